From an optimization exercise on the open Yosys and OpenROAD flow, aimed at small area; shortcuts taken in it are not production practice. At most, simulation tests tie the RTL to the original design; equivalence was not proved. Runs are listed by start time; runs that overlapped did not see each other's results, and the first one shown may already differ from the original design. Not every run is shown, and edits may drop behaviour that the tests do not exercise. The RTL of runs 7 to 13 and 15 was laid out without a check of its function. The flow treats the clock pin as an ideal source, which a real chip does not have. Power figures rest on the tool's default switching activity, not on a simulated workload.

[config.mk]
export PLATFORM = sky130hd
export DESIGN_NAME = uart
export DESIGN_NICKNAME = uart
export VERILOG_FILES = /design/flow/design.v
export SDC_FILE = /design/flow/constraint.sdc
export NUM_CORES = 4
export LEC_CHECK = 0
export CAP_MARGIN = 20
export CORE_MARGIN = 2
export CORE_UTILIZATION = 40
export SLEW_MARGIN = 20
[constraint.sdc]
create_clock -name core_clock -period 20.0 [get_ports {clk}]
set_input_delay 4.0000 -clock core_clock [delete_from_list [all_inputs] [get_ports {clk}]]
set_output_delay 4.0000 -clock core_clock [all_outputs]
set_load 0.01 [all_outputs]
[design.v]
module uart_rx #(
    parameter CLK_FREQ      = 50_000_000    ,
    parameter BAUD_RATE     = 9600          ,
    parameter DATA_WIDTH    = 8             ,
    parameter PARITY        = 0             ,    
    parameter STOP_BIT      = 1                  
)(
    input   logic                   clk             ,
    input   logic                   rst             ,
    output  logic [DATA_WIDTH-1:0]  m_axis_tdata    ,
    output  logic                   m_axis_tvalid   ,
    input   logic                   m_axis_tready   ,
    output  logic                   frame_error     ,        
    output  logic                   parity_error    ,        
    input   logic                   rx_wire         
);
    localparam BIT_PERIOD = CLK_FREQ / BAUD_RATE;
    logic   [$clog2(BIT_PERIOD)-1:0]                    baud_cnt        ;
    logic   [$clog2(DATA_WIDTH+STOP_BIT+2)-1:0]         bit_cnt         ;
    logic                                               rx_wire_d0      ;
    logic                                               rx_wire_d1      ;
    logic                                               rx_flag         ;         
    wire                                                rx_wire_negedge ;
    assign rx_wire_negedge = ~rx_wire_d0 & rx_wire_d1; 
    always_ff @(posedge clk or posedge rst) begin
        if (rst) begin
           rx_wire_d0   <=  '0;
           rx_wire_d1   <=  '0;
        end
        else begin
            rx_wire_d0  <=  rx_wire;
            rx_wire_d1  <=  rx_wire_d0;
        end
    end
    always_ff @( posedge clk or posedge rst ) begin
        if (rst) begin
            rx_flag <=  1'b0;
        end
        else begin
            rx_flag <=  rx_wire_negedge? 1'b1 :
                        m_axis_tvalid?   1'b0 : rx_flag;         
        end 
    end
    always_ff @( posedge clk or posedge rst ) begin : baud_cnt_logic 
        if (rst) begin
            baud_cnt <= '0;
        end
        else if (rx_flag) begin
            baud_cnt <= (baud_cnt == BIT_PERIOD-1) ? '0 : baud_cnt + 1;
        end
        else begin
            baud_cnt <= '0;
        end
    end
    always_ff @( posedge clk or posedge rst ) begin : bit_cnt_logic
        if (rst) begin
            bit_cnt <= '0;
        end
        else if (rx_flag) begin
            bit_cnt <= (baud_cnt == BIT_PERIOD-1) ? bit_cnt + 1 : bit_cnt;
        end
        else begin
            bit_cnt <= '0;
        end
    end
    logic   [DATA_WIDTH:0]  rx_data;
    always_ff @( posedge clk or posedge rst ) begin
        if (rst) begin
           rx_data  <= '0; 
        end
        else begin
            rx_data[DATA_WIDTH]     <= (baud_cnt == BIT_PERIOD/2 - 1)? rx_wire : rx_data[DATA_WIDTH];
            rx_data[DATA_WIDTH-1:0] <= (baud_cnt == BIT_PERIOD/2 - 1)? rx_data[DATA_WIDTH:1] : rx_data[DATA_WIDTH-1:0];
        end
    end
    logic [DATA_WIDTH-1:0] uart_rx_data;
    logic [STOP_BIT:0] bit_data;             
    always_ff @( posedge clk or posedge rst ) begin
        if (rst) begin
            uart_rx_data <= '0;
            bit_data <= '0;
        end  
        else begin
            uart_rx_data <= (bit_cnt == DATA_WIDTH )&&(baud_cnt == BIT_PERIOD/2)? rx_data[DATA_WIDTH:1] : uart_rx_data;
            for (int i=0; i < STOP_BIT + 1;i++) begin
                bit_data[i] <= (bit_cnt == DATA_WIDTH + 1 +i) && (baud_cnt == BIT_PERIOD/2 - 1)? rx_wire : bit_data[i];   
            end
        end
    end
    always_comb begin
        if ( ( bit_cnt == DATA_WIDTH + STOP_BIT + PARITY[0] + PARITY[1]) && ( baud_cnt == BIT_PERIOD/2 ) ) begin         
            if (PARITY == 1) begin
                parity_error = ^uart_rx_data == bit_data[0];
                frame_error  = bit_data[STOP_BIT:1] != {STOP_BIT{1'b1}} ? 1'b1 : 1'b0;
            end
            else if (PARITY == 2) begin
                parity_error = ~^uart_rx_data == bit_data[0];
                frame_error  = bit_data[STOP_BIT:1] != {STOP_BIT{1'b1}} ? 1'b1 : 1'b0;
            end
            else begin
                parity_error = 1'b0;
                frame_error  = bit_data[STOP_BIT-1:0] != {STOP_BIT{1'b1}} ? 1'b1 : 1'b0;
            end
            m_axis_tdata = uart_rx_data;
            m_axis_tvalid = 1'b1;
        end
        else begin
            frame_error   = 1'b0;
            parity_error  = 1'b0;
            m_axis_tvalid = 1'b0;
            m_axis_tdata  = '0;
        end
    end
endmodule
module uart_tx #(
    parameter CLK_FREQ      = 50_000_000    ,
    parameter BAUD_RATE     = 9600          ,
    parameter DATA_WIDTH    = 8             ,
    parameter PARITY        = 0             ,    
    parameter STOP_BIT      = 1                  
)(
    input   logic                   clk             ,
    input   logic                   rst             ,
    input   logic [DATA_WIDTH-1:0]  s_axis_tdata    ,
    input   logic                   s_axis_tvalid   ,
    output  logic                   s_axis_tready   ,
    output  logic                   tx_wire         
);
    localparam BIT_PERIOD = CLK_FREQ / BAUD_RATE;
    logic   [$clog2(BIT_PERIOD)-1:0]                                        baud_cnt    ;
    logic   [$clog2(DATA_WIDTH+STOP_BIT+2)-1:0]                             bit_cnt     ;             
    logic   [DATA_WIDTH+STOP_BIT+PARITY[0]+PARITY[1]:0]                     tx_data     ;             
    logic                                                                   tx_finish   ;
    wire                                                                    parity_bit_data = ^s_axis_tdata;
    wire    [STOP_BIT-1:0]                                                  stop_bit_data = '1;
    assign tx_finish = (bit_cnt == DATA_WIDTH + STOP_BIT + PARITY[0] + PARITY[1])&&(baud_cnt == BIT_PERIOD - 1) ? 1'b1 : 1'b0;   
    always_ff @( posedge clk or posedge rst ) begin
        if (rst) begin
           s_axis_tready    <=  1'b1; 
           tx_data          <=  '0;
        end
        else if (s_axis_tvalid&&s_axis_tready) begin        
            s_axis_tready   <=  1'b0;
            if (PARITY == 1) begin  
                tx_data <= {stop_bit_data,~parity_bit_data,s_axis_tdata,1'b0};               
            end
            else if (PARITY == 2) begin 
                tx_data <= {stop_bit_data,parity_bit_data,s_axis_tdata,1'b0};              
            end
            else begin 
                tx_data <= {stop_bit_data,s_axis_tdata,1'b0};              
            end
        end
        else begin
            s_axis_tready   <=  tx_finish?     1'b1 : s_axis_tready;    
            tx_data         <=  (baud_cnt == BIT_PERIOD - 1)?   tx_data >> 1 : tx_data;
        end
    end
    always_ff @( posedge clk or posedge rst ) begin : baud_cnt_logic 
        if (rst) begin
            baud_cnt <= '0;
        end
        else if (!s_axis_tready) begin
            baud_cnt <= (baud_cnt == BIT_PERIOD-1) ? '0 : baud_cnt + 1;
        end
        else begin
            baud_cnt <= '0;
        end
    end
    always_ff @( posedge clk or posedge rst ) begin : bit_cnt_logic
        if (rst) begin
            bit_cnt <= '0;
        end
        else if (!s_axis_tready) begin
            bit_cnt <= (baud_cnt == BIT_PERIOD-1) ? bit_cnt + 1 : bit_cnt;
        end
        else begin
            bit_cnt <= '0;
        end
    end
    always_comb begin : send_data
        tx_wire = s_axis_tready? 1'b1 : tx_data[0];
    end
endmodule
module uart #(
    parameter CLK_FREQ      = 50_000_000    ,
    parameter BAUD_RATE     = 115200        ,
    parameter DATA_WIDTH    = 8             ,
    parameter PARITY        = 2             ,    
    parameter STOP_BIT      = 1                  
)(
    input   logic                   clk             ,
    input   logic                   rst             ,
    input   logic [DATA_WIDTH-1:0]  s_axis_tdata    ,
    input   logic                   s_axis_tvalid   ,
    output  logic                   s_axis_tready   ,
    output  logic [DATA_WIDTH-1:0]  m_axis_tdata    ,
    output  logic                   m_axis_tvalid   ,
    input   logic                   m_axis_tready   ,
    output  logic                   frame_error     ,        
    output  logic                   parity_error    ,        
    input   logic                   rx_wire         ,
    output  logic                   tx_wire         
);
    uart_rx #(
        .CLK_FREQ      (CLK_FREQ  ),
        .BAUD_RATE     (BAUD_RATE ),
        .DATA_WIDTH    (DATA_WIDTH),
        .PARITY        (PARITY    ),
        .STOP_BIT      (STOP_BIT  )   
    )u_uart_rx(
        .clk             ,
        .rst             ,
        .m_axis_tdata    ,
        .m_axis_tvalid   ,
        .m_axis_tready   ,
        .frame_error     ,
        .parity_error    ,
        .rx_wire         
    );
    uart_tx #(
        .CLK_FREQ      (CLK_FREQ  ),
        .BAUD_RATE     (BAUD_RATE ),
        .DATA_WIDTH    (DATA_WIDTH),    
        .PARITY        (PARITY    ),
        .STOP_BIT      (STOP_BIT  )   
    )u_uart_tx(
        .clk             ,
        .rst             ,
        .s_axis_tdata    ,
        .s_axis_tvalid   ,
        .s_axis_tready   ,
        .tx_wire         
    );
endmodule
[run.sh]
#!/bin/bash
# synth_recipe.tcl (not shown) runs the flow's synth.tcl, then flattens the netlist and writes it again
# the make line also repeats each setting of config.mk as NAME=value (left out here)
make -C /OpenROAD-flow-scripts/flow DESIGN_CONFIG=/design/flow/config.mk WORK_HOME=/design/flow/orfs CLKGATE_MAP_FILE= SYNTH_SCRIPT=/design/flow/synth_recipe.tcl finish
==> results.json, run 1 <==
{
  "status": "timing/DRC/antenna clean",
  "critPathLaunch": "u_uart_rx.baud_cnt[5]$_DFF_PP0_",
  "comb_power_share_pct": 14.8,
  "io_buffers": 24,
  "r2r_slack_ns": 17.77,
  "avgSynthCellArea_sq_um": 11.3,
  "pwr-share-seq_pct": 50.8,
  "ys_seq_area_share_pct": 51.4,
  "gp_congestion": 0.734,
  "ant_nets": 0,
  "critPathMaxFanout": 12,
  "fmax_ghz": 0.149,
  "drive_above_1_share_pct": 14.1,
  "finalCriticalPeriod_ns": 6.69,
  "ir_drop_mv": 0.0521,
  "max-slew-margin-rel_pct": 51.3,
  "min_path_type": "flip-flop to flip-flop",
  "final_cell_mix": "dfrtp_1, nor2_1, xnor2_1, clkdlybuf4s50_1, mux2_2",
  "clock_latency_ns": 0.34,
  "first_pass_iters": 5,
  "power.density_nw_per_um2": 92.3,
  "grt_antenna_before_repair": 0,
  "hp-start": "u_uart_rx.rx_wire_d0$_DFF_PP0_",
  "power.switching_uw": 93.6,
  "grtUsageMet1_pct": 19.2,
  "reg2reg_to": "u_uart_tx.baud_cnt[3]$_DFF_PP0_",
  "cts_setup_buffers": 0,
  "yosys.area.top_type": "dfrtp_1",
  "die_area_sq_um": 7890,
  "path_buf_inv": 1,
  "cts_resized": 0,
  "tightestPinTransition_ns": 0.730,
  "root_buffer": "clkbuf_8",
  "reg2reg_from": "u_uart_tx.baud_cnt[3]$_DFF_PP0_",
  "dp_hpwl_um": 3130,
  "rsz0062_at_grt": "false",
  "placed_area_sq_um": 3220,
  "fin_crit_sh_pct": 33.5,
  "die_h_um": 88.8,
  "syn-instance-count": 255,
  "grt_pass1_wl_um": 8260,
  "r2r_cells": 4,
  "stdcell_area_sq_um": 3420,
  "cpMaxStageDelayCell": "clkdlybuf4s50_1",
  "drtIter0Drc": 62,
  "clkPwrFrac_pct": 34.4,
  "nets": 310,
  "coreArea_sq_um": 6870,
  "wl_per_cell_um": 11.9,
  "ys_warn_count": 2,
  "worstSetupPathDepth": 5,
  "critical-path-max-stage-delay_ns": 0.54,
  "async_flop_share_pct": 100,
  "initial_core_util_pct": 41.9,
  "synth_cell_types": 36,
  "sw_frac_of_total_pct": 29.7,
  "busiest_layer": "met2",
  "tns_ns": 0,
  "p_leak_uw": 0.00157,
  "critPathKind": "flip-flop to output port",
  "track_usage_pct": 13.8,
  "die_w_um": 88.8,
  "grt_pass1_vias": 1718,
  "cts_sinks": 59,
  "area_growth_pct": 18.9,
  "path_delay_family": "simple AND/OR/NAND/NOR gates",
  "synth_area_sq_um": 2880,
  "synth_edf_count": 0,
  "end_kind": "output port",
  "drcViolationCount": 0,
  "cts_tree": "yes",
  "grtUsageMet3_pct": 4.76,
  "syn_nets": 279,
  "synthFlopType": "dfrtp_1",
  "synthTopCellsByArea": "dfrtp_1, xnor2_1, mux2_2, ha_1, nor2_1",
  "htree_levels": 3,
  "maxCapViolCount": 0,
  "ctsLongestPathBuffers": 2,
  "maxSlewViolCount": 0,
  "cp.arrival_ns": 2.69,
  "ys_ff_latch": 59,
  "num_vias": 1797,
  "layout_commonest_cell": "dfrtp_1",
  "crit_end": "m_axis_tdata[2]",
  "path_cells": "nand4b_1 > nor4b_4 > and4_1 > and2_1 > clkdlybuf4s50_1",
  "io_pins": 26,
  "routed_wl_um": 4620,
  "use_met2_pct": 19.3,
  "cts_inserted_buffers": 9,
  "synth_top_cell_area_share_pct": 50.5,
  "grt_max_degree": 60,
  "intPower_uw": 222,
  "finalHoldViolCount": 0,
  "finClkSkew_ns": 0.0133,
  "crit_path_start_kind": "flip-flop",
  "avgViaCountPerCell": 4.64,
  "finalSetupViolations": 0,
  "crit_required_ns": 16.00,
  "n_antenna_cell": 0,
  "path_clk_slew_ns": 0.08,
  "cts_hold_repair.buffers": 0,
  "overflow": 0,
  "fp-row-count": 30
}
-- how the worst min path moves through the flow --
stage	to	depth (start not counted)	slack, ns
5_1_grt	u_uart_rx.rx_wire_d1$_DFF_PP0_	0	0.41
2_1_floorplan	u_uart_rx.rx_wire_d1$_DFF_PP0_	0	0.35
4_1_cts	u_uart_rx.rx_wire_d1$_DFF_PP0_	0	0.39
6_report	u_uart_rx.rx_wire_d1$_DFF_PP0_	0	0.39
3_5_place_dp	u_uart_rx.rx_wire_d1$_DFF_PP0_	0	0.37
3_3_place_gp	u_uart_rx.rx_wire_d1$_DFF_PP0_	0	0.36
-- power groups by stage --
| stage | combinational [uW] | sequential [uW] | clock [uW] |
|---|---|---|---|
| floorplan | 38.2 | 156 | 0 |
| global placement | 46.5 | 161 | 0 |
| detailed placement | 47.6 | 162 | 0 |
| CTS | 47.6 | 160 | 113 |
| global route | 53.9 | 164 | 119 |
| finish | 46.5 | 160 | 109 |
-- flip-flops by register name, indices dropped and copies added (netlist names) --
| register | flops |
|---|---|
| u_uart_tx.tx_data | 11 |
| u_uart_rx.baud_cnt | 9 |
| u_uart_tx.baud_cnt | 9 |
| u_uart_rx.rx_data | 8 |
| u_uart_rx.uart_rx_data | 8 |
| u_uart_rx.bit_cnt | 4 |
| u_uart_tx.bit_cnt | 4 |
| u_uart_rx.bit_data | 2 |
| u_uart_rx.rx_flag | 1 |
| u_uart_rx.rx_wire_d0 | 1 |
| u_uart_rx.rx_wire_d1 | 1 |
| u_uart_tx.s_axis_tready | 1 |
-- kinds of logic (layout without fill, tap and decap cells) --
| group | after synthesis | in the layout | synth area share [%] |
|---|---|---|---|
| adders and majority gates | 11 | 11 | 4.78 |
| buffers and inverters | 17 | 53 | 2.44 |
| AOI/OAI and AO/OA | 17 | 17 | 3.18 |
| DFF | 59 | 59 | 51.4 |
| xor gates and xnor gates | 33 | 33 | 10.5 |
| muxes | 29 | 29 | 10.9 |
| and+or+nand+nor | 89 | 89 | 16.8 |
-- per-stage QoR --
stage	hold slack, ns	total power [uW]	utilization [%]	setup WS, ns	cells
global placement	0.363	208	46.9	13.67	371
detailed placement	0.369	210	46.9	13.65	371
finish	0.386	315	49.8	13.31	387
CTS	0.393	321	49.8	13.25	387
floorplan	0.355	195	-	14.39	255
global route	0.408	337	49.8	13.10	387
-- Yosys cell counts, drive strengths merged, types with 2 or more instances --
cell	count
a21oi	3
and2	11
and3	2
and4	4
buf	3
clkbuf	2
dfrtp	58
ha	11
inv	12
mux2	18
mux2i	11
nand2	16
nand3	8
nand4	4
nand4b	2
nor2	30
nor2b	2
nor3	4
nor4b	2
o21ai	11
xnor2	24
xor2	8
-- per-layer routing --
metal  up-vias  part of all wire [%]
met5         -                     0
met4         0                  0.85
met3         4                   4.1
met2        27                    44
met1       845                    51
li1        921                     -
-- cell type report --
class,instances,area [sq um]
clock buffer,9,124
clock inverter,7,76.3
fill,647,3450
inverter,12,45.0
multi-input combinational,179,1330
sequential,59,1480
tap,96,120
timing repair buffer,25,248
==> run 2: changes to the inputs <==
==> design.v (replaced) <==
module uart_rx #(
    parameter CLK_FREQ      = 50_000_000    ,
    parameter BAUD_RATE     = 9600          ,
    parameter DATA_WIDTH    = 8             ,
    parameter PARITY        = 0             ,
    parameter STOP_BIT      = 1
)(
    input   logic                   clk             ,
    input   logic                   rst             ,
    output  logic [DATA_WIDTH-1:0]  m_axis_tdata    ,
    output  logic                   m_axis_tvalid   ,
    input   logic                   m_axis_tready   ,
    output  logic                   frame_error     ,
    output  logic                   parity_error    ,
    input   logic                   rx_wire
);
    localparam logic [8:0] POS_0   = 9'b011000111;   
    localparam logic [8:0] POS_217 = 9'b000010000;   
    logic       rx_d0, rx_d1, rx_flag;
    logic [8:0] lfsr;
    logic [3:0] tick_cnt;      
    logic [7:0] shreg;
    logic       par;
    wire tick  = lfsr[0] & ~lfsr[1] & ~lfsr[3] & ~lfsr[4] & ~lfsr[5] & ~lfsr[6] & lfsr[7];
    wire pos_v = ~(lfsr[0] | lfsr[1] | lfsr[3] | lfsr[5] | lfsr[6] | lfsr[7] | lfsr[8]);
    wire rx_negedge = rx_d1 & ~rx_d0;
    assign m_axis_tvalid = pos_v & (tick_cnt == 4'd0);    
    assign m_axis_tdata  = shreg;
    assign parity_error  = par;
    assign frame_error   = ~rx_d0;
    always_ff @(posedge clk or posedge rst) begin
        if (rst) begin
            rx_d0    <= 1'b0;
            rx_d1    <= 1'b0;
            rx_flag  <= 1'b0;
            tick_cnt <= 4'd5;
        end else begin
            rx_d0    <= rx_wire;
            rx_d1    <= rx_d0;
            rx_flag  <= rx_negedge | (rx_flag & ~m_axis_tvalid);
            tick_cnt <= rx_flag ? tick_cnt + {3'd0, tick} : 4'd5;
        end
    end
    always_ff @(posedge clk) begin
        lfsr <= !rx_flag ? POS_0 : tick ? POS_217 : {lfsr[7:0], lfsr[8] ^ lfsr[1]};
        if (tick && tick_cnt[3:1] != 3'b111)
            shreg <= {rx_wire, shreg[7:1]};
        if (tick)
            par <= (tick_cnt == 4'd5) ? 1'b0 : (tick_cnt == 4'd15) ? par : par ^ rx_wire;
    end
endmodule
module uart_tx #(
    parameter CLK_FREQ      = 50_000_000    ,
    parameter BAUD_RATE     = 9600          ,
    parameter DATA_WIDTH    = 8             ,
    parameter PARITY        = 0             ,
    parameter STOP_BIT      = 1
)(
    input   logic                   clk             ,
    input   logic                   rst             ,
    input   logic [DATA_WIDTH-1:0]  s_axis_tdata    ,
    input   logic                   s_axis_tvalid   ,
    output  logic                   s_axis_tready   ,
    output  logic                   tx_wire
);
    localparam logic [8:0] POS_0 = 9'b000010000;
    logic [8:0] lfsr;
    logic [3:0] slot;          
    logic [7:0] data;          
    logic       par;           
    wire last = lfsr[0] & ~lfsr[1] & ~lfsr[3] & ~lfsr[4] & ~lfsr[5] & ~lfsr[6] & lfsr[7];
    wire hs   = s_axis_tvalid & s_axis_tready;
    always_ff @(posedge clk or posedge rst) begin
        if (rst)
            s_axis_tready <= 1'b1;
        else if (hs)
            s_axis_tready <= 1'b0;
        else if (last && slot == 4'd10)
            s_axis_tready <= 1'b1;
    end
    always_ff @(posedge clk) begin
        lfsr <= (s_axis_tready | last) ? POS_0 : {lfsr[7:0], lfsr[8] ^ lfsr[1]};
        slot <= s_axis_tready ? 4'd0 : slot + {3'd0, last};
        if (hs)
            data <= {s_axis_tdata[6:0], s_axis_tdata[7]};
        par  <= s_axis_tready ? 1'b0 : par ^ (last & tx_wire);
    end
    always_comb begin
        if (s_axis_tready)
            tx_wire = 1'b1;
        else if (slot == 4'd0)
            tx_wire = 1'b0;
        else if (slot == 4'd9)
            tx_wire = par;
        else if (slot == 4'd10)
            tx_wire = 1'b1;
        else
            tx_wire = data[slot[2:0]];
    end
endmodule
module uart #(
    parameter CLK_FREQ      = 50_000_000    ,
    parameter BAUD_RATE     = 115200        ,
    parameter DATA_WIDTH    = 8             ,
    parameter PARITY        = 2             ,    
    parameter STOP_BIT      = 1                  
)(
    input   logic                   clk             ,
    input   logic                   rst             ,
    input   logic [DATA_WIDTH-1:0]  s_axis_tdata    ,
    input   logic                   s_axis_tvalid   ,
    output  logic                   s_axis_tready   ,
    output  logic [DATA_WIDTH-1:0]  m_axis_tdata    ,
    output  logic                   m_axis_tvalid   ,
    input   logic                   m_axis_tready   ,
    output  logic                   frame_error     ,        
    output  logic                   parity_error    ,        
    input   logic                   rx_wire         ,
    output  logic                   tx_wire         
);
    uart_rx #(
        .CLK_FREQ      (CLK_FREQ  ),
        .BAUD_RATE     (BAUD_RATE ),
        .DATA_WIDTH    (DATA_WIDTH),
        .PARITY        (PARITY    ),
        .STOP_BIT      (STOP_BIT  )   
    )u_uart_rx(
        .clk             ,
        .rst             ,
        .m_axis_tdata    ,
        .m_axis_tvalid   ,
        .m_axis_tready   ,
        .frame_error     ,
        .parity_error    ,
        .rx_wire         
    );
    uart_tx #(
        .CLK_FREQ      (CLK_FREQ  ),
        .BAUD_RATE     (BAUD_RATE ),
        .DATA_WIDTH    (DATA_WIDTH),    
        .PARITY        (PARITY    ),
        .STOP_BIT      (STOP_BIT  )   
    )u_uart_tx(
        .clk             ,
        .rst             ,
        .s_axis_tdata    ,
        .s_axis_tvalid   ,
        .s_axis_tready   ,
        .tx_wire         
    );
endmodule
==> run 2 against run 1 <==
Against the previous run:
- synthesized area decreased by 39%
- core utilization increased by 0.36 points
- hold slack about the same
- synthesized cell count is 47% lower
- via count shrank 41%
- critical path depth unchanged
- largest cell class unchanged
==> results.json, run 2 <==
{
  "tightestPinTransition_ns": 0.885,
  "grt_antenna_before_repair": 0,
  "critPathKind": "flip-flop to output port",
  "status": "timing/DRC/antenna clean",
  "overflow": 0,
  "finalPower_uw": 253,
  "synthFlopType": "dfxtp_1",
  "drive_above_1_share_pct": 7.98,
  "synth_edf_count": 17,
  "grt_max_degree": 18,
  "nets": 179,
  "syn-instance-count": 135,
  "hp-start": "u_uart_rx.rx_d0$_DFF_PP0_",
  "yosysMostFrequentCell": "dfxtp_1",
  "finalSetupViolations": 0,
  "critical-path-max-stage-delay_ns": 0.50,
  "cts_inserted_buffers": 5,
  "drcViolationCount": 0,
  "grt_pass1_vias": 1066,
  "wl_per_cell_um": 13.0,
  "finalHoldViolCount": 0,
  "die_area_sq_um": 4940,
  "syn_nets": 152,
  "first_pass_iters": 4,
  "ys_ff_latch": 48,
  "cp.arrival_ns": 2.31,
  "fp-row-count": 24,
  "num_vias": 1064,
  "crit_path_start_kind": "flip-flop",
  "fin_crit_sh_pct": 31.6,
  "gp_congestion": 0.844,
  "root_buffer": "clkbuf_8",
  "ctsLongestPathBuffers": 2,
  "synth_compound_area_share_pct": 4.63,
  "cts_setup_buffers": 0,
  "die_w_um": 70.3,
  "io_buffers": 24,
  "ir_drop_mv": 0.0628,
  "critPathLaunch": "u_uart_tx.slot[0]$_SDFF_PP0_",
  "avgSynthCellArea_sq_um": 13.0,
  "synth_xor_area_share_pct": 3.49,
  "die_h_um": 70.3,
  "critPathMaxFanout": 8,
  "area_growth_pct": 22.5,
  "track_usage_pct": 13.1,
  "top_regs": "u_uart_rx.lfsr (9), u_uart_tx.lfsr (9)",
  "path_buf_inv": 1,
  "maxSlewViolCount": 0,
  "path_cells": "mux2i_1 > nor2_1 > or3_1 > or3_1 > clkdlybuf4s50_1",
  "ys_seq_area_share_pct": 66.8,
  "fmax_ghz": 0.158,
  "layout_commonest_cell": "clkdlybuf4s50_1",
  "cpMaxStageDelayCell": "dfxtp_1",
  "synth_area_sq_um": 1760,
  "min_path_type": "flip-flop to flip-flop",
  "path_delay_family": "simple AND/OR/NAND/NOR gates",
  "cts_sinks": 48,
  "yosys.area.top_type": "edfxtp_1",
  "rsz0062_at_grt": "false",
  "initial_core_util_pct": 40.9,
  "cpMostUsedCell": "or3_1",
  "clock_latency_ns": 0.30,
  "synth_fa_ha_area_share_pct": 2.85,
  "synth_mux_area_share_pct": 2.28,
  "cts_resized": 0,
  "synthTopCellsByArea": "edfxtp_1, dfxtp_1, dfrtp_1, dfstp_2, ha_1",
  "n_antenna_cell": 0,
  "cts_tree": "yes",
  "synth_common_cells": "dfxtp_1, edfxtp_1, nor2_1",
  "crit_required_ns": 16.00,
  "yosys.area_share.simple_pct": 17.7,
  "io_pins": 26,
  "hold_ws_ns": 0.387,
  "async_flop_share_pct": 16.7,
  "final_cell_mix": "clkdlybuf4s50_1, dfxtp_1, edfxtp_1, nor2_1",
  "htree_levels": 2,
  "synth_cell_types": 36,
  "grt_pass1_wl_um": 5070,
  "drtIter0Drc": 47,
  "reg2reg_from": "u_uart_rx.lfsr[1]$_SDFF_PN1_",
  "dp_hpwl_um": 2030,
  "routed_wl_um": 2800,
  "synth_top_cell_area_share_pct": 29.0,
  "finClkSkew_ns": 0.00655,
  "tns_ns": 0,
  "max-slew-margin-rel_pct": 40.7,
  "avgViaCountPerCell": 4.95,
  "path_clk_slew_ns": 0.09,
  "ant_nets": 0,
  "p_leak_uw": 0.000851,
  "coreArea_sq_um": 4290,
  "finalCriticalPeriod_ns": 6.31,
  "ys_warn_count": 2,
  "maxCapViolCount": 0,
  "end_kind": "output port",
  "synth_top_family_by_area": "simple AND/OR/NAND/NOR gates",
  "cts_hold_repair.buffers": 0,
  "power.density_nw_per_um2": 118
}
==> run 2: cell types whose count changed in the layout (fill, tap and decap cells not counted), sizes merged, moves of 12 or more <==
cell / delta
dfrtp: -53
dfxtp: +23
edfxtp: +17
mux2: -18
nand2: -12
nor2: -19
xnor2: -19
==> run 2: final timing paths <==
kind | depth (start not counted) | to | slack, ns
min in group asynchronous | 2 | u_uart_rx.rx_flag$_DFF_PP0_ | 3.93
worst min register to register | 0 | u_uart_rx.rx_d1$_DFF_PP0_ | 0.39
worst min-delay path | 0 | u_uart_rx.rx_d1$_DFF_PP0_ | 0.39
worst max register to register | 3 | u_uart_rx.shreg[7]$_DFFE_PP_ | 17.87
worst max-delay path | 5 | tx_wire | 13.69
max in group asynchronous | 2 | u_uart_tx.s_axis_tready$_DFFE_PP1P_ | 15.79
==> run 2: through the flow <==
stage / instance area (sq um) / setup WS [ns] / instances / util [%]
3_3_place_gp: 2040 / 14.01 / 207 / 47.5
3_5_place_dp: 2040 / 14.02 / 207 / 47.5
5_1_grt: 2150 / 13.59 / 215 / 50.1
4_1_cts: 2150 / 13.68 / 215 / 50.1
6_report: 2150 / 13.69 / 215 / 50.1
2_1_floorplan: 1760 / 14.59 / 135 / -
==> run 2: worst register-to-register path, stage by stage (launching register included) <==
cell and delay [ns]:
dfxtp_1 0.34, nor4_1 0.37, nand4b_1 0.31, a31oi_1 0.75
==> run 2: logic make-up after synthesis <==
family / count (synthesis)
fa+ha+maj: 4
simple gates: 53
compound gates: 11
flops: 48
buf+inv: 8
xor+xnor: 7
mux: 4
==> run 2: area by class of cell <==
class,instances,area (sq um)
Fill cell,382,2140
Sequential cell,48,1170
Multi-Input combinational cell,79,544
Timing Repair Buffer,24,240
Clock buffer,5,68.8
Tap cell,52,65.1
Clock inverter,3,45.0
Inverter,4,15.0
==> run 2: layer usage <==
metal	up-vias	part of all wire [%]	GRT usage, %
met2	25	46	20.5
met3	6	5.3	4.76
met1	505	47	16.4
li1	528	-	-
met5	-	0	0
met4	0	1.8	5.13
==> run 2: power by group <==
part / internal, uW / switching (uW)
registers: 127 / 18.1
logic: 24.2 / 14.2
clock network: 37.7 / 31.9
total: 189 / 64.2
==> run 3: changes to the inputs <==
--- a/config.mk
+++ b/config.mk
@@ -10,2 +10,4 @@
 export CORE_UTILIZATION = 40
+export CTS_CLUSTER_DIAMETER = 200
+export CTS_CLUSTER_SIZE = 50
 export SLEW_MARGIN = 20
==> run 3 against run 2 <==
Against the previous run:
- die area unchanged
- synthesized area unchanged
- clock power about the same
- still clean on timing, DRC and antenna
- largest cell class unchanged
- highest routed layer unchanged
==> results.json, run 3 <==
{
  "status": "timing/DRC/antenna clean",
  "layout_commonest_cell": "clkdlybuf4s50_1",
  "placed_area_sq_um": 2040,
  "grt_pass1_wl_um": 5070,
  "avgViaCountPerCell": 4.95,
  "crit_required_ns": 16.00,
  "r2r_cells": 3,
  "path_delay_family": "simple AND/OR/NAND/NOR gates",
  "gp_congestion": 0.844,
  "synth_cell_types": 36,
  "min_path_type": "flip-flop to flip-flop",
  "io_buffers": 24,
  "htree_levels": 2,
  "pwr-share-seq_pct": 57.3,
  "grt_antenna_before_repair": 0,
  "reg2reg_from": "u_uart_rx.lfsr[1]$_SDFF_PN1_",
  "syn-instance-count": 135,
  "root_buffer": "clkbuf_8",
  "critPathKind": "flip-flop to output port",
  "dp_cells": 207,
  "layout.cells.non_filler": 215,
  "ir_drop_mv": 0.0628,
  "first_pass_iters": 4,
  "finalHoldViolCount": 0,
  "crit_path_start_kind": "flip-flop",
  "syn_nets": 152,
  "ys_warn_count": 2,
  "worst_slack_ns": 13.69,
  "power.switching_uw": 64.2,
  "wl_per_cell_um": 13.0,
  "maxSlewViolCount": 0,
  "comb_power_share_pct": 15.2,
  "max-slew-margin-rel_pct": 40.7,
  "synth_top_cell_area_share_pct": 29.0,
  "tightestPinTransition_ns": 0.885,
  "finClkSkew_ns": 0.00655,
  "num_vias": 1064,
  "die_h_um": 70.3,
  "hp-start": "u_uart_rx.rx_d0$_DFF_PP0_",
  "grt_max_degree": 18,
  "path_clk_slew_ns": 0.09,
  "ant_nets": 0,
  "synth_area_sq_um": 1760,
  "fin_crit_sh_pct": 31.6,
  "yosys.area.top_type": "edfxtp_1",
  "overflow": 0,
  "top_regs": "u_uart_rx.lfsr (9), u_uart_tx.lfsr (9)",
  "drtIter0Drc": 47,
  "cts_setup_buffers": 0,
  "fmax_ghz": 0.158,
  "reg2reg_to": "u_uart_rx.shreg[7]$_DFFE_PP_",
  "critical-path-max-stage-delay_ns": 0.50,
  "coreArea_sq_um": 4290,
  "path_cells": "mux2i_1 > nor2_1 > or3_1 > or3_1 > clkdlybuf4s50_1",
  "cts_tree": "yes",
  "n_antenna_cell": 0,
  "cp.arrival_ns": 2.31,
  "track_usage_pct": 13.1,
  "cts_resized": 0,
  "ctsLongestPathBuffers": 2,
  "routed_wl_um": 2800,
  "p_leak_uw": 0.000851,
  "yosysMostFrequentCell": "dfxtp_1",
  "drive_above_1_share_pct": 7.98,
  "synth_common_cells": "dfxtp_1, edfxtp_1, nor2_1",
  "synthTopCellsByArea": "edfxtp_1, dfxtp_1, dfrtp_1, dfstp_2, ha_1",
  "clkPwrFrac_pct": 27.5,
  "area_growth_pct": 22.5,
  "initial_core_util_pct": 40.9,
  "avgSynthCellArea_sq_um": 13.0,
  "ys_seq_area_share_pct": 66.8,
  "clock_latency_ns": 0.30,
  "maxCapViolCount": 0,
  "path_buf_inv": 1,
  "sw_frac_of_total_pct": 25.4,
  "tns_ns": 0,
  "grt_pass1_vias": 1066,
  "power.density_nw_per_um2": 118,
  "ys_ff_latch": 48,
  "whs_path_depth": 0,
  "cts_sinks": 48,
  "die_w_um": 70.3,
  "finalCriticalPeriod_ns": 6.31,
  "nets": 179,
  "final_cell_mix": "clkdlybuf4s50_1, dfxtp_1, edfxtp_1, nor2_1",
  "intPower_uw": 189,
  "io_pins": 26,
  "async_flop_share_pct": 16.7,
  "cts_hold_repair.buffers": 0,
  "cts_inserted_buffers": 5,
  "cpMaxStageDelayCell": "dfxtp_1",
  "critPathMaxFanout": 8,
  "rsz0062_at_grt": "false",
  "fp-row-count": 24,
  "min_to": "u_uart_rx.rx_d1$_DFF_PP0_",
  "dp_hpwl_um": 2030,
  "die_area_sq_um": 4940,
  "synth_edf_count": 17,
  "drcViolationCount": 0,
  "stdcell_area_sq_um": 2150,
  "synthFlopType": "dfxtp_1",
  "end_kind": "output port",
  "r2r_slack_ns": 17.87,
  "cpMostUsedCell": "or3_1",
  "dp_slack_ns": 14.02,
  "finalSetupViolations": 0
}
## run 3: worst max path at each step
stage | startpoint | to | slack (ns) | depth (start not counted)
finish | u_uart_tx.slot[0]$_SDFF_PP0_ | tx_wire | 13.69 | 5
global placement | u_uart_tx.slot[0]$_SDFF_PP0_ | tx_wire | 14.01 | 5
CTS | u_uart_tx.slot[0]$_SDFF_PP0_ | tx_wire | 13.68 | 5
global route | u_uart_tx.slot[0]$_SDFF_PP0_ | tx_wire | 13.59 | 5
detailed placement | u_uart_tx.slot[0]$_SDFF_PP0_ | tx_wire | 14.02 | 5
floorplan | u_uart_tx.slot[3]$_SDFF_PP0_ | tx_wire | 14.59 | 4
## run 3: through the flow
stage / utilization (%) / hold WS [ns] / power [uW]
floorplan: - / 0.354 / 173
detailed placement: 47.5 / 0.376 / 186
global route: 50.1 / 0.407 / 269
CTS: 50.1 / 0.395 / 257
global placement: 47.5 / 0.372 / 183
finish: 50.1 / 0.387 / 253
## run 3: cell type report
type	instances	area (sq um)
Fill cell	382	2140
Sequential cell	48	1170
Multi-Input combinational cell	79	544
Timing Repair Buffer	24	240
Clock buffer	5	68.8
Tap cell	52	65.1
Clock inverter	3	45.0
Inverter	4	15.0
## run 3: worst register-to-register path, cell delays in order (launching register included)
cell and delay [ns]:
dfxtp_1 0.34, nor4_1 0.37, nand4b_1 0.31, a31oi_1 0.75
## run 3: cells by family (layout without fill, tap and decap cells)
group                    Yosys count  count (layout)  synth area share (%)
XOR/XNOR                           7               7                  3.49
AO/OA/AOI/OAI                     11              11                  4.63
multiplexers                       4               4                  2.28
buffers and inverters              8              36                  2.21
AND/OR/NAND/NOR                   53              53                  17.7
flip-flops                        48              48                  66.8
adder cells (fa/ha/maj)            4               4                  2.85
## run 3: power by group through the flow
stage / clock network, uW / logic, uW / registers [uW]
6_report: 69.7 / 38.4 / 145
5_1_grt: 76.7 / 44.0 / 149
4_1_cts: 72.3 / 39.1 / 145
3_5_place_dp: 0 / 38.7 / 147
3_3_place_gp: 0 / 37.2 / 146
2_1_floorplan: 0 / 32.7 / 140
## run 3: layer usage
layer	share of wire, %	global-route usage, %	up-vias
met5	0	0	-
met4	1.8	5.13	0
met3	5.3	4.76	6
met2	46	20.5	25
met1	47	16.4	505
li1	-	-	528
==> run 4: changes to the inputs <==
--- a/config.mk
+++ b/config.mk
@@ -10,2 +10,3 @@
 export CORE_UTILIZATION = 40
+export CTS_BUF_LIST = sky130_fd_sc_hd__clkbuf_8
 export CTS_CLUSTER_DIAMETER = 200
==> run 4 against run 3 <==
Against the previous run:
- setup slack unchanged
- hold slack unchanged
- wire length unchanged
- flip-flop and latch count unchanged
- critical path type unchanged
- critical endpoint unchanged
- largest cell class unchanged
==> results.json, run 4 <==
{
  "avgViaCountPerCell": 4.95,
  "ys_warn_count": 2,
  "rsz0062_at_grt": "false",
  "layout_commonest_cell": "clkdlybuf4s50_1",
  "synth_area_sq_um": 1760,
  "n_fill_cell": 382,
  "ir_drop_mv": 0.0628,
  "cpMostUsedCell": "or3_1",
  "maxSlewViolCount": 0,
  "avgSynthCellArea_sq_um": 13.0,
  "gp_congestion": 0.844,
  "status": "timing/DRC/antenna clean",
  "synth_cell_types": 36,
  "drcViolationCount": 0,
  "drive_above_1_share_pct": 7.98,
  "root_buffer": "clkbuf_8",
  "final_util_pct": 50.1,
  "track_usage_pct": 13.1,
  "syn-instance-count": 135,
  "path_delay_family": "simple AND/OR/NAND/NOR gates",
  "grt_pass1_wl_um": 5070,
  "fin_crit_sh_pct": 31.6,
  "nets": 179,
  "top_regs": "u_uart_rx.lfsr (9), u_uart_tx.lfsr (9)",
  "die_w_um": 70.3,
  "htree_levels": 2,
  "async_flop_share_pct": 16.7,
  "area_growth_pct": 22.5,
  "clock_latency_ns": 0.30,
  "cts_tree": "yes",
  "die_area_sq_um": 4940,
  "maxCapViolCount": 0,
  "path_buf_inv": 1,
  "dp_cells": 207,
  "tightestPinTransition_ns": 0.885,
  "tns_ns": 0,
  "power.density_nw_per_um2": 118,
  "grt_antenna_before_repair": 0,
  "drtIter0Drc": 47,
  "cts_resized": 0,
  "grt_max_degree": 18,
  "dp_hpwl_um": 2030,
  "cpMaxStageDelayCell": "dfxtp_1",
  "end_kind": "output port",
  "finalCriticalPeriod_ns": 6.31,
  "fmax_ghz": 0.158,
  "critPathMaxFanout": 8,
  "finalHoldViolCount": 0,
  "crit_required_ns": 16.00,
  "finalSetupViolations": 0,
  "coreArea_sq_um": 4290,
  "yosysMostFrequentCell": "dfxtp_1",
  "first_pass_iters": 4,
  "initial_core_util_pct": 40.9,
  "max-slew-margin-rel_pct": 40.7,
  "final_cell_mix": "clkdlybuf4s50_1, dfxtp_1, edfxtp_1, nor2_1",
  "ys_seq_area_share_pct": 66.8,
  "io_buffers": 24,
  "synthTopCellsByArea": "edfxtp_1, dfxtp_1, dfrtp_1, dfstp_2, ha_1",
  "synth_common_cells": "dfxtp_1, edfxtp_1, nor2_1",
  "finClkSkew_ns": 0.00655,
  "fp-row-count": 24,
  "critPathKind": "flip-flop to output port",
  "cp.arrival_ns": 2.31,
  "io_pins": 26,
  "grt_pass1_vias": 1066,
  "cts_hold_repair.buffers": 0,
  "p_leak_uw": 0.000851,
  "ys_ff_latch": 48,
  "critical-path-max-stage-delay_ns": 0.50,
  "layout.cells.non_filler": 215,
  "n_antenna_cell": 0,
  "die_h_um": 70.3,
  "routed_wl_um": 2800,
  "overflow": 0,
  "synth_top_cell_area_share_pct": 29.0,
  "syn_nets": 152,
  "wl_per_cell_um": 13.0,
  "synthFlopType": "dfxtp_1",
  "cts_inserted_buffers": 5,
  "cts_sinks": 48,
  "min_path_type": "flip-flop to flip-flop",
  "crit_path_start_kind": "flip-flop",
  "ant_nets": 0,
  "path_clk_slew_ns": 0.09,
  "yosys.area.top_type": "edfxtp_1",
  "ctsLongestPathBuffers": 2,
  "synth_edf_count": 17,
  "cts_setup_buffers": 0,
  "num_vias": 1064,
  "path_cells": "mux2i_1 > nor2_1 > or3_1 > or3_1 > clkdlybuf4s50_1"
}
-- run 4: cell counts after synthesis --
Identical to the previous run, type by type.
-- run 4: per-layer routing --
| metal | GRT usage, % | routed length, um | up-vias |
|---|---|---|---|
| met2 | 20.5 | 1290 | 25 |
| met3 | 4.76 | 147 | 6 |
| li1 | - | - | 528 |
| met4 | 5.13 | 50 | 0 |
| met5 | 0 | 0 | - |
| met1 | 16.4 | 1310 | 505 |
-- run 4: layout make-up --
| type | instances | area [sq um] | share of cell area [%] |
|---|---|---|---|
| Tap cell | 52 | 65.1 | 3.02 |
| Inverter | 4 | 15.0 | 0.697 |
| Sequential cell | 48 | 1170 | 54.6 |
| Timing Repair Buffer | 24 | 240 | 11.2 |
| Clock inverter | 3 | 45.0 | 2.09 |
| Multi-Input combinational cell | 79 | 544 | 25.3 |
| Clock buffer | 5 | 68.8 | 3.20 |
-- run 4: path summary, 6_finish.rpt --
path                       cells after the start                                  end                    startpoint  slack [ns]
max                                            5                              tx_wire  u_uart_tx.slot[0]$_SDFF_PP0_       13.69
min                                            0            u_uart_rx.rx_d1$_DFF_PP0_     u_uart_rx.rx_d0$_DFF_PP0_        0.39
max reg2reg                                    3         u_uart_rx.shreg[7]$_DFFE_PP_  u_uart_rx.lfsr[1]$_SDFF_PN1_       17.87
min reg2reg                                    0            u_uart_rx.rx_d1$_DFF_PP0_     u_uart_rx.rx_d0$_DFF_PP0_        0.39
max in group asynchronous                      2  u_uart_tx.s_axis_tready$_DFFE_PP1P_                           rst       15.79
min in group asynchronous                      2          u_uart_rx.rx_flag$_DFF_PP0_                           rst        3.93
-- run 4: logic make-up after synthesis --
kind of cell | share of synthesized area [%]
XOR/XNOR | 3.49
multiplexers | 2.28
flip-flops | 66.8
buffers and inverters | 2.21
AO/OA/AOI/OAI | 4.63
adder cells (fa/ha/maj) | 2.85
AND/OR/NAND/NOR | 17.7
-- run 4: power by group --
group          leakage (uW)  internal, uW  switching [uW]
Combinational      0.000356          24.2            14.2
Clock             0.0000591          37.7            31.9
Sequential         0.000436           127            18.1
-- run 4: per-stage QoR --
stage                     setup slack, ns  total power, uW  hold slack (ns)  cell area, sq um
after floorplan                     14.59              173            0.354              1760
after global placement              14.01              183            0.372              2040
after detailed placement            14.02              186            0.376              2040
after CTS                           13.68              257            0.395              2150
after global routing                13.59              269            0.407              2150
final                               13.69              253            0.387              2150
-- run 4: worst reg2reg max path: cells and delay by family (launching register included) --
| kind | cells | cell delay (ns) |
|---|---|---|
| AO/OA/AOI/OAI | 1 | 0.75 |
| flip-flops | 1 | 0.34 |
| AND/OR/NAND/NOR | 2 | 0.68 |
==> run 5: changes to the inputs <==
==> flow/run.sh (new file) <==
#!/bin/bash
bash standard.sh BUFFER_PORTS_ARGS="-buffer_cell sky130_fd_sc_hd__buf_1" CTS_ARGS="-repair_clock_nets -buf_list sky130_fd_sc_hd__clkbuf_8 -dont_use_dummy_load" finish > standard.log 2>&1
==> standard.sh (new file) <==
#!/bin/bash
# synth_recipe.tcl (not shown) runs the flow's synth.tcl, then flattens the netlist and writes it again
# the make line also repeats each setting of config.mk as NAME=value (left out here)
make -C /OpenROAD-flow-scripts/flow DESIGN_CONFIG=/design/flow/config.mk WORK_HOME=/design/flow/orfs CLKGATE_MAP_FILE= SYNTH_SCRIPT=/design/flow/synth_recipe.tcl "${@:-finish}"
--- a/config.mk
+++ b/config.mk
@@ -10,5 +10,2 @@
 export CORE_UTILIZATION = 40
-export CTS_BUF_LIST = sky130_fd_sc_hd__clkbuf_8
-export CTS_CLUSTER_DIAMETER = 200
-export CTS_CLUSTER_SIZE = 50
 export SLEW_MARGIN = 20
removed: run.sh
==> run 5 against run 4 <==
Against the previous run:
- combinational power decreased by 6.5%
- sequential share of layout area increased by 5.4 points
- sequential power about the same
- global-route usage decreased by 0.081 points
- via count increased by 0.38%
- clock-buffer cell count unchanged
==> results.json, run 5 <==
{
  "status": "timing/DRC/antenna clean",
  "end_kind": "output port",
  "layout_commonest_cell": "buf_1",
  "cpMaxStageDelayCell": "dfxtp_1",
  "critPathKind": "flip-flop to output port",
  "synth_edf_count": 17,
  "drive_above_1_share_pct": 6.25,
  "grt_max_degree": 18,
  "synth_fa_ha_area_share_pct": 2.85,
  "maxCapViolCount": 0,
  "cts_inserted_buffers": 5,
  "cts_setup_buffers": 0,
  "die_h_um": 70.3,
  "synth_cell_types": 36,
  "die_w_um": 70.3,
  "worstSetupPathDepth": 5,
  "path_delay_family": "simple AND/OR/NAND/NOR gates",
  "n_antenna_cell": 0,
  "syn-instance-count": 135,
  "avgViaCountPerCell": 5.04,
  "final_util_pct": 45.6,
  "grt_antenna_before_repair": 0,
  "crit_required_ns": 16.00,
  "io_buffers": 24,
  "cts_resized": 0,
  "n_fill_cell": 419,
  "ir_drop_mv": 0.0349,
  "cts_sinks": 48,
  "wl_per_cell_um": 13.0,
  "coreArea_sq_um": 4290,
  "critPathMaxFanout": 8,
  "yosys.area.top_type": "edfxtp_1",
  "dp_hpwl_um": 2010,
  "io_pins": 26,
  "tightestPinTransition_ns": 0.857,
  "drcViolationCount": 0,
  "fp-row-count": 24,
  "synth_top_family_by_area": "simple AND/OR/NAND/NOR gates",
  "async_flop_share_pct": 16.7,
  "p_leak_uw": 0.000764,
  "finalHoldViolCount": 0,
  "htree_levels": 2,
  "maxSlewViolCount": 0,
  "power.density_nw_per_um2": 118,
  "synth_area_sq_um": 1760,
  "initial_core_util_pct": 40.9,
  "ys_ff_latch": 48,
  "synthFlopType": "dfxtp_1",
  "min_path_type": "flip-flop to flip-flop",
  "tns_ns": 0,
  "clock_latency_ns": 0.30,
  "cts_hold_repair.buffers": 0,
  "r2r_cells": 3,
  "cpMostUsedCell": "or3_1",
  "synth_compound_area_share_pct": 4.63,
  "final_cell_mix": "buf_1, dfxtp_1, edfxtp_1, nor2_1",
  "yosys.area_share.simple_pct": 17.7,
  "rsz0062_at_grt": "false",
  "grt_pass1_wl_um": 4940,
  "path_buf_inv": 1,
  "drtIter0Drc": 59,
  "whs_path_depth": 0,
  "yosysMostFrequentCell": "dfxtp_1",
  "num_vias": 1068,
  "cp.arrival_ns": 1.99,
  "synth_xor_area_share_pct": 3.49,
  "first_pass_iters": 4,
  "ys_seq_area_share_pct": 66.8,
  "fin_crit_sh_pct": 30.0,
  "track_usage_pct": 13.0,
  "avgSynthCellArea_sq_um": 13.0,
  "synthTopCellsByArea": "edfxtp_1, dfxtp_1, dfrtp_1, dfstp_2, ha_1",
  "routed_wl_um": 2760,
  "synth_common_cells": "dfxtp_1, edfxtp_1, nor2_1",
  "top_regs": "u_uart_rx.lfsr (9), u_uart_tx.lfsr (9)",
  "nets": 179,
  "grt_pass1_vias": 1059,
  "root_buffer": "clkbuf_8",
  "overflow": 0,
  "finalCriticalPeriod_ns": 5.99,
  "critical-path-max-stage-delay_ns": 0.50,
  "ys_warn_count": 2,
  "finClkSkew_ns": 0.0128,
  "synth_top_cell_area_share_pct": 29.0,
  "finalSetupViolations": 0,
  "synth_mux_area_share_pct": 2.28,
  "die_area_sq_um": 4940,
  "area_growth_pct": 11.4,
  "path_cells": "mux2i_1 > nor2_1 > or3_1 > or3_1 > buf_1",
  "syn_nets": 152,
  "ant_nets": 0,
  "cts_tree": "yes",
  "fmax_ghz": 0.167,
  "gp_congestion": 0.791,
  "max-slew-margin-rel_pct": 42.6,
  "path_clk_slew_ns": 0.08,
  "ctsLongestPathBuffers": 2,
  "crit_path_start_kind": "flip-flop"
}
run 5: cell counts after synthesis:
Identical to the previous run, type by type.
run 5: path summary, 6_finish.rpt:
kind                                               from                                  end  slack (ns)
max                        u_uart_tx.slot[0]$_SDFF_PP0_                              tx_wire       14.01
min                           u_uart_rx.rx_d0$_DFF_PP0_            u_uart_rx.rx_d1$_DFF_PP0_        0.39
max reg2reg                u_uart_rx.lfsr[1]$_SDFF_PN1_         u_uart_rx.shreg[0]$_DFFE_PP_       17.91
min reg2reg                   u_uart_rx.rx_d0$_DFF_PP0_            u_uart_rx.rx_d1$_DFF_PP0_        0.39
max in group asynchronous                           rst  u_uart_tx.s_axis_tready$_DFFE_PP1P_       16.10
min in group asynchronous                           rst      u_uart_rx.tick_cnt[3]$_DFF_PP0_        3.61
run 5: per-layer routing:
metal  global-route usage [%]  vias to the layer above  wire length [um]
li1                         -                      523                 -
met1                     17.2                      516              1320
met2                     18.3                       21              1230
met3                     4.76                        8               124
met4                     7.05                        0                80
met5                        0                        -                 0
run 5: where the power goes:
part / switching, uW / internal, uW / total, uW
Sequential: 17.4 / 127 / 145
Clock: 27.7 / 22.5 / 50.2
Combinational: 14.5 / 21.4 / 35.9
run 5: kinds of logic after synthesis:
logic type | after synthesis
simple gates | 53
flops | 48
compound gates | 11
buf+inv | 8
xor+xnor | 7
mux | 4
fa+ha+maj | 4
run 5: cell type report:
cell class | count | area (sq um) | share of cell area, %
Sequential cell | 48 | 1170 | 60.0
Multi-Input combinational cell | 79 | 544 | 27.8
Timing Repair Buffer | 24 | 90.1 | 4.60
Clock buffer | 5 | 68.8 | 3.51
Tap cell | 52 | 65.1 | 3.32
Inverter | 4 | 15.0 | 0.767
run 5: per-stage QoR:
stage / cell area (sq um) / hold WS [ns] / setup slack (ns) / instances / power (uW)
after detailed placement: 1890 / 0.364 / 14.36 / 207 / 183
after CTS: 1960 / 0.390 / 14.01 / 212 / 234
after global placement: 1890 / 0.367 / 14.36 / 207 / 180
after floorplan: 1760 / 0.354 / 14.59 / 135 / 173
final: 1960 / 0.388 / 14.01 / 212 / 231
after global routing: 1960 / 0.411 / 13.85 / 212 / 245
==> run 6: changes to the inputs <==
==> flow/run.sh (replaced) <==
#!/bin/bash
bash standard.sh BUFFER_PORTS_ARGS="-buffer_cell sky130_fd_sc_hd__buf_1" CTS_ARGS="-sink_clustering_enable -repair_clock_nets -sink_clustering_size 64 -sink_clustering_max_diameter 500 -buf_list sky130_fd_sc_hd__clkbuf_16 -dont_use_dummy_load" finish > standard.log 2>&1
==> run 6 against run 5 <==
Against the previous run:
- setup slack better by 0.023 ns
- combinational power about the same
- clock power up 47%
- sequential power about the same
- highest routed layer unchanged
- sequential share of layout area down 1.7 points
- critical endpoint unchanged
- via count unchanged
- maximum frequency up 0.39%
- wire length up 0.18%
==> results.json, run 6 <==
{
  "htree_levels": 2,
  "cts_setup_buffers": 0,
  "synth_cell_types": 36,
  "io_pins": 26,
  "die_area_sq_um": 4940,
  "maxSlewViolCount": 0,
  "synthFlopType": "dfxtp_1",
  "fin_crit_sh_pct": 29.8,
  "critPathMaxFanout": 8,
  "syn_nets": 152,
  "clock_latency_ns": 0.28,
  "final_cell_mix": "buf_1, dfxtp_1, edfxtp_1, nor2_1",
  "coreArea_sq_um": 4290,
  "ir_drop_mv": 0.0380,
  "ctsLongestPathBuffers": 2,
  "overflow": 0,
  "synthTopCellsByArea": "edfxtp_1, dfxtp_1, dfrtp_1, dfstp_2, ha_1",
  "yosys.area.top_type": "edfxtp_1",
  "max-slew-margin-rel_pct": 42.6,
  "synth_common_cells": "dfxtp_1, edfxtp_1, nor2_1",
  "finalSetupViolations": 0,
  "dp_slack_ns": 14.36,
  "drtIter0Drc": 79,
  "nets": 179,
  "crit_path_start_kind": "flip-flop",
  "gp_congestion": 0.791,
  "cp.arrival_ns": 1.97,
  "first_pass_iters": 4,
  "grt_antenna_before_repair": 0,
  "synth_area_sq_um": 1760,
  "crit_required_ns": 16.00,
  "end_kind": "output port",
  "fp-row-count": 24,
  "path_clk_slew_ns": 0.06,
  "rsz0062_at_grt": "false",
  "finalCriticalPeriod_ns": 5.97,
  "grt_pass1_vias": 1065,
  "n_antenna_cell": 0,
  "cts_sinks": 48,
  "num_vias": 1068,
  "drive_above_1_share_pct": 6.25,
  "die_h_um": 70.3,
  "finClkSkew_ns": 0.00931,
  "cts_hold_repair.buffers": 0,
  "synth_top_cell_area_share_pct": 29.0,
  "initial_core_util_pct": 40.9,
  "grt_pass1_wl_um": 4960,
  "cts_resized": 0,
  "worst_slack_ns": 14.03,
  "reg2reg_to": "u_uart_rx.shreg[0]$_DFFE_PP_",
  "ys_seq_area_share_pct": 66.8,
  "synth_edf_count": 17,
  "wl_per_cell_um": 13.0,
  "track_usage_pct": 12.9,
  "whs_path_depth": 0,
  "io_buffers": 24,
  "syn-instance-count": 135,
  "avgSynthCellArea_sq_um": 13.0,
  "cts_inserted_buffers": 5,
  "finalHoldViolCount": 0,
  "ant_nets": 0,
  "min_path_type": "flip-flop to flip-flop",
  "tns_ns": 0,
  "reg2reg_from": "u_uart_rx.lfsr[1]$_SDFF_PN1_",
  "yosysMostFrequentCell": "dfxtp_1",
  "cts_tree": "yes",
  "maxCapViolCount": 0,
  "hp-start": "u_uart_rx.rx_d0$_DFF_PP0_",
  "area_growth_pct": 14.6,
  "final_util_pct": 46.9,
  "r2r_cells": 3,
  "min_to": "u_uart_rx.rx_d1$_DFF_PP0_",
  "tightestPinTransition_ns": 0.858,
  "status": "timing/DRC/antenna clean",
  "dp_hpwl_um": 2010,
  "avgViaCountPerCell": 5.04,
  "power.density_nw_per_um2": 126,
  "die_w_um": 70.3,
  "async_flop_share_pct": 16.7,
  "routed_wl_um": 2760,
  "r2r_slack_ns": 17.92,
  "drcViolationCount": 0,
  "critPathKind": "flip-flop to output port",
  "fmax_ghz": 0.168,
  "root_buffer": "clkbuf_16",
  "ys_warn_count": 2,
  "layout_commonest_cell": "buf_1",
  "ys_ff_latch": 48,
  "grt_max_degree": 18,
  "top_regs": "u_uart_rx.lfsr (9), u_uart_tx.lfsr (9)",
  "p_leak_uw": 0.000789
}
[run 6: cell counts after synthesis]
No cell type changed its count.
[run 6: worst max path at each step]
| stage | start | cells after the start | to | slack (ns) |
|---|---|---|---|---|
| after detailed placement | u_uart_tx.slot[0]$_SDFF_PP0_ | 5 | tx_wire | 14.36 |
| final | u_uart_tx.slot[0]$_SDFF_PP0_ | 5 | tx_wire | 14.03 |
| after global routing | u_uart_tx.slot[0]$_SDFF_PP0_ | 5 | tx_wire | 13.88 |
| after CTS | u_uart_tx.slot[0]$_SDFF_PP0_ | 5 | tx_wire | 14.03 |
| after floorplan | u_uart_tx.slot[3]$_SDFF_PP0_ | 4 | tx_wire | 14.59 |
| after global placement | u_uart_tx.slot[0]$_SDFF_PP0_ | 5 | tx_wire | 14.36 |
[run 6: kinds of logic (layout without fill, tap and decap cells)]
logic type      after synthesis  after routing  synth area share [%]
mux                           4              4                  2.28
buf+inv                       8             33                  2.21
fa+ha+maj                     4              4                  2.85
simple gates                 53             53                  17.7
compound gates               11             11                  4.63
flops                        48             48                  66.8
xor+xnor                      7              7                  3.49
[run 6: per-layer routing]
layer  GRT usage [%]  routed length [um]  share of wire (%)  vias up
met2            18.4                1250                 45       29
met4            6.41                  61                2.2        0
met3            4.33                 145                5.2        5
met5               0                   0                  0        -
met1            17.4                1310                 47      509
li1                -                   -                  -      525
[run 6: power breakdown]
group / switching [uW] / total [uW] / leakage (uW) / internal (uW)
Clock: 29.9 / 74.0 / 0.0000616 / 44.1
Combinational: 14.6 / 36.0 / 0.000292 / 21.4
Sequential: 17.4 / 145 / 0.000436 / 127
[run 6: worst max-delay path, stage by stage, from the launching register on]
cell and delay (ns):
dfxtp_1 0.50, mux2i_1 0.25, nor2_1 0.08, or3_1 0.36, or3_1 0.36, buf_1 0.14
[run 6: metrics by stage]
step,hold WS (ns),std cells,total power (uW),instance area [sq um]
floorplan,0.354,135,173,1760
global placement,0.367,207,180,1890
detailed placement,0.364,207,183,1890
CTS,0.385,212,259,2010
global route,0.406,212,270,2010
finish,0.383,212,255,2010
[run 6: layout make-up]
class / count / area [sq um]
Clock buffer: 5 / 125
Fill cell: 411 / 2280
Inverter: 4 / 15.0
Multi-Input combinational cell: 79 / 544
Sequential cell: 48 / 1170
Tap cell: 52 / 65.1
Timing Repair Buffer: 24 / 90.1
==> run 7: changes to the inputs <==
--- a/design.v
+++ b/design.v
@@ -26,3 +26,3 @@
     wire rx_negedge = rx_d1 & ~rx_d0;
-    assign m_axis_tvalid = pos_v & (tick_cnt == 4'd0);    
+    assign m_axis_tvalid = rx_flag & pos_v & (tick_cnt == 4'd0);    
     assign m_axis_tdata  = shreg;
@@ -35,3 +35,2 @@
             rx_flag  <= 1'b0;
-            tick_cnt <= 4'd5;
         end else begin
@@ -40,3 +39,2 @@
             rx_flag  <= rx_negedge | (rx_flag & ~m_axis_tvalid);
-            tick_cnt <= rx_flag ? tick_cnt + {3'd0, tick} : 4'd5;
         end
@@ -44,2 +42,3 @@
     always_ff @(posedge clk) begin
+        tick_cnt <= rx_flag ? tick_cnt + {3'd0, tick} : 4'd5;
         lfsr <= !rx_flag ? POS_0 : tick ? POS_217 : {lfsr[7:0], lfsr[8] ^ lfsr[1]};
@@ -67,4 +66,3 @@
     logic [8:0] lfsr;
-    logic [3:0] slot;          
-    logic [7:0] data;          
+    logic [9:0] shreg;
     logic       par;           
@@ -72,2 +70,3 @@
     wire hs   = s_axis_tvalid & s_axis_tready;
+    wire tail = (shreg[9:1] == 9'd0);      
     always_ff @(posedge clk or posedge rst) begin
@@ -77,3 +76,3 @@
             s_axis_tready <= 1'b0;
-        else if (last && slot == 4'd10)
+        else if (last && tail && !shreg[0])
             s_axis_tready <= 1'b1;
@@ -82,19 +81,9 @@
         lfsr <= (s_axis_tready | last) ? POS_0 : {lfsr[7:0], lfsr[8] ^ lfsr[1]};
-        slot <= s_axis_tready ? 4'd0 : slot + {3'd0, last};
         if (hs)
-            data <= {s_axis_tdata[6:0], s_axis_tdata[7]};
-        par  <= s_axis_tready ? 1'b0 : par ^ (last & tx_wire);
+            shreg <= {1'b1, s_axis_tdata, 1'b0};
+        else if (last)
+            shreg <= {1'b0, shreg[9:1]};
+        par  <= s_axis_tready ? 1'b0 : par ^ (last & shreg[0] & ~tail);
     end
-    always_comb begin
-        if (s_axis_tready)
-            tx_wire = 1'b1;
-        else if (slot == 4'd0)
-            tx_wire = 1'b0;
-        else if (slot == 4'd9)
-            tx_wire = par;
-        else if (slot == 4'd10)
-            tx_wire = 1'b1;
-        else
-            tx_wire = data[slot[2:0]];
-    end
+    assign tx_wire = s_axis_tready | (tail ? (~shreg[0] | par) : shreg[0]);
 endmodule
==> flow/run.sh (replaced) <==
#!/bin/bash
# Standard layout, with two changes: the port buffers are buf_1 cells, and the
# clock is distributed by a few buffers placed by flow/cts_pre.tcl instead of
# TritonCTS's tree (TritonCTS then finds no net to build). Each ORFS step logs
# to orfs/logs/; make's output goes to standard.log.
set -o pipefail
source flow/params.sh
bash standard.sh \
  BUFFER_PORTS_ARGS="-buffer_cell sky130_fd_sc_hd__buf_1" \
  PRE_CTS_TCL="$PWD/flow/cts_pre.tcl" \
  CTS_GROUPS="$CTS_GROUPS" CTS_CELL="$CTS_CELL" \
  CTS_ARGS="-clk_nets clk -dont_use_dummy_load -buf_list $CTS_CELL" \
  finish > standard.log 2>&1
==> flow/cts_pre.tcl (new file) <==
# Clock distribution for this small design: the clock pins are split into
# CTS_GROUPS groups by x position, and one buffer of type CTS_CELL, placed at
# the centroid of its group, drives each group. This replaces TritonCTS's
# H-tree, which splits the sinks into groups of at most 15.
set groups $::env(CTS_GROUPS)
set block [ord::get_db_block]
set clk_net [$block findNet clk]
set master [[ord::get_db] findMaster $::env(CTS_CELL)]
set sinks {}
foreach it [$clk_net getITerms] {
  set loc [[$it getInst] getLocation]
  lappend sinks [list [lindex $loc 0] [lindex $loc 1] $it]
}
set sinks [lsort -integer -index 0 $sinks]
set n [llength $sinks]
for {set g 0} {$g < $groups} {incr g} {
  set lo [expr {($g * $n) / $groups}]
  set hi [expr {(($g + 1) * $n) / $groups - 1}]
  set buf [odb::dbInst_create $block $master clkbuf_root_$g]
  set net [odb::dbNet_create $block clk_root_$g]
  $net setSigType CLOCK
  set sx 0
  set sy 0
  foreach s [lrange $sinks $lo $hi] {
    set sx [expr {$sx + [lindex $s 0]}]
    set sy [expr {$sy + [lindex $s 1]}]
    set it [lindex $s 2]
    $it disconnect
    $it connect $net
  }
  set cnt [expr {$hi - $lo + 1}]
  [$buf findITerm A] connect $clk_net
  [$buf findITerm X] connect $net
  $buf setLocation [expr {$sx / $cnt}] [expr {$sy / $cnt}]
  $buf setPlacementStatus PLACED
  puts "cts_pre: clkbuf_root_$g drives $cnt clock pins"
}
==> flow/params.sh (new file) <==
CTS_GROUPS=2
CTS_CELL=sky130_fd_sc_hd__clkbuf_8
==> run 7 against run 6 <==
Against the previous run:
- still clean on timing, DRC and antenna
- design area is 8.0% lower
- core utilization is 0.56 points lower
- clock skew hardly changed
- clock power is 35% lower
- die area is 5.5% lower
- synthesized area is 5.8% lower
- setup slack better by 0.16 ns
- first-iteration DRC count is 16% lower
- critical endpoint unchanged
- largest cell class unchanged
- highest routed layer unchanged
==> results.json, run 7 <==
{
  "status": "timing/DRC/antenna clean",
  "overflow": 0,
  "die_h_um": 68.3,
  "io_buffers": 24,
  "top_register": "u_uart_tx.shreg",
  "cts_inserted_buffers": 3,
  "ys_warn_count": 2,
  "num_vias": 1011,
  "power.density_nw_per_um2": 122,
  "critPathKind": "flip-flop to output port",
  "critPathLaunch": "u_uart_tx.shreg[7]$_DFFE_PP_",
  "drcViolationCount": 0,
  "track_usage_pct": 12.2,
  "final_cell_mix": "dfxtp_1, buf_1, edfxtp_1, nor2_1, a22o_1",
  "die_w_um": 68.3,
  "finalHoldViolCount": 0,
  "yosys.area_share.simple_pct": 16.8,
  "synthTopCellsByArea": "edfxtp_1, dfxtp_1, dfrtp_1, a22o_1, and2_1",
  "die_area_sq_um": 4670,
  "synth_common_cells": "dfxtp_1, edfxtp_1, a22o_1, nor2_1",
  "async_flop_share_pct": 8.70,
  "critPathMaxFanout": 4,
  "nets": 171,
  "coreArea_sq_um": 4000,
  "hp-start": "u_uart_rx.rx_d0$_DFF_PP0_",
  "layout.cells.non_filler": 204,
  "sw_frac_of_total_pct": 26.0,
  "synth_fa_ha_area_share_pct": 1.51,
  "avgViaCountPerCell": 4.96,
  "power.switching_uw": 58.9,
  "maxCapViolCount": 0,
  "synth_xor_area_share_pct": 2.65,
  "cp.arrival_ns": 1.81,
  "yosysMostFrequentCell": "dfxtp_1",
  "gp_congestion": 0.739,
  "ant_nets": 0,
  "drive_above_1_share_pct": 6.49,
  "path_clk_slew_ns": 0.12,
  "drtIter0Drc": 66,
  "ys_seq_area_share_pct": 67.2,
  "area_growth_pct": 12.0,
  "wl_per_cell_um": 13.5,
  "syn-instance-count": 129,
  "yosys.area.top_type": "edfxtp_1",
  "grt_pass1_vias": 970,
  "min_path_type": "flip-flop to flip-flop",
  "initial_core_util_pct": 41.4,
  "cts_hold_repair.buffers": 0,
  "io_pins": 26,
  "rsz0062_at_grt": "false",
  "grt_max_degree": 24,
  "pwr-share-seq_pct": 62.8,
  "first_pass_iters": 4,
  "finalSetupViolations": 0,
  "cts_resized": 0,
  "crit_required_ns": 16.00,
  "largest_reg_flops": 10,
  "ys_ff_latch": 46,
  "n_antenna_cell": 0,
  "ir_drop_mv": 0.0500,
  "n_fill_cell": 364,
  "tns_ns": 0,
  "syn_nets": 144,
  "maxSlewViolCount": 0,
  "clkPwrFrac_pct": 21.1,
  "synth_top_cell_area_share_pct": 30.8,
  "synth_area_sq_um": 1660,
  "crit_path_start_kind": "flip-flop",
  "dp_hpwl_um": 1990,
  "finalCriticalPeriod_ns": 5.81,
  "tightestPinTransition_ns": 0.868,
  "synth_edf_count": 17,
  "finClkSkew_ns": 0.00933,
  "synth_mux_area_share_pct": 0.605,
  "p_leak_uw": 0.000708,
  "reg2reg_from": "u_uart_rx.lfsr[1]$_SDFF_PN1_",
  "fin_crit_sh_pct": 29.1,
  "routed_wl_um": 2750,
  "intPower_uw": 167,
  "layout_commonest_cell": "dfxtp_1",
  "max-slew-margin-rel_pct": 41.9,
  "avgSynthCellArea_sq_um": 12.8,
  "end_kind": "output port",
  "synth_top_family_by_area": "simple AND/OR/NAND/NOR gates",
  "grt_antenna_before_repair": 0,
  "cts_setup_buffers": 0,
  "grt_pass1_wl_um": 4190,
  "cts_tree": "yes",
  "top_regs": "u_uart_tx.shreg (10), u_uart_rx.lfsr (9), u_uart_tx.lfsr (9)",
  "synth_cell_types": 38,
  "dp_cells": 199,
  "fp-row-count": 23,
  "fmax_ghz": 0.172,
  "synth_compound_area_share_pct": 8.77,
  "clock_latency_ns": 0.41,
  "synthFlopType": "dfxtp_1",
  "comb_power_share_pct": 16.0
}
==> run 7: cell types whose count changed in the layout (fill, tap and decap cells not counted), sizes merged, moves of 3 or more <==
cell	before	now
mux2i	4	1
a22o	1	8
nor2b	7	4
nand2	4	7
==> run 7: power by group through the flow <==
stage | registers (uW) | clock network, uW | logic [uW]
floorplan | 139 | 0 | 29.8
global placement | 142 | 0 | 34.4
detailed placement | 144 | 0 | 36.5
CTS | 142 | 50.2 | 36.8
global route | 145 | 53.5 | 40.6
finish | 142 | 47.8 | 36.2
==> run 7: final cells by class, without the clock buffers <==
| type | count | area, sq um | area share [%] |
|---|---|---|---|
| sequential | 46 | 1110 | 60.0 |
| tap | 50 | 62.6 | 3.37 |
| timing repair buffer | 24 | 90.1 | 4.86 |
| multi-input combinational | 74 | 502 | 27.1 |
| inverter | 5 | 18.8 | 1.01 |
| buffer | 2 | 27.5 | 1.48 |
==> run 7: cells by family after synthesis <==
| group | Yosys count |
|---|---|
| simple gates | 48 |
| flops | 46 |
| compound gates | 18 |
| buf+inv | 9 |
| xor+xnor | 5 |
| fa+ha+maj | 2 |
| mux | 1 |
==> run 7: path summary, 6_finish.rpt <==
path                       cells past startpoint  slack, ns                                  end
min                                            0       0.40            u_uart_rx.rx_d1$_DFF_PP0_
min reg2reg                                    0       0.40            u_uart_rx.rx_d1$_DFF_PP0_
max                                            5      14.19                              tx_wire
max in group asynchronous                      2      16.33  u_uart_tx.s_axis_tready$_DFFE_PP1P_
max reg2reg                                    3      17.88         u_uart_rx.shreg[5]$_DFFE_PP_
min in group asynchronous                      2       3.43            u_uart_rx.rx_d0$_DFF_PP0_
==> run 7: worst max-delay path, stage by stage (launching register included) <==
cell and delay, ns:
edfxtp_1 0.43, nor4_1 0.33, nand3_1 0.23, mux2i_1 0.22
nand2b_1 0.07, buf_1 0.13
==> run 7: routing by layer <==
| metal | GRT usage [%] | routed length [um] | up-vias |
|---|---|---|---|
| met5 | 0 | 0 | - |
| li1 | - | - | 510 |
| met1 | 14.3 | 1320 | 477 |
| met4 | 5.50 | 52 | 0 |
| met3 | 4.11 | 104 | 6 |
| met2 | 20.3 | 1270 | 18 |
==> run 7: stage by stage <==
| stage | total power [uW] | area (sq um) | hold WS, ns | util (%) | setup slack [ns] |
|---|---|---|---|---|---|
| 3_5_place_dp | 180 | 1790 | 0.369 | 44.6 | 14.66 |
| 4_1_cts | 229 | 1850 | 0.402 | 46.4 | 14.20 |
| 5_1_grt | 239 | 1850 | 0.411 | 46.4 | 14.06 |
| 2_1_floorplan | 169 | 1660 | 0.354 | - | 14.94 |
| 6_report | 226 | 1850 | 0.398 | 46.4 | 14.19 |
| 3_3_place_gp | 177 | 1790 | 0.364 | 44.6 | 14.67 |
==> run 8: changes to the inputs <==
--- a/flow/run.sh
+++ b/flow/run.sh
@@ -10,3 +10,3 @@
   PRE_CTS_TCL="$PWD/flow/cts_pre.tcl" \
-  CTS_GROUPS="$CTS_GROUPS" CTS_CELL="$CTS_CELL" \
+  CTS_GROUPS="$CTS_GROUPS" CTS_CELL="$CTS_CELL" CTS_ROOT="$CTS_ROOT" \
   CTS_ARGS="-clk_nets clk -dont_use_dummy_load -buf_list $CTS_CELL" \
==> flow/cts_pre.tcl (replaced) <==
# Clock distribution for this small design, in place of TritonCTS's H-tree
# (which splits the sinks into groups of at most 15 with a buffer each).
# The clock pins are split into CTS_GROUPS groups by x position; one cell of
# type CTS_CELL, placed at the centroid of its group, drives each group. If
# CTS_ROOT is set, the clock port drives one CTS_ROOT cell, placed at the
# centroid of all sinks, and that cell drives the group cells (use a pair of
# inverters to keep the clock's polarity).
set groups $::env(CTS_GROUPS)
set block [ord::get_db_block]
set db [ord::get_db]
set clk_net [$block findNet clk]
set sinks {}
set ax 0
set ay 0
foreach it [$clk_net getITerms] {
  set loc [[$it getInst] getLocation]
  lappend sinks [list [lindex $loc 0] [lindex $loc 1] $it]
  set ax [expr {$ax + [lindex $loc 0]}]
  set ay [expr {$ay + [lindex $loc 1]}]
}
set n [llength $sinks]
set src_net $clk_net
if {[info exists ::env(CTS_ROOT)] && $::env(CTS_ROOT) ne ""} {
  set root [odb::dbInst_create $block [$db findMaster $::env(CTS_ROOT)] clkbuf_root]
  set src_net [odb::dbNet_create $block clk_root]
  $src_net setSigType CLOCK
  [$root findITerm A] connect $clk_net
  [$root findITerm Y] connect $src_net
  $root setLocation [expr {$ax / $n}] [expr {$ay / $n}]
  $root setPlacementStatus PLACED
}
set master [$db findMaster $::env(CTS_CELL)]
set out_pin [expr {[string match *inv* $::env(CTS_CELL)] ? "Y" : "X"}]
set sinks [lsort -integer -index 0 $sinks]
for {set g 0} {$g < $groups} {incr g} {
  set lo [expr {($g * $n) / $groups}]
  set hi [expr {(($g + 1) * $n) / $groups - 1}]
  set buf [odb::dbInst_create $block $master clkbuf_leaf_$g]
  set net [odb::dbNet_create $block clk_leaf_$g]
  $net setSigType CLOCK
  set sx 0
  set sy 0
  foreach s [lrange $sinks $lo $hi] {
    set sx [expr {$sx + [lindex $s 0]}]
    set sy [expr {$sy + [lindex $s 1]}]
    set it [lindex $s 2]
    $it disconnect
    $it connect $net
  }
  set cnt [expr {$hi - $lo + 1}]
  [$buf findITerm A] connect $src_net
  [$buf findITerm $out_pin] connect $net
  $buf setLocation [expr {$sx / $cnt}] [expr {$sy / $cnt}]
  $buf setPlacementStatus PLACED
  puts "cts_pre: clkbuf_leaf_$g drives $cnt clock pins"
}
==> flow/params.sh (replaced) <==
CTS_GROUPS=1
CTS_CELL=sky130_fd_sc_hd__clkinv_16
CTS_ROOT=sky130_fd_sc_hd__clkinv_1
--- a/config.mk
+++ b/config.mk
@@ -9,3 +9,4 @@
 export CORE_MARGIN = 2
-export CORE_UTILIZATION = 40
+export CORE_UTILIZATION = 70
+export PLACE_DENSITY = 0.85
 export SLEW_MARGIN = 20
==> run 8 against run 7 <==
Against the previous run:
- the run now fails in clock tree synthesis
- synthesized area unchanged
- synthesized cell count unchanged
==> results.json, run 8 <==
{
  "status": "stopped before the end",
  "haltStage": "clock tree synthesis",
  "tool.error": "[ERROR DPL-0038] Utilization greater than 100%, impossible to legalize",
  "ys_seq_area_share_pct": 67.2,
  "ys_warn_count": 2,
  "gp_congestion": 0.769,
  "die_h_um": 52.6,
  "avgSynthCellArea_sq_um": 12.8,
  "synth_edf_count": 17,
  "dp_hpwl_um": 1910,
  "synth_top_cell_area_share_pct": 30.8,
  "async_flop_share_pct": 8.70,
  "syn-instance-count": 129,
  "yosys.area.top_type": "edfxtp_1",
  "io_buffers": 24,
  "synthTopCellsByArea": "edfxtp_1, dfxtp_1, dfrtp_1, a22o_1, and2_1",
  "initial_core_util_pct": 74.1,
  "fp-row-count": 17,
  "io_pins": 26,
  "ys_ff_latch": 46,
  "synthFlopType": "dfxtp_1",
  "syn_nets": 144,
  "synth_cell_types": 38,
  "synth_common_cells": "dfxtp_1, edfxtp_1, a22o_1, nor2_1",
  "die_w_um": 52.6,
  "yosysMostFrequentCell": "dfxtp_1",
  "synth_area_sq_um": 1660
}
run 8: cell families after synthesis:
family                   synth area share [%]
XOR/XNOR                                 2.65
buffers and inverters                    2.49
flip-flops                               67.2
AO/OA/AOI/OAI                            8.77
AND/OR/NAND/NOR                          16.8
adder cells (fa/ha/maj)                  1.51
multiplexers                            0.605
run 8: stage by stage:
step	utilization [%]	instances	setup WS (ns)	total power, uW	cell area, sq um
floorplan	-	129	14.94	169	1660
global placement	78.7	177	14.68	176	1760
detailed placement	78.7	177	14.69	180	1760
run 8: how the worst max path moves through the flow:
stage	to	depth (start not counted)	slack, ns	start
floorplan	tx_wire	4	14.94	u_uart_tx.shreg[7]$_DFFE_PP_
global placement	tx_wire	5	14.68	u_uart_tx.shreg[7]$_DFFE_PP_
detailed placement	tx_wire	5	14.69	u_uart_tx.shreg[7]$_DFFE_PP_
run 8: power groups by stage:
stage	Combinational, uW	Clock (uW)	Sequential [uW]
3_5_place_dp	36.5	0	144
3_3_place_gp	34.2	0	142
2_1_floorplan	29.8	0	139
==> run 9: changes to the inputs <==
--- a/config.mk
+++ b/config.mk
@@ -9,4 +9,3 @@
 export CORE_MARGIN = 2
-export CORE_UTILIZATION = 70
-export PLACE_DENSITY = 0.85
+export CORE_UTILIZATION = 40
 export SLEW_MARGIN = 20
==> run 9 against run 8 <==
Against the previous run:
- the run fails in global routing
- synthesized cell count unchanged
- synthesized area unchanged
==> results.json, run 9 <==
{
  "gp_congestion": 0.739,
  "yosys.area.top_type": "edfxtp_1",
  "ys_warn_count": 2,
  "grt_max_degree": 47,
  "cts_setup_buffers": 0,
  "io_pins": 26,
  "die_w_um": 68.3,
  "io_buffers": 24,
  "dp_hpwl_um": 1990,
  "fp-row-count": 23,
  "synth_area_sq_um": 1660,
  "async_flop_share_pct": 8.70,
  "haltStage": "global routing",
  "synth_top_cell_area_share_pct": 30.8,
  "placed_area_sq_um": 1790,
  "ys_seq_area_share_pct": 67.2,
  "status": "stopped before the end",
  "dp_slack_ns": 14.66,
  "cts_resized": 0,
  "avgSynthCellArea_sq_um": 12.8,
  "syn-instance-count": 129,
  "synth_edf_count": 17,
  "ys_ff_latch": 46,
  "synth_common_cells": "dfxtp_1, edfxtp_1, a22o_1, nor2_1",
  "synthFlopType": "dfxtp_1",
  "cts_hold_repair.buffers": 0,
  "synth_cell_types": 38,
  "syn_nets": 144,
  "synthTopCellsByArea": "edfxtp_1, dfxtp_1, dfrtp_1, a22o_1, and2_1",
  "die_h_um": 68.3,
  "yosysMostFrequentCell": "dfxtp_1",
  "tool.error": "[ERROR RSZ-0060] Max buffer count reached.",
  "initial_core_util_pct": 41.4
}
-- run 9: cell counts after synthesis --
No cell type changed its count.
-- run 9: how the worst max path moves through the flow --
stage / startpoint / endpoint / slack (ns) / depth (start not counted)
floorplan: u_uart_tx.shreg[7]$_DFFE_PP_ / tx_wire / 14.94 / 4
global placement: u_uart_tx.shreg[7]$_DFFE_PP_ / tx_wire / 14.67 / 5
detailed placement: u_uart_tx.shreg[7]$_DFFE_PP_ / tx_wire / 14.66 / 5
CTS: u_uart_tx.shreg[6]$_DFFE_PP_ / tx_wire / 14.60 / 5
-- run 9: power groups by stage --
stage / Combinational [uW] / Clock (uW) / Sequential [uW]
floorplan: 29.8 / 0 / 139
global placement: 34.4 / 0 / 142
detailed placement: 36.5 / 0 / 144
CTS: 41.5 / 503 / 147
-- run 9: cells by family after synthesis --
group | after synthesis | synth area share, %
xor+xnor | 5 | 2.65
fa+ha+maj | 2 | 1.51
compound gates | 18 | 8.77
mux | 1 | 0.605
simple gates | 48 | 16.8
buf+inv | 9 | 2.49
flops | 46 | 67.2
-- run 9: stage by stage --
stage	cells	hold WS [ns]
after detailed placement	199	0.369
after global placement	199	0.364
after floorplan	129	0.354
after CTS	246	0.404
==> run 10: changes to the inputs <==
==> flow/params.sh (replaced) <==
CTS_GROUPS=2
CTS_CELL=sky130_fd_sc_hd__clkbuf_8
CTS_ROOT=
--- a/config.mk
+++ b/config.mk
@@ -9,3 +9,3 @@
 export CORE_MARGIN = 2
-export CORE_UTILIZATION = 40
+export CORE_UTILIZATION = 70
 export SLEW_MARGIN = 20
==> run 10 against run 9 <==
Against the previous run:
- now clean on timing, DRC and antenna
- synthesized area unchanged
- synthesized cell count is the same
==> results.json, run 10 <==
{
  "status": "timing/DRC/antenna clean",
  "critical-path-max-stage-delay_ns": 0.44,
  "ant_nets": 0,
  "intPower_uw": 167,
  "top_register": "u_uart_tx.shreg",
  "cts_tree": "yes",
  "track_usage_pct": 24.0,
  "layout_commonest_cell": "dfxtp_1",
  "ys_ff_latch": 46,
  "cts_setup_buffers": 0,
  "synth_top_family_by_area": "simple AND/OR/NAND/NOR gates",
  "drive_above_1_share_pct": 6.49,
  "n_fill_cell": 132,
  "path_clk_slew_ns": 0.12,
  "drtIter0Drc": 10,
  "reg2reg_to": "u_uart_rx.shreg[2]$_DFFE_PP_",
  "synth_compound_area_share_pct": 8.77,
  "overflow": 0,
  "power.density_nw_per_um2": 125,
  "num_vias": 1036,
  "fin_crit_sh_pct": 28.9,
  "r2r_slack_ns": 17.67,
  "fp-row-count": 17,
  "synth_area_sq_um": 1660,
  "grt_antenna_before_repair": 0,
  "die_w_um": 52.6,
  "synth_edf_count": 17,
  "grt_pass1_vias": 1041,
  "nets": 171,
  "crit_path_start_kind": "flip-flop",
  "synth_common_cells": "dfxtp_1, edfxtp_1, a22o_1, nor2_1",
  "yosys.area.top_type": "edfxtp_1",
  "maxCapViolCount": 0,
  "power.switching_uw": 60.9,
  "cpMaxStageDelayCell": "edfxtp_1",
  "stdcell_area_sq_um": 1830,
  "syn_nets": 144,
  "ir_drop_mv": 0.0984,
  "syn-instance-count": 129,
  "initial_core_util_pct": 74.1,
  "io_buffers": 24,
  "final_cell_mix": "dfxtp_1, buf_1, edfxtp_1, nor2_1, a22o_1",
  "sw_frac_of_total_pct": 26.7,
  "area_growth_pct": 10.4,
  "critPathKind": "flip-flop to output port",
  "placed_area_sq_um": 1760,
  "min_to": "u_uart_rx.rx_d1$_DFF_PP0_",
  "dp_hpwl_um": 1990,
  "end_kind": "output port",
  "hp-start": "u_uart_rx.rx_d0$_DFF_PP0_",
  "finalHoldViolCount": 0,
  "cts_hold_repair.buffers": 0,
  "async_flop_share_pct": 8.70,
  "maxSlewViolCount": 0,
  "tightestPinTransition_ns": 0.874,
  "cts_inserted_buffers": 3,
  "pwr-share-seq_pct": 62.8,
  "finClkSkew_ns": 0.00720,
  "synth_cell_types": 38,
  "ys_warn_count": 2,
  "die_h_um": 52.6,
  "n_antenna_cell": 0,
  "finalCriticalPeriod_ns": 5.78,
  "critPathMaxFanout": 4,
  "ys_seq_area_share_pct": 67.2,
  "tns_ns": 0,
  "layout.cells.non_filler": 182,
  "r2r_cells": 3,
  "comb_power_share_pct": 16.4,
  "cp.arrival_ns": 1.78,
  "synth_fa_ha_area_share_pct": 1.51,
  "yosysMostFrequentCell": "dfxtp_1",
  "clkPwrFrac_pct": 20.8,
  "reg2reg_from": "u_uart_rx.lfsr[1]$_SDFF_PN1_",
  "p_leak_uw": 0.000708,
  "path_cells": "nor4_1 > nand3_1 > mux2i_1 > nand2b_1 > buf_1",
  "dp_cells": 177,
  "synth_xor_area_share_pct": 2.65,
  "grt_pass1_wl_um": 4660,
  "avgSynthCellArea_sq_um": 12.8,
  "drcViolationCount": 0,
  "max-slew-margin-rel_pct": 41.5,
  "clock_latency_ns": 0.40,
  "wl_per_cell_um": 15.9,
  "grt_max_degree": 24,
  "synth_mux_area_share_pct": 0.605,
  "io_pins": 26,
  "seqCellArea_sq_um": 1110,
  "min_path_type": "flip-flop to flip-flop",
  "fmax_ghz": 0.173,
  "die_area_sq_um": 2770,
  "largest_reg_flops": 10,
  "first_pass_iters": 4,
  "whs_path_depth": 0,
  "synth_top_cell_area_share_pct": 30.8,
  "synthFlopType": "dfxtp_1",
  "rsz0062_at_grt": "false",
  "coreArea_sq_um": 2230,
  "finalSetupViolations": 0,
  "gp_congestion": 0.757,
  "crit_required_ns": 16.00,
  "top_regs": "u_uart_tx.shreg (10), u_uart_rx.lfsr (9), u_uart_tx.lfsr (9)",
  "synthTopCellsByArea": "edfxtp_1, dfxtp_1, dfrtp_1, a22o_1, and2_1",
  "cts_resized": 0,
  "yosys.area_share.simple_pct": 16.8,
  "multiInputGateArea_sq_um": 502,
  "routed_wl_um": 2890,
  "avgViaCountPerCell": 5.69
}
run 10: stage by stage:
stage               total power [uW]  hold slack, ns  setup slack (ns)  util, %
finish                           228           0.394             14.22     81.8
global route                     240           0.413             14.07     81.8
CTS                              229           0.399             14.23     81.8
detailed placement               181           0.373             14.70     78.7
global placement                 176           0.362             14.71     78.7
floorplan                        169           0.354             14.94        -
run 10: power groups by stage:
stage | Clock (uW) | Sequential (uW) | Combinational (uW)
after floorplan | 0 | 139 | 29.8
after global placement | 0 | 142 | 34.0
after global routing | 51.7 | 146 | 42.0
after CTS | 48.4 | 143 | 38.1
final | 47.5 | 143 | 37.5
after detailed placement | 0 | 144 | 37.0
run 10: worst max path at each step:
stage	from	to	slack, ns	cells after the start
after floorplan	u_uart_tx.shreg[7]$_DFFE_PP_	tx_wire	14.94	4
after global placement	u_uart_tx.shreg[7]$_DFFE_PP_	tx_wire	14.71	5
after detailed placement	u_uart_tx.shreg[7]$_DFFE_PP_	tx_wire	14.70	5
after CTS	u_uart_tx.shreg[7]$_DFFE_PP_	tx_wire	14.23	5
after global routing	u_uart_rx.rx_flag$_DFF_PP0_	m_axis_tvalid	14.07	4
final	u_uart_tx.shreg[7]$_DFFE_PP_	tx_wire	14.22	5
run 10: worst max-delay path: cells and delay by family (launching register included):
kind / cells / cell delay, ns
buffers and inverters: 1 / 0.12
DFF: 1 / 0.44
and+or+nand+nor: 3 / 0.61
muxes: 1 / 0.21
run 10: final cells by class, without the clock buffers:
class	count	area share [%]
buffer	2	1.51
inverter	5	1.03
multi-input combinational	74	27.5
sequential	46	60.9
tap	28	1.92
timing repair buffer	24	4.93
run 10: per-layer routing:
layer,global-route usage (%),part of all wire (%),vias to the layer above
li1,-,-,507
met1,28.4,43,510
met2,44.0,53,17
met3,6.57,3.4,2
met4,3.42,0.48,0
met5,0,0,-
run 10: cell families (layout without fill, tap and decap cells):
group / Yosys count / count (layout)
buffers and inverters: 9 / 34
adders and majority gates: 2 / 2
xor gates and xnor gates: 5 / 5
and+or+nand+nor: 48 / 48
muxes: 1 / 1
DFF: 46 / 46
AOI/OAI and AO/OA: 18 / 18
==> run 11: changes to the inputs <==
==> flow/run.sh (replaced) <==
#!/bin/bash
# Standard layout, with two changes: the port buffers are buf_1 cells, and the
# clock is distributed by the small tree of flow/cts_tree.tcl instead of
# TritonCTS's H-tree (flow/cts_pre.tcl and flow/cts_post.tcl, hooked around
# the CTS step). Each ORFS step logs to orfs/logs/; make's output goes to
# standard.log.
set -o pipefail
source flow/params.sh
bash standard.sh \
  BUFFER_PORTS_ARGS="-buffer_cell sky130_fd_sc_hd__buf_1" \
  PRE_CTS_TCL="$PWD/flow/cts_pre.tcl" \
  POST_CTS_TCL="$PWD/flow/cts_post.tcl" \
  CTS_GROUPS="$CTS_GROUPS" CTS_CELL="$CTS_CELL" CTS_ROOT="$CTS_ROOT" \
  CTS_ARGS="-clk_nets clk -dont_use_dummy_load -buf_list sky130_fd_sc_hd__clkbuf_1" \
  finish > standard.log 2>&1
==> flow/cts_post.tcl (new file) <==
# After CTS: put the clock pins back on net clk, remove the temporary buffer,
# build the clock tree of flow/cts_tree.tcl and legalize its cells.
set block [ord::get_db_block]
set clk_net [$block findNet clk]
set tmp_net [$block findNet clk_tmp]
set tmp [$block findInst clk_tmp_buf]
foreach it [$tmp_net getITerms] {
  if {[$it getInst] ne $tmp} {
    $it disconnect
    $it connect $clk_net
  }
}
odb::dbInst_destroy $tmp
odb::dbNet_destroy $tmp_net
source [file join [file dirname [info script]] cts_tree.tcl]
detailed_placement
check_placement -verbose
estimate_parasitics -placement
report_clock_skew
==> flow/cts_pre.tcl (replaced) <==
# Before CTS: hide the clock pins behind one temporary buffer, so that
# TritonCTS (run on net clk only) finds a single sink and builds nothing, and
# repair_clock_inverters finds no inverter to clone.
set block [ord::get_db_block]
set clk_net [$block findNet clk]
set tmp [odb::dbInst_create $block [[ord::get_db] findMaster sky130_fd_sc_hd__clkbuf_1] clk_tmp_buf]
set tmp_net [odb::dbNet_create $block clk_tmp]
$tmp_net setSigType CLOCK
foreach it [$clk_net getITerms] {
  $it disconnect
  $it connect $tmp_net
}
[$tmp findITerm A] connect $clk_net
[$tmp findITerm X] connect $tmp_net
set core [$block getCoreArea]
$tmp setLocation [$core xMin] [$core yMin]
$tmp setPlacementStatus PLACED
==> flow/cts_tree.tcl (new file) <==
# Clock distribution for this small design, in place of TritonCTS's H-tree
# (which splits the sinks into groups of at most 15 with a buffer each).
# The clock pins are split into CTS_GROUPS groups by x position; one cell of
# type CTS_CELL, placed at the centroid of its group, drives each group. If
# CTS_ROOT is set, the clock port drives one CTS_ROOT cell, placed at the
# centroid of all sinks, and that cell drives the group cells (use a pair of
# inverters to keep the clock's polarity).
set groups $::env(CTS_GROUPS)
set block [ord::get_db_block]
set db [ord::get_db]
set clk_net [$block findNet clk]
set sinks {}
set ax 0
set ay 0
foreach it [$clk_net getITerms] {
  set loc [[$it getInst] getLocation]
  lappend sinks [list [lindex $loc 0] [lindex $loc 1] $it]
  set ax [expr {$ax + [lindex $loc 0]}]
  set ay [expr {$ay + [lindex $loc 1]}]
}
set n [llength $sinks]
set src_net $clk_net
if {[info exists ::env(CTS_ROOT)] && $::env(CTS_ROOT) ne ""} {
  set root [odb::dbInst_create $block [$db findMaster $::env(CTS_ROOT)] clkbuf_root]
  set src_net [odb::dbNet_create $block clk_root]
  $src_net setSigType CLOCK
  [$root findITerm A] connect $clk_net
  [$root findITerm Y] connect $src_net
  $root setLocation [expr {$ax / $n}] [expr {$ay / $n}]
  $root setPlacementStatus PLACED
}
set master [$db findMaster $::env(CTS_CELL)]
set out_pin [expr {[string match *inv* $::env(CTS_CELL)] ? "Y" : "X"}]
set sinks [lsort -integer -index 0 $sinks]
for {set g 0} {$g < $groups} {incr g} {
  set lo [expr {($g * $n) / $groups}]
  set hi [expr {(($g + 1) * $n) / $groups - 1}]
  set buf [odb::dbInst_create $block $master clkbuf_leaf_$g]
  set net [odb::dbNet_create $block clk_leaf_$g]
  $net setSigType CLOCK
  set sx 0
  set sy 0
  foreach s [lrange $sinks $lo $hi] {
    set sx [expr {$sx + [lindex $s 0]}]
    set sy [expr {$sy + [lindex $s 1]}]
    set it [lindex $s 2]
    $it disconnect
    $it connect $net
  }
  set cnt [expr {$hi - $lo + 1}]
  [$buf findITerm A] connect $src_net
  [$buf findITerm $out_pin] connect $net
  $buf setLocation [expr {$sx / $cnt}] [expr {$sy / $cnt}]
  $buf setPlacementStatus PLACED
  puts "cts_pre: clkbuf_leaf_$g drives $cnt clock pins"
}
==> flow/params.sh (replaced) <==
CTS_GROUPS=1
CTS_CELL=sky130_fd_sc_hd__clkinv_16
CTS_ROOT=sky130_fd_sc_hd__inv_4
--- a/config.mk
+++ b/config.mk
@@ -9,3 +9,3 @@
 export CORE_MARGIN = 2
-export CORE_UTILIZATION = 70
+export CORE_UTILIZATION = 40
 export SLEW_MARGIN = 20
==> run 11 against run 10 <==
Against the previous run:
- still clean
- hold slack worse by 0.0074 ns
- core utilization down 36 points
- combinational power down 3%
- critical path type unchanged
- largest power group unchanged
- highest routed layer unchanged
==> results.json, run 11 <==
{
  "status": "timing/DRC/antenna clean",
  "fp-row-count": 23,
  "crit_required_ns": 16.00,
  "maxSlewViolCount": 0,
  "ys_seq_area_share_pct": 67.2,
  "path_cells": "nor4_1 > nand3_1 > mux2i_1 > nand2b_1 > buf_1",
  "initial_core_util_pct": 41.4,
  "nets": 168,
  "critPathKind": "flip-flop to output port",
  "num_vias": 988,
  "reg2reg_to": "u_uart_rx.shreg[5]$_DFFE_PP_",
  "coreArea_sq_um": 4000,
  "n_fill_cell": 365,
  "min_path_type": "flip-flop to flip-flop",
  "io_buffers": 24,
  "area_growth_pct": 10.1,
  "path_buf_inv": 1,
  "critical-path-max-stage-delay_ns": 0.42,
  "hp-start": "u_uart_rx.rx_d0$_DFF_PP0_",
  "synth_common_cells": "dfxtp_1, edfxtp_1, a22o_1, nor2_1",
  "grt_pass1_vias": 941,
  "finalSetupViolations": 0,
  "pwr-share-seq_pct": 67.1,
  "n_antenna_cell": 0,
  "power.switching_uw": 61.1,
  "async_flop_share_pct": 8.70,
  "max-slew-margin-rel_pct": 43.3,
  "clkPwrFrac_pct": 15.7,
  "r2r_slack_ns": 17.91,
  "sw_frac_of_total_pct": 28.9,
  "cpMaxStageDelayCell": "edfxtp_1",
  "ir_drop_mv": 0.0520,
  "rsz0062_at_grt": "false",
  "crit_path_start_kind": "flip-flop",
  "synth_top_cell_area_share_pct": 30.8,
  "tightestPinTransition_ns": 0.846,
  "tns_ns": 0,
  "yosys.area.top_type": "edfxtp_1",
  "grt_pass1_wl_um": 4080,
  "routed_wl_um": 2680,
  "synth_area_sq_um": 1660,
  "cp.arrival_ns": 1.54,
  "whs_path_depth": 0,
  "overflow": 0,
  "intPower_uw": 150,
  "track_usage_pct": 10.9,
  "fin_crit_sh_pct": 27.7,
  "path_delay_family": "simple AND/OR/NAND/NOR gates",
  "layout_commonest_cell": "dfxtp_1",
  "synthFlopType": "dfxtp_1",
  "die_h_um": 68.3,
  "drcViolationCount": 0,
  "end_kind": "output port",
  "reg2reg_from": "u_uart_rx.lfsr[1]$_SDFF_PN1_",
  "wl_per_cell_um": 13.3,
  "drive_above_1_share_pct": 4.64,
  "die_area_sq_um": 4670,
  "ys_warn_count": 2,
  "finClkSkew_ns": 0.00483,
  "path_clk_slew_ns": 0.09,
  "dp_slack_ns": 14.66,
  "first_pass_iters": 4,
  "min_to": "u_uart_rx.rx_d1$_DFF_PP0_",
  "fmax_ghz": 0.180,
  "syn_nets": 144,
  "gp_congestion": 0.739,
  "top_register": "u_uart_tx.shreg",
  "maxCapViolCount": 0,
  "final_cell_mix": "dfxtp_1, buf_1, edfxtp_1, nor2_1, a22o_1",
  "ant_nets": 0,
  "clock_latency_ns": 0.14,
  "avgViaCountPerCell": 4.92,
  "syn-instance-count": 129,
  "worst_slack_ns": 14.46,
  "synth_edf_count": 17,
  "yosysMostFrequentCell": "dfxtp_1",
  "r2r_cells": 3,
  "die_w_um": 68.3,
  "dp_hpwl_um": 1990,
  "power.density_nw_per_um2": 116,
  "top_regs": "u_uart_tx.shreg (10), u_uart_rx.lfsr (9), u_uart_tx.lfsr (9)",
  "p_leak_uw": 0.000688,
  "comb_power_share_pct": 17.2,
  "avgSynthCellArea_sq_um": 12.8,
  "drtIter0Drc": 63,
  "finalHoldViolCount": 0,
  "ys_ff_latch": 46,
  "finalPower_uw": 211,
  "grt_antenna_before_repair": 0,
  "grt_max_degree": 47,
  "io_pins": 26,
  "largest_reg_flops": 10,
  "synthTopCellsByArea": "edfxtp_1, dfxtp_1, dfrtp_1, a22o_1, and2_1",
  "critPathMaxFanout": 4,
  "finalCriticalPeriod_ns": 5.54,
  "synth_cell_types": 38
}
[run 11: cell counts after synthesis]
Identical to the previous run, type by type.
[run 11: worst max path at each step]
stage	from	end	slack [ns]	depth (start not counted)
after floorplan	u_uart_tx.shreg[7]$_DFFE_PP_	tx_wire	14.94	4
after global placement	u_uart_tx.shreg[7]$_DFFE_PP_	tx_wire	14.67	5
after detailed placement	u_uart_tx.shreg[7]$_DFFE_PP_	tx_wire	14.66	5
after global routing	u_uart_tx.shreg[6]$_DFFE_PP_	tx_wire	14.34	5
final	u_uart_tx.shreg[7]$_DFFE_PP_	tx_wire	14.46	5
[run 11: per-stage QoR]
stage               area (sq um)  hold WS, ns  utilization [%]  instances
floorplan                   1660        0.354                -        129
global placement            1790        0.364             44.6        199
detailed placement          1790        0.369             44.6        199
global route                1820        0.406             45.5        201
finish                      1820        0.387             45.5        201
[run 11: layer usage]
layer | up-vias | global-route usage (%) | wire (um)
met3 | 2 | 0.822 | 87
met2 | 14 | 20.5 | 1240
li1 | 501 | - | -
met5 | - | 0 | 0
met4 | 0 | 1.50 | 23
met1 | 471 | 14.0 | 1320
[run 11: logic make-up after synthesis]
logic type,Yosys count,synth area share [%]
adders and majority gates,2,1.51
xor gates and xnor gates,5,2.65
and+or+nand+nor,48,16.8
buffers and inverters,9,2.49
AOI/OAI and AO/OA,18,8.77
DFF,46,67.2
muxes,1,0.605
[run 11: worst register-to-register path, delay by kind of cell, from the launching register on]
kind	cells	cell delay, ns
flip-flops	1	0.34
AND/OR/NAND/NOR	2	0.65
AO/OA/AOI/OAI	1	0.73
[run 11: cell type report]
cell class / count / area (sq um) / area share, %
Inverter: 7 / 55.1 / 3.02
Multi-Input combinational cell: 74 / 502 / 27.5
Sequential cell: 46 / 1110 / 61.1
Tap cell: 50 / 62.6 / 3.43
Timing Repair Buffer: 24 / 90.1 / 4.95
[run 11: power by group through the flow]
stage               clock (uW)  sequential [uW]  combinational, uW
global route              38.4              145               40.6
floorplan                    0              139               29.8
finish                    33.2              142               36.3
global placement             0              142               34.4
detailed placement           0              144               36.5
==> run 12: changes to the inputs <==
==> flow/params.sh (replaced) <==
CTS_GROUPS=1
CTS_CELL=sky130_fd_sc_hd__clkinv_16
CTS_ROOT=sky130_fd_sc_hd__inv_2
--- a/config.mk
+++ b/config.mk
@@ -9,3 +9,3 @@
 export CORE_MARGIN = 2
-export CORE_UTILIZATION = 40
+export CORE_UTILIZATION = 70
 export SLEW_MARGIN = 20
==> run 12 against run 11 <==
Against the previous run:
- clock skew decreased by 0.0020 ns
- global-route usage increased by 10 points
- maximum frequency decreased by 0.30%
- synthesized cell count unchanged
==> results.json, run 12 <==
{
  "synth_area_sq_um": 1660,
  "synthTopCellsByArea": "edfxtp_1, dfxtp_1, dfrtp_1, a22o_1, and2_1",
  "dp_hpwl_um": 1990,
  "die_h_um": 52.6,
  "ys_ff_latch": 46,
  "finalCriticalPeriod_ns": 5.56,
  "drcViolationCount": 0,
  "io_buffers": 24,
  "syn_nets": 144,
  "p_leak_uw": 0.000688,
  "finalPower_uw": 213,
  "final_cell_mix": "dfxtp_1, buf_1, edfxtp_1, nor2_1, a22o_1",
  "finalHoldViolCount": 0,
  "n_antenna_cell": 0,
  "finalSetupViolations": 0,
  "critPathMaxFanout": 4,
  "ant_nets": 0,
  "critical-path-max-stage-delay_ns": 0.43,
  "fin_crit_sh_pct": 27.8,
  "io_pins": 26,
  "path_delay_family": "simple AND/OR/NAND/NOR gates",
  "syn-instance-count": 129,
  "die_w_um": 52.6,
  "tns_ns": 0,
  "drtIter0Drc": 13,
  "path_buf_inv": 1,
  "largest_reg_flops": 10,
  "nets": 168,
  "ys_seq_area_share_pct": 67.2,
  "grt_pass1_vias": 1024,
  "finClkSkew_ns": 0.00279,
  "initial_core_util_pct": 74.1,
  "crit_path_start_kind": "flip-flop",
  "first_pass_iters": 4,
  "grt_max_degree": 47,
  "cpMaxStageDelayCell": "edfxtp_1",
  "grtUsageMet1_pct": 26.9,
  "maxCapViolCount": 0,
  "num_vias": 1026,
  "gp_congestion": 0.757,
  "layout_commonest_cell": "dfxtp_1",
  "status": "timing/DRC/antenna clean",
  "yosys.area.top_type": "edfxtp_1",
  "grt_pass1_wl_um": 4470,
  "crit_required_ns": 16.00,
  "synth_common_cells": "dfxtp_1, edfxtp_1, a22o_1, nor2_1",
  "use_met2_pct": 41.5,
  "ys_warn_count": 2,
  "area_growth_pct": 8.24,
  "synth_cell_types": 38,
  "tightestPinTransition_ns": 0.870,
  "overflow": 0,
  "wl_per_cell_um": 15.2,
  "clock_latency_ns": 0.18,
  "fp-row-count": 17,
  "async_flop_share_pct": 8.70,
  "ir_drop_mv": 0.0963,
  "end_kind": "output port",
  "synth_edf_count": 17,
  "yosysMostFrequentCell": "dfxtp_1",
  "fmax_ghz": 0.180,
  "grt_antenna_before_repair": 0,
  "drive_above_1_share_pct": 4.64,
  "top_register": "u_uart_tx.shreg",
  "maxSlewViolCount": 0,
  "cp.arrival_ns": 1.56,
  "track_usage_pct": 21.3,
  "hold_ws_ns": 0.389,
  "avgSynthCellArea_sq_um": 12.8,
  "rsz0062_at_grt": "false",
  "synthFlopType": "dfxtp_1",
  "max-slew-margin-rel_pct": 41.8,
  "die_area_sq_um": 2770,
  "layout.cells.non_filler": 179,
  "coreArea_sq_um": 2230,
  "routed_wl_um": 2720,
  "critPathKind": "flip-flop to output port",
  "path_clk_slew_ns": 0.09,
  "avgViaCountPerCell": 5.73,
  "synth_top_cell_area_share_pct": 30.8,
  "min_path_type": "flip-flop to flip-flop",
  "path_cells": "nor4_1 > nand3_1 > mux2i_1 > nand2b_1 > buf_1",
  "top_regs": "u_uart_tx.shreg (10), u_uart_rx.lfsr (9), u_uart_tx.lfsr (9)",
  "busiest_layer": "met2",
  "dp_cells": 177,
  "grtUsageMet3_pct": 1.43,
  "power.density_nw_per_um2": 119,
  "final_util_pct": 80.2
}
run 12: cell counts after synthesis:
No cell type changed its count.
run 12: worst paths after layout:
path / startpoint / depth (start not counted) / to / slack, ns
worst max-delay path: u_uart_tx.shreg[7]$_DFFE_PP_ / 5 / tx_wire / 14.44
worst max register to register: u_uart_rx.lfsr[1]$_SDFF_PN1_ / 3 / u_uart_rx.shreg[5]$_DFFE_PP_ / 17.81
worst min-delay path: u_uart_rx.rx_d0$_DFF_PP0_ / 0 / u_uart_rx.rx_d1$_DFF_PP0_ / 0.39
max in group asynchronous: rst / 2 / u_uart_tx.s_axis_tready$_DFFE_PP1P_ / 16.13
worst min register to register: u_uart_rx.rx_d0$_DFF_PP0_ / 0 / u_uart_rx.rx_d1$_DFF_PP0_ / 0.39
min in group asynchronous: rst / 2 / u_uart_rx.rx_d0$_DFF_PP0_ / 3.65
run 12: layout make-up:
class	count	area [sq um]
fillers	138	442
well taps	28	35.0
inverters	7	52.6
repair buffers	24	90.1
flip-flops and latches	46	1110
multi-input cells	74	502
run 12: cells by family (layout without fill, tap and decap cells):
group	after synthesis	after routing	share of synthesized area, %
AND/OR/NAND/NOR	48	48	16.8
flip-flops	46	46	67.2
AO/OA/AOI/OAI	18	18	8.77
buffers and inverters	9	31	2.49
XOR/XNOR	5	5	2.65
adder cells (fa/ha/maj)	2	2	1.51
multiplexers	1	1	0.605
run 12: through the flow:
| stage | setup WS [ns] | cell area (sq um) |
|---|---|---|
| floorplan | 14.94 | 1660 |
| global placement | 14.71 | 1760 |
| detailed placement | 14.70 | 1760 |
| global route | 14.30 | 1790 |
| finish | 14.44 | 1790 |
run 12: report_power, final:
group          switching, uW  internal, uW  leakage (uW)
clock network           28.2          4.33     0.0000157
logic                   16.0          21.0      0.000264
registers               18.9           124      0.000407
run 12: routing by layer:
metal  routed length [um]  share of wire [%]  vias up
met5                    0                  0        -
met4                    0                  0        0
met3                   65                2.4        0
met2                 1440                 53       14
met1                 1210                 45      508
li1                     -                  -      504
run 12: worst reg2reg max path: stages, from the launching register on:
cell and delay (ns):
dfxtp_1 0.35, nor4_1 0.40, nand4b_1 0.32, a31oi_1 0.74
==> run 13: changes to the inputs <==
--- a/design.v
+++ b/design.v
@@ -33,3 +33,2 @@
             rx_d0    <= 1'b0;
-            rx_d1    <= 1'b0;
             rx_flag  <= 1'b0;
@@ -37,3 +36,2 @@
             rx_d0    <= rx_wire;
-            rx_d1    <= rx_d0;
             rx_flag  <= rx_negedge | (rx_flag & ~m_axis_tvalid);
@@ -42,2 +40,3 @@
     always_ff @(posedge clk) begin
+        rx_d1    <= rx_d0;
         tick_cnt <= rx_flag ? tick_cnt + {3'd0, tick} : 4'd5;
--- a/flow/run.sh
+++ b/flow/run.sh
@@ -1,3 +1,5 @@
 #!/bin/bash
-# Standard layout, with two changes: the port buffers are buf_1 cells, and the
+# Standard layout, with three changes: gates are sized down to their smallest
+# variant after floorplan (flow/downsize.tcl), the port buffers are buf_1 cells,
+# and the
 # clock is distributed by the small tree of flow/cts_tree.tcl instead of
@@ -12,2 +14,3 @@
   POST_CTS_TCL="$PWD/flow/cts_post.tcl" \
+  POST_FLOORPLAN_TCL="$PWD/flow/downsize.tcl" \
   CTS_GROUPS="$CTS_GROUPS" CTS_CELL="$CTS_CELL" CTS_ROOT="$CTS_ROOT" \
==> flow/downsize.tcl (new file) <==
# After floorplan: Yosys/ABC sizes some gates up for a timing target far
# tighter than this design needs. Give every logic gate the smallest-area
# variant of its own function (same cell name, other drive strength); the
# resizer's repair_design then fixes any slew or capacitance limit this
# breaks. Flip-flops keep their cells.
set db [ord::get_db]
set dont_use {}
foreach p $::env(DONT_USE_CELLS) { lappend dont_use $p }
proc is_dont_use {name} {
  foreach p $::dont_use { if {[string match $p $name]} { return 1 } }
  return 0
}
set swapped 0
foreach inst [[ord::get_db_block] getInsts] {
  set m [$inst getMaster]
  if {[$m getType] ne "CORE"} { continue }
  set name [$m getName]
  if {![regexp {^(sky130_fd_sc_hd__[a-z0-9]+?)_([0-9]+)$} $name -> base size]} { continue }
  if {[regexp {__(s?e?df|dl|clk)} $base]} { continue }
  set best $m
  set best_area [expr {[$m getWidth] * [$m getHeight]}]
  foreach s {0 1 2} {
    set c [$db findMaster ${base}_$s]
    if {$c eq "NULL" || [is_dont_use [$c getName]]} { continue }
    set a [expr {[$c getWidth] * [$c getHeight]}]
    if {$a < $best_area} {
      set best $c
      set best_area $a
    }
  }
  if {$best ne $m} {
    puts "downsize: [$inst getName] $name -> [$best getName]"
    $inst swapMaster $best
    incr swapped
  }
}
puts "downsize: $swapped cells"
==> flow/params.sh (replaced) <==
CTS_GROUPS=1
CTS_CELL=sky130_fd_sc_hd__clkinv_16
CTS_ROOT=sky130_fd_sc_hd__inv_4
--- a/config.mk
+++ b/config.mk
@@ -9,3 +9,3 @@
 export CORE_MARGIN = 2
-export CORE_UTILIZATION = 70
+export CORE_UTILIZATION = 40
 export SLEW_MARGIN = 20
==> run 13 against run 12 <==
Against the previous run:
- the run now fails in floorplan
- synthesized cell count unchanged
- synthesized area down 0.30%
==> results.json, run 13 <==
{
  "syn-instance-count": 129,
  "synth_edf_count": 17,
  "syn_nets": 144,
  "yosys.area.top_type": "dfxtp_1",
  "status": "stopped before the end",
  "ys_warn_count": 2,
  "yosysMostFrequentCell": "dfxtp_1",
  "die_w_um": 68.2,
  "synthTopCellsByArea": "dfxtp_1, edfxtp_1, a22o_1, dfrtp_1, and2_1",
  "fp-row-count": 23,
  "ys_seq_area_share_pct": 67.1,
  "ys_ff_latch": 46,
  "avgSynthCellArea_sq_um": 12.8,
  "tool.error": "Error: floorplan.tcl, 161 can't read \"::dont_use\": no such variable",
  "die_h_um": 68.2,
  "initial_core_util_pct": 41.6,
  "synth_common_cells": "dfxtp_1, edfxtp_1, a22o_1, nor2_1",
  "synth_top_cell_area_share_pct": 31.5,
  "synth_area_sq_um": 1650,
  "synth_cell_types": 38,
  "synthFlopType": "dfxtp_1",
  "async_flop_share_pct": 6.52,
  "haltStage": "floorplan"
}
[run 13: cell count changes after synthesis]
cell,previous run,this run
dfrtp_1,3,2
dfxtp_1,25,26
[run 13: logic make-up after synthesis]
logic type / synth area share, %
AND/OR/NAND/NOR: 16.8
flip-flops: 67.1
AO/OA/AOI/OAI: 8.79
buffers and inverters: 2.50
XOR/XNOR: 2.65
adder cells (fa/ha/maj): 1.52
multiplexers: 0.607
==> run 14: changes to the inputs <==
--- a/design.v
+++ b/design.v
@@ -63,3 +63,2 @@
 );
-    localparam logic [8:0] POS_0 = 9'b000010000;
     logic [8:0] lfsr;
@@ -67,3 +66,3 @@
     logic       par;           
-    wire last = lfsr[0] & ~lfsr[1] & ~lfsr[3] & ~lfsr[4] & ~lfsr[5] & ~lfsr[6] & lfsr[7];
+    wire last = ~lfsr[0] & lfsr[1] & lfsr[3] & ~lfsr[4] & ~lfsr[5] & ~lfsr[6] & ~lfsr[7] & ~lfsr[8];
     wire hs   = s_axis_tvalid & s_axis_tready;
@@ -79,3 +78,3 @@
     always_ff @(posedge clk) begin
-        lfsr <= (s_axis_tready | last) ? POS_0 : {lfsr[7:0], lfsr[8] ^ lfsr[1]};
+        lfsr <= (s_axis_tready | last) ? 9'd0 : {~lfsr[7:0], ~(lfsr[8] ^ lfsr[1])};
         if (hs)
==> run 14 against run 13 <==
Against the previous run:
- the flow again stops in floorplan
- synthesized cell count stayed put
- synthesized area is 2.0% higher
==> results.json, run 14 <==
{
  "syn_nets": 144,
  "synth_edf_count": 17,
  "ys_seq_area_share_pct": 65.8,
  "async_flop_share_pct": 6.52,
  "die_w_um": 68.9,
  "synthFlopType": "dfxtp_1",
  "fp-row-count": 23,
  "synthTopCellsByArea": "dfxtp_1, edfxtp_1, a22o_1, nor2_1, dfrtp_1",
  "haltStage": "floorplan",
  "syn-instance-count": 129,
  "synth_cell_types": 38,
  "yosysMostFrequentCell": "dfxtp_1",
  "avgSynthCellArea_sq_um": 13.1,
  "status": "stopped before the end",
  "synth_area_sq_um": 1680,
  "yosys.area.top_type": "dfxtp_1",
  "initial_core_util_pct": 41.8,
  "ys_ff_latch": 46,
  "synth_common_cells": "dfxtp_1, edfxtp_1, nor2_1",
  "die_h_um": 68.9,
  "ys_warn_count": 2,
  "tool.error": "Error: floorplan.tcl, 161 can't read \"::dont_use\": no such variable",
  "synth_top_cell_area_share_pct": 30.9
}
-- run 14: kinds of logic after synthesis --
logic type,Yosys count,share of synthesized area [%]
and+or+nand+nor,51,19.3
buffers and inverters,7,2.08
xor gates and xnor gates,5,2.60
AOI/OAI and AO/OA,17,7.88
adders and majority gates,2,1.49
muxes,1,0.891
DFF,46,65.8
==> run 15: changes to the inputs <==
--- a/design.v
+++ b/design.v
@@ -63,2 +63,3 @@
 );
+    localparam logic [8:0] POS_0 = 9'b000010000;
     logic [8:0] lfsr;
@@ -66,3 +67,3 @@
     logic       par;           
-    wire last = ~lfsr[0] & lfsr[1] & lfsr[3] & ~lfsr[4] & ~lfsr[5] & ~lfsr[6] & ~lfsr[7] & ~lfsr[8];
+    wire last = lfsr[0] & ~lfsr[1] & ~lfsr[3] & ~lfsr[4] & ~lfsr[5] & ~lfsr[6] & lfsr[7];
     wire hs   = s_axis_tvalid & s_axis_tready;
@@ -78,3 +79,3 @@
     always_ff @(posedge clk) begin
-        lfsr <= (s_axis_tready | last) ? 9'd0 : {~lfsr[7:0], ~(lfsr[8] ^ lfsr[1])};
+        lfsr <= (s_axis_tready | last) ? POS_0 : {lfsr[7:0], lfsr[8] ^ lfsr[1]};
         if (hs)
--- a/flow/downsize.tcl
+++ b/flow/downsize.tcl
@@ -6,6 +6,6 @@
 set db [ord::get_db]
-set dont_use {}
-foreach p $::env(DONT_USE_CELLS) { lappend dont_use $p }
+set ::downsize_dont_use {}
+foreach p $::env(DONT_USE_CELLS) { lappend ::downsize_dont_use $p }
 proc is_dont_use {name} {
-  foreach p $::dont_use { if {[string match $p $name]} { return 1 } }
+  foreach p $::downsize_dont_use { if {[string match $p $name]} { return 1 } }
   return 0
==> run 15 against run 14 <==
Against the previous run:
- the run now finishes clean
- synthesized area shrank 2.0%
- synthesized cell count is the same
==> results.json, run 15 <==
{
  "whs_path_depth": 0,
  "min_path_type": "flip-flop to flip-flop",
  "synth_area_sq_um": 1650,
  "placed_area_sq_um": 1770,
  "n_antenna_cell": 0,
  "sw_frac_of_total_pct": 28.8,
  "met3WireLength_um": 149,
  "synth_edf_count": 17,
  "fmax_ghz": 0.182,
  "synthFlopType": "dfxtp_1",
  "ys_ff_latch": 46,
  "syn_nets": 144,
  "ant_nets": 0,
  "top_register": "u_uart_tx.shreg",
  "routed_wl_um": 2700,
  "die_h_um": 68.2,
  "area_growth_pct": 9.25,
  "power.density_nw_per_um2": 117,
  "power.switching_uw": 60.5,
  "synth_common_cells": "dfxtp_1, edfxtp_1, a22o_1, nor2_1",
  "finClkSkew_ns": 0.00327,
  "cpMaxStageDelayCell": "edfxtp_1",
  "cp.arrival_ns": 1.49,
  "first_pass_iters": 4,
  "worstSetupPathDepth": 5,
  "finalSetupViolations": 0,
  "critical-path-max-stage-delay_ns": 0.42,
  "coreArea_sq_um": 3970,
  "finalPower_uw": 210,
  "fin_crit_sh_pct": 27.4,
  "die_area_sq_um": 4660,
  "nets": 168,
  "clkPwrFrac_pct": 15.9,
  "layout_commonest_cell": "dfxtp_1",
  "path_cells": "nor4_1 > nand3_1 > mux2i_1 > nand2b_1 > buf_1",
  "pwr-share-seq_pct": 67.2,
  "intPower_uw": 150,
  "wl_per_cell_um": 13.4,
  "fp-row-count": 23,
  "dp_hpwl_um": 1990,
  "ir_drop_mv": 0.0575,
  "num_vias": 1020,
  "crit_path_start_kind": "flip-flop",
  "synth_cell_types": 38,
  "clock_latency_ns": 0.14,
  "wl_met1_um": 1280,
  "io_pins": 26,
  "yosysMostFrequentCell": "dfxtp_1",
  "path_clk_slew_ns": 0.09,
  "stdcell_area_sq_um": 1800,
  "grt_pass1_vias": 946,
  "finalCriticalPeriod_ns": 5.49,
  "top_regs": "u_uart_tx.shreg (10), u_uart_rx.lfsr (9), u_uart_tx.lfsr (9)",
  "io_buffers": 24,
  "r2r_cells": 3,
  "avgSynthCellArea_sq_um": 12.8,
  "overflow": 0,
  "grt_antenna_before_repair": 0,
  "gp_congestion": 0.770,
  "path_delay_family": "simple AND/OR/NAND/NOR gates",
  "max-slew-margin-rel_pct": 44.3,
  "ys_seq_area_share_pct": 67.1,
  "critPathKind": "flip-flop to output port",
  "rsz0062_at_grt": "false",
  "ys_warn_count": 2,
  "track_usage_pct": 11.5,
  "async_flop_share_pct": 6.52,
  "path_buf_inv": 1,
  "syn-instance-count": 129,
  "tns_ns": 0,
  "dr_wl_met2_um": 1240,
  "drtIter0Drc": 51,
  "maxCapViolCount": 0,
  "drive_above_1_share_pct": 3.31,
  "drcViolationCount": 0,
  "initial_core_util_pct": 41.6,
  "final_cell_mix": "dfxtp_1, buf_1, edfxtp_1, nor2_1, a22o_1",
  "synthTopCellsByArea": "dfxtp_1, edfxtp_1, a22o_1, dfrtp_1, and2_1",
  "critPathMaxFanout": 4,
  "comb_power_share_pct": 16.9,
  "largest_reg_flops": 10,
  "tightestPinTransition_ns": 0.831,
  "avgViaCountPerCell": 5.07,
  "grt_max_degree": 47,
  "die_w_um": 68.2,
  "maxSlewViolCount": 0,
  "end_kind": "output port",
  "routed.top_layer": "met4",
  "grt_pass1_wl_um": 4250,
  "p_leak_uw": 0.000683,
  "status": "timing/DRC/antenna clean",
  "crit_required_ns": 16.00,
  "finalHoldViolCount": 0,
  "synth_top_cell_area_share_pct": 31.5,
  "yosys.area.top_type": "dfxtp_1"
}
[run 15: cell types whose count changed after synthesis, moves of 2 or more]
cell / before / now
nor2b_1: 1 / 4
clkbuf_1: 1 / 3
and2_1: 3 / 7
nor2_1: 16 / 8
nor4b_4: 2 / 0
[run 15: final timing paths]
path | from | to | slack [ns]
worst max-delay path | u_uart_tx.shreg[6]$_DFFE_PP_ | tx_wire | 14.51
worst min-delay path | u_uart_rx.rx_d0$_DFF_PP0_ | u_uart_rx.rx_d1$_DFF_P_ | 0.39
worst max register to register | u_uart_rx.lfsr[1]$_SDFF_PN1_ | u_uart_rx.shreg[0]$_DFFE_PP_ | 17.95
worst min register to register | u_uart_rx.rx_d0$_DFF_PP0_ | u_uart_rx.rx_d1$_DFF_P_ | 0.39
max in group asynchronous | rst | u_uart_tx.s_axis_tready$_DFFE_PP1P_ | 16.11
min in group asynchronous | rst | u_uart_rx.rx_flag$_DFF_PP0_ | 3.68
[run 15: kinds of logic (layout without fill, tap and decap cells)]
logic type / Yosys count / in the layout / synth area share (%)
XOR/XNOR: 5 / 5 / 2.65
multiplexers: 1 / 1 / 0.607
AO/OA/AOI/OAI: 18 / 18 / 8.79
buffers and inverters: 9 / 31 / 2.50
adder cells (fa/ha/maj): 2 / 2 / 1.52
AND/OR/NAND/NOR: 48 / 48 / 16.8
flip-flops: 46 / 46 / 67.1
[run 15: worst register-to-register path, cell delays in order (launching register included)]
cell and delay, ns:
dfxtp_1 0.35, nor4_1 0.32, nand4b_1 0.31, a31oi_1 0.72
[run 15: power groups by stage]
stage	logic (uW)	clock network, uW	registers [uW]
2_1_floorplan	29.7	0	139
3_3_place_gp	33.9	0	142
3_5_place_dp	35.8	0	143
5_1_grt	40.5	38.4	145
6_report	35.5	33.4	141
[run 15: layout make-up]
type                    instances  area [sq um]
flip-flops and latches         46          1110
multi-input cells              74           488
inverters                       7          55.1
well taps                      50          62.6
fillers                       368          2170
repair buffers                 24          90.1
[run 15: per-layer routing]
metal  vias to the layer above  track usage [%]
li1                        501                -
met1                       490             16.5
met2                        27             18.7
met3                         2             1.32
met4                         0             2.75
met5                         -                0
[run 15: metrics by stage]
| step | std cells | util, % | setup WS, ns | hold slack (ns) |
|---|---|---|---|---|
| floorplan | 129 | - | 14.94 | 0.347 |
| global route | 201 | 45.4 | 14.41 | 0.405 |
| finish | 201 | 45.4 | 14.51 | 0.388 |
| detailed placement | 199 | 44.5 | 14.68 | 0.367 |
| global placement | 199 | 44.5 | 14.68 | 0.357 |
==> run 16: changes to the inputs <==
--- a/design.v
+++ b/design.v
@@ -63,3 +63,2 @@
 );
-    localparam logic [8:0] POS_0 = 9'b000010000;
     logic [8:0] lfsr;
@@ -67,3 +66,3 @@
     logic       par;           
-    wire last = lfsr[0] & ~lfsr[1] & ~lfsr[3] & ~lfsr[4] & ~lfsr[5] & ~lfsr[6] & lfsr[7];
+    wire last = ~lfsr[0] & lfsr[1] & lfsr[3] & ~lfsr[4] & ~lfsr[5] & ~lfsr[6] & ~lfsr[7] & ~lfsr[8];
     wire hs   = s_axis_tvalid & s_axis_tready;
@@ -79,3 +78,3 @@
     always_ff @(posedge clk) begin
-        lfsr <= (s_axis_tready | last) ? POS_0 : {lfsr[7:0], lfsr[8] ^ lfsr[1]};
+        lfsr <= (s_axis_tready | last) ? 9'd0 : {~lfsr[7:0], ~(lfsr[8] ^ lfsr[1])};
         if (hs)
==> run 16 against run 15 <==
Against the previous run:
- first-iteration DRC count shrank 35%
- critical endpoint unchanged
- setup slack lost 0.15 ns
- critical path depth is the same
- synthesized area grew 2.0%
- total power shrank 4.0%
- clock power grew 2%
- still clean
- global-route usage shrank 0.41 points
- sequential share of layout area grew 0.56 points
- wire length shrank 2.0%
- combinational power shrank 19%
- sequential power is essentially flat
==> results.json, run 16 <==
{
  "syn_nets": 144,
  "syn-instance-count": 129,
  "fin_crit_sh_pct": 28.2,
  "grt_pass1_vias": 961,
  "path_buf_inv": 1,
  "synth_xor_area_share_pct": 2.60,
  "die_h_um": 68.9,
  "top_regs": "u_uart_tx.shreg (10), u_uart_rx.lfsr (9), u_uart_tx.lfsr (9)",
  "largest_reg_flops": 10,
  "finalHoldViolCount": 0,
  "grt_pass1_wl_um": 4200,
  "ir_drop_mv": 0.0668,
  "track_usage_pct": 11.1,
  "rsz0062_at_grt": "false",
  "crit_required_ns": 16.00,
  "path_clk_slew_ns": 0.10,
  "yosys.area_share.simple_pct": 19.3,
  "max-slew-margin-rel_pct": 44.5,
  "maxSlewViolCount": 0,
  "finalSetupViolations": 0,
  "coreArea_sq_um": 4030,
  "grt_max_degree": 47,
  "p_leak_uw": 0.000674,
  "synthTopCellsByArea": "dfxtp_1, edfxtp_1, a22o_1, nor2_1, dfrtp_1",
  "io_pins": 26,
  "overflow": 0,
  "synth_common_cells": "dfxtp_1, edfxtp_1, nor2_1",
  "synth_mux_area_share_pct": 0.892,
  "critPathMaxFanout": 3,
  "num_vias": 1026,
  "hp-start": "u_uart_rx.rx_d0$_DFF_PP0_",
  "gp_congestion": 0.668,
  "path_delay_family": "simple AND/OR/NAND/NOR gates",
  "cpMaxStageDelayCell": "nor4_1",
  "avgViaCountPerCell": 5.08,
  "drtIter0Drc": 33,
  "wl_per_cell_um": 13.1,
  "top_register": "u_uart_tx.shreg",
  "min_path_type": "flip-flop to flip-flop",
  "first_pass_iters": 4,
  "ys_seq_area_share_pct": 65.8,
  "async_flop_share_pct": 6.52,
  "drcViolationCount": 0,
  "drive_above_1_share_pct": 1.97,
  "finalCriticalPeriod_ns": 5.63,
  "synth_fa_ha_area_share_pct": 1.49,
  "synth_compound_area_share_pct": 7.88,
  "synth_top_cell_area_share_pct": 30.9,
  "maxCapViolCount": 0,
  "die_w_um": 68.9,
  "fp-row-count": 23,
  "grt_antenna_before_repair": 0,
  "final_cell_mix": "dfxtp_1, buf_1, nor2_1, edfxtp_1, nand2_1",
  "ys_warn_count": 2,
  "end_kind": "output port",
  "clkPwrFrac_pct": 16.9,
  "nets": 169,
  "yosysMostFrequentCell": "dfxtp_1",
  "critPathLaunch": "u_uart_tx.shreg[7]$_DFFE_PP_",
  "path_cells": "nor4_1 > nand3_1 > nor3b_1 > o21bai_1 > buf_1",
  "status": "timing/DRC/antenna clean",
  "intPower_uw": 144,
  "tightestPinTransition_ns": 0.828,
  "critPathKind": "flip-flop to output port",
  "initial_core_util_pct": 41.8,
  "pwr-share-seq_pct": 68.9,
  "synth_cell_types": 38,
  "area_growth_pct": 6.09,
  "sw_frac_of_total_pct": 28.9,
  "synth_top_family_by_area": "simple AND/OR/NAND/NOR gates",
  "reg2reg_from": "u_uart_rx.lfsr[1]$_SDFF_PN1_",
  "die_area_sq_um": 4750,
  "fmax_ghz": 0.177,
  "tns_ns": 0,
  "clock_latency_ns": 0.14,
  "avgSynthCellArea_sq_um": 13.1,
  "n_antenna_cell": 0,
  "power.density_nw_per_um2": 113,
  "cp.arrival_ns": 1.63,
  "io_buffers": 24,
  "dp_hpwl_um": 1960,
  "comb_power_share_pct": 14.2,
  "ys_ff_latch": 46,
  "ant_nets": 0,
  "crit_path_start_kind": "flip-flop",
  "synthFlopType": "dfxtp_1",
  "n_fill_cell": 383,
  "placed_area_sq_um": 1750,
  "power.switching_uw": 58.2,
  "finalPower_uw": 202,
  "routed_wl_um": 2640,
  "stdcell_area_sq_um": 1790,
  "finClkSkew_ns": 0.00284,
  "layout_commonest_cell": "dfxtp_1",
  "critical-path-max-stage-delay_ns": 0.45,
  "yosys.area.top_type": "dfxtp_1",
  "synth_area_sq_um": 1680,
  "synth_edf_count": 17
}
==> run 16: cell types whose count changed in the layout (fill, tap and decap cells not counted), moves of 2 or more <==
| cell | delta |
|---|---|
| nor2_1 | +8 |
| and2_1 | -4 |
| nor2b_1 | -3 |
| nand2_1 | +2 |
==> run 16: area by class of cell <==
class	instances	area (sq um)	area share [%]
sequential	46	1110	62.0
multi-input combinational	76	475	26.6
timing repair buffer	24	90.1	5.04
tap	50	62.6	3.50
inverter	6	51.3	2.87
==> run 16: power groups by stage <==
stage	logic, uW	registers (uW)	clock network [uW]
finish	28.7	139	34.1
global route	33.1	142	37.7
detailed placement	28.8	141	0
global placement	27.4	140	0
floorplan	26.0	140	0
==> run 16: per-layer routing <==
layer  track usage [%]  vias to the layer above  part of all wire (%)
met5                 0                        -                     0
met1              15.4                      506                    48
met2              20.0                       12                    49
li1                  -                      506                     -
met4             0.980                        0                  0.64
met3             0.649                        2                   2.9
==> run 16: through the flow <==
step	util, %	setup WS (ns)	hold slack [ns]	instances
after global placement	43.4	14.57	0.358	200
after global routing	44.3	14.30	0.396	202
after detailed placement	43.4	14.56	0.361	200
after floorplan	-	14.88	0.347	129
final	44.3	14.37	0.379	202
==> run 16: worst paths after layout <==
path                       slack [ns]  depth (start not counted)                                   to
max reg2reg                     17.92                          3         u_uart_rx.shreg[0]$_DFFE_PP_
min                              0.38                          0              u_uart_rx.rx_d1$_DFF_P_
max in group asynchronous       16.11                          2  u_uart_tx.s_axis_tready$_DFFE_PP1P_
max                             14.37                          5                              tx_wire
min reg2reg                      0.38                          0              u_uart_rx.rx_d1$_DFF_P_
min in group asynchronous        3.68                          2            u_uart_rx.rx_d0$_DFF_PP0_
==> run 16: cell families after synthesis <==
group	count (synthesis)
xor+xnor	5
fa+ha+maj	2
compound gates	17
buf+inv	7
flops	46
simple gates	51
mux	1
==> run 17: changes to the inputs <==
--- a/design.v
+++ b/design.v
@@ -16,4 +16,4 @@
 );
-    localparam logic [8:0] POS_0   = 9'b011000111;   
-    localparam logic [8:0] POS_217 = 9'b000010000;   
+    localparam logic [8:0] POS_0   = 9'b100000111;   
+    localparam logic [8:0] POS_217 = 9'b011000011;   
     logic       rx_d0, rx_d1, rx_flag;
@@ -23,4 +23,4 @@
     logic       par;
-    wire tick  = lfsr[0] & ~lfsr[1] & ~lfsr[3] & ~lfsr[4] & ~lfsr[5] & ~lfsr[6] & lfsr[7];
-    wire pos_v = ~(lfsr[0] | lfsr[1] | lfsr[3] | lfsr[5] | lfsr[6] | lfsr[7] | lfsr[8]);
+    wire tick  = lfsr[0] & ~lfsr[1] & ~lfsr[2] & lfsr[3] & ~lfsr[4] & lfsr[6] & ~lfsr[8];
+    wire pos_v = lfsr[0] & ~lfsr[2] & ~lfsr[4] & ~lfsr[5] & lfsr[6] & lfsr[7] & ~lfsr[8];
     wire rx_negedge = rx_d1 & ~rx_d0;
@@ -42,3 +42,3 @@
         tick_cnt <= rx_flag ? tick_cnt + {3'd0, tick} : 4'd5;
-        lfsr <= !rx_flag ? POS_0 : tick ? POS_217 : {lfsr[7:0], lfsr[8] ^ lfsr[1]};
+        lfsr <= !rx_flag ? POS_0 : tick ? POS_217 : {~lfsr[7:0], lfsr[8] ^ lfsr[1]};
         if (tick && tick_cnt[3:1] != 3'b111)
@@ -66,3 +66,3 @@
     logic       par;           
-    wire last = ~lfsr[0] & lfsr[1] & lfsr[3] & ~lfsr[4] & ~lfsr[5] & ~lfsr[6] & ~lfsr[7] & ~lfsr[8];
+    wire last = lfsr[0] & ~lfsr[1] & lfsr[2] & lfsr[4] & ~lfsr[5] & lfsr[6] & lfsr[8];
     wire hs   = s_axis_tvalid & s_axis_tready;
@@ -78,3 +78,3 @@
     always_ff @(posedge clk) begin
-        lfsr <= (s_axis_tready | last) ? 9'd0 : {~lfsr[7:0], ~(lfsr[8] ^ lfsr[1])};
+        lfsr <= (s_axis_tready | last) ? 9'b000001000 : {~lfsr[7:0], lfsr[8] ^ lfsr[1]};
         if (hs)
--- a/flow/downsize.tcl
+++ b/flow/downsize.tcl
@@ -4,3 +4,5 @@
 # resizer's repair_design then fixes any slew or capacitance limit this
-# breaks. Flip-flops keep their cells.
+# breaks. Flip-flops keep their cells. Buffers that ABC added are removed
+# first.
+remove_buffers
 set db [ord::get_db]
==> run 17 against run 16 <==
Against the previous run:
- total power up 0.79%
- design area about the same
- wire length up 2.1%
- global-route usage up 0.28 points
- first-iteration DRC count up 64%
- core utilization up 0.29 points
- cell count up 0.99%
- maximum frequency up 1.4%
- clock skew up 0.00099 ns
- setup slack better by 0.080 ns
- synthesized cell count up 2.3%
- critical path depth unchanged
- critical endpoint unchanged
- largest power group unchanged
==> results.json, run 17 <==
{
  "synth_top_cell_area_share_pct": 31.4,
  "finalCriticalPeriod_ns": 5.55,
  "fin_crit_sh_pct": 27.8,
  "ys_warn_count": 2,
  "die_area_sq_um": 4680,
  "layout_commonest_cell": "dfxtp_1",
  "fmax_ghz": 0.180,
  "top_regs": "u_uart_tx.shreg (10), u_uart_rx.lfsr (9), u_uart_tx.lfsr (9)",
  "synthFlopType": "dfxtp_1",
  "path_cells": "nor4_1 > nand3_1 > nor3b_1 > o21bai_1 > buf_1",
  "max-slew-margin-rel_pct": 47.0,
  "gp_congestion": 0.802,
  "routed_wl_um": 2700,
  "dp_hpwl_um": 2090,
  "drcViolationCount": 0,
  "path_delay_family": "simple AND/OR/NAND/NOR gates",
  "stdcell_area_sq_um": 1790,
  "track_usage_pct": 11.4,
  "coreArea_sq_um": 4000,
  "status": "timing/DRC/antenna clean",
  "synth_edf_count": 17,
  "avgViaCountPerCell": 5.10,
  "critPathMaxFanout": 3,
  "overflow": 0,
  "io_buffers": 24,
  "tightestPinTransition_ns": 0.791,
  "finalPower_uw": 203,
  "die_w_um": 68.4,
  "min_path_type": "flip-flop to flip-flop",
  "drtIter0Drc": 54,
  "drive_above_1_share_pct": 3.90,
  "yosysMostFrequentCell": "dfxtp_1",
  "finClkSkew_ns": 0.00383,
  "cp.arrival_ns": 1.55,
  "initial_core_util_pct": 41.4,
  "critical-path-max-stage-delay_ns": 0.40,
  "r2r_slack_ns": 17.76,
  "nets": 171,
  "die_h_um": 68.4,
  "grt_pass1_wl_um": 4210,
  "path_clk_slew_ns": 0.09,
  "largest_reg_flops": 10,
  "p_leak_uw": 0.000661,
  "placed_area_sq_um": 1750,
  "critPathKind": "flip-flop to output port",
  "syn_nets": 147,
  "grt_antenna_before_repair": 0,
  "syn-instance-count": 132,
  "clock_latency_ns": 0.14,
  "grt_pass1_vias": 982,
  "io_pins": 26,
  "async_flop_share_pct": 6.52,
  "n_antenna_cell": 0,
  "grt_max_degree": 47,
  "num_vias": 1040,
  "end_kind": "output port",
  "finalHoldViolCount": 0,
  "ys_seq_area_share_pct": 66.8,
  "path_buf_inv": 1,
  "final_util_pct": 44.6,
  "fp-row-count": 23,
  "synth_common_cells": "dfxtp_1, edfxtp_1, nor2_1",
  "yosys.area.top_type": "dfxtp_1",
  "ir_drop_mv": 0.0537,
  "maxCapViolCount": 0,
  "hold_ws_ns": 0.376,
  "ant_nets": 0,
  "cpMaxStageDelayCell": "edfxtp_1",
  "maxSlewViolCount": 0,
  "avgSynthCellArea_sq_um": 12.6,
  "synth_cell_types": 40,
  "top_register": "u_uart_tx.shreg",
  "finalSetupViolations": 0,
  "area_growth_pct": 7.70,
  "power.density_nw_per_um2": 114,
  "final_cell_mix": "dfxtp_1, buf_1, nor2_1, edfxtp_1, a22o_1",
  "crit_required_ns": 16.00,
  "rsz0062_at_grt": "false",
  "crit_path_start_kind": "flip-flop",
  "ys_ff_latch": 46,
  "wl_per_cell_um": 13.2,
  "synthTopCellsByArea": "dfxtp_1, edfxtp_1, a22o_1, nor2_1, dfrtp_1",
  "synth_area_sq_um": 1660,
  "first_pass_iters": 4,
  "tns_ns": 0
}
-- run 17: metrics by stage --
step | cells | worst slack (ns)
3_5_place_dp | 202 | 14.59
2_1_floorplan | 132 | 14.84
5_1_grt | 204 | 14.25
3_3_place_gp | 202 | 14.58
6_report | 204 | 14.45
-- run 17: final timing paths --
kind | start | to | cells after the start
max | u_uart_tx.shreg[6]$_DFFE_PP_ | tx_wire | 5
min | u_uart_rx.rx_d0$_DFF_PP0_ | u_uart_rx.rx_d1$_DFF_P_ | 0
max reg2reg | u_uart_rx.lfsr[4]$_SDFF_PP0_ | u_uart_rx.shreg[4]$_DFFE_PP_ | 3
min reg2reg | u_uart_rx.rx_d0$_DFF_PP0_ | u_uart_rx.rx_d1$_DFF_P_ | 0
max in group asynchronous | rst | u_uart_tx.s_axis_tready$_DFFE_PP1P_ | 2
min in group asynchronous | rst | u_uart_rx.rx_d0$_DFF_PP0_ | 2
-- run 17: area by class of cell --
type | count | area, sq um
Tap cell | 50 | 62.6
Sequential cell | 46 | 1110
Inverter | 6 | 51.3
Fill cell | 371 | 2210
Timing Repair Buffer | 24 | 90.1
Multi-Input combinational cell | 78 | 474
-- run 17: metal layers --
layer	global-route usage (%)	vias up	share of wire, %
met2	21.3	20	49
met1	14.1	505	46
met3	1.15	2	4.8
met4	2.25	0	0.89
met5	0	-	0
li1	-	513	-
-- run 17: kinds of logic (layout without fill, tap and decap cells) --
family / Yosys count / in the layout / synth area share, %
muxes: 1 / 1 / 0.679
xor gates and xnor gates: 5 / 5 / 2.64
adders and majority gates: 2 / 2 / 1.51
and+or+nand+nor: 49 / 49 / 15.5
DFF: 46 / 46 / 66.8
buffers and inverters: 8 / 30 / 2.26
AOI/OAI and AO/OA: 21 / 21 / 10.6
-- run 17: report_power, final --
| part | internal, uW | leakage (uW) | total, uW | switching [uW] |
|---|---|---|---|---|
| Combinational | 16.2 | 0.000241 | 30.2 | 14.0 |
| Clock | 5.17 | 0.0000159 | 32.6 | 27.4 |
| Sequential | 123 | 0.000404 | 141 | 17.1 |
-- run 17: worst reg2reg max path, cell delays in order (launching register included) --
cell and delay, ns:
dfxtp_1 0.32, or2_1 0.23, or4_1 0.67, a31oi_1 0.66
==> run 18: changes to the inputs <==
--- a/design.v
+++ b/design.v
@@ -16,4 +16,4 @@
 );
-    localparam logic [8:0] POS_0   = 9'b100000111;   
-    localparam logic [8:0] POS_217 = 9'b011000011;   
+    localparam logic [8:0] POS_0   = 9'b011000111;   
+    localparam logic [8:0] POS_217 = 9'b000010000;   
     logic       rx_d0, rx_d1, rx_flag;
@@ -23,4 +23,4 @@
     logic       par;
-    wire tick  = lfsr[0] & ~lfsr[1] & ~lfsr[2] & lfsr[3] & ~lfsr[4] & lfsr[6] & ~lfsr[8];
-    wire pos_v = lfsr[0] & ~lfsr[2] & ~lfsr[4] & ~lfsr[5] & lfsr[6] & lfsr[7] & ~lfsr[8];
+    wire tick  = lfsr[0] & ~lfsr[1] & ~lfsr[3] & ~lfsr[4] & ~lfsr[5] & ~lfsr[6] & lfsr[7];
+    wire pos_v = ~(lfsr[0] | lfsr[1] | lfsr[3] | lfsr[5] | lfsr[6] | lfsr[7] | lfsr[8]);
     wire rx_negedge = rx_d1 & ~rx_d0;
@@ -42,3 +42,3 @@
         tick_cnt <= rx_flag ? tick_cnt + {3'd0, tick} : 4'd5;
-        lfsr <= !rx_flag ? POS_0 : tick ? POS_217 : {~lfsr[7:0], lfsr[8] ^ lfsr[1]};
+        lfsr <= !rx_flag ? POS_0 : tick ? POS_217 : {lfsr[7:0], lfsr[8] ^ lfsr[1]};
         if (tick && tick_cnt[3:1] != 3'b111)
@@ -66,3 +66,3 @@
     logic       par;           
-    wire last = lfsr[0] & ~lfsr[1] & lfsr[2] & lfsr[4] & ~lfsr[5] & lfsr[6] & lfsr[8];
+    wire last = ~lfsr[0] & lfsr[1] & lfsr[3] & ~lfsr[4] & ~lfsr[5] & ~lfsr[6] & ~lfsr[7] & ~lfsr[8];
     wire hs   = s_axis_tvalid & s_axis_tready;
@@ -78,3 +78,3 @@
     always_ff @(posedge clk) begin
-        lfsr <= (s_axis_tready | last) ? 9'b000001000 : {~lfsr[7:0], lfsr[8] ^ lfsr[1]};
+        lfsr <= (s_axis_tready | last) ? 9'd0 : {~lfsr[7:0], ~(lfsr[8] ^ lfsr[1])};
         if (hs)
--- a/flow/run.sh
+++ b/flow/run.sh
@@ -1,3 +1,4 @@
 #!/bin/bash
-# Standard layout, with three changes: gates are sized down to their smallest
+# Standard layout, with three changes: gates are re-mapped for area and sized
+# down to their smallest
 # variant after floorplan (flow/downsize.tcl), the port buffers are buf_1 cells,
--- a/flow/downsize.tcl
+++ b/flow/downsize.tcl
@@ -5,4 +5,11 @@
 # breaks. Flip-flops keep their cells. Buffers that ABC added are removed
-# first.
+# first, and the gates are first re-mapped for area by OpenROAD's restructure
+# (ABC), which leaves the flip-flops alone.
 remove_buffers
+set rs_dir $::env(OBJECTS_DIR)/restructure
+file mkdir $rs_dir
+restructure -liberty_file [lindex $::env(LIB_FILES) 0] -target area \
+  -tielo_port [join $::env(TIELO_CELL_AND_PORT) /] \
+  -tiehi_port [join $::env(TIEHI_CELL_AND_PORT) /] \
+  -work_dir $rs_dir -abc_logfile $::env(LOG_DIR)/2_1_restructure_abc.log
 set db [ord::get_db]
==> run 18 against run 17 <==
Against the previous run:
- critical endpoint unchanged
- synthesized cell count down 2.3%
- flip-flop and latch count unchanged
- still clean on timing, DRC and antenna
- hold slack better by 0.015 ns
- die area up 1.5%
- setup slack worse by 0.36 ns
- critical path type unchanged
==> results.json, run 18 <==
{
  "synth_mux_area_share_pct": 0.892,
  "routed_wl_um": 2580,
  "io_buffers": 24,
  "gp_congestion": 0.817,
  "n_antenna_cell": 0,
  "layout_commonest_cell": "dfxtp_1",
  "nets": 175,
  "top_regs": "u_uart_tx.shreg (10), u_uart_rx.lfsr (9), u_uart_tx.lfsr (9)",
  "min_path_type": "flip-flop to flip-flop",
  "maxCapViolCount": 0,
  "critPathKind": "flip-flop to output port",
  "fp-row-count": 23,
  "die_area_sq_um": 4750,
  "finClkSkew_ns": 0.00461,
  "finalSetupViolations": 0,
  "fmax_ghz": 0.169,
  "synthFlopType": "dfxtp_1",
  "tns_ns": 0,
  "reg2reg_to": "u_uart_rx.shreg[4]$_DFFE_PP_",
  "synth_xor_area_share_pct": 2.60,
  "avgSynthCellArea_sq_um": 13.1,
  "grt_antenna_before_repair": 0,
  "maxSlewViolCount": 0,
  "rsz0062_at_grt": "false",
  "async_flop_share_pct": 6.52,
  "avgViaCountPerCell": 4.94,
  "yosys.area_share.simple_pct": 19.3,
  "path_clk_slew_ns": 0.09,
  "yosysMostFrequentCell": "dfxtp_1",
  "r2r_cells": 4,
  "p_leak_uw": 0.000609,
  "drive_above_1_share_pct": 2.50,
  "overflow": 0,
  "crit_path_start_kind": "flip-flop",
  "drcViolationCount": 0,
  "track_usage_pct": 11.7,
  "ys_seq_area_share_pct": 65.8,
  "grt_pass1_wl_um": 4440,
  "finalHoldViolCount": 0,
  "die_w_um": 68.9,
  "synth_fa_ha_area_share_pct": 1.49,
  "fin_crit_sh_pct": 29.6,
  "largest_reg_flops": 10,
  "synthTopCellsByArea": "dfxtp_1, edfxtp_1, a22o_1, nor2_1, dfrtp_1",
  "ys_warn_count": 2,
  "r2r_slack_ns": 17.25,
  "synth_top_family_by_area": "simple AND/OR/NAND/NOR gates",
  "hp-start": "u_uart_rx.rx_d0$_DFF_PP0_",
  "io_pins": 26,
  "whs_path_depth": 0,
  "min_to": "u_uart_rx.rx_d1$_DFF_P_",
  "top_register": "u_uart_tx.shreg",
  "tightestPinTransition_ns": 0.819,
  "synth_compound_area_share_pct": 7.88,
  "synth_area_sq_um": 1680,
  "synth_cell_types": 38,
  "status": "timing/DRC/antenna clean",
  "ir_drop_mv": 0.0597,
  "synth_edf_count": 17,
  "finalCriticalPeriod_ns": 5.91,
  "yosys.area.top_type": "dfxtp_1",
  "synth_top_cell_area_share_pct": 30.9,
  "final_cell_mix": "dfxtp_1, buf_1, nor2_1, clkinv_1, edfxtp_1",
  "initial_core_util_pct": 41.8,
  "n_fill_cell": 386,
  "power.density_nw_per_um2": 113,
  "ant_nets": 0,
  "reg2reg_from": "u_uart_rx.lfsr[1]$_SDFF_PN1_",
  "critPathMaxFanout": 3,
  "synth_common_cells": "dfxtp_1, edfxtp_1, nor2_1",
  "coreArea_sq_um": 4030,
  "die_h_um": 68.9,
  "crit_required_ns": 16.00,
  "cp.arrival_ns": 1.91,
  "num_vias": 1037,
  "grt_max_degree": 47,
  "max-slew-margin-rel_pct": 44.9,
  "wl_per_cell_um": 12.3,
  "clock_latency_ns": 0.14,
  "drtIter0Drc": 38,
  "syn-instance-count": 129,
  "finalPower_uw": 202,
  "grt_pass1_vias": 1023,
  "ys_ff_latch": 46,
  "syn_nets": 144,
  "dp_hpwl_um": 2000,
  "end_kind": "output port",
  "first_pass_iters": 4,
  "area_growth_pct": 5.72
}
## run 18: changes by cell type in the layout (fill, tap and decap cells not counted), moves of 4 or more
cell | previous run | this run
o21ai_0 | 2 | 7
a22o_1 | 8 | 0
a32o_1 | 0 | 8
clkinv_1 | 0 | 17
xnor2_1 | 4 | 0
nand3_1 | 5 | 0
## run 18: layout make-up
cell class | count | area, sq um | area share (%)
repair buffers | 25 | 97.6 | 5.48
multi-input cells | 70 | 413 | 23.2
flip-flops and latches | 46 | 1110 | 62.2
inverters | 19 | 100 | 5.62
well taps | 50 | 62.6 | 3.51
## run 18: worst max-delay path: stages (launching register included)
cell and delay [ns]:
edfxtp_1 0.39, or4_1 0.54, nor4_1 0.41, a21oi_1 0.17, o21ai_0 0.10, buf_1 0.17
## run 18: cells by family after synthesis
group,after synthesis
AND/OR/NAND/NOR,51
flip-flops,46
AO/OA/AOI/OAI,17
buffers and inverters,7
XOR/XNOR,5
adder cells (fa/ha/maj),2
multiplexers,1
## run 18: metrics by stage
step	hold WS, ns	instance area (sq um)	instances	setup WS (ns)	util [%]
2_1_floorplan	0.347	1680	129	14.88	-
3_3_place_gp	0.359	1740	208	14.29	43.3
3_5_place_dp	0.371	1740	208	14.27	43.3
5_1_grt	0.404	1780	210	13.90	44.2
6_report	0.390	1780	210	14.09	44.2
## run 18: worst max-delay path by stage
| stage | startpoint | to | slack, ns | cells after the start |
|---|---|---|---|---|
| floorplan | u_uart_tx.shreg[7]$_DFFE_PP_ | tx_wire | 14.88 | 4 |
| global placement | u_uart_tx.shreg[3]$_DFFE_PP_ | tx_wire | 14.29 | 5 |
| detailed placement | u_uart_tx.shreg[3]$_DFFE_PP_ | tx_wire | 14.27 | 5 |
| global route | u_uart_tx.shreg[4]$_DFFE_PP_ | tx_wire | 13.90 | 5 |
| finish | u_uart_tx.shreg[3]$_DFFE_PP_ | tx_wire | 14.09 | 5 |
## run 18: per-layer routing
| metal | GRT usage, % | wire [um] |
|---|---|---|
| met5 | 0 | 0 |
| met4 | 0.980 | 19 |
| met3 | 0.974 | 107 |
| met2 | 21.6 | 1270 |
| met1 | 15.5 | 1190 |
## run 18: power by group
part	internal (uW)	total, uW	switching, uW
Combinational	15.9	32.9	16.9
Sequential	123	135	12.4
Clock	5.21	33.5	28.2
Total	144	202	57.5
==> run 19: changes to the inputs <==
--- a/design.v
+++ b/design.v
@@ -16,4 +16,4 @@
 );
-    localparam logic [8:0] POS_0   = 9'b011000111;   
-    localparam logic [8:0] POS_217 = 9'b000010000;   
+    localparam logic [8:0] POS_0   = 9'b100000111;   
+    localparam logic [8:0] POS_217 = 9'b011000011;   
     logic       rx_d0, rx_d1, rx_flag;
@@ -23,4 +23,4 @@
     logic       par;
-    wire tick  = lfsr[0] & ~lfsr[1] & ~lfsr[3] & ~lfsr[4] & ~lfsr[5] & ~lfsr[6] & lfsr[7];
-    wire pos_v = ~(lfsr[0] | lfsr[1] | lfsr[3] | lfsr[5] | lfsr[6] | lfsr[7] | lfsr[8]);
+    wire tick  = lfsr[0] & ~lfsr[1] & ~lfsr[2] & lfsr[3] & ~lfsr[4] & lfsr[6] & ~lfsr[8];
+    wire pos_v = lfsr[0] & ~lfsr[2] & ~lfsr[4] & ~lfsr[5] & lfsr[6] & lfsr[7] & ~lfsr[8];
     wire rx_negedge = rx_d1 & ~rx_d0;
@@ -42,3 +42,3 @@
         tick_cnt <= rx_flag ? tick_cnt + {3'd0, tick} : 4'd5;
-        lfsr <= !rx_flag ? POS_0 : tick ? POS_217 : {lfsr[7:0], lfsr[8] ^ lfsr[1]};
+        lfsr <= !rx_flag ? POS_0 : tick ? POS_217 : {~lfsr[7:0], lfsr[8] ^ lfsr[1]};
         if (tick && tick_cnt[3:1] != 3'b111)
@@ -66,3 +66,3 @@
     logic       par;           
-    wire last = ~lfsr[0] & lfsr[1] & lfsr[3] & ~lfsr[4] & ~lfsr[5] & ~lfsr[6] & ~lfsr[7] & ~lfsr[8];
+    wire last = lfsr[0] & ~lfsr[1] & lfsr[2] & lfsr[4] & ~lfsr[5] & lfsr[6] & lfsr[8];
     wire hs   = s_axis_tvalid & s_axis_tready;
@@ -78,3 +78,3 @@
     always_ff @(posedge clk) begin
-        lfsr <= (s_axis_tready | last) ? 9'd0 : {~lfsr[7:0], ~(lfsr[8] ^ lfsr[1])};
+        lfsr <= (s_axis_tready | last) ? 9'b000001000 : {~lfsr[7:0], lfsr[8] ^ lfsr[1]};
         if (hs)
==> run 19 against run 18 <==
Against the previous run:
- highest routed layer unchanged
- total power rose by 1.9%
- maximum frequency shrank 0.37%
- combinational power is 4% lower
- die area shrank 1.5%
- design area decreased by 1.5%
- via count rose by 3.8%
- still clean
- clock power barely moved
- sequential share of layout area increased by 0.98 points
- global-route usage shrank 0.25 points
==> results.json, run 19 <==
{
  "crit_path_start_kind": "flip-flop",
  "critPathMaxFanout": 2,
  "hold_ws_ns": 0.387,
  "ir_drop_mv": 0.0518,
  "ys_seq_area_share_pct": 66.8,
  "synth_xor_area_share_pct": 2.64,
  "fmax_ghz": 0.168,
  "synth_area_sq_um": 1660,
  "fp-row-count": 23,
  "async_flop_share_pct": 6.52,
  "status": "timing/DRC/antenna clean",
  "synthFlopType": "dfxtp_1",
  "tns_ns": 0,
  "first_pass_iters": 4,
  "grt_pass1_wl_um": 4260,
  "yosysMostFrequentCell": "dfxtp_1",
  "drcViolationCount": 0,
  "top_register": "u_uart_tx.shreg",
  "critPathKind": "flip-flop to output port",
  "synth_cell_types": 40,
  "r2r_cells": 6,
  "fin_crit_sh_pct": 29.7,
  "coreArea_sq_um": 4000,
  "synthTopCellsByArea": "dfxtp_1, edfxtp_1, a22o_1, nor2_1, dfrtp_1",
  "yosys.area_share.simple_pct": 15.5,
  "finalHoldViolCount": 0,
  "routed_wl_um": 2690,
  "whs_path_depth": 1,
  "clock_latency_ns": 0.14,
  "grt_antenna_before_repair": 0,
  "die_h_um": 68.4,
  "finClkSkew_ns": 0.0144,
  "grt_pass1_vias": 1027,
  "end_kind": "output port",
  "synth_compound_area_share_pct": 10.6,
  "ys_warn_count": 2,
  "dp_hpwl_um": 2050,
  "track_usage_pct": 11.4,
  "n_antenna_cell": 0,
  "top_regs": "u_uart_tx.shreg (10), u_uart_rx.lfsr (9), u_uart_tx.lfsr (9)",
  "max-slew-margin-rel_pct": 53.5,
  "num_vias": 1076,
  "io_buffers": 24,
  "largest_reg_flops": 10,
  "area_growth_pct": 5.74,
  "initial_core_util_pct": 41.4,
  "ys_ff_latch": 46,
  "drtIter0Drc": 87,
  "drive_above_1_share_pct": 2.55,
  "syn-instance-count": 132,
  "wl_per_cell_um": 13.0,
  "maxCapViolCount": 0,
  "syn_nets": 147,
  "die_w_um": 68.4,
  "grt_max_degree": 47,
  "synth_mux_area_share_pct": 0.679,
  "nets": 172,
  "p_leak_uw": 0.000626,
  "maxSlewViolCount": 0,
  "die_area_sq_um": 4680,
  "min_path_type": "flip-flop to flip-flop",
  "crit_required_ns": 16.00,
  "io_pins": 26,
  "synth_edf_count": 17,
  "layout_commonest_cell": "dfxtp_1",
  "n_fill_cell": 385,
  "final_cell_mix": "dfxtp_1, buf_1, nor2_1, edfxtp_1, clkinv_1",
  "avgViaCountPerCell": 5.20,
  "ant_nets": 0,
  "avgSynthCellArea_sq_um": 12.6,
  "rsz0062_at_grt": "false",
  "synth_top_cell_area_share_pct": 31.4,
  "synth_top_family_by_area": "simple AND/OR/NAND/NOR gates",
  "yosys.area.top_type": "dfxtp_1",
  "power.density_nw_per_um2": 117,
  "overflow": 0,
  "tightestPinTransition_ns": 0.695,
  "gp_congestion": 0.774,
  "synth_fa_ha_area_share_pct": 1.51,
  "path_clk_slew_ns": 0.10,
  "finalSetupViolations": 0,
  "cp.arrival_ns": 1.94,
  "finalCriticalPeriod_ns": 5.94,
  "synth_common_cells": "dfxtp_1, edfxtp_1, nor2_1"
}
## run 19: cell types whose count changed after synthesis, moves of 2 or more
cell / before / now
nand2b_1: 6 / 4
nor4b_4: 2 / 0
clkbuf_1: 1 / 3
and3_1: 2 / 0
a21oi_2: 0 / 2
nor3_1: 1 / 3
nand3_1: 2 / 5
## run 19: cells by family after synthesis
group	Yosys count
and+or+nand+nor	49
adders and majority gates	2
AOI/OAI and AO/OA	21
xor gates and xnor gates	5
DFF	46
buffers and inverters	8
muxes	1
## run 19: worst paths after layout
path	startpoint	end	slack, ns
max reg2reg	u_uart_tx.shreg[5]$_DFFE_PP_	u_uart_tx.par$_SDFF_PP0_	18.12
min in group asynchronous	rst	u_uart_rx.rx_d0$_DFF_PP0_	3.68
max in group asynchronous	rst	u_uart_tx.s_axis_tready$_DFFE_PP1P_	16.12
min reg2reg	u_uart_tx.lfsr[3]$_SDFF_PP1_	u_uart_tx.lfsr[4]$_SDFF_PP0_	0.39
min	u_uart_tx.lfsr[3]$_SDFF_PP1_	u_uart_tx.lfsr[4]$_SDFF_PP0_	0.39
max	u_uart_tx.shreg[5]$_DFFE_PP_	tx_wire	14.06
## run 19: worst max-delay path, cell delays in order, from the launching register on
cell      delay (ns)
edfxtp_1        0.39
or4_1           0.54
nor4_1          0.39
clkinv_1        0.15
nor2_1          0.10
o21ai_0         0.07
buf_1           0.14
## run 19: layer usage
| layer | global-route usage [%] | routed length [um] | vias to the layer above |
|---|---|---|---|
| li1 | - | - | 534 |
| met1 | 14.9 | 1230 | 523 |
| met2 | 21.2 | 1340 | 17 |
| met3 | 0.987 | 107 | 2 |
| met4 | 1.25 | 13 | 0 |
| met5 | 0 | 0 | - |
## run 19: per-stage QoR
| step | power, uW | worst slack (ns) | cell area (sq um) | instances | util, % |
|---|---|---|---|---|---|
| global route | 218 | 13.90 | 1750 | 207 | 43.8 |
| global placement | 172 | 14.30 | 1720 | 205 | 42.9 |
| detailed placement | 175 | 14.24 | 1720 | 205 | 42.9 |
| floorplan | 165 | 14.84 | 1660 | 132 | - |
| finish | 205 | 14.06 | 1750 | 207 | 43.8 |
## run 19: final cells by class
| class | instances | area (sq um) | area share, % |
|---|---|---|---|
| inverters | 15 | 85.1 | 4.85 |
| multi-input cells | 71 | 400 | 22.8 |
| flip-flops and latches | 46 | 1110 | 63.2 |
| well taps | 50 | 62.6 | 3.57 |
| repair buffers | 25 | 97.6 | 5.57 |
## run 19: where the power goes
group,internal (uW),switching [uW],total (uW)
Combinational,16.2,15.3,31.5
Clock,5.21,28.1,33.3
Sequential,124,16.3,140
Total,146,59.7,205
==> run 20: changes to the inputs <==
--- a/config.mk
+++ b/config.mk
@@ -7,5 +7,5 @@
 export LEC_CHECK = 0
-export CAP_MARGIN = 20
+export CAP_MARGIN = 0
 export CORE_MARGIN = 2
 export CORE_UTILIZATION = 40
-export SLEW_MARGIN = 20
+export SLEW_MARGIN = 0
==> run 20 against run 19 <==
Against the previous run:
- still clean
- design area is the same
- maximum frequency unchanged
- sequential share of layout area is the same
- first-iteration DRC count unchanged
- register-to-register slack hardly changed
- clock skew did not move
- global-route usage did not move
- cell count stayed put
- via count stayed put
- die area unchanged
- synthesized cell count is the same
- critical path type unchanged
- largest cell class unchanged
==> results.json, run 20 <==
{
  "tns_ns": 0,
  "r2r_cells": 6,
  "path_buf_inv": 2,
  "synth_common_cells": "dfxtp_1, edfxtp_1, nor2_1",
  "ant_nets": 0,
  "drive_above_1_share_pct": 2.55,
  "finClkSkew_ns": 0.0144,
  "drtIter0Drc": 87,
  "finalHoldViolCount": 0,
  "routed.top_layer": "met4",
  "n_fill_cell": 385,
  "num_vias": 1076,
  "maxSlewViolCount": 0,
  "cp.arrival_ns": 1.94,
  "largest_reg_flops": 10,
  "io_buffers": 24,
  "layout_commonest_cell": "dfxtp_1",
  "coreArea_sq_um": 4000,
  "path_delay_family": "simple AND/OR/NAND/NOR gates",
  "wl_met1_um": 1230,
  "overflow": 0,
  "finalCriticalPeriod_ns": 5.94,
  "ir_drop_mv": 0.0518,
  "dp_hpwl_um": 2050,
  "critical-path-max-stage-delay_ns": 0.54,
  "min_path_type": "flip-flop to flip-flop",
  "gp_congestion": 0.774,
  "final_util_pct": 43.8,
  "p_leak_uw": 0.000626,
  "clock_latency_ns": 0.14,
  "fmax_ghz": 0.168,
  "async_flop_share_pct": 6.52,
  "ys_ff_latch": 46,
  "fin_crit_sh_pct": 29.7,
  "avgViaCountPerCell": 5.20,
  "seqCellArea_sq_um": 1110,
  "placed_area_sq_um": 1720,
  "critPathMaxFanout": 2,
  "status": "timing/DRC/antenna clean",
  "met3WireLength_um": 107,
  "ys_warn_count": 2,
  "path_clk_slew_ns": 0.10,
  "area_growth_pct": 5.74,
  "ys_seq_area_share_pct": 66.8,
  "top_regs": "u_uart_tx.shreg (10), u_uart_rx.lfsr (9), u_uart_tx.lfsr (9)",
  "drcViolationCount": 0,
  "grt_antenna_before_repair": 0,
  "synthFlopType": "dfxtp_1",
  "top_register": "u_uart_tx.shreg",
  "yosys.area.top_type": "dfxtp_1",
  "initial_core_util_pct": 41.4,
  "whs_path_depth": 1,
  "critPathKind": "flip-flop to output port",
  "wl_per_cell_um": 13.0,
  "syn_nets": 147,
  "yosysMostFrequentCell": "dfxtp_1",
  "first_pass_iters": 4,
  "grt_max_degree": 47,
  "die_w_um": 68.4,
  "synth_edf_count": 17,
  "final_cell_mix": "dfxtp_1, buf_1, nor2_1, edfxtp_1, clkinv_1",
  "power.density_nw_per_um2": 117,
  "path_cells": "or4_1 > nor4_1 > clkinv_1 > nor2_1 > o21ai_0 > buf_1",
  "synthTopCellsByArea": "dfxtp_1, edfxtp_1, a22o_1, nor2_1, dfrtp_1",
  "n_antenna_cell": 0,
  "track_usage_pct": 11.4,
  "finalSetupViolations": 0,
  "synth_top_cell_area_share_pct": 31.4,
  "stdcell_area_sq_um": 1750,
  "grt_pass1_wl_um": 4260,
  "die_area_sq_um": 4680,
  "dr_wl_met2_um": 1340,
  "crit_required_ns": 16.00,
  "routed_wl_um": 2690,
  "rsz0062_at_grt": "false",
  "cpMaxStageDelayCell": "or4_1",
  "end_kind": "output port",
  "worstSetupPathDepth": 6,
  "nets": 172,
  "max-slew-margin-rel_pct": 53.5,
  "fp-row-count": 23,
  "io_pins": 26,
  "maxCapViolCount": 0,
  "avgSynthCellArea_sq_um": 12.6,
  "crit_path_start_kind": "flip-flop",
  "tightestPinTransition_ns": 0.695,
  "syn-instance-count": 132,
  "synth_cell_types": 40,
  "synth_area_sq_um": 1660,
  "hold_ws_ns": 0.387,
  "die_h_um": 68.4,
  "multiInputGateArea_sq_um": 400,
  "grt_pass1_vias": 1027
}
run 20: cell families (layout without fill, tap and decap cells):
group                      after synthesis  count (layout)  synth area share [%]
and+or+nand+nor                         49              45                  15.5
xor gates and xnor gates                 5               1                  2.64
muxes                                    1               0                 0.679
DFF                                     46              46                  66.8
adders and majority gates                2               0                  1.51
AOI/OAI and AO/OA                       21              25                  10.6
buffers and inverters                    8              40                  2.26
run 20: per-layer routing:
layer  up-vias  global-route usage, %
met1       523                   14.9
met5         -                      0
met4         0                   1.25
met2        17                   21.2
li1        534                      -
met3         2                  0.987
run 20: path summary, 6_finish.rpt:
check | startpoint | to | slack [ns]
worst max-delay path | u_uart_tx.shreg[5]$_DFFE_PP_ | tx_wire | 14.06
worst min-delay path | u_uart_tx.lfsr[3]$_SDFF_PP1_ | u_uart_tx.lfsr[4]$_SDFF_PP0_ | 0.39
worst max register to register | u_uart_tx.shreg[5]$_DFFE_PP_ | u_uart_tx.par$_SDFF_PP0_ | 18.12
worst min register to register | u_uart_tx.lfsr[3]$_SDFF_PP1_ | u_uart_tx.lfsr[4]$_SDFF_PP0_ | 0.39
max in group asynchronous | rst | u_uart_tx.s_axis_tready$_DFFE_PP1P_ | 16.12
min in group asynchronous | rst | u_uart_rx.rx_d0$_DFF_PP0_ | 3.68
run 20: cell type report:
| cell class | instances | share of cell area, % |
|---|---|---|
| Sequential cell | 46 | 63.2 |
| Timing Repair Buffer | 25 | 5.57 |
| Tap cell | 50 | 3.57 |
| Multi-Input combinational cell | 71 | 22.8 |
| Inverter | 15 | 4.85 |
run 20: metrics by stage:
stage	std cells	worst slack, ns	total power [uW]
after floorplan	132	14.84	165
after global placement	205	14.30	172
after detailed placement	205	14.24	175
after global routing	207	13.90	218
final	207	14.06	205
run 20: power by group:
part | switching [uW] | total [uW] | internal [uW] | leakage, uW
clock | 28.1 | 33.3 | 5.21 | 0.0000159
sequential | 16.3 | 140 | 124 | 0.000405
combinational | 15.3 | 31.5 | 16.2 | 0.000205
total | 59.7 | 205 | 146 | 0.000626
run 20: worst register-to-register path: cells and delay by family, from the launching register on:
kind | cells | cell delay [ns]
xor gates and xnor gates | 1 | 0.15
buffers and inverters | 1 | 0.15
and+or+nand+nor | 4 | 1.10
DFF | 1 | 0.39

==> re-timing with driven ports <==
The flow's constraints put no driver on any port. The routed layouts listed below were extracted and timed again, unchanged, in two steps.
Step 1 sets driving cells, clkbuf_16 on the clock port and buf_2 on the other inputs (assumed; they add their load-dependent delay and slew).
Step 2 times the ports against the registers' clock, not the clock port: input delays grow and output delays shrink by t, the midpoint of the rising clock arrivals with the driver on.
Slacks: ideal ports / drivers / drivers and shift; pairs: ideal ports / drivers.
| run | t, ns | setup slack, ns | worst setup path at the end | worst register clock-pin slew, ns | worst data-port slew with drivers (ns) |
|---|---|---|---|---|---|
| run 1 | 0.358 | 13.306 / 13.276 / 13.634 | register to output | 0.08 / 0.08 | 0.04 |
| run 2 | 0.322 | 13.688 / 13.662 / 13.983 | register to output | 0.09 / 0.09 | 0.03 |
| run 3 | 0.322 | 13.688 / 13.662 / 13.983 | register to output | 0.09 / 0.09 | 0.03 |
| run 4 | 0.322 | 13.688 / 13.662 / 13.983 | register to output | 0.09 / 0.09 | 0.03 |
| run 5 | 0.318 | 14.009 / 13.981 / 14.299 | register to output | 0.08 / 0.08 | 0.03 |
| run 6 | 0.307 | 14.032 / 14.003 / 14.310 | register to output | 0.06 / 0.06 | 0.03 |
| run 7 | 0.426 | 14.187 / 14.163 / 14.589 | register to output | 0.12 / 0.12 | 0.04 |
| run 10 | 0.426 | 14.220 / 14.195 / 14.621 | register to output | 0.12 / 0.12 | 0.04 |
| run 11 | 0.171 | 14.459 / 14.427 / 14.599 | register to output | 0.09 / 0.09 | 0.04 |
| run 12 | 0.205 | 14.442 / 14.418 / 14.623 | register to output | 0.11 / 0.11 | 0.03 |
| run 15 | 0.175 | 14.513 / 14.477 / 14.652 | register to output | 0.09 / 0.09 | 0.04 |
| run 16 | 0.171 | 14.365 / 14.335 / 14.507 | register to output | 0.10 / 0.10 | 0.03 |
| run 17 | 0.170 | 14.445 / 14.413 / 14.583 | register to output | 0.09 / 0.09 | 0.03 |
| run 18 | 0.169 | 14.086 / 14.056 / 14.225 | register to output | 0.09 / 0.09 | 0.03 |
| run 19 | 0.171 | 14.064 / 14.032 / 14.203 | register to output | 0.10 / 0.10 | 0.03 |
| run 20 | 0.171 | 14.064 / 14.032 / 14.203 | register to output | 0.10 / 0.10 | 0.03 |
After both steps setup and hold are still met in every run listed.
